What follows belongs to an exercise in optimizing a design on an open flow for small area; a production flow would make more cautious choices.
Only simulation tests tie the RTL to the original design; equivalence was not proved.
Runs are listed by start time; runs that overlapped did not see each other's results, and the first one shown may already differ from the original design.
The series may have gaps, and a smaller design here may also do less where the tests do not look.
In runs 10 to 24 the design's own scripts or RTL, not TritonCTS, make the clock network.
The clock port is modelled as an ideal driver, which makes a skipped or thinned clock tree look cheaper than it is; a real chip needs a root buffer or a tree.

`flow/run.sh`:
```
#!/bin/bash
# synth_recipe.tcl (not shown) runs the flow's synth.tcl, then flattens the netlist and writes it again
# the make line also repeats each setting of config.mk as NAME=value (left out here)
make -C /OpenROAD-flow-scripts/flow DESIGN_CONFIG=/design/flow/config.mk WORK_HOME=/design/flow/orfs CLKGATE_MAP_FILE= SYNTH_SCRIPT=/design/flow/synth_recipe.tcl finish
```
`flow/config.mk`:
```
export PLATFORM = sky130hd
export DESIGN_NAME = top
export DESIGN_NICKNAME = top
export VERILOG_FILES = /design/flow/design.v
export SDC_FILE = /design/flow/constraint.sdc
export NUM_CORES = 4
export LEC_CHECK = 0
export CAP_MARGIN = 20
export CORE_MARGIN = 2
export CORE_UTILIZATION = 40
export SLEW_MARGIN = 20
```
`flow/constraint.sdc`:
```
create_clock -name core_clock -period 37.0 [get_ports {clk}]
set_input_delay 7.4000 -clock core_clock [delete_from_list [all_inputs] [get_ports {clk}]]
set_output_delay 7.4000 -clock core_clock [all_outputs]
set_load 0.01 [all_outputs]
```
`flow/design.v`:
```
module edge_det (
  input  wire clk,
  input  wire btn_in,    
  input  wire armed,
  output wire press
);
  reg s0, s1, s2, s3;
  always @(posedge clk) begin
    s0 <= btn_in;
    s1 <= s0;
    s2 <= s1;
    s3 <= s2;
  end
  assign press = armed & ~s2 & s3;
endmodule
module uart_rx (
  input  wire clk,
  input  wire rst,
  input  wire din,
  input  wire tick,
  output wire up,
  output wire down
);
  reg m, s;
  always @(posedge clk) begin
    m <= din;
    s <= m;
  end
  reg [7:0] pos;
  reg ok, b0, we;
  wire idle    = ~|pos[7:3];
  wire lo15    = &pos[3:0];
  wire st_end  = ~|pos[7:4] & (&pos[2:0]);    
  wire sp_end  = pos[7] & pos[4] & lo15;      
  always @(posedge clk) begin
    we <= 1'b0;
    if (rst) pos <= 8'd0;
    else if (tick) begin
      if (idle) begin
        if (~s) pos <= 8'd8;
      end else if (st_end & s) pos <= 8'd0;
      else if (sp_end) begin
        pos <= 8'd0;
        we  <= s & ok;
      end else pos <= pos + 8'd1;
    end
  end
  always @(posedge clk) begin
    if (tick & lo15) begin
      case (pos[7:4])
        4'd1: begin b0 <= s; ok <= 1'b1; end
        4'd2: ok <= ok & ~s;
        4'd3: ok <= ok & s;
        4'd4: ok <= ok & ~s;
        4'd5: ok <= ok & (s == b0);
        4'd7: ok <= ok & s;
        4'd8: ok <= ok & ~s;
        default: ;
      endcase
    end
  end
  assign up   = we & b0;
  assign down = we & ~b0;
endmodule
module uart_keypad (
  input  wire clk,
  input  wire rst,
  output wire tick,
  output wire armed
);
  reg [10:0] c;
  reg [10:0] pc;
  assign tick  = &c[10:7];
  assign armed = pc[10] & pc[8] & pc[7] & pc[5];   
  always @(posedge clk) begin
    if (rst) c <= 11'd45;
    else     c <= c + (tick ? 11'd301 : 11'd128);
  end
  always @(posedge clk) begin
    if (rst) pc <= 11'd0;
    else if (!armed && c == 11'd1792) pc <= pc + 11'd1;
  end
endmodule
module uart_tx (
  input  wire       clk,
  input  wire       rst,
  input  wire       go,      
  input  wire [7:0] chr,     
  output wire       re,
  output wire       rd,
  output wire       dout
);
  reg [3:0] s;
  reg [7:0] baud;
  wire tx_on = ~s[3] | ~s[2] | (s[1] & s[0]);
  wire full  = baud[7] & baud[6] & baud[5] & baud[3] & baud[0];   
  wire w     = s[3] & s[2] & ~s[1] & ~s[0];
  assign re  = s[3] & s[2] & ~s[1] & s[0];
  assign rd  = s[3] & s[2] & s[1] & ~s[0];
  wire stop  = s[3] & ~s[2];
  always @(posedge clk) begin
    if (rst) s <= 4'd12;
    else if (tx_on & full & stop) s <= 4'd12;
    else if ((tx_on & full) | (w & go) | re | rd) s <= s + 4'd1;
  end
  always @(posedge clk) begin
    if (tx_on & ~full) baud <= baud + 8'd1;
    else baud <= 8'd0;
  end
  assign dout = s[3] ? ~(&s) : chr[s[2:0]];
endmodule
module top (
    input wire clk,
    input wire rst,
    input wire rx,
    input wire btn1,
    input wire btn2,
    output wire tx,
    output wire [5:0] led
);
  wire tick, armed;
  uart_keypad u_tb (.clk(clk), .rst(rst), .tick(tick), .armed(armed));
  wire p1, p2;
  edge_det u_ed1 (.clk(clk), .btn_in(btn1), .armed(armed), .press(p1));
  edge_det u_ed2 (.clk(clk), .btn_in(btn2), .armed(armed), .press(p2));
  wire k_up, k_down;
  uart_rx u_rx (.clk(clk), .rst(rst), .din(rx), .tick(tick), .up(k_up), .down(k_down));
  wire b1 = p1 | k_up;
  wire b2 = p2 | k_down;
  wire press_any = b1 | b2;
  reg  [5:0] cnt;
  wire [5:0] next_cnt = b1 ? cnt + 6'd1 : cnt - 6'd1;
  reg       busy, de, sn, pending, adv;
  reg [3:0] idx;
  reg [5:0] lat;
  wire re, rd;
  wire last = idx[3];
  wire adv_set = press_any ? ~busy : (busy & ~re & de & (~last | pending));
  always @(posedge clk) begin
    if (rst) begin
      cnt  <= 6'd0;
      busy <= 1'b0;
    end else if (press_any) begin
      cnt <= next_cnt;
      if (!busy) begin
        busy    <= 1'b1;
        pending <= 1'b0;
        idx     <= 4'd0;
        lat     <= next_cnt;
        de      <= 1'b0;
        sn      <= 1'b0;
      end else pending <= 1'b1;
    end else if (busy) begin
      if (re) de <= 1'b1;
      else if (de) begin
        de <= 1'b0;
        if (last) begin
          if (pending) begin
            pending <= 1'b0;
            idx     <= 4'd0;
            lat     <= cnt;
            sn      <= 1'b1;
          end else busy <= 1'b0;
        end else begin
          idx <= idx + 4'd1;
          sn  <= 1'b1;
        end
      end else if (sn) sn <= 1'b0;
    end
  end
  always @(posedge clk) adv <= adv_set | (adv & ~rd);
  wire [3:0] cur = adv ? (idx == 4'd0 ? 4'd8 : idx - 4'd1) : idx;
  wire [2:0] tens  = lat / 6'd10;
  wire [3:0] units = lat % 6'd10;
  reg  [7:0] chr;
  always @(*) begin
    case (cur)
      4'd0: chr = 8'h43;   
      4'd1: chr = 8'h4E;   
      4'd2: chr = 8'h54;   
      4'd3: chr = 8'h3A;   
      4'd4: chr = 8'h20;   
      4'd5: chr = {5'b00110, tens};
      4'd6: chr = {4'b0011, units};
      4'd7: chr = 8'h0D;   
      default: chr = 8'h0A;   
    endcase
  end
  uart_tx u_tx (.clk(clk), .rst(rst), .go(busy & ~sn), .chr(chr), .re(re), .rd(rd), .dout(tx));
  assign led = ~cnt;
endmodule
```
==> metrics.md, run 1 <==
| Metric | Value |
|---|---|
| Clock latency on the worst-skew pair | roughly 0.35 ns |
| Core Box Area | between 0.01 and 0.015 mm2 |
| Design area | about 0.0046 mm2 |
| Final setup vio count | 0 |
| MaxCap Viol Count | 0 |
| RSZ-0062 raised after global routing | false |
| Initial core utilization | about two fifths |
| FP Rows | 37 |
| Reg2reg path depth | 9 |
| Post-synthesis cell type count | 75 |
| Fin. max-slew vios | 0 |
| GRT Util Overall | 15.1% |
| Clk buf depth | 2 |
| Number of port buffers | 11 |
| Chip Height | between 100 and 150 um |
| Fraction of layout cells with a size suffix above 1 | 7.36% |
| Grt ovf | 0 |
| Initial antenna violation count | 0 |
| Final Hold Violating Endpoints | 0 |
| Largest net degree at the start of global routing | 38 |
| Predominant post-synthesis flop cell | dfxtp_1 |
| Synth Register Bits | between 70 and 80 |
| Post-detail-place hpwl | ~5800 um |
| Die X | between 100 and 150 um |
| Ys Warns | 5 |
| WL final | roughly 8100 um |
| Fin Setup TNS | 0 ns |
| Synthesized area per cell | a little under 9 um2 |
| Clock skew | ~0.0085 ns |
| CTS tree | yes |
| Worst Path Max Fanout | 11 |
| Count of flip-flops with a built-in enable after synthesis | 15 |
| Final period util | around 29% |
| Ant diodes | 0 |
| Flop2flop setup slack | 34.09 ns |
| Hold Path End | u_ed2.s1 |
| Root buf cell | clkbuf_8 |
| TritonCTS Sinks | 76 |
| Vias in the first global route | approximately 3200 |
| Mapped Cells | slightly below 500 |
| Final Critical Period | 10.72 ns |
| Final ANT Viol Nets | 0 |
| DR pass1 iterations | 4 |
| 1st-iter DRT viols | 126 |
| Final #Nets | a little over 500 |
| Post-CTS resize count | 0 |
| FF-to-FF Start | u_tb.c[9] |
| CTS Buf Count | 9 |
| Post-Syn Area | 0.00432 mm2 |
| Worst min path class | reg -> reg |
| CTS H-tree lvls | 3 |
| First-pass GRT wire length | around 14000 um |
| WP data arrival | 3.32 ns |
| Peak Freq | roughly 93 MHz |
| Post-DR wirelength/cell | 12.9 um |
| DP Area | roughly 0.0044 mm2 |
| Sequential area share after synthesis | 38.7% |
| RR Endpoint | u_tb.c[9] |
| IO Pins | 12 |
| Area growth, synth to finish | 7.30% |
| HP Start | u_ed2.s0 |
| Crit. End Element | output port |
| Via count | between 3000 and 4000 |
| Postcts setup bufs | 0 |
| Syn_nets | 516 |
| Final GP Congestion | between 0.8 and 0.9 |
| CP Launch Type | flop |
| Register clock-pin slew on the reported worst setup and hold paths | 0.09 ns |
| Status | finished clean |
| Relative slew slack | 58.1% |
| Data required time of the critical path | a little under 30 ns |
| Ys async rst share | 0% |
| Hold path cells | 0 |
| Die area | approximately 0.012 mm2 |
| Worst-margin pin slew | between 0.6 and 0.7 ns |
| Post-route DRC | 0 |
| Via density | 5.30 |
| Hold bufs inserted after CTS | 0 |
| Crit path kind | reg -> out |
## cell type report
cell class / instances / area (um2)
Fill cell: 1046 / 5780
Sequential cell: 76 / 1670
Inverter: 21 / 78.8
Tap cell: 136 / 170
Clock inverter: 7 / 60.1
Timing Repair Buffer: 12 / 118
Multi-Input combinational cell: 364 / 2410
Clock buffer: 9 / 124
## sequential cells by signal, indices dropped and copies added (netlist names), 4 cells and up
register,count
cnt,6
idx,4
lat,6
u_rx.pos,8
u_tb.c,11
u_tb.pc,11
u_tx.baud,8
u_tx.s,4
## cells in the final DEF (no fill, tap or decap), drive strengths merged, types with 15 or more instances in the layout
cell type	count
edfxtp	15
inv	24
a21oi	32
o21ai	22
nand2	24
dfxtp	61
ha	22
xnor2	21
nand3	16
nor2	63
## Yosys cell counts, types with 5 or more instances
cell type	n	area share (%)
and2_1	6	0.87
o21ai_0	19	2.2
ha_1	22	6.4
nand2b_1	10	1.4
xnor2_1	21	4.3
nor2b_1	11	1.6
a21o_1	5	0.87
xor2_1	14	2.8
nor2_1	62	5.4
a21oi_1	31	3.6
buf_4	5	0.87
nand4_1	6	0.87
o21a_1	5	0.87
a31oi_1	7	1.0
dfxtp_1	61	28
nand3_1	16	1.9
nand2_1	24	2.1
and3_1	10	1.4
edfxtp_1	15	10
inv_1	21	1.8
nor3_1	13	1.5
clkbuf_1	8	0.70
buf_2	8	0.93
## worst max-delay path by stage
stage | slack (ns) | end | from | depth (start not counted)
floorplan | 27.40 | tx | idx[0] | 9
global placement | 26.74 | tx | idx[0] | 8
detailed placement | 26.69 | tx | idx[0] | 8
CTS | 26.29 | tx | idx[0] | 8
global route | 26.09 | tx | idx[0] | 8
finish | 26.28 | tx | idx[0] | 8
## metal layers
metal,track usage (%),share of wire (%)
met5,0,0
met4,4.67,0.93
met3,4.00,2.9
met2,25.9,48
met1,18.4,48
## logic make-up after synthesis
group           share of synthesized area, %
fa+ha+maj                               6.84
xor+xnor                                7.10
compound gates                          16.8
flops                                   38.7
simple gates                            23.6
buf+inv                                 5.45
mux                                     1.45
## worst max-delay path, stage by stage (launching register included)
cell and delay, ns:
edfxtp_1 0.56, inv_1 0.13, ha_1 0.26, nor3b_1 0.18
o32ai_1 0.55, o21ai_1 0.15, a2111o_1 0.38, a32oi_1 0.19
clkdlybuf4s50_1 0.56
## through the flow
stage	setup slack (ns)	std cells	hold slack (ns)	utilization, %
3_5_place_dp	26.69	609	0.314	42.7
4_1_cts	26.29	625	0.332	44.5
3_3_place_gp	26.74	609	0.311	42.7
5_1_grt	26.09	625	0.337	44.5
6_report	26.28	625	0.332	44.5
2_1_floorplan	27.40	488	0.310	-
Power of run 1 is not shown: the default activity estimate is doubtful for this run.
==> run 2, diff against run 1 <==
--- a/flow/config.mk
+++ b/flow/config.mk
@@ -5,6 +5,7 @@
 export SDC_FILE = /design/flow/constraint.sdc
 export NUM_CORES = 4
 export LEC_CHECK = 0
+export ABC_AREA = 1
 export CAP_MARGIN = 20
 export CORE_MARGIN = 2
 export CORE_UTILIZATION = 40
==> run 2 against run 1 <==
  * Via count rose by 4.3%
  * Critical path depth rose by 7
  * Synthesized area fell by 4.7%
  * Sequential share of layout area rose by 0.44 points
  * Routed wire length fell by 3.4%
  * Still clean
  * Clock skew rose by 0.0013 ns
  * Hold slack barely moved
==> metrics.md, run 2 <==
| Metric | Value |
|---|---|
| Via density | 4.92 (-7.2%) |
| Peak Freq | 97.4 MHz (+4.4%) |
| RSZ-0062 raised after global routing | false |
| Status | finished clean |
| Number of port buffers | 11 (unchanged) |
| Xor and xnor fraction of the mapped netlist area | 1.28% (-5.8 points) |
| Core Box Area | 0.0101 mm2 (-2.7%) |
| CTS Buf Count | 9 (unchanged) |
| Final Critical Period | 10.27 ns (-0.454 ns) |
| Post-synthesis mux area share | 0% (-1.4 points) |
| Regs by FF count | u_tb.c: 11 flops, u_tb.pc: 11 flops |
| Syn_nets | 573 (+11%) |
| IO Pins | 12 (unchanged) |
| Final ANT Viol Nets | 0 (unchanged) |
| Data required time of the critical path | 29.60 ns (about the same) |
| Post-Place Setup Slack | 27.08 ns (+0.394 ns) |
| Clock latency on the worst-skew pair | 0.34 ns (about the same) |
| WL final | 7800 um (-3.4%) |
| Ys async rst share | 0% (unchanged) |
| Worst-margin pin slew | 0.848 ns (+0.220 ns) |
| Post-route DRC | 0 (unchanged) |
| Root buf cell | clkbuf_8 |
| Initial core utilization | 40.6% (-0.88 points) |
| Predominant post-synthesis flop cell | dfxtp_1 |
| Final period util | 27.8% (-1.2 points) |
| First-pass GRT wire length | 14000 um (-1.6%) |
| CP max-delay cell | clkdlybuf4s50_1 |
| GRT Util Overall | 15.2% (+0.12 points) |
| Dominant cells by area after synthesis | dfxtp_1 (30%), edfxtp_1 (11%), nand2_1 (8.8%), inv_1 (7.8%), ha_1 (6.7%) |
| Leading area contributor after synthesis | dfxtp_1 |
| Crit. End Element | output port |
| Post-detail-place hpwl | 5840 um (+0.14%) |
| Chip Height | 105 um (-2.3%) |
| Hold bufs inserted after CTS | 0 (unchanged) |
| Compound-Gate Fraction of Synth Area | 14.7% (-2.2 points) |
| Synth Register Bits | 76 (unchanged) |
| Post-Synth Simple-Gate Area | 26.7% (+3.1 points) |
| Fin Setup TNS | 0 ns (unchanged) |
| Ant diodes | 0 (unchanged) |
| Final setup vio count | 0 (unchanged) |
| Initial antenna violation count | 0 (unchanged) |
| Area growth, synth to finish | 11.3% |
| Relative slew slack | 43.0% (-15 points) |
| Worst min path class | reg -> reg |
| Synth top area share | 29.7% (+1.4 points) |
| Final Hold Violating Endpoints | 0 (unchanged) |
| Final #Nets | 589 (+15%) |
| Fin. max-slew vios | 0 (unchanged) |
| Die X | 105 um (-2.3%) |
| Largest family of logic cells by synthesized area | simple AND/OR/NAND/NOR gates |
| Worst Path Max Fanout | 5 (-6) |
| CP Launch Type | flop |
| TritonCTS Sinks | 76 (unchanged) |
| 1st-iter DRT viols | 136 (+7.9%) |
| Critical path cell sequence | inv_1 -> ha_1 -> nand3_1 -> o21ai_2 -> nand2_1 -> nor3_1 -> nand2_1 -> inv_1 -> a21oi_1 -> nand2_1 -> nand2_1 -> nand2_1 -> nand2_1 -> a21oi_2 -> clkdlybuf4s50_1 |
| DR pass1 iterations | 4 (unchanged) |
| Crit path kind | reg -> out |
| Post-CTS resize count | 0 (unchanged) |
| CP most frequent cell | nand2_1 |
| Ys Warns | 5 (unchanged) |
| FP Rows | 37 (unchanged) |
| Via count | 3455 (+4.3%) |
| Final GP Congestion | 0.876 (+3.7%) |
| Count leader, synth | nand2_1 |
| CTS tree | yes |
| Count of flip-flops with a built-in enable after synthesis | 15 (unchanged) |
| Clock skew | 0.00980 ns (+0.00131 ns) |
| MaxCap Viol Count | 0 (unchanged) |
| Post-synthesis cell type count | 48 (-36%) |
| Die area | 0.0111 mm2 (-4.5%) |
| CTS H-tree lvls | 3 (unchanged) |
| Adder-cell share of the synthesized area | 7.18% (+0.34 points) |
| Finished Layout Cells | 702 (+12%) |
| Synthesized area per cell | 7.55 um2 (-15%) |
| Placed Cells | 686 (+13%) |
| Crit-path max cell delay | 0.54 ns (-0.02 ns) |
| Final core utilization | 45.1% (+0.66 points) |
| Register clock-pin slew on the reported worst setup and hold paths | 0.08 ns (about the same) |
| WP data arrival | 2.87 ns (-0.45 ns) |
| Post-Syn Area | 0.00411 mm2 (-4.7%) |
| Largest net degree at the start of global routing | 25 (-34%) |
| Postcts setup bufs | 0 (unchanged) |
| Commonest cells in the synthesized netlist | nand2_1 (96), inv_1 (85), dfxtp_1 (61), nor2_1 (55), a21oi_1 (41) |
| Clk buf depth | 2 (unchanged) |
| Vias in the first global route | 3256 (+2.5%) |
| Grt ovf | 0 (unchanged) |
| Post-DR wirelength/cell | 11.1 um (-14%) |
| Commonest non-fill, non-tap cell in the layout | nand2_1 |
| Most frequent cells in the layout | nand2_1 (96), inv_1 (85), dfxtp_1 (61) |
| Mapped Cells | 545 (+12%) |
| Fraction of layout cells with a size suffix above 1 | 9.36% (+2.0 points) |
| Sequential area share after synthesis | 40.6% (+1.9 points) |
| Setup ws final | 26.73 ns (+0.454 ns) |
[run 2: cell types whose count changed after synthesis, moves of 7 or more]
cell / change
a21oi_1: +10
inv_1: +64
inv_2: +8
nand2_1: +72
nand2b_1: -10
nand3_1: +16
nor2_1: -7
nor2b_1: -11
xnor2_1: -19
xor2_1: -10
[run 2: critical path: cells and delay by family, from the launching register on]
kind | cells | cell delay, ns
compound gates | 3 | 0.39
fa+ha+maj | 1 | 0.20
buf+inv | 3 | 0.73
flops | 1 | 0.46
simple gates | 8 | 0.75
[run 2: final cells by class]
| type | instances | area, um2 |
|---|---|---|
| clock buffers | 11 | 151 |
| clock inverters | 5 | 57.6 |
| fillers | 1010 | 5560 |
| inverters | 94 | 353 |
| multi-input cells | 367 | 2050 |
| flip-flops and latches | 76 | 1670 |
| well taps | 136 | 170 |
| repair buffers | 13 | 125 |
[run 2: per-stage QoR]
| stage | instance area, um2 | hold WS (ns) |
|---|---|---|
| 2_1_floorplan | 4110 | 0.310 |
| 3_3_place_gp | 4370 | 0.312 |
| 3_5_place_dp | 4370 | 0.312 |
| 4_1_cts | 4580 | 0.331 |
| 5_1_grt | 4580 | 0.345 |
| 6_report | 4580 | 0.332 |
[run 2: logic make-up after synthesis]
family | count (synthesis)
fa+ha+maj | 23
flops | 76
xor+xnor | 6
simple gates | 235
compound gates | 103
buf+inv | 102
[run 2: metal layers]
| layer | vias to the layer above | GRT usage [%] | part of all wire, % |
|---|---|---|---|
| li1 | 1834 | - | - |
| met1 | 1569 | 19.0 | 49 |
| met2 | 39 | 25.6 | 46 |
| met3 | 13 | 3.40 | 2.6 |
| met4 | 0 | 5.52 | 2.0 |
| met5 | - | 0 | 0 |
[run 2: final timing paths]
| check | startpoint | end | slack, ns | depth (start not counted) |
|---|---|---|---|---|
| hold reg to reg | u_ed2.s1 | u_ed2.s2 | 0.33 | 0 |
| setup / recovery | idx[0] | tx | 26.73 | 15 |
| setup reg to reg | u_tb.pc[7] | lat[0] | 34.20 | 11 |
| hold / removal | u_ed2.s1 | u_ed2.s2 | 0.33 | 0 |
Power of run 2 is not shown: the default activity estimate is doubtful for this run.
==> run 3, diff against run 2 <==
--- a/flow/design.v
+++ b/flow/design.v
@@ -28,26 +28,21 @@
   end
   reg [7:0] pos;
   reg ok, b0, we;
-  wire idle    = ~|pos[7:3];
-  wire lo15    = &pos[3:0];
-  wire st_end  = ~|pos[7:4] & (&pos[2:0]);    
-  wire sp_end  = pos[7] & pos[4] & lo15;      
+  wire [3:0] ph = pos[7:4];
+  wire idle = pos[7] & pos[6];
+  wire dec  = tick & ~pos[3] & pos[2] & pos[1] & pos[0];
+  wire ph0  = ~|ph;
+  wire stp  = pos[7] & pos[4];
+  wire leave = dec & ((ph0 & s) | stp);
   always @(posedge clk) begin
     we <= 1'b0;
-    if (rst) pos <= 8'd0;
-    else if (tick) begin
-      if (idle) begin
-        if (~s) pos <= 8'd8;
-      end else if (st_end & s) pos <= 8'd0;
-      else if (sp_end) begin
-        pos <= 8'd0;
-        we  <= s & ok;
-      end else pos <= pos + 8'd1;
-    end
+    if (rst | leave) pos <= 8'hff;
+    else if (tick & (~idle | ~s)) pos <= pos + 8'd1;
+    if (~rst & dec & stp) we <= s & ok;
   end
   always @(posedge clk) begin
-    if (tick & lo15) begin
-      case (pos[7:4])
+    if (dec) begin
+      case (ph)
         4'd1: begin b0 <= s; ok <= 1'b1; end
         4'd2: ok <= ok & ~s;
         4'd3: ok <= ok & s;
@@ -62,38 +57,35 @@
   assign up   = we & b0;
   assign down = we & ~b0;
 endmodule
-module uart_keypad (
-  input  wire clk,
-  input  wire rst,
-  output wire tick,
-  output wire armed
-);
-  reg [10:0] c;
+module uart_keypad (input wire clk, input wire rst, output wire tick, output wire armed);
+  reg [3:0] hi; reg [6:0] lo;
   reg [10:0] pc;
-  assign tick  = &c[10:7];
-  assign armed = pc[10] & pc[8] & pc[7] & pc[5];   
+  assign tick  = &hi;
+  assign armed = (pc[10:9]==2'b11) && (pc[7:0]==8'b00001001);
+  wire [7:0] lo45 = {1'b0, lo} + 8'd45;
   always @(posedge clk) begin
-    if (rst) c <= 11'd45;
-    else     c <= c + (tick ? 11'd301 : 11'd128);
+    if (rst) begin hi <= 4'd0; lo <= 7'd45; end
+    else if (tick) begin hi <= {2'b00, lo45[7], ~lo45[7]}; lo <= lo45[6:0]; end
+    else hi <= hi + 4'd1;
   end
   always @(posedge clk) begin
     if (rst) pc <= 11'd0;
-    else if (!armed && c == 11'd1792) pc <= pc + 11'd1;
+    else if (!armed && hi == 4'd14 && lo == 7'd0) pc <= {pc[9:0], ~(pc[10] ^ pc[8])};
   end
 endmodule
 module uart_tx (
   input  wire       clk,
   input  wire       rst,
-  input  wire       go,      
-  input  wire [7:0] chr,     
+  input  wire       go,
+  input  wire [7:0] chr,
   output wire       re,
   output wire       rd,
   output wire       dout
 );
   reg [3:0] s;
-  reg [7:0] baud;
+  reg [7:0] baud;    
   wire tx_on = ~s[3] | ~s[2] | (s[1] & s[0]);
-  wire full  = baud[7] & baud[6] & baud[5] & baud[3] & baud[0];   
+  wire full  = (baud == 8'd168);
   wire w     = s[3] & s[2] & ~s[1] & ~s[0];
   assign re  = s[3] & s[2] & ~s[1] & s[0];
   assign rd  = s[3] & s[2] & s[1] & ~s[0];
@@ -104,7 +96,7 @@
     else if ((tx_on & full) | (w & go) | re | rd) s <= s + 4'd1;
   end
   always @(posedge clk) begin
-    if (tx_on & ~full) baud <= baud + 8'd1;
+    if (tx_on & ~full) baud <= {baud[6:0], ~(baud[7] ^ baud[5] ^ baud[4] ^ baud[3])};
     else baud <= 8'd0;
   end
   assign dout = s[3] ? ~(&s) : chr[s[2:0]];
==> run 3 against run 2 <==
  * Still clean on timing, DRC and antenna
  * First-iteration DRC count shrank 8.8%
  * Synthesized cell count shrank 6.1%
  * Non-clock buffer count is 1 lower
==> metrics.md, run 3 <==
| Metric | Value |
|---|---|
| Synthesized area per cell | 7.82 um2 (+3.6%) |
| Multi-input logic area | 0.00194 mm2 (-5.4%) |
| Relative slew slack | 52.8% (+9.7 points) |
| Regs by FF count | u_tb.pc: 11 flops, u_rx.pos: 8 flops, u_tx.baud: 8 flops |
| Post-CTS resize count | 0 (unchanged) |
| Post-synthesis cell type count | 46 (-4.2%) |
| Post-route DRC | 0 (unchanged) |
| Hold path cells | 0 (unchanged) |
| Via count | 3187 (-7.8%) |
| Register area | 0.00167 mm2 (unchanged) |
| Area growth, synth to finish | 10.0% |
| FF-to-FF Start | u_tb.pc[6] |
| HP Start | u_ed1.s1 |
| DR pass1 iterations | 4 (unchanged) |
| Largest net degree at the start of global routing | 21 (-16%) |
| Fillers | 1024 (+1.4%) |
| Ys async rst share | 0% (unchanged) |
| Largest Register | u_tb.pc |
| Final Hold Violating Endpoints | 0 (unchanged) |
| Chip Height | 104 um (-1.3%) |
| Initial antenna violation count | 0 (unchanged) |
| MaxCap Viol Count | 0 (unchanged) |
| Final GP Congestion | 0.861 (-1.7%) |
| Initial core utilization | 41.2% (+0.57 points) |
| Register clock-pin slew on the reported worst setup and hold paths | 0.08 ns (about the same) |
| Postcts setup bufs | 0 (unchanged) |
| Post-DR wirelength/cell | 10.8 um (-2.4%) |
| CTS tree | yes |
| Hold bufs inserted after CTS | 0 (unchanged) |
| Final setup vio count | 0 (unchanged) |
| Commonest non-fill, non-tap cell in the layout | inv_1 |
| Reg2reg path depth | 11 (unchanged) |
| Leading area contributor after synthesis | dfxtp_1 |
| Status | finished clean |
| 1st-iter DRT viols | 124 (-8.8%) |
| WL final | 7200 um (-7.7%) |
| Worst min path class | reg -> reg |
| Predominant post-synthesis flop cell | dfxtp_1 |
| Clock latency on the worst-skew pair | 0.35 ns (about the same) |
| Worst-margin pin slew | 0.706 ns (-0.142 ns) |
| Syn_nets | 534 (-6.8%) |
| Count leader, synth | inv_1 |
| Fin. max-slew vios | 0 (unchanged) |
| Root buf cell | clkbuf_8 |
| Max reg flops | 11 |
| Data required time of the critical path | 29.60 ns (about the same) |
| Final #Nets | 548 (-7.0%) |
| Die X | 104 um (-1.3%) |
| Count of flip-flops with a built-in enable after synthesis | 15 (unchanged) |
| FP Rows | 36 (-2.7%) |
| CTS Buf Count | 9 (unchanged) |
| Synth Register Bits | 76 (unchanged) |
| Post-Syn Area | 0.00400 mm2 (-2.7%) |
| Core Box Area | 0.00973 mm2 (-4.0%) |
| Grt ovf | 0 (unchanged) |
| WP data arrival | 2.96 ns (+0.09 ns) |
| CP Launch Type | flop |
| Post-detail-place hpwl | 5400 um (-7.5%) |
| Crit path kind | reg -> out |
| Final period util | 28.0% (+0.25 points) |
| IO Pins | 12 (unchanged) |
| Dominant cells by area after synthesis | dfxtp_1 (31%), edfxtp_1 (11%), inv_1 (8.0%), nand2_1 (7.9%), nand3_1 (5.3%) |
| Final ANT Viol Nets | 0 (unchanged) |
| Commonest cells in the synthesized netlist | inv_1 (85), nand2_1 (84), dfxtp_1 (61), nor2_1 (45), nand3_1 (42) |
| Clk buf depth | 2 (unchanged) |
| Fin Setup TNS | 0 ns (unchanged) |
| Most frequent cells in the layout | inv_1 (85), nand2_1 (84), dfxtp_1 (61) |
| Mapped Cells | 512 (-6.1%) |
| Die area | 0.0108 mm2 (-2.6%) |
| Fraction of layout cells with a size suffix above 1 | 11.1% (+1.7 points) |
| Sequential area share after synthesis | 41.8% (+1.1 points) |
| Ys Warns | 5 (unchanged) |
| CTS H-tree lvls | 3 (unchanged) |
| Crit. End Element | output port |
| Clock skew | 0.00978 ns (-0.0000201 ns) |
| Worst Path Max Fanout | 5 (unchanged) |
| GRT Util Overall | 14.3% (-0.88 points) |
| TritonCTS Sinks | 76 (unchanged) |
| Hold Path End | u_ed1.s2 |
| Synth top area share | 30.5% (+0.82 points) |
| Via density | 4.80 (-2.5%) |
| Ant diodes | 0 (unchanged) |
| RR Endpoint | lat[0] |
| Final Critical Period | 10.36 ns (+0.0922 ns) |
| RSZ-0062 raised after global routing | false |
| Peak Freq | 96.5 MHz (-0.89%) |
| Number of port buffers | 11 (unchanged) |
| Flop2flop setup slack | 34.00 ns (-0.20 ns) |
| Vias in the first global route | 3042 (-6.6%) |
| First-pass GRT wire length | 13000 um (-6.8%) |
[run 3: cell types whose count changed after synthesis, sizes merged, moves of 7 or more]
cell / previous run / this run
a211oi: 1 / 9
a21oi: 42 / 35
nand2: 103 / 92
nand3: 34 / 46
nor2: 58 / 49
[run 3: worst max path at each step]
stage	depth (start not counted)	endpoint	start
3_3_place_gp	17	tx	idx[1]
6_report	15	tx	idx[1]
3_5_place_dp	17	tx	idx[1]
5_1_grt	17	tx	idx[1]
4_1_cts	17	tx	idx[1]
2_1_floorplan	16	tx	idx[0]
[run 3: area by class of cell]
type	count	share of cell area (%)
clock buffers	10	3.12
clock inverters	6	0.824
inverters	90	7.67
multi-input cells	337	44.0
flip-flops and latches	76	37.9
well taps	133	3.78
repair buffers	12	2.67
[run 3: kinds of logic after synthesis]
group / Yosys count / synth area share (%)
xor gates and xnor gates: 12 / 3.00
buffers and inverters: 99 / 9.84
adders and majority gates: 17 / 5.50
AOI/OAI and AO/OA: 86 / 12.8
DFF: 76 / 41.7
and+or+nand+nor: 222 / 27.1
[run 3: per-stage QoR]
step                hold WS (ns)  cell area, um2  utilization, %  instances  worst slack, ns
CTS                        0.333            4410            45.3        664            26.61
floorplan                  0.310            4000               -        512            27.71
detailed placement         0.313            4230            43.5        648            27.00
global placement           0.313            4230            43.5        648            27.09
finish                     0.330            4410            45.3        664            26.64
global route               0.341            4410            45.3        664            26.37
[run 3: metal layers]
metal | vias up | routed length (um) | track usage [%]
met5 | - | 0 | 0
met4 | 0 | 163 | 6.56
met3 | 15 | 179 | 2.57
met2 | 37 | 3360 | 24.7
met1 | 1429 | 3490 | 17.3
li1 | 1706 | - | -
[run 3: critical path, stage by stage (launching register included)]
cell and delay, ns:
edfxtp_1 0.42, inv_1 0.17, ha_1 0.19, inv_1 0.05
nor3_2 0.19, nand2_2 0.12, nand3_2 0.15, inv_1 0.11
nor3b_1 0.18, o21ai_0 0.11, nand3_1 0.08, nand2_1 0.05
nand2_1 0.06, a21oi_1 0.07, a21oi_2 0.13, clkdlybuf4s50_1 0.54
Power of run 3 is not shown: the default activity estimate is doubtful for this run.
==> run 4, diff against run 3 <==
==> flow/flow/run.sh (new file) <==
#!/bin/bash
# Standard ORFS layout with three changes: an area-oriented ABC mapping
# script for synthesis (registers are untouched), no dummy loads in clock
# tree synthesis, and the smallest buffer on the ports.
set -euo pipefail
W=$(pwd)
rm -rf "$W/myscripts"
cp -r "$FLOW_HOME/scripts" "$W/myscripts"
cp "$W/flow/abc_area.script" "$W/myscripts/abc_area.script"
bash standard.sh SCRIPTS_DIR="$W/myscripts" synth > "$W/synth.log" 2>&1
export CTS_ARGS="-sink_clustering_enable -repair_clock_nets -dont_use_dummy_load"
export BUFFER_PORTS_ARGS="-buffer_cell sky130_fd_sc_hd__buf_1"
bash standard.sh > "$W/layout.log" 2>&1
==> flow/flow/abc_area.script (new file) <==
strash
dc2
dch -f
amap
topo
==> flow/standard.sh (new file) <==
#!/bin/bash
# synth_recipe.tcl (not shown) runs the flow's synth.tcl, then flattens the netlist and writes it again
# the make line also repeats each setting of config.mk as NAME=value (left out here)
make -C /OpenROAD-flow-scripts/flow DESIGN_CONFIG=/design/flow/config.mk WORK_HOME=/design/flow/orfs CLKGATE_MAP_FILE= SYNTH_SCRIPT=/design/flow/synth_recipe.tcl "${@:-finish}"
removed: flow/run.sh
==> run 4 against run 3 <==
  * Still clean
  * Register-to-register slack worse by 0.62 ns
  * Critical path depth rose by 2
  * Non-clock buffer count is 1 higher
  * Final cell count fell by 18%
  * Synthesized cell count decreased by 19%
  * Die area decreased by 11%
  * Fmax fell by 4.7%
  * Hold slack got worse by 0.0020 ns
  * Critical path type unchanged
  * Critical endpoint unchanged
  * Highest routed layer unchanged
==> metrics.md, run 4 <==
| Metric | Value |
|---|---|
| CP Launch Type | flop |
| Most frequent cells in the layout | nor2_1 (70), clkinv_1 (61), dfxtp_1 (61) |
| Hold bufs inserted after CTS | 0 (unchanged) |
| Number of port buffers | 11 (unchanged) |
| MaxCap Viol Count | 0 (unchanged) |
| IO Pins | 12 (unchanged) |
| RSZ-0062 raised after global routing | false |
| Core Box Area | 0.00868 mm2 (-11%) |
| Post-Place Setup Slack | 26.55 ns (-0.454 ns) |
| Family with the most delay on the worst path | compound AO/OA/AOI/OAI gates |
| Post-DR wirelength/cell | 12.3 um (+13%) |
| Synthesized area per cell | 8.61 um2 (+10%) |
| Ys Warns | 5 (unchanged) |
| Final Hold Violating Endpoints | 0 (unchanged) |
| GRT Util Overall | 15.1% (+0.81 points) |
| FP Rows | 34 (-5.6%) |
| Leading area contributor after synthesis | dfxtp_1 |
| Die area | 0.00966 mm2 (-11%) |
| Worst path buffer plus inverter count | 3 (-1) |
| Final period util | 29.4% (+1.4 points) |
| Worst Path Max Fanout | 5 (unchanged) |
| Hold Path End | u_rx.s |
| Crit-path max cell delay | 0.40 ns (-0.14 ns) |
| Design area | 0.00386 mm2 (-12%) |
| Register clock-pin slew on the reported worst setup and hold paths | 0.06 ns (-0.02 ns) |
| Post-detail-place hpwl | 5040 um (-6.7%) |
| Commonest non-fill, non-tap cell in the layout | nor2_1 |
| Post-CTS resize count | 0 (unchanged) |
| TritonCTS Sinks | 76 (unchanged) |
| Gr busiest metal | met2 |
| CTS Buf Count | 9 (unchanged) |
| Status | finished clean |
| Chip Height | 98.3 um (-5.6%) |
| Peak Freq | 91.9 MHz (-4.7%) |
| Root buf cell | clkbuf_8 |
| Final Critical Period | 10.88 ns (+0.514 ns) |
| WP data arrival | 3.48 ns (+0.52 ns) |
| FF-to-FF Start | u_tb.pc[5] |
| Synth top area share | 34.4% (+3.9 points) |
| Initial antenna violation count | 0 (unchanged) |
| Via count | 2912 (-8.6%) |
| Die X | 98.3 um (-5.6%) |
| Final #Nets | 458 (-16%) |
| Post-synthesis cell type count | 42 (-8.7%) |
| CTS H-tree lvls | 3 (unchanged) |
| Post-route DRC | 0 (unchanged) |
| Final GP Congestion | 0.877 (+1.8%) |
| WL final | 6670 um (-7.4%) |
| Mapped Cells | 413 (-19%) |
| Hold path cells | 0 (unchanged) |
| Grt ovf | 0 (unchanged) |
| Clk buf depth | 2 (unchanged) |
| Synth Register Bits | 76 (unchanged) |
| Final core utilization | 44.5% (-0.77 points) |
| Predominant post-synthesis flop cell | dfxtp_1 |
| DP Area | 0.00374 mm2 (-12%) |
| Crit path kind | reg -> out |
| Largest Register | u_tb.pc |
| Area growth, synth to finish | 8.66% |
| Fraction of layout cells with a size suffix above 1 | 2.53% (-8.6 points) |
| Setup ws final | 26.12 ns (-0.514 ns) |
| First-pass GRT wire length | 12200 um (-6.4%) |
| Postcts setup bufs | 0 (unchanged) |
| Count of flip-flops with a built-in enable after synthesis | 15 (unchanged) |
| Reg2reg path depth | 10 (-1) |
| Sequential area share after synthesis | 47.0% (+5.3 points) |
| Grt met3 use | 2.65% (+0.080 points) |
| Vias in the first global route | 2784 (-8.5%) |
| DR pass1 iterations | 4 (unchanged) |
| GR Util met2 | 24.3% (-0.38 points) |
| CP most frequent cell | nor2_1 |
| 1st-iter DRT viols | 100 (-19%) |
| Fin Setup TNS | 0 ns (unchanged) |
| RR Endpoint | lat[4] |
| Data required time of the critical path | 29.60 ns (about the same) |
| Count leader, synth | nor2_1 |
| Worst-margin pin slew | 0.815 ns (+0.109 ns) |
| Final setup vio count | 0 (unchanged) |
| Initial core utilization | 41.0% (-0.19 points) |
| Ys async rst share | 0% (unchanged) |
| Clock latency on the worst-skew pair | 0.33 ns (-0.02 ns) |
| Dominant cells by area after synthesis | dfxtp_1 (34%), edfxtp_1 (13%), nor2_1 (7.4%), clkinv_1 (6.4%), ha_1 (5.6%) |
| Worst min path class | reg -> reg |
| CTS tree | yes |
| Syn_nets | 435 (-19%) |
| Register area | 0.00167 mm2 (unchanged) |
| Critical path cell sequence | o21ai_0 -> nor2_1 -> clkinv_1 -> o211a_1 -> a21oi_1 -> nor2_1 -> o22a_1 -> a21o_1 -> o21ai_0 -> clkinv_1 -> or3_1 -> a311oi_1 -> o32a_1 -> nor2_1 -> nor2_1 -> a21oi_1 -> buf_1 |
| Ant diodes | 0 (unchanged) |
| Flop2flop setup slack | 33.38 ns (-0.62 ns) |
| Largest net degree at the start of global routing | 22 (+4.8%) |
| Met1 Track Usage GR | 20.1% (+2.8 points) |
| Multi-input logic area | 0.00165 mm2 (-15%) |
| Via density | 5.37 (+12%) |
| HP Start | u_rx.m |
| Fin. max-slew vios | 0 (unchanged) |
| Final ANT Viol Nets | 0 (unchanged) |
| Clock skew | 0.0204 ns (+0.0107 ns) |
| Fillers | 899 (-12%) |
| Relative slew slack | 45.1% (-7.7 points) |
| Commonest cells in the synthesized netlist | nor2_1 (70), clkinv_1 (61), dfxtp_1 (61), nand2_1 (26), a21oi_1 (24) |
| Regs by FF count | u_tb.pc: 11 flops, u_rx.pos: 8 flops, u_tx.baud: 8 flops |
| Crit. End Element | output port |
| Post-Syn Area | 0.00355 mm2 (-11%) |
| CP max-delay cell | edfxtp_1 |
| Max reg flops | 11 (unchanged) |
[run 4: final cells by class]
class                      count  share of cell area [%]
sequential                    76                    43.3
multi-input combinational    275                    42.6
inverter                      61                    5.93
tap                          108                    3.50
clock buffer                   9                    3.21
timing repair buffer          13                    1.46
[run 4: worst max path at each step]
stage,start,endpoint,slack [ns],cells past startpoint
5_1_grt,lat[5],tx,25.64,17
6_report,lat[5],tx,26.12,17
3_3_place_gp,lat[5],tx,26.67,17
2_1_floorplan,lat[5],tx,26.94,16
3_5_place_dp,lat[5],tx,26.55,17
4_1_cts,lat[5],tx,26.13,17
[run 4: metrics by stage]
step	hold slack, ns	std cells
after detailed placement	0.312	533
after floorplan	0.310	413
after global routing	0.334	542
final	0.328	542
after global placement	0.311	533
after CTS	0.328	542
[run 4: worst reg2reg max path, stage by stage (launching register included)]
cell,delay (ns)
dfxtp_1,0.33
or4_1,0.53
nor4_1,0.47
nand2_1,0.11
nor2_1,0.15
a311oi_1,0.06
buf_4,0.21
ha_1,0.23
nor3_1,0.26
o21ai_0,0.21
nor3_1,0.70
[run 4: cell families (layout without fill, tap and decap cells)]
| group | after synthesis | in the layout | synth area share [%] |
|---|---|---|---|
| and+or+nand+nor | 153 | 153 | 19.5 |
| AOI/OAI and AO/OA | 104 | 104 | 20.4 |
| DFF | 76 | 76 | 47.0 |
| buffers and inverters | 62 | 83 | 6.65 |
| adders and majority gates | 17 | 17 | 6.19 |
| xor gates and xnor gates | 1 | 1 | 0.246 |
[run 4: routing by layer]
layer,wire length [um],part of all wire [%]
met1,3280,49
met3,153,2.3
met2,3130,47
met5,0,0
met4,105,1.6
Power of run 4 is not shown: the default activity estimate is doubtful for this run.
==> run 5, diff against run 4 <==
--- a/flow/design.v
+++ b/flow/design.v
@@ -121,7 +121,7 @@
   wire b2 = p2 | k_down;
   wire press_any = b1 | b2;
   reg  [5:0] cnt;
-  wire [5:0] next_cnt = b1 ? cnt + 6'd1 : cnt - 6'd1;
+  wire [5:0] cnt_nx = b1 ? cnt + 6'd1 : b2 ? cnt - 6'd1 : cnt;
   reg       busy, de, sn, pending, adv;
   reg [3:0] idx;
   reg [5:0] lat;
@@ -130,15 +130,13 @@
   wire adv_set = press_any ? ~busy : (busy & ~re & de & (~last | pending));
   always @(posedge clk) begin
     if (rst) begin
-      cnt  <= 6'd0;
       busy <= 1'b0;
     end else if (press_any) begin
-      cnt <= next_cnt;
       if (!busy) begin
         busy    <= 1'b1;
         pending <= 1'b0;
         idx     <= 4'd0;
-        lat     <= next_cnt;
+        lat     <= cnt_nx;
         de      <= 1'b0;
         sn      <= 1'b0;
       end else pending <= 1'b1;
@@ -150,7 +148,7 @@
           if (pending) begin
             pending <= 1'b0;
             idx     <= 4'd0;
-            lat     <= cnt;
+            lat     <= cnt_nx;   
             sn      <= 1'b1;
           end else busy <= 1'b0;
         end else begin
@@ -160,6 +158,7 @@
       end else if (sn) sn <= 1'b0;
     end
   end
+  always @(posedge clk) cnt <= rst ? 6'd0 : cnt_nx;
   always @(posedge clk) adv <= adv_set | (adv & ~rd);
   wire [3:0] cur = adv ? (idx == 4'd0 ? 4'd8 : idx - 4'd1) : idx;
   wire [2:0] tens  = lat / 6'd10;
--- a/flow/flow/run.sh
+++ b/flow/flow/run.sh
@@ -8,6 +8,6 @@
 cp -r "$FLOW_HOME/scripts" "$W/myscripts"
 cp "$W/flow/abc_area.script" "$W/myscripts/abc_area.script"
 bash standard.sh SCRIPTS_DIR="$W/myscripts" synth > "$W/synth.log" 2>&1
-export CTS_ARGS="-sink_clustering_enable -repair_clock_nets -dont_use_dummy_load"
+export CTS_ARGS="-sink_clustering_enable -repair_clock_nets -dont_use_dummy_load -sink_clustering_size 25 -sink_clustering_max_diameter 300 -buf_list {sky130_fd_sc_hd__clkbuf_4 sky130_fd_sc_hd__clkbuf_8}"
 export BUFFER_PORTS_ARGS="-buffer_cell sky130_fd_sc_hd__buf_1"
 bash standard.sh > "$W/layout.log" 2>&1
==> run 5 against run 4 <==
  * Core utilization fell by 0.071 points
  * Synthesized area fell by 0.70%
  * Final cell count rose by 0.92%
  * Clock-buffer cell count did not move
  * Critical path type unchanged
  * Largest cell class unchanged
  * Synthesized cell count rose by 1.2%
  * Critical endpoint unchanged
==> metrics.md, run 5 <==
| Metric | Value |
|---|---|
| Initial antenna violation count | 0 (unchanged) |
| CTS H-tree lvls | 3 (unchanged) |
| Setup ws final | 26.25 ns (+0.122 ns) |
| Ys Warns | 5 (unchanged) |
| Post-DR wirelength/cell | 11.7 um (-4.6%) |
| Grt ovf | 0 (unchanged) |
| Final ANT Viol Nets | 0 (unchanged) |
| Final #Nets | 460 (+0.44%) |
| HP Start | u_ed1.s0 |
| Post-detail-place hpwl | 4700 um (-6.7%) |
| WL final | 6420 um (-3.7%) |
| CTS tree | yes |
| Sequential area share after synthesis | 47.4% (+0.33 points) |
| Final Hold Violating Endpoints | 0 (unchanged) |
| Root buf cell | clkbuf_8 |
| Relative slew slack | 41.7% (-3.4 points) |
| Final Critical Period | 10.75 ns (-0.122 ns) |
| Mapped Cells | 418 (+1.2%) |
| Syn_nets | 437 (+0.46%) |
| Post-route DRC | 0 (unchanged) |
| GRT Util Overall | 14.4% (-0.74 points) |
| Final setup vio count | 0 (unchanged) |
| Fin Setup TNS | 0 ns (unchanged) |
| Worst-margin pin slew | 0.868 ns (+0.0532 ns) |
| Core Box Area | 0.00864 mm2 (-0.49%) |
| Status | finished clean |
| Largest Register | u_tb.pc |
| Post-synthesis cell type count | 39 (-7.1%) |
| Reg2reg path depth | 9 (-1) |
| Crit path launch | lat[3] |
| Count of flip-flops with a built-in enable after synthesis | 15 (unchanged) |
| IO Pins | 12 (unchanged) |
| RSZ-0062 raised after global routing | false |
| Via density | 5.24 (-2.4%) |
| Chip Height | 97.9 um (-0.34%) |
| Die area | 0.00959 mm2 (-0.68%) |
| Post-Syn Area | 0.00353 mm2 (-0.70%) |
| Multi-input logic area | 0.00160 mm2 (-2.9%) |
| Commonest cells in the synthesized netlist | nor2_1 (77), clkinv_1 (69), dfxtp_1 (61), o21ai_0 (24), a21oi_1 (23) |
| Commonest non-fill, non-tap cell in the layout | nor2_1 |
| Worst min path class | reg -> reg |
| Crit-path max cell delay | 0.38 ns (-0.02 ns) |
| Clock latency on the worst-skew pair | 0.35 ns (+0.02 ns) |
| FF-to-FF Start | u_tb.pc[5] |
| Die X | 97.9 um (-0.34%) |
| Finished Layout Cells | 547 (+0.92%) |
| 1st-iter DRT viols | 116 (+16%) |
| First-pass GRT wire length | 11600 um (-5.2%) |
| Final period util | 29.1% (-0.33 points) |
| Gr busiest metal | met2 |
| Count leader, synth | nor2_1 |
| Most frequent cells in the layout | nor2_1 (77), clkinv_1 (69), dfxtp_1 (61) |
| CP max-delay cell | a2111o_1 |
| Worst Path Max Fanout | 4 (-1) |
| Vias in the first global route | 2754 (-1.1%) |
| Leading area contributor after synthesis | dfxtp_1 |
| Ant diodes | 0 (unchanged) |
| Postcts setup bufs | 0 (unchanged) |
| Crit. End Element | output port |
| Ys async rst share | 0% (unchanged) |
| WP data arrival | 3.35 ns (-0.13 ns) |
| Synthesized area per cell | 8.44 um2 (-1.9%) |
| Final GP Congestion | 0.899 (+2.6%) |
| Critical path cell sequence | o21ai_0 -> nor2_1 -> nor2_1 -> o21a_1 -> nor2_1 -> nor2_1 -> o22ai_1 -> o21ai_0 -> o21ai_0 -> clkinv_1 -> nor2_1 -> nor2_1 -> a2111o_1 -> nand3_1 -> nand2_1 -> nand3_1 -> a21oi_1 -> a31oi_1 -> buf_1 |
| Max reg flops | 11 (unchanged) |
| DP Area | 0.00371 mm2 (-0.67%) |
| TritonCTS Sinks | 76 (unchanged) |
| MaxCap Viol Count | 0 (unchanged) |
| CP most frequent cell | nor2_1 |
| Post-Place Setup Slack | 26.60 ns (+0.0495 ns) |
| Largest net degree at the start of global routing | 24 (+9.1%) |
| Register clock-pin slew on the reported worst setup and hold paths | 0.08 ns (+0.02 ns) |
| Met1 Track Usage GR | 18.2% (-1.9 points) |
| Peak Freq | 93.0 MHz (+1.1%) |
| Crit path kind | reg -> out |
| Area growth, synth to finish | 8.72% (about the same) |
| FP Rows | 34 (unchanged) |
| Fillers | 869 (-3.3%) |
| CP Launch Type | flop |
| Number of port buffers | 11 (unchanged) |
| Regs by FF count | u_tb.pc: 11 flops, u_rx.pos: 8 flops, u_tx.baud: 8 flops |
| CTS Buf Count | 9 (unchanged) |
| Dominant cells by area after synthesis | dfxtp_1 (35%), edfxtp_1 (13%), nor2_1 (8.2%), clkinv_1 (7.3%), ha_1 (5.0%) |
| Hold bufs inserted after CTS | 0 (unchanged) |
| Placed Cells | 538 (+0.94%) |
| Fraction of layout cells with a size suffix above 1 | 2.28% (-0.26 points) |
| Hold path cells | 0 (unchanged) |
| Data required time of the critical path | 29.60 ns (about the same) |
| Predominant post-synthesis flop cell | dfxtp_1 |
| Grt met3 use | 4.22% (+1.6 points) |
| Synth top area share | 34.6% (+0.24 points) |
| Register area | 0.00167 mm2 (unchanged) |
| Clk buf depth | 2 (unchanged) |
| Initial core utilization | 40.9% (-0.088 points) |
| Via count | 2867 (-1.5%) |
| Post-CTS resize count | 0 (unchanged) |
| GR Util met2 | 22.8% (-1.5 points) |
| DR pass1 iterations | 4 (unchanged) |
| Design area | 0.00384 mm2 (-0.65%) |
| Synth Register Bits | 76 (unchanged) |
| Clock skew | 0.0269 ns (+0.00646 ns) |
| Fin. max-slew vios | 0 (unchanged) |
==> run 5: path summary, 6_finish.rpt <==
kind,endpoint,slack (ns)
min reg2reg,u_ed1.s1,0.33
max,tx,26.25
min,u_ed1.s1,0.33
max reg2reg,lat[0],33.23
==> run 5: final cells by class <==
cell class                 instances  area share (%)
tap                              108            3.52
timing repair buffer              12            1.27
inverter                          69            6.75
clock buffer                       9            3.23
multi-input combinational        273            41.7
sequential                        76            43.6
==> run 5: cells by family after synthesis <==
| logic type | Yosys count | synth area share (%) |
|---|---|---|
| buf+inv | 69 | 7.34 |
| simple gates | 158 | 20.5 |
| xor+xnor | 1 | 0.248 |
| fa+ha+maj | 14 | 4.96 |
| compound gates | 100 | 19.6 |
| flops | 76 | 47.4 |
==> run 5: stage by stage <==
step / hold slack (ns) / util (%)
6_report: 0.332 / 44.4
5_1_grt: 0.343 / 44.4
4_1_cts: 0.334 / 44.4
3_5_place_dp: 0.312 / 43.0
3_3_place_gp: 0.312 / 43.0
2_1_floorplan: 0.310 / -
==> run 5: critical path, delay by kind of cell, from the launching register on <==
family | cells | cell delay (ns)
and+or+nand+nor | 9 | 0.92
DFF | 1 | 0.37
AOI/OAI and AO/OA | 8 | 1.37
buffers and inverters | 2 | 0.36
==> run 5: metal layers <==
layer	up-vias	wire length (um)	share of wire (%)
met3	12	187	2.9
li1	1514	-	-
met1	1304	3200	50
met5	-	0	0
met4	0	116	1.8
met2	37	2910	45
Power of run 5 is not shown: the default activity estimate is doubtful for this run.
==> run 6, diff against run 5 <==
==> flow/flow/run.sh (replaced) <==
#!/bin/bash
# Standard ORFS layout with three changes: an area-oriented ABC mapping
# script for synthesis (registers are untouched), no dummy loads in clock
# tree synthesis, and the smallest buffer on the ports.
set -euo pipefail
W=$(pwd)
rm -rf "$W/myscripts"
cp -r "$FLOW_HOME/scripts" "$W/myscripts"
cp "$W/flow/abc_area.script" "$W/myscripts/abc_area.script"
bash standard.sh SCRIPTS_DIR="$W/myscripts" synth > "$W/synth.log" 2>&1
export CTS_ARGS="-sink_clustering_enable -repair_clock_nets -dont_use_dummy_load -sink_clustering_size 40 -sink_clustering_max_diameter 300 -buf_list sky130_fd_sc_hd__clkbuf_8"
export BUFFER_PORTS_ARGS="-buffer_cell sky130_fd_sc_hd__buf_1"
bash standard.sh > "$W/layout.log" 2>&1
==> run 6 against run 5 <==
  * Sequential share of layout area unchanged
  * Via count unchanged
  * Critical path depth unchanged
  * Synthesized area unchanged
  * Fmax unchanged
  * Routed wire length unchanged
==> metrics.md, run 6 <==
| Metric | Value |
|---|---|
| Status | finished clean |
| Regs by FF count | u_tb.pc: 11 flops, u_rx.pos: 8 flops, u_tx.baud: 8 flops |
| Post-DR wirelength/cell | 11.7 um (unchanged) |
| Reg2reg path depth | 9 (unchanged) |
| Number of port buffers | 11 (unchanged) |
| Final ANT Viol Nets | 0 (unchanged) |
| Ant diodes | 0 (unchanged) |
| Predominant post-synthesis flop cell | dfxtp_1 |
| Leading area contributor after synthesis | dfxtp_1 |
| Placed Cells | 538 (unchanged) |
| Data required time of the critical path | 29.60 ns (about the same) |
| Core Box Area | 0.00864 mm2 (unchanged) |
| FP Rows | 34 (unchanged) |
| Final period util | 29.1% (unchanged) |
| Syn_nets | 437 (unchanged) |
| Final Critical Period | 10.75 ns (unchanged) |
| RR Endpoint | lat[0] |
| Fin Setup TNS | 0 ns (unchanged) |
| Synth Register Bits | 76 (unchanged) |
| FF-to-FF Start | u_tb.pc[5] |
| MaxCap Viol Count | 0 (unchanged) |
| Count of flip-flops with a built-in enable after synthesis | 15 (unchanged) |
| CTS Buf Count | 9 (unchanged) |
| Die area | 0.00959 mm2 (unchanged) |
| GRT Util Overall | 14.4% (unchanged) |
| Via density | 5.24 (unchanged) |
| Clk buf depth | 2 (unchanged) |
| HP Start | u_ed1.s0 |
| Crit path kind | reg -> out |
| Hold path cells | 0 (unchanged) |
| Finished Layout Cells | 547 (unchanged) |
| Ys Warns | 5 (unchanged) |
| Dominant cells by area after synthesis | dfxtp_1 (35%), edfxtp_1 (13%), nor2_1 (8.2%), clkinv_1 (7.3%), ha_1 (5.0%) |
| Count leader, synth | nor2_1 |
| Hold Path End | u_ed1.s1 |
| Final setup vio count | 0 (unchanged) |
| WP data arrival | 3.35 ns (about the same) |
| Crit. End Element | output port |
| Design area | 0.00384 mm2 (unchanged) |
| IO Pins | 12 (unchanged) |
| CP Launch Type | flop |
| Most frequent cells in the layout | nor2_1 (77), clkinv_1 (69), dfxtp_1 (61) |
| Fin. max-slew vios | 0 (unchanged) |
| Die X | 97.9 um (unchanged) |
| Post-Syn Area | 0.00353 mm2 (unchanged) |
| Area growth, synth to finish | 8.72% (unchanged) |
| Post-CTS resize count | 0 (unchanged) |
| Hold slack | 0.332 ns (unchanged) |
| Initial antenna violation count | 0 (unchanged) |
| Postcts setup bufs | 0 (unchanged) |
| 1st-iter DRT viols | 116 (unchanged) |
| Peak Freq | 93.0 MHz (unchanged) |
| Hold bufs inserted after CTS | 0 (unchanged) |
| Ys async rst share | 0% (unchanged) |
| CTS tree | yes |
| Relative slew slack | 41.7% (unchanged) |
| Vias in the first global route | 2754 (unchanged) |
| Flop2flop setup slack | 33.23 ns (about the same) |
| Commonest cells in the synthesized netlist | nor2_1 (77), clkinv_1 (69), dfxtp_1 (61), o21ai_0 (24), a21oi_1 (23) |
| DR pass1 iterations | 4 (unchanged) |
| Sequential area share after synthesis | 47.4% (unchanged) |
| WL final | 6420 um (unchanged) |
| Synth top area share | 34.6% (unchanged) |
| Fraction of layout cells with a size suffix above 1 | 2.28% (unchanged) |
| TritonCTS Sinks | 76 (unchanged) |
| Register clock-pin slew on the reported worst setup and hold paths | 0.08 ns (about the same) |
| Largest net degree at the start of global routing | 24 (unchanged) |
| Grt ovf | 0 (unchanged) |
| Chip Height | 97.9 um (unchanged) |
| Max reg flops | 11 (unchanged) |
| Via count | 2867 (unchanged) |
| Final Hold Violating Endpoints | 0 (unchanged) |
| Worst min path class | reg -> reg |
| Synthesized area per cell | 8.44 um2 (unchanged) |
| Largest Register | u_tb.pc |
| DP Area | 0.00371 mm2 (unchanged) |
| RSZ-0062 raised after global routing | false |
| Clock skew | 0.0269 ns (unchanged) |
| Mapped Cells | 418 (unchanged) |
| First-pass GRT wire length | 11600 um (unchanged) |
| Commonest non-fill, non-tap cell in the layout | nor2_1 |
| Worst-margin pin slew | 0.868 ns (unchanged) |
| Worst Path Max Fanout | 4 (unchanged) |
| Initial core utilization | 40.9% (unchanged) |
| Final GP Congestion | 0.899 (unchanged) |
| Post-synthesis cell type count | 39 (unchanged) |
| Post-detail-place hpwl | 4700 um (unchanged) |
| CTS H-tree lvls | 3 (unchanged) |
| Clock latency on the worst-skew pair | 0.35 ns (about the same) |
| Final #Nets | 460 (unchanged) |
| Post-route DRC | 0 (unchanged) |
| Root buf cell | clkbuf_8 |
run 6: layout make-up:
cell class              instances  area, um2
fillers                       869       4800
flip-flops and latches         76       1670
multi-input cells             273       1600
inverters                      69        259
well taps                     108        135
clock buffers                   9        124
repair buffers                 12       48.8
run 6: layer usage:
metal	part of all wire, %	global-route usage (%)	routed length [um]	vias up
met5	0	0	0	-
met4	1.8	6.41	116	0
met3	2.9	4.22	187	12
met2	45	22.8	2910	37
met1	50	18.2	3200	1304
li1	-	-	-	1514
run 6: worst max-delay path by stage:
| stage | end | from | cells after the start |
|---|---|---|---|
| after global routing | tx | lat[5] | 19 |
| after detailed placement | tx | lat[5] | 19 |
| after floorplan | tx | lat[3] | 18 |
| final | tx | lat[3] | 19 |
| after CTS | tx | lat[3] | 19 |
| after global placement | tx | lat[3] | 19 |
run 6: logic make-up (layout without fill, tap and decap cells):
logic type	count (synthesis)	in the layout	share of synthesized area [%]
and+or+nand+nor	158	158	20.5
DFF	76	76	47.4
buffers and inverters	69	90	7.34
xor gates and xnor gates	1	1	0.248
adders and majority gates	14	14	4.96
AOI/OAI and AO/OA	100	100	19.6
run 6: worst max-delay path, cell delays in order, from the launching register on:
cell,delay [ns]
edfxtp_1,0.37
o21ai_0,0.10
nor2_1,0.14
nor2_1,0.07
o21a_1,0.11
nor2_1,0.17
nor2_1,0.08
o22ai_1,0.25
o21ai_0,0.12
o21ai_0,0.21
clkinv_1,0.20
nor2_1,0.16
nor2_1,0.05
a2111o_1,0.38
nand3_1,0.10
nand2_1,0.06
nand3_1,0.09
a21oi_1,0.07
a31oi_1,0.13
buf_1,0.16
run 6: metrics by stage:
step           setup WS [ns]  util [%]
2_1_floorplan          27.01         -
3_3_place_gp           26.73      43.0
3_5_place_dp           26.60      43.0
4_1_cts                26.23      44.4
5_1_grt                25.78      44.4
6_report               26.25      44.4
Power of run 6 is not shown: the default activity estimate is doubtful for this run.
==> run 7, diff against run 6 <==
--- a/flow/flow/run.sh
+++ b/flow/flow/run.sh
@@ -8,6 +8,6 @@
 cp -r "$FLOW_HOME/scripts" "$W/myscripts"
 cp "$W/flow/abc_area.script" "$W/myscripts/abc_area.script"
 bash standard.sh SCRIPTS_DIR="$W/myscripts" synth > "$W/synth.log" 2>&1
-export CTS_ARGS="-sink_clustering_enable -repair_clock_nets -dont_use_dummy_load -sink_clustering_size 40 -sink_clustering_max_diameter 300 -buf_list sky130_fd_sc_hd__clkbuf_8"
+export CTS_ARGS="-sink_clustering_enable -repair_clock_nets -dont_use_dummy_load"
 export BUFFER_PORTS_ARGS="-buffer_cell sky130_fd_sc_hd__buf_1"
 bash standard.sh > "$W/layout.log" 2>&1
==> flow/flow/abc_area.script (replaced) <==
strash
dc2
dch -f
amap
strash
dch -f
amap
topo
==> run 7 against run 6 <==
  * Final cell count fell by 0.55%
  * First-iteration DRC count rose by 47%
  * Fmax fell by 0.46%
  * Worst setup slack got worse by 0.049 ns
  * Register-to-register slack improved by 0.08 ns
  * Synthesized area fell by 1.7%
  * Via count fell by 0.28%
  * Hold slack improved by 0.0015 ns
  * Critical path depth fell by 3
  * Highest routed layer unchanged
==> metrics.md, run 7 <==
| Metric | Value |
|---|---|
| CP max-delay cell | edfxtp_1 |
| Final ANT Viol Nets | 0 (unchanged) |
| Synth top area share | 35.2% (+0.61 points) |
| Post-CTS resize count | 0 (unchanged) |
| Register area | 0.00167 mm2 (unchanged) |
| Vias in the first global route | 2576 (-6.5%) |
| Via density | 5.26 (+0.27%) |
| Relative slew slack | 41.9% (+0.26 points) |
| Predominant post-synthesis flop cell | dfxtp_1 |
| Worst min path class | reg -> reg |
| DR pass1 iterations | 5 (+1) |
| Hold slack | 0.334 ns (+0.00155 ns) |
| Clock latency on the worst-skew pair | 0.36 ns (about the same) |
| Synthesized area per cell | 8.30 um2 (-1.7%) |
| Via count | 2859 (-0.28%) |
| Synth Register Bits | 76 (unchanged) |
| Data required time of the critical path | 29.60 ns (about the same) |
| Most frequent cells in the layout | nor2_1 (81), clkinv_1 (61), dfxtp_1 (61) |
| Sequential area share after synthesis | 48.2% (+0.84 points) |
| Status | finished clean |
| Regs by FF count | u_tb.pc: 11 flops, u_rx.pos: 8 flops, u_tx.baud: 8 flops |
| Multi-input logic area | 0.00157 mm2 (-2.0%) |
| Crit. End Element | output port |
| Commonest cells in the synthesized netlist | nor2_1 (81), clkinv_1 (61), dfxtp_1 (61), o21ai_0 (28), a21oi_1 (22) |
| Hold Path End | u_ed2.s1 |
| WL final | 6470 um (+0.81%) |
| TritonCTS Sinks | 76 (unchanged) |
| Largest net degree at the start of global routing | 31 (+29%) |
| CTS H-tree lvls | 3 (unchanged) |
| GR Util met2 | 23.2% (+0.42 points) |
| Family with the most delay on the worst path | compound AO/OA/AOI/OAI gates |
| HP Start | u_ed2.s0 |
| Post-Place Setup Slack | 26.55 ns (-0.0469 ns) |
| Ant diodes | 0 (unchanged) |
| GRT Util Overall | 14.8% (+0.39 points) |
| Die X | 97.1 um (-0.84%) |
| RR Endpoint | lat[0] |
| Peak Freq | 92.6 MHz (-0.46%) |
| Post-Syn Area | 0.00347 mm2 (-1.7%) |
| CTS tree | yes |
| Clock skew | 0.0313 ns (+0.00443 ns) |
| Critical path cell sequence | clkinv_1 -> ha_1 -> a31oi_1 -> clkinv_1 -> o22ai_1 -> clkinv_1 -> nor3_1 -> nand2_1 -> a221oi_1 -> o21ai_0 -> o311ai_0 -> nand2_1 -> a31oi_1 -> a211oi_1 -> a31oi_1 -> buf_1 |
| Core Box Area | 0.00830 mm2 (-3.9%) |
| WP data arrival | 3.40 ns (+0.05 ns) |
| Post-synthesis cell type count | 41 (+5.1%) |
| Chip Height | 97.1 um (-0.84%) |
| Fraction of layout cells with a size suffix above 1 | 2.28% (unchanged) |
| Ys Warns | 5 (unchanged) |
| Post-DR wirelength/cell | 11.9 um (+1.4%) |
| Fin. max-slew vios | 0 (unchanged) |
| Register clock-pin slew on the reported worst setup and hold paths | 0.09 ns (about the same) |
| Met1 Track Usage GR | 19.4% (+1.2 points) |
| Count of flip-flops with a built-in enable after synthesis | 15 (unchanged) |
| Final setup vio count | 0 (unchanged) |
| CTS Buf Count | 9 (unchanged) |
| Final #Nets | 460 (unchanged) |
| Post-route DRC | 0 (unchanged) |
| Dominant cells by area after synthesis | dfxtp_1 (35%), edfxtp_1 (13%), nor2_1 (8.8%), clkinv_1 (6.6%), ha_1 (5.1%) |
| Final Hold Violating Endpoints | 0 (unchanged) |
| Grt ovf | 0 (unchanged) |
| Area growth, synth to finish | 8.77% (about the same) |
| Final Critical Period | 10.80 ns (+0.0493 ns) |
| First-pass GRT wire length | 11500 um (-0.29%) |
| 1st-iter DRT viols | 170 (+47%) |
| Crit path kind | reg -> out |
| Crit-path max cell delay | 0.44 ns (+0.06 ns) |
| Count leader, synth | nor2_1 |
| CP Launch Type | flop |
| RSZ-0062 raised after global routing | false |
| Fin Setup TNS | 0 ns (unchanged) |
| Hold bufs inserted after CTS | 0 (unchanged) |
| Root buf cell | clkbuf_8 |
| MaxCap Viol Count | 0 (unchanged) |
| Ys async rst share | 0% (unchanged) |
| FP Rows | 33 (-2.9%) |
| Post-detail-place hpwl | 4740 um (+0.83%) |
| Initial core utilization | 41.8% (+0.92 points) |
| Worst-margin pin slew | 0.865 ns (-0.00390 ns) |
| FF-to-FF Start | u_tb.pc[5] |
| Hold path cells | 0 (unchanged) |
| Final period util | 29.2% (+0.13 points) |
| Grt met3 use | 4.32% (+0.093 points) |
| Final GP Congestion | 0.756 (-16%) |
| Die area | 0.00943 mm2 (-1.7%) |
| Setup ws final | 26.20 ns (-0.0493 ns) |
| Fillers | 822 (-5.4%) |
| Max reg flops | 11 (unchanged) |
| Flop2flop setup slack | 33.31 ns (+0.08 ns) |
| Gr busiest metal | met2 |
| Number of port buffers | 11 (unchanged) |
| Syn_nets | 437 (unchanged) |
| Postcts setup bufs | 0 (unchanged) |
| Clk buf depth | 2 (unchanged) |
| Worst Path Max Fanout | 6 (+2) |
| Initial antenna violation count | 0 (unchanged) |
| Commonest non-fill, non-tap cell in the layout | nor2_1 |
| Reg2reg path depth | 9 (unchanged) |
| IO Pins | 12 (unchanged) |
| Leading area contributor after synthesis | dfxtp_1 |
| Largest Register | u_tb.pc |
| Mapped Cells | 418 (unchanged) |
| Worst path buffer plus inverter count | 4 (+2) |
[run 7: cell count changes in the layout (fill, tap and decap cells not counted), sizes merged, moves of 3 or more]
cell	change
a211oi	+3
clkinv	-8
o21ai	+4
o22ai	+13
o221a	-10
nor2	+4
or2	-3
[run 7: area by class of cell]
type,instances,area share (%)
flip-flops and latches,76,44.3
repair buffers,12,1.29
well taps,105,3.48
multi-input cells,281,41.6
inverters,61,6.07
clock buffers,9,3.28
[run 7: routing by layer]
layer / part of all wire [%] / wire length [um]
met3: 2.9 / 186
met2: 44 / 2880
met4: 1.6 / 106
met1: 51 / 3300
met5: 0 / 0
[run 7: logic make-up (layout without fill, tap and decap cells)]
logic type | after synthesis | count (layout) | share of synthesized area, %
AND/OR/NAND/NOR | 160 | 160 | 20.9
flip-flops | 76 | 76 | 48.2
buffers and inverters | 61 | 82 | 6.60
AO/OA/AOI/OAI | 107 | 107 | 19.3
adder cells (fa/ha/maj) | 14 | 14 | 5.05
[run 7: worst max-delay path by stage]
| stage | startpoint | to | slack, ns | depth (start not counted) |
|---|---|---|---|---|
| 6_report | idx[0] | tx | 26.20 | 16 |
| 5_1_grt | lat[5] | tx | 25.75 | 18 |
| 4_1_cts | lat[5] | tx | 26.16 | 18 |
| 3_5_place_dp | lat[5] | tx | 26.55 | 18 |
| 3_3_place_gp | lat[3] | tx | 26.64 | 19 |
| 2_1_floorplan | idx[0] | tx | 26.94 | 15 |
[run 7: per-stage QoR]
stage | instances | util [%] | instance area (um2)
2_1_floorplan | 418 | - | 3470
3_3_place_gp | 535 | 44.0 | 3650
3_5_place_dp | 535 | 44.0 | 3650
4_1_cts | 544 | 45.5 | 3770
5_1_grt | 544 | 45.5 | 3770
6_report | 544 | 45.5 | 3770
[run 7: worst register-to-register path, stage by stage (launching register included)]
cell,delay [ns]
dfxtp_1,0.33
or4_1,0.53
nor4_1,0.43
nand2_1,0.10
o22ai_1,0.24
nor2_1,0.19
ha_1,0.24
nor3_1,0.23
o21ai_0,0.23
nor3_1,0.76
Power of run 7 is not shown: the default activity estimate is doubtful for this run.
==> run 8, diff against run 7 <==
--- a/flow/design.v
+++ b/flow/design.v
@@ -27,7 +27,8 @@
     s <= m;
   end
   reg [7:0] pos;
-  reg ok, b0, we;
+  reg ok, b0;
+  wire we = pos[7] & pos[6] & ~pos[0];
   wire [3:0] ph = pos[7:4];
   wire idle = pos[7] & pos[6];
   wire dec  = tick & ~pos[3] & pos[2] & pos[1] & pos[0];
@@ -35,10 +36,9 @@
   wire stp  = pos[7] & pos[4];
   wire leave = dec & ((ph0 & s) | stp);
   always @(posedge clk) begin
-    we <= 1'b0;
-    if (rst | leave) pos <= 8'hff;
-    else if (tick & (~idle | ~s)) pos <= pos + 8'd1;
-    if (~rst & dec & stp) we <= s & ok;
+    if (rst) pos <= 8'hff;
+    else if (leave) pos <= {7'h7f, ~(stp & s & ok)};
+    else if ((tick & (~idle | ~s)) | we) pos <= pos + 8'd1;
   end
   always @(posedge clk) begin
     if (dec) begin
@@ -123,10 +123,26 @@
   reg  [5:0] cnt;
   wire [5:0] cnt_nx = b1 ? cnt + 6'd1 : b2 ? cnt - 6'd1 : cnt;
   reg       busy, de, sn, pending, adv;
-  reg [3:0] idx;
+  reg [3:0] cur;
   reg [5:0] lat;
   wire re, rd;
-  wire last = idx[3];
+  reg [3:0] nxt1;
+  always @(*) begin
+    case (cur)
+      4'd0: nxt1 = 4'd1;
+      4'd1: nxt1 = 4'd5;
+      4'd5: nxt1 = 4'd13;
+      4'd13: nxt1 = 4'd15;
+      4'd15: nxt1 = 4'd11;
+      4'd11: nxt1 = 4'd3;
+      4'd3: nxt1 = 4'd2;
+      4'd2: nxt1 = 4'd10;
+      4'd10: nxt1 = 4'd0;
+      default: nxt1 = 4'd0;
+    endcase
+  end
+  wire [3:0] nxt = adv ? nxt1 : cur;
+  wire last = adv ? (cur == 4'd2) : (cur == 4'd10);
   wire adv_set = press_any ? ~busy : (busy & ~re & de & (~last | pending));
   always @(posedge clk) begin
     if (rst) begin
@@ -135,7 +151,6 @@
       if (!busy) begin
         busy    <= 1'b1;
         pending <= 1'b0;
-        idx     <= 4'd0;
         lat     <= cnt_nx;
         de      <= 1'b0;
         sn      <= 1'b0;
@@ -147,20 +162,19 @@
         if (last) begin
           if (pending) begin
             pending <= 1'b0;
-            idx     <= 4'd0;
             lat     <= cnt_nx;   
             sn      <= 1'b1;
           end else busy <= 1'b0;
-        end else begin
-          idx <= idx + 4'd1;
-          sn  <= 1'b1;
-        end
+        end else sn <= 1'b1;
       end else if (sn) sn <= 1'b0;
     end
   end
   always @(posedge clk) cnt <= rst ? 6'd0 : cnt_nx;
   always @(posedge clk) adv <= adv_set | (adv & ~rd);
-  wire [3:0] cur = adv ? (idx == 4'd0 ? 4'd8 : idx - 4'd1) : idx;
+  always @(posedge clk) begin
+    if (press_any & ~busy) cur <= 4'd10;
+    else if (rd) cur <= nxt;
+  end
   wire [2:0] tens  = lat / 6'd10;
   wire [3:0] units = lat % 6'd10;
   reg  [7:0] chr;
@@ -168,13 +182,14 @@
     case (cur)
       4'd0: chr = 8'h43;   
       4'd1: chr = 8'h4E;   
-      4'd2: chr = 8'h54;   
-      4'd3: chr = 8'h3A;   
-      4'd4: chr = 8'h20;   
-      4'd5: chr = {5'b00110, tens};
-      4'd6: chr = {4'b0011, units};
-      4'd7: chr = 8'h0D;   
-      default: chr = 8'h0A;   
+      4'd5: chr = 8'h54;   
+      4'd13: chr = 8'h3A;   
+      4'd15: chr = 8'h20;   
+      4'd11: chr = {5'b00110, tens};
+      4'd3: chr = {4'b0011, units};
+      4'd2: chr = 8'h0D;   
+      4'd10: chr = 8'h0A;   
+      default: chr = 8'h00;
     endcase
   end
   uart_tx u_tx (.clk(clk), .rst(rst), .go(busy & ~sn), .chr(chr), .re(re), .rd(rd), .dout(tx));
==> run 8 against run 7 <==
  * Still clean on timing, DRC and antenna
  * Global-route usage up 0.61 points
  * Core utilization decreased by 0.83 points
  * Sequential share of layout area rose by 0.087 points
  * Worst setup slack lost 0.35 ns
  * First-iteration DRC count decreased by 35%
  * Fmax down 3.1%
  * Hold slack got worse by 0.0046 ns
  * Critical path type unchanged
==> metrics.md, run 8 <==
| Metric | Value |
|---|---|
| Status | finished clean |
| Final #Nets | 445 (-3.3%) |
| Die X | 95.1 um (-2.1%) |
| Count leader, synth | nor2_1 |
| Post-DR wirelength/cell | 11.7 um (-1.6%) |
| Chip Height | 95.1 um (-2.1%) |
| Most frequent cells in the layout | nor2_1 (79), clkinv_1 (65), dfxtp_1 (64) |
| WP data arrival | 3.75 ns (+0.35 ns) |
| Clock skew | 0.0248 ns (-0.00656 ns) |
| FF-to-FF Start | u_tb.pc[5] |
| Fraction of layout cells with a size suffix above 1 | 2.57% (+0.29 points) |
| CTS H-tree lvls | 3 (unchanged) |
| Synth top area share | 38.6% (+3.4 points) |
| First-pass GRT wire length | 11100 um (-3.7%) |
| Vias in the first global route | 2623 (+1.8%) |
| Max reg flops | 11 (unchanged) |
| Predominant post-synthesis flop cell | dfxtp_1 |
| Commonest cells in the synthesized netlist | nor2_1 (79), clkinv_1 (65), dfxtp_1 (64), nand2_1 (26), o21ai_0 (23) |
| Hold path cells | 0 (unchanged) |
| Post-Synth Simple-Gate Area | 20.5% (-0.38 points) |
| Grt met3 use | 4.74% (+0.43 points) |
| Final GP Congestion | 0.826 (+9.2%) |
| Count of flip-flops with a built-in enable after synthesis | 11 (-4) |
| Post-Syn Area | 0.00332 mm2 (-4.3%) |
| WL final | 6240 um (-3.6%) |
| Post-detail-place hpwl | 4600 um (-2.9%) |
| 1st-iter DRT viols | 111 (-35%) |
| Worst min path class | reg -> reg |
| FP Rows | 33 (unchanged) |
| CTS tree | yes |
| Initial core utilization | 40.8% (-1.0 points) |
| Dominant cells by area after synthesis | dfxtp_1 (39%), edfxtp_1 (10%), nor2_1 (8.9%), clkinv_1 (7.4%), ha_1 (3.8%) |
| Core Box Area | 0.00813 mm2 (-2.0%) |
| Initial antenna violation count | 0 (unchanged) |
| CP Launch Type | flop |
| Commonest non-fill, non-tap cell in the layout | nor2_1 |
| Reg2reg path depth | 10 (+1) |
| HP Start | u_ed2.s0 |
| Postcts setup bufs | 0 (unchanged) |
| GR Util met2 | 26.2% (+3.0 points) |
| DR pass1 iterations | 4 (-1) |
| Die area | 0.00904 mm2 (-4.1%) |
| Synthesized area per cell | 8.17 um2 (-1.5%) |
| Relative slew slack | 45.9% (+4.0 points) |
| Hold slack | 0.329 ns (-0.00462 ns) |
| Mapped Cells | 406 (-2.9%) |
| Syn_nets | 421 (-3.7%) |
| IO Pins | 12 (unchanged) |
| Final Critical Period | 11.15 ns (+0.345 ns) |
| Sequential area share after synthesis | 48.6% (+0.37 points) |
| Ys Warns | 5 (unchanged) |
| Crit. End Element | output port |
| MaxCap Viol Count | 0 (unchanged) |
| GRT Util Overall | 15.4% (+0.61 points) |
| Ys async rst share | 0% (unchanged) |
| Post-route DRC | 0 (unchanged) |
| Final period util | 30.1% (+0.93 points) |
| Hold Path End | u_ed2.s1 |
| Final setup vio count | 0 (unchanged) |
| Final ANT Viol Nets | 0 (unchanged) |
| Ant diodes | 0 (unchanged) |
| Synth Register Bits | 75 (-1.3%) |
| Area growth, synth to finish | 9.39% |
| Peak Freq | 89.7 MHz (-3.1%) |
| Fin. max-slew vios | 0 (unchanged) |
| Grt ovf | 0 (unchanged) |
| Flop2flop setup slack | 33.56 ns (+0.25 ns) |
| RSZ-0062 raised after global routing | false |
| Clk buf depth | 2 (unchanged) |
| Largest net degree at the start of global routing | 28 (-9.7%) |
| Root buf cell | clkbuf_8 |
| TritonCTS Sinks | 75 (-1.3%) |
| Clock latency on the worst-skew pair | 0.35 ns (about the same) |
| Final Hold Violating Endpoints | 0 (unchanged) |
| Worst-margin pin slew | 0.803 ns (-0.0619 ns) |
| Largest Register | u_tb.pc |
| Adder-cell share of the synthesized area | 3.77% (-1.3 points) |
| Gr busiest metal | met2 |
| Post-synthesis cell type count | 30 (-27%) |
| RR Endpoint | lat[5] |
| Leading area contributor after synthesis | dfxtp_1 |
| CTS Buf Count | 9 (unchanged) |
| Number of port buffers | 11 (unchanged) |
| Via density | 5.23 (-0.44%) |
| Largest family of logic cells by synthesized area | simple AND/OR/NAND/NOR gates |
| Xor and xnor fraction of the mapped netlist area | 0% (unchanged) |
| Crit path kind | reg -> out |
| Data required time of the critical path | 29.60 ns (about the same) |
| Compound-Gate Fraction of Synth Area | 19.8% (+0.53 points) |
| Regs by FF count | u_tb.pc: 11 flops, u_rx.pos: 8 flops, u_tx.baud: 8 flops |
| Post-CTS resize count | 0 (unchanged) |
| Via count | 2789 (-2.4%) |
| Fin Setup TNS | 0 ns (unchanged) |
| Hold bufs inserted after CTS | 0 (unchanged) |
| Post-synthesis mux area share | 0% (unchanged) |
| Register clock-pin slew on the reported worst setup and hold paths | 0.07 ns (-0.02 ns) |
| Worst Path Max Fanout | 4 (-2) |
| Met1 Track Usage GR | 18.9% (-0.52 points) |
## run 8: layout make-up
| cell class | count | area, um2 |
|---|---|---|
| fillers | 799 | 4500 |
| flip-flops and latches | 75 | 1610 |
| clock buffers | 9 | 124 |
| well taps | 105 | 131 |
| inverters | 65 | 244 |
| repair buffers | 13 | 56.3 |
| multi-input cells | 266 | 1460 |
## run 8: metrics by stage
step / instances / setup slack [ns] / area [um2] / utilization (%)
detailed placement: 524 / 26.23 / 3510 / 43.1
floorplan: 406 / 26.78 / 3320 / -
global placement: 524 / 26.38 / 3510 / 43.1
finish: 533 / 25.85 / 3630 / 44.6
CTS: 533 / 25.85 / 3630 / 44.6
global route: 533 / 25.47 / 3630 / 44.6
## run 8: critical path, cell delays in order (launching register included)
cell       delay [ns]
edfxtp_1         0.39
nor2_1           0.07
nor2_1           0.21
o22ai_1          0.15
nor2b_1          0.18
o21ai_0          0.24
clkinv_1         0.12
a21oi_1          0.27
clkinv_1         0.09
o21ai_0          0.15
o221ai_1         0.22
clkinv_1         0.13
a221oi_1         0.09
a2111oi_0        0.38
a21oi_1          0.13
nor2_1           0.10
a211oi_1         0.06
o32a_1           0.30
buf_1            0.13
## run 8: worst max-delay path by stage
stage          startpoint  end  slack [ns]  depth (start not counted)
3_5_place_dp       lat[3]   tx       26.23                         17
6_report           lat[3]   tx       25.85                         18
2_1_floorplan      lat[3]   tx       26.78                         17
5_1_grt            lat[5]   tx       25.47                         18
4_1_cts            lat[3]   tx       25.85                         18
3_3_place_gp       lat[5]   tx       26.38                         18
## run 8: routing by layer
layer  wire length [um]  share of wire [%]
met1               3130                 50
met2               2880                 46
met3                170                2.7
met4                 63                1.0
met5                  0                  0
## run 8: cell families (layout without fill, tap and decap cells)
kind of cell	count (synthesis)	after routing
fa+ha+maj	10	10
buf+inv	65	87
simple gates	155	155
compound gates	101	101
flops	75	75
Power of run 8 is not shown: the default activity estimate is doubtful for this run.
==> run 9, diff against run 8 <==
==> flow/flow/run.sh (replaced) <==
#!/bin/bash
# Standard ORFS layout with three changes: an area-oriented ABC mapping
# script for synthesis (registers are untouched), a one-level clock tree
# (flow/cts_hook.tcl), and the smallest buffer on the ports.
set -euo pipefail
W=$(pwd)
rm -rf "$W/myscripts"
cp -r "$FLOW_HOME/scripts" "$W/myscripts"
cp "$W/flow/abc_area.script" "$W/myscripts/abc_area.script"
bash standard.sh SCRIPTS_DIR="$W/myscripts" synth > "$W/synth.log" 2>&1
export PRE_CTS_TCL="$W/flow/cts_hook.tcl"
export CLK_NBUF=1
export CLK_BUFCELL=sky130_fd_sc_hd__clkbuf_16
export BUFFER_PORTS_ARGS="-buffer_cell sky130_fd_sc_hd__buf_1"
bash standard.sh > "$W/layout.log" 2>&1
==> flow/flow/cts_hook.tcl (new file) <==
# Sourced before clock tree synthesis (PRE_CTS_TCL). Replaces TritonCTS's
# H-tree, which for a design this small puts nine large buffers on the
# clock, with a one-level tree: CLK_NBUF buffers of type CLK_BUFCELL, each
# driving the flip-flops of one slice of the die, fed from the clock port.
rename clock_tree_synthesis __tritoncts
proc clock_tree_synthesis { args } {
  set nbuf $::env(CLK_NBUF)
  set cell $::env(CLK_BUFCELL)
  set db [ord::get_db]
  set block [ord::get_db_block]
  set master [$db findMaster $cell]
  set clk_name [get_name [get_ports -of_objects [get_clocks]]]
  set clknet [$block findNet $clk_name]
  set sinks {}
  foreach it [$clknet getITerms] {
    set loc [[$it getInst] getLocation]
    lappend sinks [list [lindex $loc 0] [lindex $loc 1] $it]
  }
  set sinks [lsort -integer -index 0 $sinks]
  set n [llength $sinks]
  puts "custom clock tree: $n sinks, $nbuf x $cell"
  for { set b 0 } { $b < $nbuf } { incr b } {
    set lo [expr { ($n * $b) / $nbuf }]
    set hi [expr { ($n * ($b + 1)) / $nbuf - 1 }]
    set group [lrange $sinks $lo $hi]
    set sx 0
    set sy 0
    foreach s $group {
      set sx [expr { $sx + [lindex $s 0] }]
      set sy [expr { $sy + [lindex $s 1] }]
    }
    set k [llength $group]
    set inst [odb::dbInst_create $block $master "clkbuf_custom_$b"]
    $inst setLocation [expr { $sx / $k }] [expr { $sy / $k }]
    $inst setPlacementStatus PLACED
    set net [odb::dbNet_create $block "clknet_custom_$b"]
    $net setSigType CLOCK
    [$inst findITerm A] connect $clknet
    [$inst findITerm X] connect $net
    foreach s $group {
      set it [lindex $s 2]
      $it disconnect
      $it connect $net
    }
  }
  set_propagated_clock [all_clocks]
}
==> run 9 against run 8 <==
  * The flow now stops in 4_1_cts
  * Synthesized cell count unchanged
  * Synthesized area unchanged
==> metrics.md, run 9 <==
| Metric | Value |
|---|---|
| Post-detail-place hpwl | 4600 um (unchanged) |
| Error | [ERROR STA-2204] get_property  is not an object. |
| Placed Cells | 524 (unchanged) |
| Final GP Congestion | 0.826 (unchanged) |
| Syn_nets | 421 (unchanged) |
| Post-synthesis cell type count | 30 (unchanged) |
| Synth top area share | 38.6% (unchanged) |
| Initial core utilization | 40.8% (unchanged) |
| Mapped Cells | 406 (unchanged) |
| Number of port buffers | 11 (unchanged) |
| Sequential area share after synthesis | 48.6% (unchanged) |
| FP Rows | 33 (unchanged) |
| Die X | 95.1 um (unchanged) |
| Predominant post-synthesis flop cell | dfxtp_1 |
| Stopped at | 4_1_cts |
| Count leader, synth | nor2_1 |
| Count of flip-flops with a built-in enable after synthesis | 11 (unchanged) |
| Post-Syn Area | 0.00332 mm2 (unchanged) |
| IO Pins | 12 (unchanged) |
| Synthesized area per cell | 8.17 um2 (unchanged) |
| Dominant cells by area after synthesis | dfxtp_1 (39%), edfxtp_1 (10%), nor2_1 (8.9%), clkinv_1 (7.4%), ha_1 (3.8%) |
| Chip Height | 95.1 um (unchanged) |
| Ys async rst share | 0% (unchanged) |
| Synth Register Bits | 75 (unchanged) |
| Commonest cells in the synthesized netlist | nor2_1 (79), clkinv_1 (65), dfxtp_1 (64), nand2_1 (26), o21ai_0 (23) |
| Ys Warns | 5 (unchanged) |
| Leading area contributor after synthesis | dfxtp_1 |
| Status | aborted with a tool error |
-- run 9: worst min-delay path by stage --
stage | slack, ns | cells after the start | startpoint | to
floorplan | 0.31 | 0 | u_ed1.s0 | u_ed1.s1
global placement | 0.31 | 0 | u_ed1.s1 | u_ed1.s2
detailed placement | 0.31 | 0 | u_ed2.s0 | u_ed2.s1
-- run 9: cells by family after synthesis --
| logic type | share of synthesized area [%] |
|---|---|
| buf+inv | 7.35 |
| flops | 48.6 |
| fa+ha+maj | 3.77 |
| compound gates | 19.8 |
| simple gates | 20.5 |
-- run 9: stage by stage --
step | setup slack, ns | hold WS, ns | cell area (um2)
3_3_place_gp | 26.38 | 0.311 | 3510
3_5_place_dp | 26.23 | 0.314 | 3510
2_1_floorplan | 26.78 | 0.310 | 3320
==> run 10, diff against run 9 <==
--- a/flow/flow/run.sh
+++ b/flow/flow/run.sh
@@ -9,7 +9,7 @@
 cp "$W/flow/abc_area.script" "$W/myscripts/abc_area.script"
 bash standard.sh SCRIPTS_DIR="$W/myscripts" synth > "$W/synth.log" 2>&1
 export PRE_CTS_TCL="$W/flow/cts_hook.tcl"
-export CLK_NBUF=1
-export CLK_BUFCELL=sky130_fd_sc_hd__clkbuf_16
+export CLK_NBUF=4
+export CLK_BUFCELL=sky130_fd_sc_hd__clkbuf_8
 export BUFFER_PORTS_ARGS="-buffer_cell sky130_fd_sc_hd__buf_1"
 bash standard.sh > "$W/layout.log" 2>&1
==> flow/flow/cts_hook.tcl (replaced) <==
# Sourced before clock tree synthesis (PRE_CTS_TCL). Replaces TritonCTS's
# H-tree, which for a design this small puts nine large buffers on the
# clock, with a one-level tree: CLK_NBUF buffers of type CLK_BUFCELL, each
# driving the flip-flops of one slice of the die, fed from the clock port.
rename clock_tree_synthesis __tritoncts
proc clock_tree_synthesis { args } {
  set nbuf $::env(CLK_NBUF)
  set cell $::env(CLK_BUFCELL)
  set db [ord::get_db]
  set block [ord::get_db_block]
  set master [$db findMaster $cell]
  set clk_name [get_full_name [lindex [get_property [lindex [all_clocks] 0] sources] 0]]
  set clknet [$block findNet $clk_name]
  set sinks {}
  foreach it [$clknet getITerms] {
    set loc [[$it getInst] getLocation]
    lappend sinks [list [lindex $loc 0] [lindex $loc 1] $it]
  }
  set n [llength $sinks]
  puts "custom clock tree: $n sinks, $nbuf x $cell"
  # k-means on the sink locations, seeded from slices along x
  set sinks [lsort -integer -index 0 $sinks]
  set cx {}
  set cy {}
  for { set b 0 } { $b < $nbuf } { incr b } {
    set s [lindex $sinks [expr { ($n * (2 * $b + 1)) / (2 * $nbuf) }]]
    lappend cx [lindex $s 0]
    lappend cy [lindex $s 1]
  }
  for { set iter 0 } { $iter < 20 } { incr iter } {
    set assign {}
    foreach s $sinks {
      set best 0
      set bd -1
      for { set b 0 } { $b < $nbuf } { incr b } {
        set dx [expr { [lindex $s 0] - [lindex $cx $b] }]
        set dy [expr { [lindex $s 1] - [lindex $cy $b] }]
        set d [expr { abs($dx) + abs($dy) }]
        if { $bd < 0 || $d < $bd } {
          set bd $d
          set best $b
        }
      }
      lappend assign $best
    }
    set ncx {}
    set ncy {}
    for { set b 0 } { $b < $nbuf } { incr b } {
      set sx 0
      set sy 0
      set k 0
      foreach s $sinks a $assign {
        if { $a == $b } {
          set sx [expr { $sx + [lindex $s 0] }]
          set sy [expr { $sy + [lindex $s 1] }]
          incr k
        }
      }
      if { $k > 0 } {
        lappend ncx [expr { $sx / $k }]
        lappend ncy [expr { $sy / $k }]
      } else {
        lappend ncx [lindex $cx $b]
        lappend ncy [lindex $cy $b]
      }
    }
    set cx $ncx
    set cy $ncy
  }
  for { set b 0 } { $b < $nbuf } { incr b } {
    set inst [odb::dbInst_create $block $master "clkbuf_custom_$b"]
    $inst setLocation [lindex $cx $b] [lindex $cy $b]
    $inst setPlacementStatus PLACED
    set net [odb::dbNet_create $block "clknet_custom_$b"]
    $net setSigType CLOCK
    [$inst findITerm A] connect $clknet
    [$inst findITerm X] connect $net
    foreach s $sinks a $assign {
      if { $a == $b } {
        set it [lindex $s 2]
        $it disconnect
        $it connect $net
      }
    }
  }
  set_propagated_clock [all_clocks]
}
==> run 10 against run 9 <==
  * The run now finishes clean
  * Synthesized area unchanged
  * Synthesized cell count unchanged
==> metrics.md, run 10 <==
| Metric | Value |
|---|---|
| Final #Nets | 440 |
| FP Rows | 33 (unchanged) |
| 1st-iter DRT viols | 114 |
| Number of port buffers | 11 (unchanged) |
| Worst min path class | reg -> reg |
| Synthesized area per cell | 8.17 um2 (unchanged) |
| Die X | 95.1 um (unchanged) |
| Relative slew slack | 46.5% |
| Final GP Congestion | 0.826 (unchanged) |
| Max reg flops | 11 |
| GRT Util Overall | roughly 14% |
| CP max-delay cell | edfxtp_1 |
| Grt ovf | 0 |
| Vias in the first global route | around 2600 |
| Clock skew | between 0.01 and 0.015 ns |
| Grt met3 use | under 10% |
| Dominant cells by area after synthesis | dfxtp_1 (39%), edfxtp_1 (10%), nor2_1 (8.9%), clkinv_1 (7.4%), ha_1 (3.8%) |
| Ys Warns | 5 (unchanged) |
| Post-synthesis cell type count | 30 (unchanged) |
| Final ANT Viol Nets | 0 |
| Clock latency on the worst-skew pair | ~0.17 ns |
| Hold bufs inserted after CTS | 0 |
| Crit-path max cell delay | 0.40 ns |
| Synth top area share | 38.6% (unchanged) |
| CP Launch Type | flop |
| Chip Height | 95.1 um (unchanged) |
| Ys async rst share | 0% (unchanged) |
| RSZ-0062 raised after global routing | false |
| Commonest non-fill, non-tap cell in the layout | nor2_1 |
| Die area | ~0.009 mm2 |
| Setup ws final | ~26 ns |
| WL final | around 6200 um |
| Placed Cells | 524 (unchanged) |
| Commonest cells in the synthesized netlist | nor2_1 (79), clkinv_1 (65), dfxtp_1 (64), nand2_1 (26), o21ai_0 (23) |
| Count leader, synth | nor2_1 |
| Worst Path Max Fanout | 4 |
| Final Hold Violating Endpoints | 0 |
| DR pass1 iterations | 6 |
| Via density | around 5.2 |
| Worst-margin pin slew | around 0.79 ns |
| Fin Setup TNS | 0 ns |
| Gr busiest metal | met2 |
| Register clock-pin slew on the reported worst setup and hold paths | 0.11 ns |
| Largest Register | u_tb.pc |
| Initial core utilization | 40.8% (unchanged) |
| Final period util | between 20% and 30% |
| Hold path cells | 0 |
| MaxCap Viol Count | 0 |
| Data required time of the critical path | 29.60 ns |
| Syn_nets | 421 (unchanged) |
| Postcts setup bufs | 0 |
| Mapped Cells | 406 (unchanged) |
| Post-CTS resize count | 0 |
| GR Util met2 | 26.5% |
| Predominant post-synthesis flop cell | dfxtp_1 |
| Fin. max-slew vios | 0 |
| Regs by FF count | u_tb.pc: 11 flops, u_rx.pos: 8 flops, u_tx.baud: 8 flops |
| Peak Freq | a little over 90 MHz |
| Synth Register Bits | 75 (unchanged) |
| Post-Place Setup Slack | 26.23 ns (unchanged) |
| Worst path depth | 18 |
| Area growth, synth to finish | 7.32% |
| Via count | between 2000 and 3000 |
| Leading area contributor after synthesis | dfxtp_1 |
| IO Pins | 12 (unchanged) |
| Core Box Area | between 0.008 and 0.009 mm2 |
| Fillers | around 800 |
| Crit. End Element | output port |
| Hold slack | between 0.3 and 0.4 ns |
| Post-DR wirelength/cell | roughly 12 um |
| First-pass GRT wire length | about 11000 um |
| Final Critical Period | 10.99 ns |
| Reg2reg path depth | 10 |
| Largest net degree at the start of global routing | 28 |
| Initial antenna violation count | 0 |
| WP data arrival | approximately 3.6 ns |
| Post-detail-place hpwl | 4600 um (unchanged) |
| Most frequent cells in the layout | nor2_1 (79), clkinv_1 (65), dfxtp_1 (64) |
| Ant diodes | 0 |
| Crit path kind | reg -> out |
| Count of flip-flops with a built-in enable after synthesis | 11 (unchanged) |
| Finished Layout Cells | around 530 |
| Worst path buffer plus inverter count | 4 |
| Met1 Track Usage GR | about a fifth |
| Critical path cell sequence | nor2_1 -> nor2_1 -> o22ai_1 -> nor2b_1 -> o21ai_0 -> clkinv_1 -> a21oi_1 -> clkinv_1 -> o21ai_0 -> o221ai_1 -> clkinv_1 -> a221oi_1 -> a2111oi_0 -> a21oi_1 -> nor2_1 -> a211oi_1 -> o32a_1 -> buf_1 |
| Final setup vio count | 0 |
| Fraction of layout cells with a size suffix above 1 | 1.42% |
| Family with the most delay on the worst path | compound AO/OA/AOI/OAI gates |
| Post-route DRC | 0 |
| Post-Syn Area | 0.00332 mm2 (unchanged) |
| Sequential area share after synthesis | 48.6% (unchanged) |
| Status | finished clean |
run 10: cell type report:
type / instances / area, um2 / share of cell area [%]
Sequential cell: 75 / 1610 / 45.3
Multi-Input combinational cell: 266 / 1460 / 41.1
Inverter: 65 / 244 / 6.85
Tap cell: 105 / 131 / 3.69
Timing Repair Buffer: 13 / 56.3 / 1.58
Buffer: 4 / 55.1 / 1.55
run 10: per-stage QoR:
| step | utilization, % | area (um2) |
|---|---|---|
| final | 43.8 | 3560 |
| after global routing | 43.8 | 3560 |
| after CTS | 43.8 | 3560 |
| after detailed placement | 43.1 | 3510 |
| after global placement | 43.1 | 3510 |
| after floorplan | - | 3320 |
run 10: logic make-up (layout without fill, tap and decap cells):
| logic type | Yosys count | count (layout) | synth area share [%] |
|---|---|---|---|
| AND/OR/NAND/NOR | 155 | 155 | 20.5 |
| AO/OA/AOI/OAI | 101 | 101 | 19.8 |
| flip-flops | 75 | 75 | 48.6 |
| buffers and inverters | 65 | 82 | 7.35 |
| adder cells (fa/ha/maj) | 10 | 10 | 3.77 |
run 10: worst paths after layout:
| kind | start | endpoint | slack (ns) |
|---|---|---|---|
| max | lat[3] | tx | 26.01 |
| min | u_ed2.s0 | u_ed2.s1 | 0.34 |
| max reg2reg | u_tb.pc[5] | lat[1] | 33.59 |
| min reg2reg | u_ed2.s0 | u_ed2.s1 | 0.34 |
run 10: layer usage:
metal	vias up	wire length [um]
met1	1275	3050
met4	0	59
met5	-	0
met2	28	2860
met3	6	178
li1	1458	-
Power of run 10 is not shown: the default activity estimate is doubtful for this run.
==> run 11, diff against run 10 <==
--- a/flow/config.mk
+++ b/flow/config.mk
@@ -9,4 +9,5 @@
 export CAP_MARGIN = 20
 export CORE_MARGIN = 2
 export CORE_UTILIZATION = 40
+export GPL_TIMING_DRIVEN = 0
 export SLEW_MARGIN = 20
==> run 11 against run 10 <==
  * Via count shrank 1.5%
  * Register-to-register slack lost 0.17 ns
  * Global-route usage shrank 0.73 points
  * Fmax shrank 0.49%
  * Design area is essentially flat
  * Worst setup slack lost 0.054 ns
  * Synthesized cell count is the same
==> metrics.md, run 11 <==
| Metric | Value |
|---|---|
| Status | finished clean |
| GRT Util Overall | 13.6% (-0.73 points) |
| Grt ovf | 0 (unchanged) |
| CP Launch Type | flop |
| Crit path kind | reg -> out |
| Die X | 95.1 um (unchanged) |
| Post-detail-place hpwl | 4520 um (-1.7%) |
| Die area | 0.00904 mm2 (unchanged) |
| Commonest non-fill, non-tap cell in the layout | nor2_1 |
| Grt met3 use | 1.11% (-0.079 points) |
| Sequential area share after synthesis | 48.6% (unchanged) |
| Post-Syn Area | 0.00332 mm2 (unchanged) |
| Dominant cells by area after synthesis | dfxtp_1 (39%), edfxtp_1 (10%), nor2_1 (8.9%), clkinv_1 (7.4%), ha_1 (3.8%) |
| Synth Register Bits | 75 (unchanged) |
| Leading area contributor after synthesis | dfxtp_1 |
| Final Hold Violating Endpoints | 0 (unchanged) |
| Final ANT Viol Nets | 0 (unchanged) |
| Ys Warns | 5 (unchanged) |
| First-pass GRT wire length | 10500 um (-5.3%) |
| Predominant post-synthesis flop cell | dfxtp_1 |
| Register clock-pin slew on the reported worst setup and hold paths | 0.10 ns (about the same) |
| Fin Setup TNS | 0 ns (unchanged) |
| Flop2flop setup slack | 33.42 ns (-0.17 ns) |
| RSZ-0062 raised after global routing | false |
| Hold bufs inserted after CTS | 0 (unchanged) |
| Chip Height | 95.1 um (unchanged) |
| Peak Freq | 90.5 MHz (-0.49%) |
| Ant diodes | 0 (unchanged) |
| DR pass1 iterations | 4 (-2) |
| Worst min path class | reg -> reg |
| Via count | 2725 (-1.5%) |
| Regs by FF count | u_tb.pc: 11 flops, u_rx.pos: 8 flops, u_tx.baud: 8 flops |
| Post-synthesis cell type count | 30 (unchanged) |
| 1st-iter DRT viols | 77 (-32%) |
| CP most frequent cell | clkinv_1 |
| Count leader, synth | nor2_1 |
| GR Util met2 | 24.6% (-1.8 points) |
| Number of port buffers | 11 (unchanged) |
| Largest Register | u_tb.pc |
| Worst path buffer plus inverter count | 5 (+1) |
| Synthesized area per cell | 8.17 um2 (unchanged) |
| Max reg flops | 11 (unchanged) |
| Worst Path Max Fanout | 4 (unchanged) |
| Clock skew | 0.0264 ns (+0.0135 ns) |
| Ys async rst share | 0% (unchanged) |
| Post-DR wirelength/cell | 11.4 um (-2.1%) |
| CP max-delay cell | a2111oi_0 |
| Gr busiest metal | met2 |
| Core Box Area | 0.00813 mm2 (unchanged) |
| Area growth, synth to finish | 7.24% (about the same) |
| Via density | 5.17 (-1.3%) |
| Fin. max-slew vios | 0 (unchanged) |
| Final period util | 29.9% (+0.15 points) |
| WP data arrival | 3.65 ns (+0.06 ns) |
| Initial antenna violation count | 0 (unchanged) |
| Largest net degree at the start of global routing | 28 (unchanged) |
| Commonest cells in the synthesized netlist | nor2_1 (79), clkinv_1 (65), dfxtp_1 (64), nand2_1 (26), o21ai_0 (23) |
| Critical path cell sequence | clkinv_1 -> nor2_1 -> o22ai_1 -> nor2b_1 -> o21ai_0 -> clkinv_1 -> a21oi_1 -> clkinv_1 -> o21ai_0 -> o221ai_1 -> clkinv_1 -> a221oi_1 -> a2111oi_0 -> a21oi_1 -> nor2_1 -> a211oi_1 -> o32a_1 -> buf_1 |
| Post-route DRC | 0 (unchanged) |
| IO Pins | 12 (unchanged) |
| Syn_nets | 421 (unchanged) |
| Family with the most delay on the worst path | compound AO/OA/AOI/OAI gates |
| Crit. End Element | output port |
| Met1 Track Usage GR | 18.3% (-0.42 points) |
| Crit-path max cell delay | 0.44 ns (+0.04 ns) |
| Data required time of the critical path | 29.60 ns (about the same) |
| Most frequent cells in the layout | nor2_1 (79), clkinv_1 (65), dfxtp_1 (64) |
| Final setup vio count | 0 (unchanged) |
| Initial core utilization | 40.8% (unchanged) |
| Worst-margin pin slew | 0.814 ns (+0.0199 ns) |
| Post-CTS resize count | 0 (unchanged) |
| Finished Layout Cells | 527 (-0.19%) |
| Postcts setup bufs | 0 (unchanged) |
| Fraction of layout cells with a size suffix above 1 | 1.66% (+0.24 points) |
| Clock latency on the worst-skew pair | 0.18 ns (about the same) |
| Placed Cells | 523 (-0.19%) |
| Final #Nets | 439 (-0.23%) |
| MaxCap Viol Count | 0 (unchanged) |
| WL final | 6010 um (-2.3%) |
| Final GP Congestion | 0.830 (+0.58%) |
| Vias in the first global route | 2478 (-5.0%) |
| Mapped Cells | 406 (unchanged) |
| FP Rows | 33 (unchanged) |
| Count of flip-flops with a built-in enable after synthesis | 11 (unchanged) |
| Relative slew slack | 45.2% (-1.3 points) |
| Final Critical Period | 11.05 ns (+0.0539 ns) |
| Synth top area share | 38.6% (unchanged) |
## run 11: path summary, 6_finish.rpt
| path | startpoint | to | cells past startpoint |
|---|---|---|---|
| worst min-delay path | u_rx.m | u_rx.s | 0 |
| worst max register to register | u_tb.pc[5] | lat[0] | 10 |
| worst min register to register | u_rx.m | u_rx.s | 0 |
| worst max-delay path | lat[5] | tx | 18 |
## run 11: cell families after synthesis
group                    count (synthesis)  share of synthesized area, %
flip-flops                              75                          48.6
AND/OR/NAND/NOR                        155                          20.5
buffers and inverters                   65                          7.35
AO/OA/AOI/OAI                          101                          19.8
adder cells (fa/ha/maj)                 10                          3.77
## run 11: stage by stage
stage          util, %  hold WS [ns]  cell area (um2)  worst slack, ns
6_report          43.7         0.340             3560            25.95
5_1_grt           43.7         0.348             3560            25.54
2_1_floorplan        -         0.310             3320            26.78
4_1_cts           43.7         0.345             3560            25.94
3_3_place_gp      42.9         0.311             3490            26.21
3_5_place_dp      43.1         0.314             3500            26.18
## run 11: final cells by class
class | instances | area (um2)
fill | 799 | 4580
timing repair buffer | 12 | 47.5
tap | 105 | 131
buffer | 4 | 55.1
sequential | 75 | 1610
inverter | 65 | 244
multi-input combinational | 266 | 1470
## run 11: layer usage
| layer | up-vias | part of all wire [%] | wire length [um] |
|---|---|---|---|
| met5 | - | 0 | 0 |
| met4 | 0 | 0.42 | 25 |
| met3 | 2 | 2.8 | 168 |
| met2 | 20 | 46 | 2740 |
| met1 | 1241 | 51 | 3080 |
| li1 | 1462 | - | - |
Power of run 11 is not shown: the default activity estimate is doubtful for this run.
==> run 12, diff against run 11 <==
--- a/flow/design.v
+++ b/flow/design.v
@@ -143,31 +143,18 @@
   end
   wire [3:0] nxt = adv ? nxt1 : cur;
   wire last = adv ? (cur == 4'd2) : (cur == 4'd10);
-  wire adv_set = press_any ? ~busy : (busy & ~re & de & (~last | pending));
+  wire start   = press_any & ~busy;
+  wire de_proc = ~press_any & busy & ~re & de;
+  wire sn_proc = ~press_any & busy & ~re & ~de & sn;
+  wire restart = de_proc & last & pending;
+  wire finish  = de_proc & last & ~pending;
+  wire adv_set = start | (de_proc & (~last | pending));
   always @(posedge clk) begin
-    if (rst) begin
-      busy <= 1'b0;
-    end else if (press_any) begin
-      if (!busy) begin
-        busy    <= 1'b1;
-        pending <= 1'b0;
-        lat     <= cnt_nx;
-        de      <= 1'b0;
-        sn      <= 1'b0;
-      end else pending <= 1'b1;
-    end else if (busy) begin
-      if (re) de <= 1'b1;
-      else if (de) begin
-        de <= 1'b0;
-        if (last) begin
-          if (pending) begin
-            pending <= 1'b0;
-            lat     <= cnt_nx;   
-            sn      <= 1'b1;
-          end else busy <= 1'b0;
-        end else sn <= 1'b1;
-      end else if (sn) sn <= 1'b0;
-    end
+    busy    <= ~rst & (start | (busy & ~finish));
+    pending <= ~start & ~restart & (pending | (press_any & busy));
+    de      <= ~start & ((~press_any & busy & re) | (de & ~de_proc));
+    sn      <= ~start & ((de_proc & ~finish) | (sn & ~de_proc & ~sn_proc));
+    if (start | restart) lat <= cnt_nx;
   end
   always @(posedge clk) cnt <= rst ? 6'd0 : cnt_nx;
   always @(posedge clk) adv <= adv_set | (adv & ~rd);
--- a/flow/flow/run.sh
+++ b/flow/flow/run.sh
@@ -11,5 +11,7 @@
 export PRE_CTS_TCL="$W/flow/cts_hook.tcl"
 export CLK_NBUF=4
 export CLK_BUFCELL=sky130_fd_sc_hd__clkbuf_8
+export CLK_BUFCELL_BIG=sky130_fd_sc_hd__clkbuf_16
+export CLK_SLEW_UP=0.125
 export BUFFER_PORTS_ARGS="-buffer_cell sky130_fd_sc_hd__buf_1"
 bash standard.sh > "$W/layout.log" 2>&1
--- a/flow/flow/cts_hook.tcl
+++ b/flow/flow/cts_hook.tcl
@@ -84,4 +84,16 @@
     }
   }
   set_propagated_clock [all_clocks]
+  # A buffer whose output slew comes out high at this placement is swapped
+  # for the next larger one.
+  estimate_parasitics -placement
+  set big [$db findMaster $::env(CLK_BUFCELL_BIG)]
+  for { set b 0 } { $b < $nbuf } { incr b } {
+    set s [get_property [get_pins clkbuf_custom_$b/X] slew_max]
+    puts "clkbuf_custom_$b output slew $s"
+    if { $s > $::env(CLK_SLEW_UP) } {
+      [$block findInst clkbuf_custom_$b] swapMaster $big
+      puts "  swapped to $::env(CLK_BUFCELL_BIG)"
+    }
+  }
 }
--- a/flow/config.mk
+++ b/flow/config.mk
@@ -9,5 +9,4 @@
 export CAP_MARGIN = 20
 export CORE_MARGIN = 2
 export CORE_UTILIZATION = 40
-export GPL_TIMING_DRIVEN = 0
 export SLEW_MARGIN = 20
==> run 12 against run 11 <==
  * Worst setup slack improved by 0.061 ns
  * Routed wire length grew 1.4%
  * Clock skew up 0.0062 ns
  * Sequential cell count is the same
  * Fmax is 0.55% higher
  * Hold slack lost 0.0015 ns
  * Die area increased by 0.15%
  * Still clean on timing, DRC and antenna
  * Register-to-register slack improved by 0.18 ns
  * Synthesized area grew 0.15%
  * First-iteration DRC count grew 65%
  * Critical path depth rose by 1
  * Synthesized cell count is 2.5% higher
==> metrics.md, run 12 <==
| Metric | Value |
|---|---|
| FF-to-FF Start | u_tb.pc[5] |
| GRT Util Overall | 13.8% (+0.20 points) |
| Leading area contributor after synthesis | dfxtp_1 |
| Final core utilization | 44.0% (+0.23 points) |
| Worst Path Max Fanout | 4 (unchanged) |
| Ys Warns | 5 (unchanged) |
| DR top layer | met4 |
| Post-Syn Area | 0.00332 mm2 (+0.15%) |
| Final ANT Viol Nets | 0 (unchanged) |
| Final #Nets | 450 (+2.5%) |
| First-pass GRT wire length | 10700 um (+2.0%) |
| Fin. max-slew vios | 0 (unchanged) |
| Initial antenna violation count | 0 (unchanged) |
| Chip Height | 95.2 um (about the same) |
| Commonest cells in the synthesized netlist | nor2_1 (84), dfxtp_1 (67), clkinv_1 (60), nand2_1 (32), o21ai_0 (26) |
| Sequential area share after synthesis | 47.6% (-0.98 points) |
| Peak Freq | 91.0 MHz (+0.55%) |
| Syn_nets | 431 (+2.4%) |
| Status | finished clean |
| Hold path cells | 0 (unchanged) |
| Setup ws final | 26.01 ns (+0.0608 ns) |
| Crit. End Element | output port |
| Clock latency on the worst-skew pair | 0.17 ns (about the same) |
| Grt ovf | 0 (unchanged) |
| RSZ-0062 raised after global routing | false |
| Post-Place Setup Slack | 26.19 ns (+0.0128 ns) |
| Final period util | 29.7% (-0.16 points) |
| Post-route DRC | 0 (unchanged) |
| FP Rows | 33 (unchanged) |
| IO Pins | 12 (unchanged) |
| Mapped Cells | 416 (+2.5%) |
| Clock skew | 0.0326 ns (+0.00622 ns) |
| CP Launch Type | flop |
| Most frequent cells in the layout | nor2_1 (84), dfxtp_1 (67), clkinv_1 (60) |
| Final Critical Period | 10.99 ns (-0.0608 ns) |
| RR Endpoint | lat[5] |
| Post-detail-place hpwl | 4670 um (+3.2%) |
| Synthesized area per cell | 7.99 um2 (-2.3%) |
| Predominant post-synthesis flop cell | dfxtp_1 |
| Commonest non-fill, non-tap cell in the layout | nor2_1 |
| Postcts setup bufs | 0 (unchanged) |
| Ys async rst share | 0% (unchanged) |
| Core Box Area | 0.00813 mm2 (unchanged) |
| HP Start | u_ed2.s0 |
| WP data arrival | 3.59 ns (-0.06 ns) |
| Register clock-pin slew on the reported worst setup and hold paths | 0.11 ns (about the same) |
| Finished Layout Cells | 538 (+2.1%) |
| Synth top area share | 40.4% (+1.7 points) |
| Die X | 95.2 um (about the same) |
| Via density | 5.21 (+0.83%) |
| Hold bufs inserted after CTS | 0 (unchanged) |
| Max reg flops | 11 (unchanged) |
| Largest net degree at the start of global routing | 29 (+3.6%) |
| Dominant cells by area after synthesis | dfxtp_1 (40%), nor2_1 (9.5%), edfxtp_1 (7.2%), clkinv_1 (6.8%), o21ai_0 (3.9%) |
| Post-synthesis cell type count | 36 (+20%) |
| Synth Register Bits | 75 (unchanged) |
| Via count | 2805 (+2.9%) |
| Hold Path End | u_ed2.s1 |
| Fraction of layout cells with a size suffix above 1 | 1.39% (-0.27 points) |
| Worst-margin pin slew | 0.832 ns (+0.0181 ns) |
| MaxCap Viol Count | 0 (unchanged) |
| Fillers | 834 (+4.4%) |
| Count leader, synth | nor2_1 |
| Data required time of the critical path | 29.60 ns (about the same) |
| Number of port buffers | 11 (unchanged) |
| Vias in the first global route | 2493 (+0.61%) |
| Final Hold Violating Endpoints | 0 (unchanged) |
| Die area | 0.00905 mm2 (+0.15%) |
| Relative slew slack | 43.9% (-1.2 points) |
| Placed Cells | 534 (+2.1%) |
| Final setup vio count | 0 (unchanged) |
| Count of flip-flops with a built-in enable after synthesis | 8 (-3) |
| Worst min path class | reg -> reg |
| 1st-iter DRT viols | 127 (+65%) |
| Flop2flop setup slack | 33.60 ns (+0.18 ns) |
| Post-DR wirelength/cell | 11.3 um (-0.64%) |
| Area growth, synth to finish | 7.64% |
| Fin Setup TNS | 0 ns (unchanged) |
| DR WL met3 | 179 um (+6.5%) |
| WL final | 6100 um (+1.4%) |
| Met2 WL | 2980 um (+8.9%) |
| Crit path kind | reg -> out |
| Final GP Congestion | 0.802 (-3.4%) |
| Largest Register | u_tb.pc |
| Metal-1 WL | 2870 um (-6.7%) |
| Regs by FF count | u_tb.pc: 11 flops, u_rx.pos: 8 flops, u_tx.baud: 8 flops |
| Post-CTS resize count | 0 (unchanged) |
| Reg2reg path depth | 8 (-2) |
| Ant diodes | 0 (unchanged) |
| Initial core utilization | 40.9% (+0.062 points) |
| Crit path launch | lat[4] |
| DR pass1 iterations | 4 (unchanged) |
==> run 12: cell count changes after synthesis, sizes merged, moves of 4 or more <==
cell    delta
clkinv     -5
a211oi     -4
a21oi      +4
nand2      +6
o22ai     -11
a22oi      +9
nor2b      -4
nor2       +5
==> run 12: area by class of cell <==
class	instances	area [um2]	share of cell area, %
Sequential cell	75	1580	44.2
Multi-Input combinational cell	281	1520	42.4
Inverter	60	225	6.30
Tap cell	105	131	3.67
Buffer	4	66.3	1.85
Timing Repair Buffer	13	56.3	1.57
==> run 12: routing by layer <==
metal	up-vias	global-route usage [%]
li1	1476	-
met2	35	25.7
met5	-	0
met1	1288	18.0
met4	0	0.966
met3	6	1.03
==> run 12: worst max path at each step <==
stage,endpoint,slack (ns),cells past startpoint
finish,tx,26.01,19
detailed placement,tx,26.19,19
global route,tx,25.68,19
global placement,tx,26.36,19
CTS,tx,25.99,19
floorplan,tx,26.69,18
==> run 12: per-stage QoR <==
step / instance area, um2 / hold WS [ns]
finish: 3580 / 0.338
global route: 3580 / 0.346
CTS: 3580 / 0.342
detailed placement: 3510 / 0.314
global placement: 3510 / 0.311
floorplan: 3320 / 0.310
==> run 12: cell families (layout without fill, tap and decap cells) <==
kind of cell | Yosys count | in the layout | synth area share (%)
fa+ha+maj | 10 | 10 | 3.77
simple gates | 169 | 169 | 22.3
compound gates | 102 | 102 | 19.6
buf+inv | 60 | 77 | 6.78
flops | 75 | 75 | 47.6
==> run 12: worst max-delay path: stages, from the launching register on <==
cell       delay (ns)
edfxtp_1         0.44
o21ai_0          0.37
o22ai_1          0.16
nor2_1           0.19
o21a_1           0.20
nor2_1           0.06
a21oi_1          0.19
clkinv_1         0.10
o21ai_0          0.14
o221ai_1         0.20
clkinv_1         0.13
o22ai_1          0.08
a2111oi_0        0.41
a31oi_1          0.07
nor2_1           0.10
o32a_1           0.16
nor2_1           0.05
nor3_1           0.18
a31oi_1          0.07
buf_1            0.15
Power of run 12 is not shown: the default activity estimate is doubtful for this run.
==> run 13, diff against run 12 <==
--- a/flow/design.v
+++ b/flow/design.v
@@ -40,19 +40,15 @@
     else if (leave) pos <= {7'h7f, ~(stp & s & ok)};
     else if ((tick & (~idle | ~s)) | we) pos <= pos + 8'd1;
   end
+  wire p1 = ~ph[3] & ~ph[2] & ~ph[1] & ph[0];
+  wire bad = (~ph[3] & ~ph[2] & ph[1] & (s ^ ph[0]))           
+           | (~ph[3] & ph[2] & ~ph[1] & ~ph[0] & s)            
+           | (~ph[3] & ph[2] & ~ph[1] & ph[0] & (s ^ b0))      
+           | (ph[2] & ph[1] & ph[0] & ~s)                      
+           | (ph[3] & ~ph[0] & s);                             
   always @(posedge clk) begin
-    if (dec) begin
-      case (ph)
-        4'd1: begin b0 <= s; ok <= 1'b1; end
-        4'd2: ok <= ok & ~s;
-        4'd3: ok <= ok & s;
-        4'd4: ok <= ok & ~s;
-        4'd5: ok <= ok & (s == b0);
-        4'd7: ok <= ok & s;
-        4'd8: ok <= ok & ~s;
-        default: ;
-      endcase
-    end
+    ok <= (dec & p1) | (ok & ~(dec & bad));
+    if (dec & p1) b0 <= s;
   end
   assign up   = we & b0;
   assign down = we & ~b0;
@@ -126,23 +122,17 @@
   reg [3:0] cur;
   reg [5:0] lat;
   wire re, rd;
-  reg [3:0] nxt1;
-  always @(*) begin
-    case (cur)
-      4'd0: nxt1 = 4'd1;
-      4'd1: nxt1 = 4'd5;
-      4'd5: nxt1 = 4'd13;
-      4'd13: nxt1 = 4'd15;
-      4'd15: nxt1 = 4'd11;
-      4'd11: nxt1 = 4'd3;
-      4'd3: nxt1 = 4'd2;
-      4'd2: nxt1 = 4'd10;
-      4'd10: nxt1 = 4'd0;
-      default: nxt1 = 4'd0;
-    endcase
-  end
+  wire [3:0] nxt1;
+  assign nxt1[0] = (cur[1] & cur[0]) | (cur[3] & cur[2]);
+  assign nxt1[1] = (cur[2]) | (cur[1] & ~cur[0]);
+  assign nxt1[2] = (~cur[1] & ~cur[0]) | (cur[3] & ~cur[0]);
+  assign nxt1[3] = (cur[0]) | (~cur[2] & cur[1]) | (cur[3] & cur[1]);
+  wire is_tens = (cur[2] & cur[0]);
+  wire is_units = (~cur[2] & cur[1] & cur[0]);
+  wire is_last_a = (~cur[1] & cur[0]);
+  wire is_last_n = (cur[3] & ~cur[1] & ~cur[0]);
   wire [3:0] nxt = adv ? nxt1 : cur;
-  wire last = adv ? (cur == 4'd2) : (cur == 4'd10);
+  wire last = adv ? is_last_a : is_last_n;
   wire start   = press_any & ~busy;
   wire de_proc = ~press_any & busy & ~re & de;
   wire sn_proc = ~press_any & busy & ~re & ~de & sn;
@@ -159,26 +149,20 @@
   always @(posedge clk) cnt <= rst ? 6'd0 : cnt_nx;
   always @(posedge clk) adv <= adv_set | (adv & ~rd);
   always @(posedge clk) begin
-    if (press_any & ~busy) cur <= 4'd10;
+    if (press_any & ~busy) cur <= 4'd8;
     else if (rd) cur <= nxt;
   end
   wire [2:0] tens  = lat / 6'd10;
   wire [3:0] units = lat % 6'd10;
-  reg  [7:0] chr;
-  always @(*) begin
-    case (cur)
-      4'd0: chr = 8'h43;   
-      4'd1: chr = 8'h4E;   
-      4'd5: chr = 8'h54;   
-      4'd13: chr = 8'h3A;   
-      4'd15: chr = 8'h20;   
-      4'd11: chr = {5'b00110, tens};
-      4'd3: chr = {4'b0011, units};
-      4'd2: chr = 8'h0D;   
-      4'd10: chr = 8'h0A;   
-      default: chr = 8'h00;
-    endcase
-  end
+  wire [7:0] chr;
+  assign chr[0] = (cur[2] & ~cur[1]) | (~cur[1] & cur[0]) | (is_tens & tens[0]) | (is_units & units[0]);
+  assign chr[1] = (~cur[3] & cur[2]) | (cur[3] & ~cur[2] & ~cur[0]) | (is_tens & tens[1]) | (is_units & units[1]);
+  assign chr[2] = (~cur[1] & cur[0]) | (~cur[3] & cur[1]) | (is_tens & tens[2]) | (is_units & units[2]);
+  assign chr[3] = (~cur[1] & cur[0]) | (~cur[3] & cur[2] & cur[1]) | (cur[3] & ~cur[2] & ~cur[0]) | (is_units & units[3]);
+  assign chr[4] = (~cur[2] & cur[1]) | (cur[2] & cur[0]);
+  assign chr[5] = (cur[3] & cur[1]);
+  assign chr[6] = (~cur[3]);
+  assign chr[7] = 1'b0;
   uart_tx u_tx (.clk(clk), .rst(rst), .go(busy & ~sn), .chr(chr), .re(re), .rd(rd), .dout(tx));
   assign led = ~cnt;
 endmodule
==> flow/flow/run.sh (replaced) <==
#!/bin/bash
# Standard ORFS layout with three changes:
#  - synthesis maps the logic with an area-oriented ABC script instead of
#    ORFS's abc_area.script: each flow/*.script is tried and the one giving
#    the smallest netlist is used (the registers are the same for all);
#  - a one-level clock tree built by flow/cts_hook.tcl instead of TritonCTS;
#  - the smallest buffer on the ports.
set -euo pipefail
W=$(pwd)
best=""
best_area=""
for s in "$W"/flow/*.script; do
  n=$(basename "$s" .script)
  rm -rf "$W/scripts_$n" "$W/trial_$n"
  cp -r "$FLOW_HOME/scripts" "$W/scripts_$n"
  cp "$s" "$W/scripts_$n/abc_area.script"
  if bash standard.sh WORK_HOME="$W/trial_$n" SCRIPTS_DIR="$W/scripts_$n" synth > "$W/trial_$n.log" 2>&1; then
    a=$(awk '/Chip area for module/ {print $NF}' "$W"/trial_$n/reports/*/top/base/synth_stat.txt)
    echo "$n $a" >> "$W/trials.txt"
    if [[ -z "$best_area" ]] || awk -v a="$a" -v b="$best_area" 'BEGIN { exit !(a < b) }'; then
      best=$n
      best_area=$a
    fi
  fi
  rm -rf "$W/trial_$n"
done
echo "using $best $best_area" >> "$W/trials.txt"
bash standard.sh SCRIPTS_DIR="$W/scripts_$best" synth > "$W/synth.log" 2>&1
export PRE_CTS_TCL="$W/flow/cts_hook.tcl"
export CLK_NBUF=4
export CLK_BUFCELL=sky130_fd_sc_hd__clkbuf_8
export CLK_BUFCELL_BIG=sky130_fd_sc_hd__clkbuf_16
export CLK_SLEW_UP=0.125
export BUFFER_PORTS_ARGS="-buffer_cell sky130_fd_sc_hd__buf_1"
bash standard.sh > "$W/layout.log" 2>&1
==> flow/flow/amap.script (new file) <==
strash
dc2
dch -f
amap
topo
==> flow/flow/b2.script (new file) <==
strash
dc2
dch -f
amap
strash
dch -f
amap
topo
==> flow/flow/b6.script (new file) <==
strash
dc2
dch -f
amap -F 4 -A 4
topo
==> flow/flow/c2.script (new file) <==
strash
dc2
dch -f
amap
strash
dch -f
amap
strash
dch -f
amap
topo
==> flow/flow/c4.script (new file) <==
strash
&get -n
&dc2
&dch -f
&put
amap
strash
&get -n
&dch -f
&put
amap
topo
==> flow/flow/d6.script (new file) <==
strash
dc2
dch -f
amap
strash
dch -f
amap
strash
fraig
dch -f
amap
topo
removed: flow/flow/abc_area.script
==> run 13 against run 12 <==
  * Fmax up 3.3%
  * Global-route usage down 0.084 points
  * Die area down 2.9%
  * Worst setup slack better by 0.35 ns
  * Clock skew down 0.014 ns
  * Final cell count fell by 2.8%
  * Routed wire length down 3.5%
  * Synthesized cell count is 2.6% lower
  * Via count decreased by 4.4%
  * Critical path type unchanged
  * Largest cell class unchanged
  * Highest routed layer unchanged
==> metrics.md, run 13 <==
| Metric | Value |
|---|---|
| Status | finished clean |
| Largest net degree at the start of global routing | 29 (unchanged) |
| Die X | 93.8 um (-1.4%) |
| Post-route DRC | 0 (unchanged) |
| IO Pins | 12 (unchanged) |
| Hold path cells | 0 (unchanged) |
| Final Critical Period | 10.64 ns (-0.348 ns) |
| Via density | 5.13 (-1.6%) |
| Grt ovf | 0 (unchanged) |
| Largest Register | u_tb.pc |
| Post-CTS resize count | 0 (unchanged) |
| Commonest cells in the synthesized netlist | nor2_1 (94), dfxtp_1 (68), clkinv_1 (56), a21oi_1 (27), o21ai_0 (27) |
| Data required time of the critical path | 29.60 ns (about the same) |
| Post-synthesis cell type count | 33 (-8.3%) |
| MaxCap Viol Count | 0 (unchanged) |
| Vias in the first global route | 2367 (-5.1%) |
| Final ANT Viol Nets | 0 (unchanged) |
| Ys Warns | 5 (unchanged) |
| Ys async rst share | 0% (unchanged) |
| Post-DR wirelength/cell | 11.2 um (-0.78%) |
| Final Hold Violating Endpoints | 0 (unchanged) |
| Final #Nets | 436 (-3.1%) |
| Relative slew slack | 43.5% (-0.42 points) |
| WP data arrival | 3.24 ns (-0.35 ns) |
| Fin. max-slew vios | 0 (unchanged) |
| Reg2reg path depth | 14 (+6) |
| Mapped Cells | 405 (-2.6%) |
| FP Rows | 32 (-3.0%) |
| Via count | 2682 (-4.4%) |
| Post-Syn Area | 0.00322 mm2 (-3.0%) |
| Clock skew | 0.0186 ns (-0.0140 ns) |
| Fin Setup TNS | 0 ns (unchanged) |
| Crit. End Element | output port |
| Final GP Congestion | 0.836 (+4.3%) |
| Leading area contributor after synthesis | dfxtp_1 |
| Postcts setup bufs | 0 (unchanged) |
| Regs by FF count | u_tb.pc: 11 flops, u_rx.pos: 8 flops, u_tx.baud: 8 flops |
| Core Box Area | 0.00777 mm2 (-4.5%) |
| Post-detail-place hpwl | 4490 um (-3.7%) |
| Final setup vio count | 0 (unchanged) |
| Count of flip-flops with a built-in enable after synthesis | 7 (-1) |
| Predominant post-synthesis flop cell | dfxtp_1 |
| DR pass1 iterations | 4 (unchanged) |
| CP Launch Type | flop |
| Chip Height | 93.8 um (-1.4%) |
| Area growth, synth to finish | 7.88% |
| Peak Freq | 94.0 MHz (+3.3%) |
| Worst min path class | reg -> reg |
| Hold bufs inserted after CTS | 0 (unchanged) |
| HP Start | u_rx.m |
| First-pass GRT wire length | 10400 um (-2.5%) |
| Count leader, synth | nor2_1 |
| WL final | 5880 um (-3.5%) |
| Synth Register Bits | 75 (unchanged) |
| Most frequent cells in the layout | nor2_1 (94), dfxtp_1 (68), clkinv_1 (56) |
| Worst Path Max Fanout | 5 (+1) |
| Crit path launch | lat[3] |
| Synthesized area per cell | 7.96 um2 (-0.34%) |
| Syn_nets | 418 (-3.0%) |
| RSZ-0062 raised after global routing | false |
| Dominant cells by area after synthesis | dfxtp_1 (42%), nor2_1 (11%), clkinv_1 (6.5%), edfxtp_1 (6.5%), a21oi_1 (4.2%) |
| Initial core utilization | 41.5% (+0.66 points) |
| Clock latency on the worst-skew pair | 0.15 ns (-0.02 ns) |
| Die area | 0.00879 mm2 (-2.9%) |
| Crit path kind | reg -> out |
| Max reg flops | 11 (unchanged) |
| Ant diodes | 0 (unchanged) |
| Number of port buffers | 11 (unchanged) |
| Final period util | 28.7% (-0.94 points) |
| Fraction of layout cells with a size suffix above 1 | 1.19% (-0.20 points) |
| Sequential area share after synthesis | 48.7% (+1.1 points) |
| Initial antenna violation count | 0 (unchanged) |
| Worst-margin pin slew | 0.838 ns (+0.00627 ns) |
| Synth top area share | 42.2% (+1.9 points) |
| FF-to-FF Start | u_tb.pc[7] |
| GRT Util Overall | 13.7% (-0.084 points) |
| Register clock-pin slew on the reported worst setup and hold paths | 0.08 ns (-0.03 ns) |
| 1st-iter DRT viols | 81 (-36%) |
| Commonest non-fill, non-tap cell in the layout | nor2_1 |
-- run 13: cell families after synthesis --
| group | Yosys count | synth area share [%] |
|---|---|---|
| AOI/OAI and AO/OA | 102 | 19.8 |
| adders and majority gates | 8 | 3.10 |
| buffers and inverters | 56 | 6.52 |
| DFF | 75 | 48.7 |
| and+or+nand+nor | 164 | 21.8 |
-- run 13: per-layer routing --
| layer | track usage (%) | routed length, um | vias to the layer above |
|---|---|---|---|
| met5 | 0 | 0 | - |
| met4 | 1.45 | 63 | 0 |
| met3 | 0.803 | 122 | 4 |
| met2 | 24.3 | 2730 | 29 |
| met1 | 18.9 | 2970 | 1220 |
| li1 | - | - | 1429 |
-- run 13: path summary, 6_finish.rpt --
path | end | slack, ns
hold reg to reg | u_rx.s | 0.33
setup reg to reg | lat[5] | 33.57
setup / recovery | tx | 26.36
hold / removal | u_rx.s | 0.33
-- run 13: critical path, cell delays in order (launching register included) --
cell and delay [ns]:
edfxtp_1 0.44, o21ai_0 0.31, o21ai_0 0.19, nor2_1 0.16, nor2_1 0.08, o21ai_0 0.27
nor2_1 0.11, nor2b_1 0.18, nor2_1 0.09, nor2_1 0.16, nor2_1 0.06, a21oi_1 0.13
a31oi_1 0.10, a31oi_1 0.18, nor2_1 0.06, o221a_1 0.26, a21oi_1 0.14, buf_1 0.17
-- run 13: layout make-up --
| class | count | area [um2] |
|---|---|---|
| plain buffers | 4 | 77.6 |
| repair buffers | 12 | 48.8 |
| inverters | 56 | 210 |
| fillers | 782 | 4290 |
| well taps | 102 | 128 |
| multi-input cells | 274 | 1440 |
| flip-flops and latches | 75 | 1570 |
-- run 13: stage by stage --
step / setup WS, ns / utilization, % / hold WS (ns) / cells / instance area, um2
5_1_grt: 25.96 / 44.8 / 0.339 / 523 / 3480
3_5_place_dp: 26.49 / 43.8 / 0.314 / 519 / 3400
6_report: 26.36 / 44.8 / 0.331 / 523 / 3480
2_1_floorplan: 26.99 / - / 0.310 / 405 / 3220
3_3_place_gp: 26.67 / 43.8 / 0.313 / 519 / 3400
4_1_cts: 26.33 / 44.8 / 0.335 / 523 / 3480
Power of run 13 is not shown: the default activity estimate is doubtful for this run.
==> run 14, diff against run 13 <==
--- a/flow/config.mk
+++ b/flow/config.mk
@@ -9,4 +9,5 @@
 export CAP_MARGIN = 20
 export CORE_MARGIN = 2
 export CORE_UTILIZATION = 40
+export PLACE_DENSITY = 0.8
 export SLEW_MARGIN = 20
==> run 14 against run 13 <==
  * Critical endpoint unchanged
  * Global-route usage shrank 0.61 points
  * Routed wire length is essentially flat
  * Synthesized area unchanged
  * Critical path type unchanged
  * Still clean
  * Design area shrank 0.65%
  * Core utilization fell by 0.29 points
  * Fmax fell by 0.54%
  * Register-to-register slack got worse by 0.02 ns
==> metrics.md, run 14 <==
| Metric | Value |
|---|---|
| Number of port buffers | 11 (unchanged) |
| Worst Path Max Fanout | 5 (unchanged) |
| FP Rows | 32 (unchanged) |
| Post-CTS resize count | 0 (unchanged) |
| Flop2flop setup slack | 33.55 ns (-0.02 ns) |
| Final #Nets | 436 (unchanged) |
| DR pass1 iterations | 4 (unchanged) |
| Synth top area share | 42.2% (unchanged) |
| Grt ovf | 0 (unchanged) |
| Final GP Congestion | 0.856 (+2.4%) |
| Vias in the first global route | 2425 (+2.5%) |
| Relative slew slack | 41.6% (-1.9 points) |
| Peak Freq | 93.5 MHz (-0.54%) |
| Register area | 0.00157 mm2 (unchanged) |
| Die area | 0.00879 mm2 (unchanged) |
| Post-synthesis cell type count | 33 (unchanged) |
| Ys Warns | 5 (unchanged) |
| Register clock-pin slew on the reported worst setup and hold paths | 0.11 ns (+0.03 ns) |
| Crit. End Element | output port |
| Via count | 2747 (+2.4%) |
| Final Hold Violating Endpoints | 0 (unchanged) |
| Regs by FF count | u_tb.pc: 11 flops, u_rx.pos: 8 flops, u_tx.baud: 8 flops |
| Chip Height | 93.8 um (unchanged) |
| WL final | 5880 um (about the same) |
| Ys async rst share | 0% (unchanged) |
| Final Critical Period | 10.69 ns (+0.0578 ns) |
| Fin. max-slew vios | 0 (unchanged) |
| Fin Setup TNS | 0 ns (unchanged) |
| RSZ-0062 raised after global routing | false |
| Final period util | 28.9% (+0.16 points) |
| Initial core utilization | 41.5% (unchanged) |
| Fillers | 787 (+0.64%) |
| Post-route DRC | 0 (unchanged) |
| Post-Syn Area | 0.00322 mm2 (unchanged) |
| Final ANT Viol Nets | 0 (unchanged) |
| Ant diodes | 0 (unchanged) |
| Count of flip-flops with a built-in enable after synthesis | 7 (unchanged) |
| Largest Register | u_tb.pc |
| Postcts setup bufs | 0 (unchanged) |
| Initial antenna violation count | 0 (unchanged) |
| Commonest cells in the synthesized netlist | nor2_1 (94), dfxtp_1 (68), clkinv_1 (56), a21oi_1 (27), o21ai_0 (27) |
| GRT Util Overall | 13.1% (-0.61 points) |
| Synthesized area per cell | 7.96 um2 (unchanged) |
| Worst min path class | reg -> reg |
| WP data arrival | 3.29 ns (+0.05 ns) |
| Synth Register Bits | 75 (unchanged) |
| MaxCap Viol Count | 0 (unchanged) |
| Die X | 93.8 um (unchanged) |
| Clock latency on the worst-skew pair | 0.17 ns (+0.02 ns) |
| Post-DR wirelength/cell | 11.2 um (about the same) |
| Status | finished clean |
| First-pass GRT wire length | 9960 um (-4.2%) |
| Dominant cells by area after synthesis | dfxtp_1 (42%), nor2_1 (11%), clkinv_1 (6.5%), edfxtp_1 (6.5%), a21oi_1 (4.2%) |
| Hold bufs inserted after CTS | 0 (unchanged) |
| Max reg flops | 11 (unchanged) |
| Predominant post-synthesis flop cell | dfxtp_1 |
| IO Pins | 12 (unchanged) |
| Most frequent cells in the layout | nor2_1 (94), dfxtp_1 (68), clkinv_1 (56) |
| Largest net degree at the start of global routing | 29 (unchanged) |
| Data required time of the critical path | 29.60 ns (about the same) |
| Mapped Cells | 405 (unchanged) |
| Worst-margin pin slew | 0.866 ns (+0.0282 ns) |
| Final setup vio count | 0 (unchanged) |
| Clock skew | 0.0224 ns (+0.00382 ns) |
| Via density | 5.25 (+2.4%) |
| 1st-iter DRT viols | 73 (-9.9%) |
| Sequential area share after synthesis | 48.7% (unchanged) |
| CP Launch Type | flop |
| Crit path kind | reg -> out |
| Fraction of layout cells with a size suffix above 1 | 1.19% (unchanged) |
| Count leader, synth | nor2_1 |
| Multi-input logic area | 0.00144 mm2 (unchanged) |
| Area growth, synth to finish | 7.18% |
| Syn_nets | 418 (unchanged) |
| Core Box Area | 0.00777 mm2 (unchanged) |
| Commonest non-fill, non-tap cell in the layout | nor2_1 |
| Post-detail-place hpwl | 4490 um (about the same) |
| Leading area contributor after synthesis | dfxtp_1 |
[run 14: cell counts after synthesis]
No cell type changed its count.
[run 14: cell families (layout without fill, tap and decap cells)]
kind of cell / Yosys count / in the layout / synth area share, %
AND/OR/NAND/NOR: 164 / 164 / 21.8
AO/OA/AOI/OAI: 102 / 102 / 19.8
flip-flops: 75 / 75 / 48.7
buffers and inverters: 56 / 72 / 6.52
adder cells (fa/ha/maj): 8 / 8 / 3.10
[run 14: routing by layer]
layer  share of wire, %  vias to the layer above  wire length [um]  track usage (%)
met3                1.5                        7                91            0.642
met5                  0                        -                 0                0
met4                1.7                        0               100             1.81
met1                 49                     1280              2870             16.5
met2                 48                       22              2820             24.9
li1                   -                     1438                 -                -
[run 14: area by class of cell]
type | count | area share, %
Buffer | 4 | 1.59
Inverter | 56 | 6.08
Multi-Input combinational cell | 274 | 41.7
Sequential cell | 75 | 45.5
Tap cell | 102 | 3.69
Timing Repair Buffer | 12 | 1.41
[run 14: stage by stage]
step                      cell area (um2)  hold slack (ns)  worst slack [ns]  util [%]  instances
after floorplan                      3220            0.310             26.99         -        405
after global placement               3400            0.312             26.74      43.8        519
after detailed placement             3400            0.314             26.53      43.8        519
after CTS                            3460            0.340             26.31      44.5        523
after global routing                 3460            0.347             26.02      44.5        523
final                                3460            0.338             26.31      44.5        523
[run 14: path summary, 6_finish.rpt]
| check | start | cells after the start | to |
|---|---|---|---|
| setup / recovery | lat[3] | 17 | tx |
| hold / removal | u_rx.m | 0 | u_rx.s |
| hold reg to reg | u_rx.m | 0 | u_rx.s |
| setup reg to reg | u_tb.pc[5] | 14 | lat[2] |
[run 14: critical path, cell delays in order (launching register included)]
cell      delay, ns
edfxtp_1       0.44
o21ai_0        0.30
o21ai_0        0.21
nor2_1         0.17
nor2_1         0.09
o21ai_0        0.30
nor2_1         0.11
nor2b_1        0.17
nor2_1         0.09
nor2_1         0.17
nor2_1         0.06
a21oi_1        0.12
a31oi_1        0.10
a31oi_1        0.18
nor2_1         0.06
o221a_1        0.27
a21oi_1        0.13
buf_1          0.16
Power of run 14 is not shown: the default activity estimate is doubtful for this run.
==> run 15, diff against run 14 <==
--- a/flow/flow/run.sh
+++ b/flow/flow/run.sh
@@ -27,7 +27,7 @@
 echo "using $best $best_area" >> "$W/trials.txt"
 bash standard.sh SCRIPTS_DIR="$W/scripts_$best" synth > "$W/synth.log" 2>&1
 export PRE_CTS_TCL="$W/flow/cts_hook.tcl"
-export CLK_NBUF=4
+export CLK_NBUF=3
 export CLK_BUFCELL=sky130_fd_sc_hd__clkbuf_8
 export CLK_BUFCELL_BIG=sky130_fd_sc_hd__clkbuf_16
 export CLK_SLEW_UP=0.125
--- a/flow/config.mk
+++ b/flow/config.mk
@@ -8,6 +8,6 @@
 export ABC_AREA = 1
 export CAP_MARGIN = 20
 export CORE_MARGIN = 2
-export CORE_UTILIZATION = 40
-export PLACE_DENSITY = 0.8
+export CORE_UTILIZATION = 70
+export PLACE_DENSITY = 0.85
 export SLEW_MARGIN = 20
==> run 15 against run 14 <==
  * Global-route usage grew 10 points
  * Sequential cell count is the same
  * Critical path type unchanged
  * Design area shrank 1.6%
  * Hold slack lost 0.0028 ns
  * Fmax grew 0.50%
  * Largest cell class unchanged
  * Routed wire length shrank 3.0%
==> metrics.md, run 15 <==
| Metric | Value |
|---|---|
| Status | finished clean |
| Crit path launch | lat[3] |
| DR pass1 iterations | 4 (unchanged) |
| Post-CTS resize count | 0 (unchanged) |
| Synth Register Bits | 75 (unchanged) |
| Via density | 5.69 (+8.3%) |
| Post-Place Setup Slack | 26.55 ns (+0.0144 ns) |
| Commonest cells in the synthesized netlist | nor2_1 (94), dfxtp_1 (68), clkinv_1 (56), a21oi_1 (27), o21ai_0 (27) |
| Max reg flops | 11 (unchanged) |
| Relative slew slack | 43.2% (+1.6 points) |
| Commonest non-fill, non-tap cell in the layout | nor2_1 |
| 1st-iter DRT viols | 214 (+190%) |
| Final Hold Violating Endpoints | 0 (unchanged) |
| Largest net degree at the start of global routing | 33 (+14%) |
| Worst Path Max Fanout | 5 (unchanged) |
| Area growth, synth to finish | 5.51% |
| Final ANT Viol Nets | 0 (unchanged) |
| Final Critical Period | 10.64 ns (-0.0534 ns) |
| Crit path to | tx |
| Final period util | 28.8% (-0.14 points) |
| Final core utilization | 77.6% (+33 points) |
| Reg2reg path depth | 14 (unchanged) |
| Peak Freq | 94.0 MHz (+0.50%) |
| Clock skew | 0.0248 ns (+0.00235 ns) |
| Data required time of the critical path | 29.60 ns (about the same) |
| Fin Setup TNS | 0 ns (unchanged) |
| First-pass GRT wire length | 10200 um (+2.6%) |
| Worst-margin pin slew | 0.843 ns (-0.0239 ns) |
| Chip Height | 71.9 um (-23%) |
| GR Util met2 | 40.4% (+15 points) |
| FP Rows | 24 (-25%) |
| Core Box Area | 0.00438 mm2 (-44%) |
| Fraction of layout cells with a size suffix above 1 | 0.952% (-0.24 points) |
| Register clock-pin slew on the reported worst setup and hold paths | 0.09 ns (-0.02 ns) |
| Final #Nets | 435 (-0.23%) |
| Count of flip-flops with a built-in enable after synthesis | 7 (unchanged) |
| Post-route DRC | 0 (unchanged) |
| GRT Util Overall | 23.4% (+10 points) |
| Initial core utilization | 73.5% (+32 points) |
| Final GP Congestion | 0.875 (+2.2%) |
| WP data arrival | 3.24 ns (-0.05 ns) |
| Ys async rst share | 0% (unchanged) |
| Count leader, synth | nor2_1 |
| Leading area contributor after synthesis | dfxtp_1 |
| Dominant cells by area after synthesis | dfxtp_1 (42%), nor2_1 (11%), clkinv_1 (6.5%), edfxtp_1 (6.5%), a21oi_1 (4.2%) |
| Fin. max-slew vios | 0 (unchanged) |
| Die X | 71.9 um (-23%) |
| Flop2flop setup slack | 33.52 ns (-0.03 ns) |
| Ys Warns | 5 (unchanged) |
| Post-Syn Area | 0.00322 mm2 (unchanged) |
| Synthesized area per cell | 7.96 um2 (unchanged) |
| Post-detail-place hpwl | 4340 um (-3.3%) |
| Die area | 0.00517 mm2 (-41%) |
| Ant diodes | 0 (unchanged) |
| Synth top area share | 42.2% (unchanged) |
| Initial antenna violation count | 0 (unchanged) |
| Via count | 2686 (-2.2%) |
| Mapped Cells | 405 (unchanged) |
| Post-DR wirelength/cell | 12.1 um (+7.5%) |
| Gr busiest metal | met2 |
| MaxCap Viol Count | 0 (unchanged) |
| Regs by FF count | u_tb.pc: 11 flops, u_rx.pos: 8 flops, u_tx.baud: 8 flops |
| Worst min path class | reg -> reg |
| Vias in the first global route | 2404 (-0.87%) |
| Crit. End Element | output port |
| Grt ovf | 0 (unchanged) |
| RSZ-0062 raised after global routing | false |
| Syn_nets | 418 (unchanged) |
| IO Pins | 12 (unchanged) |
| Number of port buffers | 11 (unchanged) |
| Setup ws final | 26.36 ns (+0.0534 ns) |
| WL final | 5700 um (-3.0%) |
| Predominant post-synthesis flop cell | dfxtp_1 |
| Sequential area share after synthesis | 48.7% (unchanged) |
| CP Launch Type | flop |
| FF-to-FF Start | u_tb.pc[4] |
| Clock latency on the worst-skew pair | 0.17 ns (about the same) |
| Most frequent cells in the layout | nor2_1 (94), dfxtp_1 (68), clkinv_1 (56) |
| Met1 Track Usage GR | 33.5% (+17 points) |
| Hold bufs inserted after CTS | 0 (unchanged) |
| RR Endpoint | lat[4] |
| Crit path kind | reg -> out |
| Final setup vio count | 0 (unchanged) |
| Largest Register | u_tb.pc |
| Grt met3 use | 0.985% (+0.34 points) |
| Postcts setup bufs | 0 (unchanged) |
| Post-synthesis cell type count | 33 (unchanged) |
==> run 15: cell counts after synthesis <==
Identical to the previous run, type by type.
==> run 15: area by class of cell <==
class | instances | area [um2]
flip-flops and latches | 75 | 1570
multi-input cells | 274 | 1440
inverters | 56 | 210
repair buffers | 12 | 48.8
plain buffers | 3 | 63.8
fillers | 322 | 982
well taps | 52 | 65.1
==> run 15: how the worst min path moves through the flow <==
| stage | start | end | cells past startpoint |
|---|---|---|---|
| 2_1_floorplan | u_ed1.s0 | u_ed1.s1 | 0 |
| 3_3_place_gp | u_rx.m | u_rx.s | 0 |
| 3_5_place_dp | u_ed2.s1 | u_ed2.s2 | 0 |
| 4_1_cts | u_rx.m | u_rx.s | 0 |
| 5_1_grt | u_ed1.s1 | u_ed1.s2 | 0 |
| 6_report | u_rx.m | u_rx.s | 0 |
==> run 15: through the flow <==
stage	hold slack, ns	cell area [um2]	instances
2_1_floorplan	0.310	3220	405
3_3_place_gp	0.310	3340	469
3_5_place_dp	0.313	3340	469
4_1_cts	0.340	3400	472
5_1_grt	0.349	3400	472
6_report	0.335	3400	472
==> run 15: kinds of logic (layout without fill, tap and decap cells) <==
group,count (synthesis),in the layout,share of synthesized area [%]
adder cells (fa/ha/maj),8,8,3.10
buffers and inverters,56,71,6.52
flip-flops,75,75,48.7
AO/OA/AOI/OAI,102,102,19.8
AND/OR/NAND/NOR,164,164,21.8
==> run 15: metal layers <==
metal	routed length [um]	vias to the layer above	part of all wire, %
met5	0	-	0
met3	208	5	3.6
met1	2810	1189	49
met2	2620	48	46
met4	63	0	1.1
li1	-	1444	-
==> run 15: critical path, cell delays in order, from the launching register on <==
cell and delay, ns:
edfxtp_1 0.44, o21ai_0 0.29, o21ai_0 0.19, nor2_1 0.17
nor2_1 0.09, o21ai_0 0.27, nor2_1 0.11, nor2b_1 0.16
nor2_1 0.09, nor2_1 0.17, nor2_1 0.06, a21oi_1 0.12
a31oi_1 0.10, a31oi_1 0.18, nor2_1 0.05, o221a_1 0.27
a21oi_1 0.13, buf_1 0.20
Power of run 15 is not shown: the default activity estimate is doubtful for this run.
==> run 16, diff against run 15 <==
--- a/flow/flow/run.sh
+++ b/flow/flow/run.sh
@@ -27,7 +27,7 @@
 echo "using $best $best_area" >> "$W/trials.txt"
 bash standard.sh SCRIPTS_DIR="$W/scripts_$best" synth > "$W/synth.log" 2>&1
 export PRE_CTS_TCL="$W/flow/cts_hook.tcl"
-export CLK_NBUF=3
+export CLK_NBUF=4
 export CLK_BUFCELL=sky130_fd_sc_hd__clkbuf_8
 export CLK_BUFCELL_BIG=sky130_fd_sc_hd__clkbuf_16
 export CLK_SLEW_UP=0.125
==> run 16 against run 15 <==
  * Hold slack gained 0.0028 ns
  * Via count rose by 0.97%
  * Design area shrank 0.26%
==> metrics.md, run 16 <==
| Metric | Value |
|---|---|
| Relative slew slack | 42.0% (-1.2 points) |
| Synth Register Bits | 75 (unchanged) |
| Regs by FF count | u_tb.pc: 11 flops, u_rx.pos: 8 flops, u_tx.baud: 8 flops |
| CP most frequent cell | nor2_1 |
| Dominant cells by area after synthesis | dfxtp_1 (42%), nor2_1 (11%), clkinv_1 (6.5%), edfxtp_1 (6.5%), a21oi_1 (4.2%) |
| Ys Warns | 5 (unchanged) |
| Count leader, synth | nor2_1 |
| Final GP Congestion | 0.875 (unchanged) |
| Commonest cells in the synthesized netlist | nor2_1 (94), dfxtp_1 (68), clkinv_1 (56), a21oi_1 (27), o21ai_0 (27) |
| Synth top area share | 42.2% (unchanged) |
| Crit-path max cell delay | 0.44 ns (about the same) |
| Most frequent cells in the layout | nor2_1 (94), dfxtp_1 (68), clkinv_1 (56) |
| Ant diodes | 0 (unchanged) |
| Die X | 71.9 um (unchanged) |
| Final period util | 28.8% (about the same) |
| IO Pins | 12 (unchanged) |
| Count of flip-flops with a built-in enable after synthesis | 7 (unchanged) |
| Post-detail-place hpwl | 4340 um (unchanged) |
| Initial antenna violation count | 0 (unchanged) |
| Number of port buffers | 11 (unchanged) |
| Postcts setup bufs | 0 (unchanged) |
| Finished Layout Cells | 473 (+0.21%) |
| Clock latency on the worst-skew pair | 0.17 ns (about the same) |
| Register clock-pin slew on the reported worst setup and hold paths | 0.10 ns (about the same) |
| Final ANT Viol Nets | 0 (unchanged) |
| GRT Util Overall | 23.3% (-0.067 points) |
| Crit path kind | reg -> out |
| Clock skew | 0.0246 ns (-0.000163 ns) |
| Commonest non-fill, non-tap cell in the layout | nor2_1 |
| 1st-iter DRT viols | 219 (+2.3%) |
| RSZ-0062 raised after global routing | false |
| FP Rows | 24 (unchanged) |
| Initial core utilization | 73.5% (unchanged) |
| Final Hold Violating Endpoints | 0 (unchanged) |
| Hold bufs inserted after CTS | 0 (unchanged) |
| Status | finished clean |
| Post-Syn Area | 0.00322 mm2 (unchanged) |
| Max reg flops | 11 (unchanged) |
| Predominant post-synthesis flop cell | dfxtp_1 |
| WP data arrival | 3.25 ns (about the same) |
| Via density | 5.73 (+0.75%) |
| Largest Register | u_tb.pc |
| Core Box Area | 0.00438 mm2 (unchanged) |
| Worst Path Max Fanout | 5 (unchanged) |
| Critical path cell sequence | o21ai_0 -> o21ai_0 -> nor2_1 -> nor2_1 -> o21ai_0 -> nor2_1 -> nor2b_1 -> nor2_1 -> nor2_1 -> nor2_1 -> a21oi_1 -> a31oi_1 -> a31oi_1 -> nor2_1 -> o221a_1 -> a21oi_1 -> buf_1 |
| Mapped Cells | 405 (unchanged) |
| Area growth, synth to finish | 5.24% |
| Leading area contributor after synthesis | dfxtp_1 |
| Syn_nets | 418 (unchanged) |
| Final Critical Period | 10.65 ns (+0.00850 ns) |
| Die area | 0.00517 mm2 (unchanged) |
| Worst-margin pin slew | 0.860 ns (+0.0177 ns) |
| Fraction of layout cells with a size suffix above 1 | 1.19% (+0.24 points) |
| Fin Setup TNS | 0 ns (unchanged) |
| Data required time of the critical path | 29.60 ns (about the same) |
| Chip Height | 71.9 um (unchanged) |
| Worst min path class | reg -> reg |
| CP max-delay cell | edfxtp_1 |
| CP Launch Type | flop |
| Sequential area share after synthesis | 48.7% (unchanged) |
| Grt ovf | 0 (unchanged) |
| Ys async rst share | 0% (unchanged) |
| Vias in the first global route | 2400 (-0.17%) |
| Final setup vio count | 0 (unchanged) |
| Fillers | 324 (+0.62%) |
| Peak Freq | 93.9 MHz (about the same) |
| First-pass GRT wire length | 10200 um (unchanged) |
| Crit. End Element | output port |
| MaxCap Viol Count | 0 (unchanged) |
| Post-DR wirelength/cell | 12.1 um (+0.51%) |
| Via count | 2712 (+0.97%) |
| Synthesized area per cell | 7.96 um2 (unchanged) |
| Post-route DRC | 0 (unchanged) |
| Final #Nets | 436 (+0.23%) |
| Post-CTS resize count | 0 (unchanged) |
| Placed Cells | 469 (unchanged) |
| Fin. max-slew vios | 0 (unchanged) |
| WL final | 5740 um (+0.72%) |
| Largest net degree at the start of global routing | 29 (-12%) |
| Post-synthesis cell type count | 33 (unchanged) |
| DR pass1 iterations | 4 (unchanged) |
-- run 16: cell count changes in the layout (fill, tap and decap cells not counted) --
cell and change:
clkbuf_8 +3, clkbuf_16 -2
-- run 16: path summary, 6_finish.rpt --
check / endpoint / slack [ns] / startpoint / cells after the start
setup reg to reg: lat[4] / 33.56 / u_tb.pc[4] / 14
hold / removal: u_rx.s / 0.34 / u_rx.m / 0
setup / recovery: tx / 26.35 / lat[3] / 17
hold reg to reg: u_rx.s / 0.34 / u_rx.m / 0
-- run 16: metrics by stage --
| step | hold slack, ns | utilization, % | worst slack, ns | cell area [um2] |
|---|---|---|---|---|
| after detailed placement | 0.313 | 76.1 | 26.55 | 3340 |
| final | 0.338 | 77.4 | 26.35 | 3390 |
| after global placement | 0.310 | 76.1 | 26.72 | 3340 |
| after global routing | 0.345 | 77.4 | 25.91 | 3390 |
| after CTS | 0.340 | 77.4 | 26.35 | 3390 |
| after floorplan | 0.310 | - | 26.99 | 3220 |
-- run 16: cell type report --
class / instances / area, um2 / area share [%]
Sequential cell: 75 / 1570 / 46.3
Inverter: 56 / 210 / 6.19
Buffer: 4 / 55.1 / 1.62
Multi-Input combinational cell: 274 / 1440 / 42.5
Tap cell: 52 / 65.1 / 1.92
Timing Repair Buffer: 12 / 48.8 / 1.44
-- run 16: cell families after synthesis --
kind of cell / share of synthesized area [%]
compound gates: 19.8
fa+ha+maj: 3.10
buf+inv: 6.52
flops: 48.7
simple gates: 21.8
-- run 16: metal layers --
| metal | track usage [%] | wire length (um) | vias to the layer above |
|---|---|---|---|
| met4 | 3.35 | 67 | 0 |
| li1 | - | - | 1442 |
| met2 | 39.6 | 2640 | 50 |
| met5 | 0 | 0 | - |
| met1 | 34.0 | 2870 | 1214 |
| met3 | 0.985 | 163 | 6 |
-- run 16: worst max-delay path, delay by kind of cell, from the launching register on --
kind,cells,cell delay [ns]
compound gates,8,1.55
buf+inv,1,0.20
flops,1,0.44
simple gates,8,0.90
Power of run 16 is not shown: the default activity estimate is doubtful for this run.
==> run 17, diff against run 16 <==
--- a/flow/config.mk
+++ b/flow/config.mk
@@ -8,6 +8,5 @@
 export ABC_AREA = 1
 export CAP_MARGIN = 20
 export CORE_MARGIN = 2
-export CORE_UTILIZATION = 70
-export PLACE_DENSITY = 0.85
+export CORE_UTILIZATION = 60
 export SLEW_MARGIN = 20
==> run 17 against run 16 <==
  * Core utilization shrank 11 points
  * Routed wire length rose by 0.40%
  * Highest routed layer unchanged
  * Final cell count increased by 3.8%
  * Clock skew down 0.011 ns
  * Global-route usage down 3.1 points
  * Hold slack improved by 0.00070 ns
  * Critical path depth stayed put
==> metrics.md, run 17 <==
| Metric | Value |
|---|---|
| Status | finished clean |
| CP Launch Type | flop |
| Synth top area share | 42.2% (unchanged) |
| RSZ-0062 raised after global routing | false |
| Fin. max-slew vios | 0 (unchanged) |
| FP Rows | 26 (+8.3%) |
| Max reg flops | 11 (unchanged) |
| Post-synthesis cell type count | 33 (unchanged) |
| Sequential area share after synthesis | 48.7% (unchanged) |
| Post-CTS resize count | 0 (unchanged) |
| Leading area contributor after synthesis | dfxtp_1 |
| FF-to-FF Start | u_tb.pc[4] |
| Worst Path Max Fanout | 5 (unchanged) |
| Final Hold Violating Endpoints | 0 (unchanged) |
| Via count | 2706 (-0.22%) |
| 1st-iter DRT viols | 177 (-19%) |
| Area growth, synth to finish | 5.94% |
| Final period util | 28.8% (-0.031 points) |
| Commonest cells in the synthesized netlist | nor2_1 (94), dfxtp_1 (68), clkinv_1 (56), a21oi_1 (27), o21ai_0 (27) |
| Post-detail-place hpwl | 4370 um (+0.50%) |
| Ant diodes | 0 (unchanged) |
| GRT Util Overall | 20.2% (-3.1 points) |
| Postcts setup bufs | 0 (unchanged) |
| Post-Syn Area | 0.00322 mm2 (unchanged) |
| Mapped Cells | 405 (unchanged) |
| Design area | 0.00342 mm2 (+0.66%) |
| Die X | 77.3 um (+7.6%) |
| Fillers | 461 (+42%) |
| Post-route DRC | 0 (unchanged) |
| Initial core utilization | 62.7% (-11 points) |
| Relative slew slack | 41.3% (-0.70 points) |
| Largest Register | u_tb.pc |
| Die area | 0.00598 mm2 (+16%) |
| Peak Freq | 94.0 MHz (+0.11%) |
| Clock latency on the worst-skew pair | 0.17 ns (about the same) |
| Most frequent cells in the layout | nor2_1 (94), dfxtp_1 (68), clkinv_1 (56) |
| Register area | 0.00157 mm2 (unchanged) |
| Hold bufs inserted after CTS | 0 (unchanged) |
| HP Start | u_ed1.s1 |
| Crit. End Element | output port |
| Synthesized area per cell | 7.96 um2 (unchanged) |
| DR pass1 iterations | 5 (+1) |
| Fin Setup TNS | 0 ns (unchanged) |
| Count leader, synth | nor2_1 |
| DP Area | 0.00336 mm2 (+0.67%) |
| Flop2flop setup slack | 33.55 ns (about the same) |
| Dominant cells by area after synthesis | dfxtp_1 (42%), nor2_1 (11%), clkinv_1 (6.5%), edfxtp_1 (6.5%), a21oi_1 (4.2%) |
| Final setup vio count | 0 (unchanged) |
| Clock skew | 0.0137 ns (-0.0109 ns) |
| Register clock-pin slew on the reported worst setup and hold paths | 0.11 ns (about the same) |
| Grt ovf | 0 (unchanged) |
| Hold Path End | u_ed1.s2 |
| Vias in the first global route | 2427 (+1.1%) |
| Final Critical Period | 10.64 ns (-0.0116 ns) |
| Crit path kind | reg -> out |
| WL final | 5770 um (+0.40%) |
| Worst-margin pin slew | 0.871 ns (+0.0103 ns) |
| Synth Register Bits | 75 (unchanged) |
| Final ANT Viol Nets | 0 (unchanged) |
| RR Endpoint | lat[3] |
| First-pass GRT wire length | 10500 um (+2.8%) |
| Hold path cells | 0 (unchanged) |
| Multi-input logic area | 0.00144 mm2 (unchanged) |
| Commonest non-fill, non-tap cell in the layout | nor2_1 |
| Worst min path class | reg -> reg |
| WP data arrival | 3.24 ns (about the same) |
| Data required time of the critical path | 29.60 ns (about the same) |
| Core Box Area | 0.00514 mm2 (+17%) |
| Ys Warns | 5 (unchanged) |
| Ys async rst share | 0% (unchanged) |
| Fraction of layout cells with a size suffix above 1 | 1.19% (unchanged) |
| Final #Nets | 436 (unchanged) |
| Via density | 5.51 (-3.9%) |
| Count of flip-flops with a built-in enable after synthesis | 7 (unchanged) |
| Post-DR wirelength/cell | 11.7 um (-3.3%) |
| Syn_nets | 418 (unchanged) |
| Final GP Congestion | 0.846 (-3.3%) |
| Regs by FF count | u_tb.pc: 11 flops, u_rx.pos: 8 flops, u_tx.baud: 8 flops |
| Predominant post-synthesis flop cell | dfxtp_1 |
| Chip Height | 77.3 um (+7.6%) |
| IO Pins | 12 (unchanged) |
| Largest net degree at the start of global routing | 29 (unchanged) |
| MaxCap Viol Count | 0 (unchanged) |
| Number of port buffers | 11 (unchanged) |
| Reg2reg path depth | 14 (unchanged) |
| Initial antenna violation count | 0 (unchanged) |
-- run 17: cell counts in the layout (fill, tap and decap cells not counted) --
Identical to the previous run, type by type.
-- run 17: worst max path at each step --
stage            from  endpoint  slack, ns  depth (start not counted)
3_5_place_dp   lat[3]        tx      26.53                         17
4_1_cts        lat[3]        tx      26.33                         17
2_1_floorplan  lat[3]        tx      26.99                         16
5_1_grt        lat[3]        tx      25.91                         17
3_3_place_gp   lat[3]        tx      26.70                         17
6_report       lat[3]        tx      26.36                         17
-- run 17: logic make-up after synthesis --
kind of cell	Yosys count	share of synthesized area (%)
AND/OR/NAND/NOR	164	21.8
AO/OA/AOI/OAI	102	19.8
flip-flops	75	48.7
buffers and inverters	56	6.52
adder cells (fa/ha/maj)	8	3.10
-- run 17: critical path: stages (launching register included) --
cell      delay (ns)
edfxtp_1        0.45
o21ai_0         0.30
o21ai_0         0.21
nor2_1          0.17
nor2_1          0.08
o21ai_0         0.26
nor2_1          0.11
nor2b_1         0.15
nor2_1          0.08
nor2_1          0.16
nor2_1          0.06
a21oi_1         0.12
a31oi_1         0.09
a31oi_1         0.20
nor2_1          0.06
o221a_1         0.26
a21oi_1         0.15
buf_1           0.18
-- run 17: area by class of cell --
type	count	area share (%)
Tap cell	70	2.56
Sequential cell	75	46.0
Buffer	4	1.61
Inverter	56	6.15
Timing Repair Buffer	12	1.43
Multi-Input combinational cell	274	42.2
-- run 17: per-layer routing --
layer	share of wire, %	wire [um]	global-route usage, %
met5	0	0	0
met4	1.4	80	2.50
met3	3.3	190	0.941
met2	44	2550	34.8
met1	51	2950	29.0
-- run 17: metrics by stage --
stage | utilization, % | worst slack [ns] | hold WS [ns] | instances
finish | 66.5 | 26.36 | 0.339 | 491
global route | 66.5 | 25.91 | 0.343 | 491
CTS | 66.5 | 26.33 | 0.339 | 491
detailed placement | 65.4 | 26.53 | 0.313 | 487
global placement | 65.4 | 26.70 | 0.310 | 487
floorplan | - | 26.99 | 0.310 | 405
Power of run 17 is not shown: the default activity estimate is doubtful for this run.
==> run 18, diff against run 17 <==
--- a/flow/design.v
+++ b/flow/design.v
@@ -72,8 +72,8 @@
 module uart_tx (
   input  wire       clk,
   input  wire       rst,
-  input  wire       go,
-  input  wire [7:0] chr,
+  input  wire       go,      
+  input  wire [7:0] chr,     
   output wire       re,
   output wire       rd,
   output wire       dout
@@ -82,20 +82,22 @@
   reg [7:0] baud;    
   wire tx_on = ~s[3] | ~s[2] | (s[1] & s[0]);
   wire full  = (baud == 8'd168);
-  wire w     = s[3] & s[2] & ~s[1] & ~s[0];
-  assign re  = s[3] & s[2] & ~s[1] & s[0];
-  assign rd  = s[3] & s[2] & s[1] & ~s[0];
-  wire stop  = s[3] & ~s[2];
+  assign re  = s[3] & ~s[1] & s[0];
+  assign rd  = s[3] & s[1] & ~s[0];
+  wire s0_n = (~s[3] & s[0] & ~full) | (~s[3] & ~s[0] & full) | (s[3] & s[1] & ~full)
+            | (s[3] & s[2] & ~s[0] & go);
+  wire s1_n = (s[1] & ~full) | (s[1] & ~s[0]) | (s[3] & ~s[1] & s[0]) | (~s[1] & s[0] & full);
+  wire s2_n = (s[2] & ~s[1]) | (s[2] & ~full) | (s[2] & ~s[0]) | (s[3] & ~s[2] & full)
+            | (~s[2] & s[1] & s[0] & full);
+  wire s3_n = (s[3] & ~s[0]) | (s[3] & ~full) | (~s[3] & s[2] & s[1] & s[0] & full);
   always @(posedge clk) begin
-    if (rst) s <= 4'd12;
-    else if (tx_on & full & stop) s <= 4'd12;
-    else if ((tx_on & full) | (w & go) | re | rd) s <= s + 4'd1;
+    s <= {s3_n | rst, s2_n | rst, s1_n & ~rst, s0_n & ~rst};
   end
   always @(posedge clk) begin
     if (tx_on & ~full) baud <= {baud[6:0], ~(baud[7] ^ baud[5] ^ baud[4] ^ baud[3])};
     else baud <= 8'd0;
   end
-  assign dout = s[3] ? ~(&s) : chr[s[2:0]];
+  assign dout = s[3] ? (~s[1] | ~s[0]) : chr[s[2:0]];
 endmodule
 module top (
     input wire clk,
==> flow/flow/d5.script (new file) <==
strash
dc2
dch -f
amap -x
strash
dch -f
amap -x
topo
==> run 18 against run 17 <==
  * Routed wire length down 0.21%
  * Critical path depth up 2
  * Register-to-register slack better by 0.62 ns
  * Global-route usage about the same
  * Synthesized cell count down 3.0%
  * Clock skew up 0.0011 ns
  * Via count down 3.9%
  * First-iteration DRC count down 50%
  * Design area down 0.84%
  * Sequential share of layout area up 0.39 points
  * Sequential cell count unchanged
  * Critical endpoint unchanged
  * Largest cell class unchanged
==> metrics.md, run 18 <==
| Metric | Value |
|---|---|
| Status | finished clean |
| Crit path kind | reg -> out |
| IO Pins | 12 (unchanged) |
| Fraction of layout cells with a size suffix above 1 | 1.46% (+0.28 points) |
| Synthesized area per cell | 8.08 um2 (+1.5%) |
| Fin Setup TNS | 0 ns (unchanged) |
| Post-CTS resize count | 0 (unchanged) |
| Die X | 76.8 um (-0.70%) |
| Syn_nets | 405 (-3.1%) |
| Regs by FF count | u_tb.pc: 11 flops, u_rx.pos: 8 flops, u_tx.baud: 8 flops |
| 1st-iter DRT viols | 89 (-50%) |
| GRT Util Overall | 20.2% (+0.046 points) |
| Initial antenna violation count | 0 (unchanged) |
| FP Rows | 26 (unchanged) |
| Ys Warns | 5 (unchanged) |
| Area growth, synth to finish | 6.62% |
| Crit. End Element | output port |
| Vias in the first global route | 2408 (-0.78%) |
| Clock skew | 0.0148 ns (+0.00113 ns) |
| Metal-1 WL | 2900 um (-1.7%) |
| Post-route DRC | 0 (unchanged) |
| Worst min path class | reg -> reg |
| Post-synthesis cell type count | 38 (+15%) |
| Worst Path Max Fanout | 3 (-2) |
| Largest net degree at the start of global routing | 32 (+10%) |
| Sequential area share after synthesis | 49.5% (+0.73 points) |
| Final period util | 29.0% (+0.28 points) |
| Fin. max-slew vios | 0 (unchanged) |
| Max reg flops | 11 (unchanged) |
| Flop2flop setup slack | 34.17 ns (+0.62 ns) |
| RSZ-0062 raised after global routing | false |
| Count leader, synth | nor2_1 |
| Final ANT Viol Nets | 0 (unchanged) |
| Die area | 0.00589 mm2 (-1.4%) |
| Postcts setup bufs | 0 (unchanged) |
| Predominant post-synthesis flop cell | dfxtp_1 |
| Final setup vio count | 0 (unchanged) |
| WL final | 5750 um (-0.21%) |
| Post-detail-place hpwl | 4280 um (-2.0%) |
| Commonest non-fill, non-tap cell in the layout | nor2_1 |
| Most frequent cells in the layout | nor2_1 (80), dfxtp_1 (68), clkinv_1 (56) |
| Via density | 5.42 (-1.7%) |
| Mapped Cells | 393 (-3.0%) |
| Register clock-pin slew on the reported worst setup and hold paths | 0.10 ns (about the same) |
| Final GP Congestion | 0.774 (-8.5%) |
| Ant diodes | 0 (unchanged) |
| Hold bufs inserted after CTS | 0 (unchanged) |
| Chip Height | 76.8 um (-0.70%) |
| Synth Register Bits | 75 (unchanged) |
| Clock latency on the worst-skew pair | 0.16 ns (about the same) |
| Grt ovf | 0 (unchanged) |
| Met2 WL | 2610 um (+2.5%) |
| Number of port buffers | 11 (unchanged) |
| Ys async rst share | 0% (unchanged) |
| Core Box Area | 0.00511 mm2 (-0.63%) |
| Worst-margin pin slew | 0.865 ns (-0.00530 ns) |
| Post-Syn Area | 0.00318 mm2 (-1.5%) |
| DR top layer | met4 |
| First-pass GRT wire length | 10400 um (-0.66%) |
| Data required time of the critical path | 29.60 ns (about the same) |
| WP data arrival | 3.34 ns (+0.10 ns) |
| Via count | 2601 (-3.9%) |
| DR pass1 iterations | 4 (-1) |
| DR WL met3 | 193 um (+1.6%) |
| Dominant cells by area after synthesis | dfxtp_1 (43%), nor2_1 (9.5%), clkinv_1 (6.6%), edfxtp_1 (6.6%), a21oi_1 (3.8%) |
| Final Hold Violating Endpoints | 0 (unchanged) |
| Peak Freq | 93.1 MHz (-0.96%) |
| Final #Nets | 424 (-2.8%) |
| Post-DR wirelength/cell | 12.0 um (+2.1%) |
| Count of flip-flops with a built-in enable after synthesis | 7 (unchanged) |
| MaxCap Viol Count | 0 (unchanged) |
| Initial core utilization | 62.2% (-0.53 points) |
| Relative slew slack | 41.7% (+0.36 points) |
| Largest Register | u_tb.pc |
| Leading area contributor after synthesis | dfxtp_1 |
| CP Launch Type | flop |
| Synth top area share | 42.9% (+0.63 points) |
| Final Critical Period | 10.74 ns (+0.103 ns) |
| Commonest cells in the synthesized netlist | nor2_1 (80), dfxtp_1 (68), clkinv_1 (56), nand2_1 (25) |
## run 18: worst max-delay path, stage by stage, from the launching register on
cell and delay, ns:
edfxtp_1 0.42, o21ai_0 0.24, or2_0 0.17, o21a_1 0.16
nand2_1 0.08, a31oi_1 0.26, nor2_1 0.09, a21oi_1 0.17
nor2b_1 0.22, nor2_1 0.08, nor2_1 0.18, nor2_1 0.08
a21oi_1 0.12, nor2_1 0.05, a2111oi_0 0.35, or3_1 0.16
a32oi_1 0.09, nand2_1 0.07, o21ai_0 0.08, buf_1 0.13
## run 18: kinds of logic (layout without fill, tap and decap cells)
| kind of cell | Yosys count | after routing | share of synthesized area, % |
|---|---|---|---|
| AOI/OAI and AO/OA | 102 | 102 | 20.1 |
| buffers and inverters | 56 | 73 | 6.62 |
| DFF | 75 | 75 | 49.5 |
| and+or+nand+nor | 153 | 153 | 21.1 |
| adders and majority gates | 7 | 7 | 2.76 |
## run 18: final timing paths
path / from / endpoint / cells past startpoint
setup / recovery: lat[4] / tx / 19
hold / removal: u_rx.m / u_rx.s / 0
setup reg to reg: u_tb.pc[5] / lat[4] / 14
hold reg to reg: u_rx.m / u_rx.s / 0
## run 18: layout make-up
class                           count  area (um2)
Fill cell                         455        1720
Sequential cell                    75        1570
Multi-Input combinational cell    262        1400
Inverter                           56         210
Tap cell                           70        87.6
Buffer                              4        66.3
Timing Repair Buffer               13        56.3
## run 18: per-stage QoR
stage / setup WS, ns / area (um2) / utilization [%] / cells / hold WS [ns]
floorplan: 26.91 / 3180 / - / 393 / 0.310
global placement: 26.62 / 3320 / 65.0 / 476 / 0.310
detailed placement: 26.47 / 3320 / 65.0 / 476 / 0.313
CTS: 26.25 / 3390 / 66.3 / 480 / 0.333
global route: 25.86 / 3390 / 66.3 / 480 / 0.343
finish: 26.26 / 3390 / 66.3 / 480 / 0.332
## run 18: layer usage
metal  GRT usage [%]  up-vias
met5               0        -
met4            2.36        0
met3            1.76        2
met2            35.2       42
met1            28.4     1154
li1                -     1403
Power of run 18 is not shown: the default activity estimate is doubtful for this run.
==> run 19, diff against run 18 <==
--- a/flow/flow/run.sh
+++ b/flow/flow/run.sh
@@ -30,6 +30,6 @@
 export CLK_NBUF=4
 export CLK_BUFCELL=sky130_fd_sc_hd__clkbuf_8
 export CLK_BUFCELL_BIG=sky130_fd_sc_hd__clkbuf_16
-export CLK_SLEW_UP=0.125
+export CLK_SLEW_UP=0.122
 export BUFFER_PORTS_ARGS="-buffer_cell sky130_fd_sc_hd__buf_1"
 bash standard.sh > "$W/layout.log" 2>&1
--- a/flow/flow/cts_hook.tcl
+++ b/flow/flow/cts_hook.tcl
@@ -27,21 +27,28 @@
     lappend cx [lindex $s 0]
     lappend cy [lindex $s 1]
   }
+  # balanced k-means: each buffer takes at most ceil(n / nbuf) sinks
+  set cap [expr { ($n + $nbuf - 1) / $nbuf }]
   for { set iter 0 } { $iter < 20 } { incr iter } {
-    set assign {}
+    set pairs {}
+    set i 0
     foreach s $sinks {
-      set best 0
-      set bd -1
       for { set b 0 } { $b < $nbuf } { incr b } {
-        set dx [expr { [lindex $s 0] - [lindex $cx $b] }]
-        set dy [expr { [lindex $s 1] - [lindex $cy $b] }]
-        set d [expr { abs($dx) + abs($dy) }]
-        if { $bd < 0 || $d < $bd } {
-          set bd $d
-          set best $b
-        }
+        set d [expr { abs([lindex $s 0] - [lindex $cx $b]) + abs([lindex $s 1] - [lindex $cy $b]) }]
+        lappend pairs [list $d $i $b]
       }
-      lappend assign $best
+      incr i
+    }
+    set pairs [lsort -integer -index 0 $pairs]
+    set assign [lrepeat $n -1]
+    set load [lrepeat $nbuf 0]
+    foreach p $pairs {
+      set i [lindex $p 1]
+      set b [lindex $p 2]
+      if { [lindex $assign $i] < 0 && [lindex $load $b] < $cap } {
+        lset assign $i $b
+        lset load $b [expr { [lindex $load $b] + 1 }]
+      }
     }
     set ncx {}
     set ncy {}
==> run 19 against run 18 <==
  * Critical endpoint unchanged
  * Design area fell by 0.33%
  * Highest routed layer unchanged
  * Global-route usage rose by 0.061 points
  * Register-to-register slack got worse by 0.02 ns
  * Core utilization fell by 0.22 points
==> metrics.md, run 19 <==
| Metric | Value |
|---|---|
| Vias in the first global route | 2418 (+0.42%) |
| Most frequent cells in the layout | nor2_1 (80), dfxtp_1 (68), clkinv_1 (56) |
| Metal-1 WL | 2880 um (-0.55%) |
| Hold slack | 0.336 ns (+0.00425 ns) |
| Final ANT Viol Nets | 0 (unchanged) |
| Status | finished clean |
| WP data arrival | 3.40 ns (+0.06 ns) |
| Syn_nets | 405 (unchanged) |
| Dominant cells by area after synthesis | dfxtp_1 (43%), nor2_1 (9.5%), clkinv_1 (6.6%), edfxtp_1 (6.6%), a21oi_1 (3.8%) |
| Final Critical Period | 10.80 ns (+0.0628 ns) |
| DR WL met3 | 172 um (-11%) |
| Area growth, synth to finish | 6.26% |
| Synthesized area per cell | 8.08 um2 (unchanged) |
| Via count | 2598 (-0.12%) |
| DR pass1 iterations | 4 (unchanged) |
| Post-DR wirelength/cell | 12.0 um (+0.42%) |
| Post-Synth Simple-Gate Area | 21.1% (unchanged) |
| Commonest cells in the synthesized netlist | nor2_1 (80), dfxtp_1 (68), clkinv_1 (56), nand2_1 (25) |
| Fin. max-slew vios | 0 (unchanged) |
| Final GP Congestion | 0.774 (unchanged) |
| Ys Warns | 5 (unchanged) |
| Crit. End Element | output port |
| Die area | 0.00589 mm2 (unchanged) |
| Clock skew | 0.0135 ns (-0.00135 ns) |
| 1st-iter DRT viols | 134 (+51%) |
| Data required time of the critical path | 29.60 ns (about the same) |
| FP Rows | 26 (unchanged) |
| Post-detail-place hpwl | 4280 um (unchanged) |
| CP most frequent cell | nor2_1 |
| Critical path cell sequence | o21ai_0 -> or2_0 -> o21a_1 -> nand2_1 -> a31oi_1 -> nor2_1 -> a21oi_1 -> nor2b_1 -> nor2_1 -> nor2_1 -> nor2_1 -> a21oi_1 -> nor2_1 -> a2111oi_0 -> or3_1 -> a32oi_1 -> nand2_1 -> o21ai_0 -> buf_1 |
| Fraction of layout cells with a size suffix above 1 | 1.46% (unchanged) |
| Worst-margin pin slew | 0.863 ns (-0.00200 ns) |
| Ant diodes | 0 (unchanged) |
| Grt ovf | 0 (unchanged) |
| Flop2flop setup slack | 34.15 ns (-0.02 ns) |
| Post-route DRC | 0 (unchanged) |
| FF-to-FF Start | u_tb.pc[5] |
| Mapped Cells | 393 (unchanged) |
| Clock latency on the worst-skew pair | 0.17 ns (about the same) |
| Hold bufs inserted after CTS | 0 (unchanged) |
| Initial core utilization | 62.2% (unchanged) |
| Reg2reg path depth | 14 (unchanged) |
| Fillers | 456 (+0.22%) |
| Final Hold Violating Endpoints | 0 (unchanged) |
| Hold Path End | u_ed1.s1 |
| Setup ws final | 26.20 ns (-0.0628 ns) |
| Worst min path class | reg -> reg |
| Core Box Area | 0.00511 mm2 (unchanged) |
| Chip Height | 76.8 um (unchanged) |
| Count of flip-flops with a built-in enable after synthesis | 7 (unchanged) |
| Predominant post-synthesis flop cell | dfxtp_1 |
| Ys async rst share | 0% (unchanged) |
| Post-synthesis mux area share | 0% (unchanged) |
| CP Launch Type | flop |
| Crit path launch | lat[4] |
| Adder-cell share of the synthesized area | 2.76% (unchanged) |
| Leading area contributor after synthesis | dfxtp_1 |
| DR top layer | met4 |
| Worst path buffer plus inverter count | 1 (unchanged) |
| GRT Util Overall | 20.3% (+0.061 points) |
| MaxCap Viol Count | 0 (unchanged) |
| Family with the most delay on the worst path | compound AO/OA/AOI/OAI gates |
| Post-synthesis cell type count | 38 (unchanged) |
| Crit path kind | reg -> out |
| Via density | 5.41 (-0.12%) |
| Regs by FF count | u_tb.pc: 11 flops, u_rx.pos: 8 flops, u_tx.baud: 8 flops |
| Post-CTS resize count | 0 (unchanged) |
| IO Pins | 12 (unchanged) |
| Final #Nets | 424 (unchanged) |
| Sequential area share after synthesis | 49.5% (unchanged) |
| First-pass GRT wire length | 10400 um (about the same) |
| Met2 WL | 2650 um (+1.4%) |
| Final setup vio count | 0 (unchanged) |
| Peak Freq | 92.6 MHz (-0.58%) |
| Crit-path max cell delay | 0.42 ns (about the same) |
| Count leader, synth | nor2_1 |
| Post-Syn Area | 0.00318 mm2 (unchanged) |
| Fin Setup TNS | 0 ns (unchanged) |
| Post-Place Setup Slack | 26.47 ns (unchanged) |
| Register clock-pin slew on the reported worst setup and hold paths | 0.12 ns (+0.02 ns) |
| Max reg flops | 11 (unchanged) |
| Die X | 76.8 um (unchanged) |
| Number of port buffers | 11 (unchanged) |
| Postcts setup bufs | 0 (unchanged) |
| Compound-Gate Fraction of Synth Area | 20.1% (unchanged) |
| CP max-delay cell | edfxtp_1 |
| Synth top area share | 42.9% (unchanged) |
| RR Endpoint | lat[5] |
| HP Start | u_ed1.s0 |
| Final period util | 29.2% (+0.17 points) |
| Worst path depth | 19 (unchanged) |
| Largest Register | u_tb.pc |
| Synth Register Bits | 75 (unchanged) |
| Relative slew slack | 41.8% (+0.13 points) |
| RSZ-0062 raised after global routing | false |
| Xor and xnor fraction of the mapped netlist area | 0% (unchanged) |
| Commonest non-fill, non-tap cell in the layout | nor2_1 |
| Initial antenna violation count | 0 (unchanged) |
| Hold path cells | 0 (unchanged) |
| WL final | 5780 um (+0.42%) |
| Largest net degree at the start of global routing | 32 (unchanged) |
| Worst Path Max Fanout | 3 (unchanged) |
| Largest family of logic cells by synthesized area | simple AND/OR/NAND/NOR gates |
-- run 19: cell count changes in the layout (fill, tap and decap cells not counted) --
cell and change:
clkbuf_16 -1, clkbuf_8 +1
-- run 19: cell families after synthesis --
logic type,Yosys count
and+or+nand+nor,153
AOI/OAI and AO/OA,102
DFF,75
buffers and inverters,56
adders and majority gates,7
-- run 19: how the worst max path moves through the flow --
stage / to / slack [ns]
global placement: tx / 26.62
floorplan: tx / 26.91
global route: tx / 25.81
detailed placement: tx / 26.47
CTS: tx / 26.23
finish: tx / 26.20
-- run 19: metal layers --
| layer | vias up | track usage (%) |
|---|---|---|
| met5 | - | 0 |
| met4 | 0 | 2.73 |
| met3 | 7 | 1.53 |
| met2 | 32 | 35.3 |
| met1 | 1155 | 28.5 |
| li1 | 1404 | - |
-- run 19: layout make-up --
class | instances | area (um2) | share of cell area (%)
inverters | 56 | 210 | 6.23
well taps | 70 | 87.6 | 2.59
flip-flops and latches | 75 | 1570 | 46.6
plain buffers | 4 | 55.1 | 1.63
repair buffers | 13 | 56.3 | 1.67
multi-input cells | 262 | 1400 | 41.3
-- run 19: stage by stage --
stage | utilization (%) | area (um2) | instances
floorplan | - | 3180 | 393
global route | 66.1 | 3380 | 480
CTS | 66.1 | 3380 | 480
finish | 66.1 | 3380 | 480
global placement | 65.0 | 3320 | 476
detailed placement | 65.0 | 3320 | 476
-- run 19: worst reg2reg max path, stage by stage, from the launching register on --
cell      delay, ns
dfxtp_1        0.33
or4_1          0.53
nor3_1         0.40
nand2_1        0.11
nor2_1         0.12
a21oi_1        0.10
clkinv_1       0.09
nor2_1         0.09
clkinv_1       0.08
nor2_1         0.06
o31ai_1        0.10
clkinv_1       0.15
nand2_1        0.11
nor2_1         0.06
a21o_1         0.28
Power of run 19 is not shown: the default activity estimate is doubtful for this run.
==> run 20, diff against run 19 <==
--- a/flow/config.mk
+++ b/flow/config.mk
@@ -6,7 +6,7 @@
 export NUM_CORES = 4
 export LEC_CHECK = 0
 export ABC_AREA = 1
-export CAP_MARGIN = 20
+export CAP_MARGIN = 0
 export CORE_MARGIN = 2
 export CORE_UTILIZATION = 60
-export SLEW_MARGIN = 20
+export SLEW_MARGIN = 0
==> run 20 against run 19 <==
  * Fmax stayed put
  * Worst setup slack unchanged
  * Core utilization unchanged
  * Via count unchanged
  * Sequential cell count is the same
  * Routed wire length did not move
  * Synthesized cell count is the same
  * Synthesized area unchanged
  * Die area stayed put
  * Still clean on timing, DRC and antenna
==> metrics.md, run 20 <==
| Metric | Value |
|---|---|
| First-pass GRT wire length | 10400 um (unchanged) |
| Count leader, synth | nor2_1 |
| Largest net degree at the start of global routing | 32 (unchanged) |
| Max reg flops | 11 (unchanged) |
| Final ANT Viol Nets | 0 (unchanged) |
| IO Pins | 12 (unchanged) |
| Area growth, synth to finish | 6.26% (unchanged) |
| Grt ovf | 0 (unchanged) |
| Crit-path max cell delay | 0.42 ns (about the same) |
| Largest Register | u_tb.pc |
| Relative slew slack | 41.8% (unchanged) |
| Post-route DRC | 0 (unchanged) |
| Core Box Area | 0.00511 mm2 (unchanged) |
| FF-to-FF Start | u_tb.pc[5] |
| Hold bufs inserted after CTS | 0 (unchanged) |
| Final GP Congestion | 0.774 (unchanged) |
| DR pass1 iterations | 4 (unchanged) |
| Chip Height | 76.8 um (unchanged) |
| Final period util | 29.2% (unchanged) |
| RSZ-0062 raised after global routing | false |
| HP Start | u_ed1.s0 |
| 1st-iter DRT viols | 134 (unchanged) |
| Synth top area share | 42.9% (unchanged) |
| Final #Nets | 424 (unchanged) |
| Fraction of layout cells with a size suffix above 1 | 1.46% (unchanged) |
| Postcts setup bufs | 0 (unchanged) |
| Mapped Cells | 393 (unchanged) |
| Peak Freq | 92.6 MHz (unchanged) |
| Flop2flop setup slack | 34.15 ns (about the same) |
| Via density | 5.41 (unchanged) |
| CP Launch Type | flop |
| Ant diodes | 0 (unchanged) |
| Most frequent cells in the layout | nor2_1 (80), dfxtp_1 (68), clkinv_1 (56) |
| FP Rows | 26 (unchanged) |
| Predominant post-synthesis flop cell | dfxtp_1 |
| Hold slack | 0.336 ns (unchanged) |
| Sequential area share after synthesis | 49.5% (unchanged) |
| Dominant cells by area after synthesis | dfxtp_1 (43%), nor2_1 (9.5%), clkinv_1 (6.6%), edfxtp_1 (6.6%), a21oi_1 (3.8%) |
| Final setup vio count | 0 (unchanged) |
| Initial core utilization | 62.2% (unchanged) |
| Register clock-pin slew on the reported worst setup and hold paths | 0.12 ns (about the same) |
| Worst-margin pin slew | 0.863 ns (unchanged) |
| Vias in the first global route | 2418 (unchanged) |
| Ys async rst share | 0% (unchanged) |
| Fin Setup TNS | 0 ns (unchanged) |
| Syn_nets | 405 (unchanged) |
| CP most frequent cell | nor2_1 |
| Die area | 0.00589 mm2 (unchanged) |
| Crit path launch | lat[4] |
| Data required time of the critical path | 29.60 ns (about the same) |
| Worst min path class | reg -> reg |
| Status | finished clean |
| Crit path kind | reg -> out |
| Worst Path Max Fanout | 3 (unchanged) |
| Ys Warns | 5 (unchanged) |
| Commonest cells in the synthesized netlist | nor2_1 (80), dfxtp_1 (68), clkinv_1 (56), nand2_1 (25) |
| Number of port buffers | 11 (unchanged) |
| Final core utilization | 66.1% (unchanged) |
| Post-detail-place hpwl | 4280 um (unchanged) |
| Die X | 76.8 um (unchanged) |
| MaxCap Viol Count | 0 (unchanged) |
| Fin. max-slew vios | 0 (unchanged) |
| Via count | 2598 (unchanged) |
| WP data arrival | 3.40 ns (about the same) |
| Post-DR wirelength/cell | 12.0 um (unchanged) |
| Post-Syn Area | 0.00318 mm2 (unchanged) |
| Critical path cell sequence | o21ai_0 -> or2_0 -> o21a_1 -> nand2_1 -> a31oi_1 -> nor2_1 -> a21oi_1 -> nor2b_1 -> nor2_1 -> nor2_1 -> nor2_1 -> a21oi_1 -> nor2_1 -> a2111oi_0 -> or3_1 -> a32oi_1 -> nand2_1 -> o21ai_0 -> buf_1 |
| Crit. End Element | output port |
| CP max-delay cell | edfxtp_1 |
| Count of flip-flops with a built-in enable after synthesis | 7 (unchanged) |
| Clock skew | 0.0135 ns (unchanged) |
| Post-CTS resize count | 0 (unchanged) |
| Post-synthesis cell type count | 38 (unchanged) |
| Final Hold Violating Endpoints | 0 (unchanged) |
| Leading area contributor after synthesis | dfxtp_1 |
| GRT Util Overall | 20.3% (unchanged) |
| Initial antenna violation count | 0 (unchanged) |
| Commonest non-fill, non-tap cell in the layout | nor2_1 |
| Synthesized area per cell | 8.08 um2 (unchanged) |
| Clock latency on the worst-skew pair | 0.17 ns (about the same) |
| Final Critical Period | 10.80 ns (unchanged) |
| Synth Register Bits | 75 (unchanged) |
| Regs by FF count | u_tb.pc: 11 flops, u_rx.pos: 8 flops, u_tx.baud: 8 flops |
| WL final | 5780 um (unchanged) |
[run 20: routing by layer]
layer | GRT usage (%) | up-vias | routed length (um)
met5 | 0 | - | 0
met4 | 2.73 | 0 | 76
met3 | 1.53 | 7 | 172
met2 | 35.3 | 32 | 2650
met1 | 28.5 | 1155 | 2880
li1 | - | 1404 | -
[run 20: critical path: cells and delay by family (launching register included)]
kind | cells | cell delay, ns
AO/OA/AOI/OAI | 8 | 1.52
flip-flops | 1 | 0.42
AND/OR/NAND/NOR | 10 | 1.18
buffers and inverters | 1 | 0.13
[run 20: final cells by class]
class,instances,area (um2)
timing repair buffer,13,56.3
sequential,75,1570
buffer,4,55.1
multi-input combinational,262,1400
fill,456,1730
inverter,56,210
tap,70,87.6
[run 20: worst paths after layout]
path | endpoint | cells after the start
worst max-delay path | tx | 19
worst max register to register | lat[5] | 14
worst min register to register | u_ed1.s1 | 0
worst min-delay path | u_ed1.s1 | 0
[run 20: cell families (layout without fill, tap and decap cells)]
family / Yosys count / count (layout) / share of synthesized area (%)
AO/OA/AOI/OAI: 102 / 102 / 20.1
adder cells (fa/ha/maj): 7 / 7 / 2.76
buffers and inverters: 56 / 73 / 6.62
flip-flops: 75 / 75 / 49.5
AND/OR/NAND/NOR: 153 / 153 / 21.1
[run 20: per-stage QoR]
step / worst slack [ns] / cell area, um2 / std cells
global placement: 26.62 / 3320 / 476
finish: 26.20 / 3380 / 480
global route: 25.81 / 3380 / 480
CTS: 26.23 / 3380 / 480
detailed placement: 26.47 / 3320 / 476
floorplan: 26.91 / 3180 / 393
Power of run 20 is not shown: the default activity estimate is doubtful for this run.
==> run 21, diff against run 20 <==
--- a/flow/config.mk
+++ b/flow/config.mk
@@ -6,7 +6,9 @@
 export NUM_CORES = 4
 export LEC_CHECK = 0
 export ABC_AREA = 1
-export CAP_MARGIN = 0
+export CAP_MARGIN = 20
 export CORE_MARGIN = 2
 export CORE_UTILIZATION = 60
-export SLEW_MARGIN = 0
+export GPL_ROUTABILITY_DRIVEN = 0
+export GPL_TIMING_DRIVEN = 0
+export SLEW_MARGIN = 20
==> run 21 against run 20 <==
  * Still clean on timing, DRC and antenna
  * Register-to-register slack got worse by 0.02 ns
  * Synthesized cell count stayed put
  * Clock skew up 0.0017 ns
  * Final cell count down 0.21%
  * Fmax rose by 0.35%
  * Core utilization is essentially flat
  * Sequential cell count is the same
  * Sequential share of layout area about the same
  * Global-route usage decreased by 0.40 points
  * Critical path depth did not move
  * Worst setup slack improved by 0.038 ns
  * Critical path type unchanged
==> metrics.md, run 21 <==
| Metric | Value |
|---|---|
| Status | finished clean |
| Max reg flops | 11 (unchanged) |
| Final Hold Violating Endpoints | 0 (unchanged) |
| FF-to-FF Start | u_tb.pc[5] |
| Syn_nets | 405 (unchanged) |
| Number of port buffers | 11 (unchanged) |
| Vias in the first global route | 2412 (-0.25%) |
| Register area | 0.00157 mm2 (unchanged) |
| Family with the most delay on the worst path | compound AO/OA/AOI/OAI gates |
| Count leader, synth | nor2_1 |
| Ys Warns | 5 (unchanged) |
| Die area | 0.00589 mm2 (unchanged) |
| Hold bufs inserted after CTS | 0 (unchanged) |
| Chip Height | 76.8 um (unchanged) |
| Die X | 76.8 um (unchanged) |
| Final #Nets | 423 (-0.24%) |
| CP Launch Type | flop |
| Fraction of layout cells with a size suffix above 1 | 1.71% (+0.25 points) |
| Clock latency on the worst-skew pair | 0.17 ns (about the same) |
| Largest Register | u_tb.pc |
| DR pass1 iterations | 4 (unchanged) |
| Crit. End Element | output port |
| Synth top area share | 42.9% (unchanged) |
| Fin Setup TNS | 0 ns (unchanged) |
| Hold path cells | 0 (unchanged) |
| Post-CTS resize count | 0 (unchanged) |
| Postcts setup bufs | 0 (unchanged) |
| Dominant cells by area after synthesis | dfxtp_1 (43%), nor2_1 (9.5%), clkinv_1 (6.6%), edfxtp_1 (6.6%), a21oi_1 (3.8%) |
| Worst path buffer plus inverter count | 1 (unchanged) |
| CP max-delay cell | edfxtp_1 |
| Most frequent cells in the layout | nor2_1 (80), dfxtp_1 (68), clkinv_1 (56) |
| Post-detail-place hpwl | 4360 um (+2.0%) |
| Clock skew | 0.0152 ns (+0.00168 ns) |
| Commonest cells in the synthesized netlist | nor2_1 (80), dfxtp_1 (68), clkinv_1 (56), nand2_1 (25) |
| Worst Path Max Fanout | 3 (unchanged) |
| Final ANT Viol Nets | 0 (unchanged) |
| Post-Syn Area | 0.00318 mm2 (unchanged) |
| Regs by FF count | u_tb.pc: 11 flops, u_rx.pos: 8 flops, u_tx.baud: 8 flops |
| Mapped Cells | 393 (unchanged) |
| Ys async rst share | 0% (unchanged) |
| First-pass GRT wire length | 10200 um (-2.2%) |
| Multi-input logic area | 0.00140 mm2 (+0.45%) |
| Sequential area share after synthesis | 49.5% (unchanged) |
| HP Start | u_ed2.s1 |
| Largest net degree at the start of global routing | 32 (unchanged) |
| IO Pins | 12 (unchanged) |
| Fillers | 465 (+2.0%) |
| FP Rows | 26 (unchanged) |
| Post-DR wirelength/cell | 12.2 um (+1.2%) |
| Synth Register Bits | 75 (unchanged) |
| Grt ovf | 0 (unchanged) |
| RSZ-0062 raised after global routing | false |
| Worst min path class | reg -> reg |
| Initial core utilization | 62.2% (unchanged) |
| Synthesized area per cell | 8.08 um2 (unchanged) |
| Count of flip-flops with a built-in enable after synthesis | 7 (unchanged) |
| WP data arrival | 3.37 ns (-0.03 ns) |
| Final Critical Period | 10.77 ns (-0.0375 ns) |
| Relative slew slack | 41.9% (about the same) |
| Final setup vio count | 0 (unchanged) |
| Flop2flop setup slack | 34.13 ns (-0.02 ns) |
| Leading area contributor after synthesis | dfxtp_1 |
| Core Box Area | 0.00511 mm2 (unchanged) |
| Register clock-pin slew on the reported worst setup and hold paths | 0.12 ns (about the same) |
| Commonest non-fill, non-tap cell in the layout | nor2_1 |
| Post-route DRC | 0 (unchanged) |
| Post-synthesis cell type count | 38 (unchanged) |
| Via count | 2623 (+0.96%) |
| 1st-iter DRT viols | 144 (+7.5%) |
| Critical path cell sequence | o21ai_0 -> or2_0 -> o21a_1 -> nand2_1 -> a31oi_1 -> nor2_1 -> a21oi_1 -> nor2b_1 -> nor2_1 -> nor2_1 -> nor2_1 -> a21oi_1 -> nor2_1 -> a2111oi_0 -> or3_1 -> a32oi_1 -> nand2_1 -> o21ai_0 -> buf_1 |
| Initial antenna violation count | 0 (unchanged) |
| Reg2reg path depth | 14 (unchanged) |
| CP most frequent cell | nor2_1 |
| Area growth, synth to finish | 6.18% (about the same) |
| WL final | 5840 um (+1.0%) |
| GRT Util Overall | 19.9% (-0.40 points) |
| Final period util | 29.1% (-0.10 points) |
| Worst-margin pin slew | 0.863 ns (-0.000232 ns) |
| Ant diodes | 0 (unchanged) |
| Peak Freq | 92.9 MHz (+0.35%) |
| Fin. max-slew vios | 0 (unchanged) |
| Data required time of the critical path | 29.60 ns (about the same) |
| Predominant post-synthesis flop cell | dfxtp_1 |
| RR Endpoint | lat[3] |
| MaxCap Viol Count | 0 (unchanged) |
| Crit-path max cell delay | 0.44 ns (+0.02 ns) |
| Crit path kind | reg -> out |
| Hold Path End | u_ed2.s2 |
| Via density | 5.48 (+1.2%) |
run 21: cell counts after synthesis:
No cell type changed its count.
run 21: logic make-up (layout without fill, tap and decap cells):
kind of cell,Yosys count,after routing,share of synthesized area [%]
AO/OA/AOI/OAI,102,102,20.1
adder cells (fa/ha/maj),7,7,2.76
buffers and inverters,56,72,6.62
flip-flops,75,75,49.5
AND/OR/NAND/NOR,153,153,21.1
run 21: worst max path at each step:
| stage | startpoint | endpoint | slack, ns | cells past startpoint |
|---|---|---|---|---|
| final | lat[4] | tx | 26.23 | 19 |
| after floorplan | lat[4] | tx | 26.91 | 18 |
| after CTS | lat[4] | tx | 26.21 | 19 |
| after detailed placement | lat[4] | tx | 26.46 | 19 |
| after global routing | lat[4] | tx | 25.74 | 19 |
| after global placement | lat[4] | tx | 26.51 | 19 |
run 21: cell type report:
class / instances / area share (%)
plain buffers: 4 / 1.63
inverters: 56 / 6.23
multi-input cells: 262 / 41.5
flip-flops and latches: 75 / 46.6
well taps: 70 / 2.60
repair buffers: 12 / 1.41
run 21: routing by layer:
metal	share of wire (%)	routed length (um)	vias up	track usage, %
li1	-	-	1398	-
met1	49	2840	1193	26.5
met2	47	2740	25	35.7
met3	2.7	155	7	1.65
met4	1.8	108	0	3.45
met5	0	0	-	0
run 21: through the flow:
stage	util, %	cell area [um2]	std cells	worst slack (ns)	hold WS [ns]
6_report	66.0	3370	479	26.23	0.335
3_3_place_gp	64.7	3310	474	26.51	0.311
5_1_grt	66.0	3370	479	25.74	0.349
4_1_cts	66.0	3370	479	26.21	0.338
3_5_place_dp	65.0	3320	475	26.46	0.313
2_1_floorplan	-	3180	393	26.91	0.310
Power of run 21 is not shown: the default activity estimate is doubtful for this run.
==> run 22, diff against run 21 <==
--- a/flow/config.mk
+++ b/flow/config.mk
@@ -9,6 +9,5 @@
 export CAP_MARGIN = 20
 export CORE_MARGIN = 2
 export CORE_UTILIZATION = 60
-export GPL_ROUTABILITY_DRIVEN = 0
 export GPL_TIMING_DRIVEN = 0
 export SLEW_MARGIN = 20
==> run 22 against run 21 <==
  * Synthesized area did not move
  * Routed wire length is the same
  * Core utilization unchanged
  * First-iteration DRC count unchanged
  * Synthesized cell count unchanged
  * Critical path depth is the same
  * Hold slack is the same
  * Die area did not move
  * Sequential cell count is the same
  * Fmax unchanged
  * Largest cell class unchanged
  * Highest routed layer unchanged
==> metrics.md, run 22 <==
| Metric | Value |
|---|---|
| Number of port buffers | 11 (unchanged) |
| Fin. max-slew vios | 0 (unchanged) |
| WL final | 5840 um (unchanged) |
| Worst Path Max Fanout | 3 (unchanged) |
| Register area | 0.00157 mm2 (unchanged) |
| WP data arrival | 3.37 ns (about the same) |
| Syn_nets | 405 (unchanged) |
| Multi-input logic area | 0.00140 mm2 (unchanged) |
| Count of flip-flops with a built-in enable after synthesis | 7 (unchanged) |
| FP Rows | 26 (unchanged) |
| CP most frequent cell | nor2_1 |
| MaxCap Viol Count | 0 (unchanged) |
| HP Start | u_ed2.s1 |
| Relative slew slack | 41.9% (unchanged) |
| First-pass GRT wire length | 10200 um (unchanged) |
| Post-detail-place hpwl | 4360 um (unchanged) |
| Post-route DRC | 0 (unchanged) |
| Clock skew | 0.0152 ns (unchanged) |
| Final GP Congestion | around 0.84 |
| Initial core utilization | 62.2% (unchanged) |
| Ys async rst share | 0% (unchanged) |
| Die area | 0.00589 mm2 (unchanged) |
| Chip Height | 76.8 um (unchanged) |
| CP max-delay cell | edfxtp_1 |
| Postcts setup bufs | 0 (unchanged) |
| Largest Register | u_tb.pc |
| Fin Setup TNS | 0 ns (unchanged) |
| Final setup vio count | 0 (unchanged) |
| Grt ovf | 0 (unchanged) |
| Max reg flops | 11 (unchanged) |
| Fillers | 465 (unchanged) |
| Worst path depth | 19 (unchanged) |
| Post-synthesis cell type count | 38 (unchanged) |
| Via density | 5.48 (unchanged) |
| Commonest non-fill, non-tap cell in the layout | nor2_1 |
| Dominant cells by area after synthesis | dfxtp_1 (43%), nor2_1 (9.5%), clkinv_1 (6.6%), edfxtp_1 (6.6%), a21oi_1 (3.8%) |
| Data required time of the critical path | 29.60 ns (about the same) |
| Final core utilization | 66.0% (unchanged) |
| Ys Warns | 5 (unchanged) |
| Compound-Gate Fraction of Synth Area | 20.1% (unchanged) |
| Synthesized area per cell | 8.08 um2 (unchanged) |
| Peak Freq | 92.9 MHz (unchanged) |
| Fraction of layout cells with a size suffix above 1 | 1.71% (unchanged) |
| RSZ-0062 raised after global routing | false |
| FF-to-FF Start | u_tb.pc[5] |
| Worst min path class | reg -> reg |
| Post-Place Setup Slack | 26.46 ns (unchanged) |
| Final Hold Violating Endpoints | 0 (unchanged) |
| Hold path cells | 0 (unchanged) |
| Reg2reg path depth | 14 (unchanged) |
| Leading area contributor after synthesis | dfxtp_1 |
| Post-CTS resize count | 0 (unchanged) |
| Final #Nets | 423 (unchanged) |
| Final period util | 29.1% (unchanged) |
| Most frequent cells in the layout | nor2_1 (80), dfxtp_1 (68), clkinv_1 (56) |
| Crit-path max cell delay | 0.44 ns (about the same) |
| Crit path kind | reg -> out |
| Predominant post-synthesis flop cell | dfxtp_1 |
| Via count | 2623 (unchanged) |
| Family with the most delay on the worst path | compound AO/OA/AOI/OAI gates |
| Hold bufs inserted after CTS | 0 (unchanged) |
| Setup ws final | 26.23 ns (unchanged) |
| Vias in the first global route | 2412 (unchanged) |
| Hold Path End | u_ed2.s2 |
| Final Critical Period | 10.77 ns (unchanged) |
| Register clock-pin slew on the reported worst setup and hold paths | 0.12 ns (about the same) |
| Ant diodes | 0 (unchanged) |
| DR pass1 iterations | 4 (unchanged) |
| Count leader, synth | nor2_1 |
| Mapped Cells | 393 (unchanged) |
| RR Endpoint | lat[3] |
| CP Launch Type | flop |
| Finished Layout Cells | 479 (unchanged) |
| Crit. End Element | output port |
| Commonest cells in the synthesized netlist | nor2_1 (80), dfxtp_1 (68), clkinv_1 (56), nand2_1 (25) |
| Initial antenna violation count | 0 (unchanged) |
| Area growth, synth to finish | 6.18% (unchanged) |
| Core Box Area | 0.00511 mm2 (unchanged) |
| GRT Util Overall | 19.9% (unchanged) |
| Final ANT Viol Nets | 0 (unchanged) |
| Post-synthesis mux area share | 0% (unchanged) |
| Flop2flop setup slack | 34.13 ns (about the same) |
| Clock latency on the worst-skew pair | 0.17 ns (about the same) |
| Placed Cells | 475 (unchanged) |
| Largest net degree at the start of global routing | 32 (unchanged) |
| Post-DR wirelength/cell | 12.2 um (unchanged) |
| Post-Synth Simple-Gate Area | 21.1% (unchanged) |
| Adder-cell share of the synthesized area | 2.76% (unchanged) |
| Synth top area share | 42.9% (unchanged) |
| 1st-iter DRT viols | 144 (unchanged) |
| Worst-margin pin slew | 0.863 ns (unchanged) |
| Sequential area share after synthesis | 49.5% (unchanged) |
| Worst path buffer plus inverter count | 1 (unchanged) |
| Status | finished clean |
| Synth Register Bits | 75 (unchanged) |
| Xor and xnor fraction of the mapped netlist area | 0% (unchanged) |
| IO Pins | 12 (unchanged) |
| Post-Syn Area | 0.00318 mm2 (unchanged) |
| Largest family of logic cells by synthesized area | simple AND/OR/NAND/NOR gates |
| Critical path cell sequence | o21ai_0 -> or2_0 -> o21a_1 -> nand2_1 -> a31oi_1 -> nor2_1 -> a21oi_1 -> nor2b_1 -> nor2_1 -> nor2_1 -> nor2_1 -> a21oi_1 -> nor2_1 -> a2111oi_0 -> or3_1 -> a32oi_1 -> nand2_1 -> o21ai_0 -> buf_1 |
| Die X | 76.8 um (unchanged) |
| Regs by FF count | u_tb.pc: 11 flops, u_rx.pos: 8 flops, u_tx.baud: 8 flops |
## run 22: cell counts after synthesis
Identical to the previous run, type by type.
## run 22: per-stage QoR
step                      instance area, um2  hold slack [ns]
after floorplan                         3180            0.310
after CTS                               3370            0.338
after detailed placement                3320            0.313
after global routing                    3370            0.349
final                                   3370            0.335
after global placement                  3310            0.311
## run 22: final cells by class
class,instances,share of cell area [%]
sequential,75,46.6
multi-input combinational,262,41.5
inverter,56,6.23
tap,70,2.60
buffer,4,1.63
timing repair buffer,12,1.41
## run 22: worst register-to-register path, delay by kind of cell, from the launching register on
family | cells | cell delay [ns]
AOI/OAI and AO/OA | 3 | 0.48
and+or+nand+nor | 8 | 1.50
DFF | 1 | 0.34
buffers and inverters | 3 | 0.32
## run 22: metal layers
layer	share of wire, %	up-vias	track usage (%)
met3	2.7	7	1.65
met2	47	25	35.7
met5	0	-	0
met4	1.8	0	3.45
met1	49	1193	26.5
li1	-	1398	-
## run 22: worst max path at each step
stage | startpoint | to
global route | lat[4] | tx
CTS | lat[4] | tx
global placement | lat[4] | tx
floorplan | lat[4] | tx
finish | lat[4] | tx
detailed placement | lat[4] | tx
## run 22: cells by family (layout without fill, tap and decap cells)
group	count (synthesis)	count (layout)
AOI/OAI and AO/OA	102	102
adders and majority gates	7	7
buffers and inverters	56	72
DFF	75	75
and+or+nand+nor	153	153
Power of run 22 is not shown: the default activity estimate is doubtful for this run.
==> run 23, diff against run 22 <==
--- a/flow/flow/run.sh
+++ b/flow/flow/run.sh
@@ -3,7 +3,8 @@
 #  - synthesis maps the logic with an area-oriented ABC script instead of
 #    ORFS's abc_area.script: each flow/*.script is tried and the one giving
 #    the smallest netlist is used (the registers are the same for all);
-#  - a one-level clock tree built by flow/cts_hook.tcl instead of TritonCTS;
+#  - a one-level clock tree of four buffers built by flow/cts_hook.tcl
+#    instead of TritonCTS;
 #  - the smallest buffer on the ports.
 set -euo pipefail
 W=$(pwd)
--- a/flow/flow/cts_hook.tcl
+++ b/flow/flow/cts_hook.tcl
@@ -1,7 +1,10 @@
 # Sourced before clock tree synthesis (PRE_CTS_TCL). Replaces TritonCTS's
 # H-tree, which for a design this small puts nine large buffers on the
-# clock, with a one-level tree: CLK_NBUF buffers of type CLK_BUFCELL, each
-# driving the flip-flops of one slice of the die, fed from the clock port.
+# clock, with a one-level tree fed from the clock port: CLK_NBUF buffers of
+# type CLK_BUFCELL, each driving an equal share of the flip-flops, grouped by
+# balanced k-means on their placed locations, with the buffer at the group's
+# centre. A buffer whose estimated output slew exceeds CLK_SLEW_UP (ns) is
+# swapped for CLK_BUFCELL_BIG.
 rename clock_tree_synthesis __tritoncts
 proc clock_tree_synthesis { args } {
   set nbuf $::env(CLK_NBUF)
--- a/flow/config.mk
+++ b/flow/config.mk
@@ -9,5 +9,4 @@
 export CAP_MARGIN = 20
 export CORE_MARGIN = 2
 export CORE_UTILIZATION = 60
-export GPL_TIMING_DRIVEN = 0
 export SLEW_MARGIN = 20
==> run 23 against run 22 <==
  * Via count shrank 0.95%
  * Sequential cell count unchanged
  * Synthesized area unchanged
  * Die area did not move
  * Highest routed layer unchanged
  * Synthesized cell count unchanged
  * Critical path depth did not move
  * Routed wire length is 1.0% lower
  * Global-route usage grew 0.40 points
  * Hold slack improved by 0.00087 ns
  * Core utilization about the same
  * First-iteration DRC count decreased by 6.9%
  * Clock skew fell by 0.0017 ns
==> metrics.md, run 23 <==
| Metric | Value |
|---|---|
| Commonest non-fill, non-tap cell in the layout | nor2_1 |
| Post-synthesis cell type count | 38 (unchanged) |
| Final Critical Period | 10.80 ns (+0.0375 ns) |
| Clock skew | 0.0135 ns (-0.00168 ns) |
| Synth top area share | 42.9% (unchanged) |
| Crit. End Element | output port |
| Via density | 5.41 (-1.2%) |
| DR pass1 iterations | 4 (unchanged) |
| Post-CTS resize count | 0 (unchanged) |
| Worst-margin pin slew | 0.863 ns (+0.000232 ns) |
| Final #Nets | 424 (+0.24%) |
| IO Pins | 12 (unchanged) |
| WL final | 5780 um (-1.0%) |
| Grt ovf | 0 (unchanged) |
| Ant diodes | 0 (unchanged) |
| Syn_nets | 405 (unchanged) |
| Initial antenna violation count | 0 (unchanged) |
| 1st-iter DRT viols | 134 (-6.9%) |
| Hold path cells | 0 (unchanged) |
| Placed Cells | 476 (+0.21%) |
| Peak Freq | 92.6 MHz (-0.35%) |
| First-pass GRT wire length | 10400 um (+2.2%) |
| Register area | 0.00157 mm2 (unchanged) |
| Regs by FF count | u_tb.pc: 11 flops, u_rx.pos: 8 flops, u_tx.baud: 8 flops |
| Post-DR wirelength/cell | 12.0 um (-1.2%) |
| Area growth, synth to finish | 6.26% (about the same) |
| Status | finished clean |
| Via count | 2598 (-0.95%) |
| Post-Syn Area | 0.00318 mm2 (unchanged) |
| Count of flip-flops with a built-in enable after synthesis | 7 (unchanged) |
| Commonest cells in the synthesized netlist | nor2_1 (80), dfxtp_1 (68), clkinv_1 (56), nand2_1 (25) |
| Final Hold Violating Endpoints | 0 (unchanged) |
| Most frequent cells in the layout | nor2_1 (80), dfxtp_1 (68), clkinv_1 (56) |
| CP Launch Type | flop |
| Ys async rst share | 0% (unchanged) |
| WP data arrival | 3.40 ns (+0.03 ns) |
| Sequential area share after synthesis | 49.5% (unchanged) |
| Multi-input logic area | 0.00140 mm2 (-0.45%) |
| Core Box Area | 0.00511 mm2 (unchanged) |
| Post-route DRC | 0 (unchanged) |
| Number of port buffers | 11 (unchanged) |
| Synth Register Bits | 75 (unchanged) |
| Design area | 0.00338 mm2 (about the same) |
| Crit path kind | reg -> out |
| Leading area contributor after synthesis | dfxtp_1 |
| Mapped Cells | 393 (unchanged) |
| Fraction of layout cells with a size suffix above 1 | 1.46% (-0.25 points) |
| Postcts setup bufs | 0 (unchanged) |
| MaxCap Viol Count | 0 (unchanged) |
| Clock latency on the worst-skew pair | 0.17 ns (about the same) |
| Predominant post-synthesis flop cell | dfxtp_1 |
| GRT Util Overall | 20.3% (+0.40 points) |
| Finished Layout Cells | 480 (+0.21%) |
| Reg2reg path depth | 14 (unchanged) |
| Fin Setup TNS | 0 ns (unchanged) |
| Data required time of the critical path | 29.60 ns (about the same) |
| Worst min path class | reg -> reg |
| Relative slew slack | 41.8% (about the same) |
| Post-detail-place hpwl | 4280 um (-1.9%) |
| Count leader, synth | nor2_1 |
| Largest net degree at the start of global routing | 32 (unchanged) |
| Dominant cells by area after synthesis | dfxtp_1 (43%), nor2_1 (9.5%), clkinv_1 (6.6%), edfxtp_1 (6.6%), a21oi_1 (3.8%) |
| Hold bufs inserted after CTS | 0 (unchanged) |
| Die area | 0.00589 mm2 (unchanged) |
| Register clock-pin slew on the reported worst setup and hold paths | 0.12 ns (about the same) |
| Synthesized area per cell | 8.08 um2 (unchanged) |
| RSZ-0062 raised after global routing | false |
| Largest Register | u_tb.pc |
| Ys Warns | 5 (unchanged) |
| Worst Path Max Fanout | 3 (unchanged) |
| FP Rows | 26 (unchanged) |
| Vias in the first global route | 2418 (+0.25%) |
| Final setup vio count | 0 (unchanged) |
| Die X | 76.8 um (unchanged) |
| Max reg flops | 11 (unchanged) |
| DP Area | 0.00332 mm2 (about the same) |
| Fillers | 456 (-1.9%) |
| Fin. max-slew vios | 0 (unchanged) |
| Final GP Congestion | 0.774 (-7.7%) |
| Initial core utilization | 62.2% (unchanged) |
| Chip Height | 76.8 um (unchanged) |
| Final ANT Viol Nets | 0 (unchanged) |
| Final period util | 29.2% (+0.10 points) |
run 23: cell counts after synthesis:
Identical to the previous run, type by type.
run 23: layout make-up:
class                           instances  area share (%)
Sequential cell                        75            46.6
Multi-Input combinational cell        262            41.3
Inverter                               56            6.23
Tap cell                               70            2.59
Timing Repair Buffer                   13            1.67
Buffer                                  4            1.63
run 23: cells by family (layout without fill, tap and decap cells):
family          after synthesis  after routing  share of synthesized area [%]
buf+inv                      56             73                           6.62
simple gates                153            153                           21.1
fa+ha+maj                     7              7                           2.76
compound gates              102            102                           20.1
flops                        75             75                           49.5
run 23: worst paths after layout:
path | from | endpoint | slack (ns)
setup / recovery | lat[4] | tx | 26.20
hold / removal | u_ed1.s0 | u_ed1.s1 | 0.34
setup reg to reg | u_tb.pc[5] | lat[5] | 34.15
hold reg to reg | u_ed1.s0 | u_ed1.s1 | 0.34
run 23: worst max-delay path: stages (launching register included):
cell and delay, ns:
edfxtp_1 0.42, o21ai_0 0.24, or2_0 0.17, o21a_1 0.16
nand2_1 0.08, a31oi_1 0.26, nor2_1 0.09, a21oi_1 0.17
nor2b_1 0.22, nor2_1 0.08, nor2_1 0.18, nor2_1 0.08
a21oi_1 0.13, nor2_1 0.05, a2111oi_0 0.39, or3_1 0.16
a32oi_1 0.09, nand2_1 0.07, o21ai_0 0.08, buf_1 0.13
run 23: per-stage QoR:
stage	worst slack, ns	utilization (%)	hold slack, ns
2_1_floorplan	26.91	-	0.310
3_3_place_gp	26.62	65.0	0.310
3_5_place_dp	26.47	65.0	0.313
4_1_cts	26.23	66.1	0.339
5_1_grt	25.81	66.1	0.348
6_report	26.20	66.1	0.336
run 23: routing by layer:
metal	global-route usage [%]	up-vias	part of all wire, %
met4	2.73	0	1.3
met1	28.5	1155	50
li1	-	1404	-
met3	1.53	7	3.0
met5	0	-	0
met2	35.3	32	46
Power of run 23 is not shown: the default activity estimate is doubtful for this run.
==> run 24, diff against run 23 <==
--- a/flow/design.v
+++ b/flow/design.v
@@ -57,7 +57,7 @@
   reg [3:0] hi; reg [6:0] lo;
   reg [10:0] pc;
   assign tick  = &hi;
-  assign armed = (pc[10:9]==2'b11) && (pc[7:0]==8'b00001001);
+  assign armed = (pc[10:9]==2'b11) && (pc[7:0]==8'b00001001);   
   wire [7:0] lo45 = {1'b0, lo} + 8'd45;
   always @(posedge clk) begin
     if (rst) begin hi <= 4'd0; lo <= 7'd45; end
==> run 24 against run 23 <==
  * Die area did not move
  * Clock skew did not move
  * Highest routed layer unchanged
  * Core utilization did not move
  * Register-to-register slack barely moved
  * Sequential share of layout area did not move
  * Critical path type unchanged
  * Still clean
  * First-iteration DRC count did not move
  * Hold slack did not move
  * Final cell count did not move
  * Routed wire length did not move
  * Synthesized cell count did not move
  * Design area did not move
  * Fmax did not move
==> metrics.md, run 24 <==
| Metric | Value |
|---|---|
| Status | finished clean |
| CP max-delay cell | edfxtp_1 |
| Worst path depth | 19 (unchanged) |
| Mapped Cells | 393 (unchanged) |
| Leading area contributor after synthesis | dfxtp_1 |
| Regs by FF count | u_tb.pc: 11 flops, u_rx.pos: 8 flops, u_tx.baud: 8 flops |
| Relative slew slack | 41.8% (unchanged) |
| Fin. max-slew vios | 0 (unchanged) |
| Ant diodes | 0 (unchanged) |
| Most frequent cells in the layout | nor2_1 (80), dfxtp_1 (68), clkinv_1 (56) |
| Reg2reg path depth | 14 (unchanged) |
| CP most frequent cell | nor2_1 |
| CP Launch Type | flop |
| Post-Syn Area | 0.00318 mm2 (unchanged) |
| First-pass GRT wire length | 10400 um (unchanged) |
| Final period util | 29.2% (unchanged) |
| Crit path kind | reg -> out |
| Crit-path max cell delay | 0.42 ns (about the same) |
| Critical path cell sequence | o21ai_0 -> or2_0 -> o21a_1 -> nand2_1 -> a31oi_1 -> nor2_1 -> a21oi_1 -> nor2b_1 -> nor2_1 -> nor2_1 -> nor2_1 -> a21oi_1 -> nor2_1 -> a2111oi_0 -> or3_1 -> a32oi_1 -> nand2_1 -> o21ai_0 -> buf_1 |
| Commonest non-fill, non-tap cell in the layout | nor2_1 |
| Hold bufs inserted after CTS | 0 (unchanged) |
| Via count | 2598 (unchanged) |
| GRT Util Overall | 20.3% (unchanged) |
| Ys Warns | 5 (unchanged) |
| Compound-Gate Fraction of Synth Area | 20.1% (unchanged) |
| Post-DR wirelength/cell | 12.0 um (unchanged) |
| Fraction of layout cells with a size suffix above 1 | 1.46% (unchanged) |
| Sequential area share after synthesis | 49.5% (unchanged) |
| Die area | 0.00589 mm2 (unchanged) |
| Final setup vio count | 0 (unchanged) |
| Fillers | 456 (unchanged) |
| Largest Register | u_tb.pc |
| MaxCap Viol Count | 0 (unchanged) |
| Peak Freq | 92.6 MHz (unchanged) |
| DR pass1 iterations | 4 (unchanged) |
| Final Critical Period | 10.80 ns (unchanged) |
| 1st-iter DRT viols | 134 (unchanged) |
| Number of port buffers | 11 (unchanged) |
| Post-synthesis mux area share | 0% (unchanged) |
| Post-Synth Simple-Gate Area | 21.1% (unchanged) |
| Grt met3 use | 1.53% (unchanged) |
| Initial antenna violation count | 0 (unchanged) |
| Area growth, synth to finish | 6.26% (unchanged) |
| Grt ovf | 0 (unchanged) |
| Worst path buffer plus inverter count | 1 (unchanged) |
| Data required time of the critical path | 29.60 ns (about the same) |
| Met1 Track Usage GR | 28.5% (unchanged) |
| FP Rows | 26 (unchanged) |
| Final #Nets | 424 (unchanged) |
| Post-synthesis cell type count | 38 (unchanged) |
| Finished Layout Cells | 480 (unchanged) |
| Vias in the first global route | 2418 (unchanged) |
| Hold path cells | 0 (unchanged) |
| Largest family of logic cells by synthesized area | simple AND/OR/NAND/NOR gates |
| WL final | 5780 um (unchanged) |
| Flop2flop setup slack | 34.15 ns (about the same) |
| Die X | 76.8 um (unchanged) |
| RSZ-0062 raised after global routing | false |
| Post-detail-place hpwl | 4280 um (unchanged) |
| Worst-margin pin slew | 0.863 ns (unchanged) |
| Worst Path Max Fanout | 3 (unchanged) |
| Commonest cells in the synthesized netlist | nor2_1 (80), dfxtp_1 (68), clkinv_1 (56), nand2_1 (25) |
| Family with the most delay on the worst path | compound AO/OA/AOI/OAI gates |
| Core Box Area | 0.00511 mm2 (unchanged) |
| Chip Height | 76.8 um (unchanged) |
| Initial core utilization | 62.2% (unchanged) |
| Xor and xnor fraction of the mapped netlist area | 0% (unchanged) |
| Final ANT Viol Nets | 0 (unchanged) |
| Worst min path class | reg -> reg |
| Synth Register Bits | 75 (unchanged) |
| Count leader, synth | nor2_1 |
| Final GP Congestion | 0.774 (unchanged) |
| GR Util met2 | 35.3% (unchanged) |
| Crit. End Element | output port |
| Post-CTS resize count | 0 (unchanged) |
| Register clock-pin slew on the reported worst setup and hold paths | 0.12 ns (about the same) |
| Adder-cell share of the synthesized area | 2.76% (unchanged) |
| Placed Cells | 476 (unchanged) |
| Syn_nets | 405 (unchanged) |
| Fin Setup TNS | 0 ns (unchanged) |
| Post-route DRC | 0 (unchanged) |
| Max reg flops | 11 (unchanged) |
| Final Hold Violating Endpoints | 0 (unchanged) |
| Ys async rst share | 0% (unchanged) |
| IO Pins | 12 (unchanged) |
| Clock skew | 0.0135 ns (unchanged) |
| Postcts setup bufs | 0 (unchanged) |
| Via density | 5.41 (unchanged) |
| Largest net degree at the start of global routing | 32 (unchanged) |
| Synth top area share | 42.9% (unchanged) |
| Clock latency on the worst-skew pair | 0.17 ns (about the same) |
| Gr busiest metal | met2 |
| Predominant post-synthesis flop cell | dfxtp_1 |
| WP data arrival | 3.40 ns (about the same) |
| Synthesized area per cell | 8.08 um2 (unchanged) |
| Count of flip-flops with a built-in enable after synthesis | 7 (unchanged) |
| Dominant cells by area after synthesis | dfxtp_1 (43%), nor2_1 (9.5%), clkinv_1 (6.6%), edfxtp_1 (6.6%), a21oi_1 (3.8%) |
[run 24: cell counts after synthesis]
Identical to the previous run, type by type.
[run 24: kinds of logic after synthesis]
kind of cell | Yosys count
compound gates | 102
fa+ha+maj | 7
buf+inv | 56
simple gates | 153
flops | 75
[run 24: metrics by stage]
step           instance area, um2  util [%]  setup WS (ns)  hold slack, ns
3_5_place_dp                 3320      65.0          26.47           0.313
5_1_grt                      3380      66.1          25.81           0.348
2_1_floorplan                3180         -          26.91           0.310
3_3_place_gp                 3320      65.0          26.62           0.310
4_1_cts                      3380      66.1          26.23           0.339
6_report                     3380      66.1          26.20           0.336
[run 24: cell type report]
cell class | count | area, um2 | area share (%)
Sequential cell | 75 | 1570 | 46.6
Inverter | 56 | 210 | 6.23
Timing Repair Buffer | 13 | 56.3 | 1.67
Multi-Input combinational cell | 262 | 1400 | 41.3
Buffer | 4 | 55.1 | 1.63
Tap cell | 70 | 87.6 | 2.59
[run 24: worst paths after layout]
kind	startpoint	to
setup / recovery	lat[4]	tx
hold / removal	u_ed1.s0	u_ed1.s1
setup reg to reg	u_tb.pc[5]	lat[5]
hold reg to reg	u_ed1.s0	u_ed1.s1
[run 24: routing by layer]
layer / vias up / wire [um] / part of all wire [%]
met4: 0 / 76 / 1.3
met5: - / 0 / 0
met1: 1155 / 2880 / 50
met3: 7 / 172 / 3.0
met2: 32 / 2650 / 46
li1: 1404 / - / -
Power of run 24 is not shown: the default activity estimate is doubtful for this run.

-- afterwards: timing with drivers on the ports --
The flow's constraints put no driver on any port. The routed layouts listed below were extracted and timed again, unchanged, in two steps.
Step 1: set_driving_cell puts a clkbuf_16 on clk and a buf_2 on each other input, an assumption about the parent block.
Step 2, shift: input delay + t, output delay - t, t = (earliest + latest rising clock arrival at the registers) / 2. This alone moves slack from input paths to output paths.
a / b / c = ideal / step 1 / step 2; a / b = the first two.
run	t (ns)	slack for setup (ns)	worst register clock-pin slew, ns	worst data-port slew with drivers (ns)	cell pins on the clock port's net
run 1	0.379	26.277 / 26.245 / 26.624	0.09 / 0.09	0.03	1
run 2	0.367	26.731 / 26.701 / 27.068	0.08 / 0.08	0.03	1
run 3	0.373	26.639 / 26.607 / 26.980	0.08 / 0.08	0.03	1
run 4	0.354	26.125 / 26.092 / 26.446	0.08 / 0.08	0.03	1
run 5	0.368	26.247 / 26.216 / 26.585	0.08 / 0.08	0.03	1
run 6	0.368	26.247 / 26.216 / 26.585	0.08 / 0.08	0.03	1
run 7	0.371	26.198 / 26.167 / 26.539	0.09 / 0.09	0.03	1
run 8	0.363	25.852 / 25.823 / 26.187	0.08 / 0.08	0.03	1
run 10	0.225	26.008 / 25.946 / 26.171	0.12 / 0.12	0.03	4
run 11	0.223	25.954 / 25.895 / 26.119	0.12 / 0.12	0.03	4
run 12	0.220	26.015 / 25.951 / 26.170	0.12 / 0.12	0.03	4
run 13	0.213	26.363 / 26.296 / 26.509	0.09 / 0.09	0.03	4
run 14	0.223	26.305 / 26.241 / 26.463	0.11 / 0.11	0.03	4
run 15	0.216	26.359 / 26.301 / 26.516	0.11 / 0.11	0.03	3
run 16	0.216	26.350 / 26.295 / 26.512	0.12 / 0.12	0.03	4
run 17	0.212	26.362 / 26.309 / 26.521	0.11 / 0.11	0.03	4
run 18	0.218	26.258 / 26.193 / 26.412	0.11 / 0.11	0.04	4
run 19	0.223	26.196 / 26.136 / 26.359	0.12 / 0.12	0.04	4
run 20	0.223	26.196 / 26.136 / 26.359	0.12 / 0.12	0.04	4
run 21	0.224	26.233 / 26.172 / 26.396	0.12 / 0.12	0.03	4
run 22	0.224	26.233 / 26.172 / 26.396	0.12 / 0.12	0.03	4
run 23	0.223	26.196 / 26.136 / 26.359	0.12 / 0.12	0.04	4
run 24	0.223	26.196 / 26.136 / 26.359	0.12 / 0.12	0.04	4
After both steps setup and hold are still met in every run listed.
